What follows belongs to an exercise in optimizing a design on an open flow for small area; a production flow would make more cautious choices.
Where RTL was checked, it was by simulation tests only, not by an equivalence proof against the original.
Order is by start time. A run may have started before the one above it ended, and the first run may already hold edits.
Not every run is shown, and edits may drop behaviour that the tests do not exercise.
No functional check of the RTL was part of runs 2 to 5 and 10.
Power and IR drop assume default switching activity. The flow treats the clock pin as an ideal source, which a real chip does not have.

<file path="design/flow/config.mk">
export PLATFORM = sky130hd
export DESIGN_NAME = UARTinterface
export DESIGN_NICKNAME = UARTinterface
export VERILOG_FILES = /design/flow/design.v
export SDC_FILE = /design/flow/constraint.sdc
export NUM_CORES = 8
export LEC_CHECK = 0
export CAP_MARGIN = 20
export CORE_MARGIN = 2
export CORE_UTILIZATION = 40
export SLEW_MARGIN = 20
</file>
<file path="design/flow/constraint.sdc">
create_clock -name core_clock -period 10.0 [get_ports {CLK}]
set_input_delay 2.0000 -clock core_clock [delete_from_list [all_inputs] [get_ports {CLK}]]
set_output_delay 2.0000 -clock core_clock [all_outputs]
set_load 0.01 [all_outputs]
</file>
<file path="design/flow/design.v">
module baudPLL(
		input CLK, RST, SET,
		input [31:0] BAUDRATE,
		output reg BAUD_TICK, BAUD_TICK_X32
	);
	reg [31:0] baudrate_reg, baud_count_reg, oversample32_count_reg;
	always@(posedge CLK or negedge RST) begin
		if (~RST) begin
			baudrate_reg <= 32'b0;
			baud_count_reg <= ~{32'b0};
			oversample32_count_reg <= 32'b0;
			BAUD_TICK <= 1'b0;
			BAUD_TICK_X32 <= 1'b0;
		end else begin
			if (SET) begin
				baudrate_reg <= BAUDRATE;
				baud_count_reg <= 32'b0;
				oversample32_count_reg <= 32'b0;
				BAUD_TICK <= 1'b0;
				BAUD_TICK_X32 <= 1'b0;
			end else begin
				if (baud_count_reg == baudrate_reg - 32'b1) begin
					baud_count_reg <= 32'b0;
					BAUD_TICK <= 1'b1;
				end else begin
					baud_count_reg <= baud_count_reg + 32'd1;
					BAUD_TICK <= 1'b0;
				end
				if (oversample32_count_reg == (baudrate_reg >> 5) - 32'b1) begin
					oversample32_count_reg <= 32'b0;
					BAUD_TICK_X32 <= 1'b1;
				end else begin
					oversample32_count_reg <= oversample32_count_reg + 32'd1;
					BAUD_TICK_X32 <= 1'b0;
				end
			end
		end
	end
endmodule 
module fifo_buffer(
		input CLK, RST, READ_BUFFER, WRITETO_BUFFER, PARITY_IN,
		input  [7:0] DATA_IN,
		output [7:0] DATA_OUT,
		output DIRTYBUFFER, FILLED, PARITY_OUT
	);
	reg [8:0] current_read;
	wire data_avail_to_read;
	reg [8:0] buffer [255:0];
	reg [255:0] buffer_valid;
	reg [7:0] write_head, read_head;
	always@(posedge CLK) begin
		if (WRITETO_BUFFER)
			buffer[write_head] <= {PARITY_IN, DATA_IN};
		if (READ_BUFFER)
			current_read <= buffer[read_head];
	end
	always@(posedge CLK or negedge RST) begin
		if (~RST) begin
			write_head <= 8'b0;
			read_head <= 8'b0;
			buffer_valid <= 256'b0;
		end else begin
			if (WRITETO_BUFFER) begin
				write_head <= write_head + 8'd1;
			end
			if (READ_BUFFER) begin
				read_head <= read_head + 8'd1;
			end
			if (WRITETO_BUFFER & READ_BUFFER) begin
				buffer_valid <= buffer_valid & ~(256'b1 << read_head) | (256'b1 << write_head);     
			end else if (WRITETO_BUFFER) begin
				buffer_valid <= buffer_valid | (256'b1 << write_head);  
			end else if (READ_BUFFER) begin
				buffer_valid <= buffer_valid & ~(256'b1 << read_head);  
			end
		end
	end
	assign DIRTYBUFFER = buffer_valid[read_head];
	assign DATA_OUT = current_read[7:0];
	assign PARITY_OUT = current_read[8];	
	assign FILLED = &{buffer_valid};
endmodule
module tx(
		input CLK, BAUD, RST, DATA_AVAILABLE,
		input [7:0] DATA,
		input  [1:0] MODE,
		output reg TX,BUSY
	);
	localparam [3:0] tx_idle   = 4'd0,
	                 tx_start  = 4'd1,
	                 tx_send   = 4'd2,
	                 tx_parity = 4'd3,
	                 tx_stop   = 4'd4,
	                 tx_sync   = 4'd5;
	reg [3:0] tx_state;
	parameter M8N1 = 00,
	          M8E1 = 01,
			    M8O1 = 11;
	reg [7:0] buffer;
	reg [2:0] count;
	wire parity;
	assign parity = ~(^buffer);
	always@(posedge CLK or negedge RST) begin
		if (~RST) begin
			TX <= 1'b1;
			BUSY <= 1'b0;
			buffer <= 8'b0;
			tx_state <= tx_idle;
			count <= 3'b0;
		end else begin
			case (tx_state)
				tx_idle:
					begin
						TX <= 1'b1;
						if (DATA_AVAILABLE) begin
							tx_state <= tx_sync;
							BUSY <= 1'b1;
						end else begin
							BUSY <= 1'b0;
						end
					end
				tx_sync:
					begin
						TX <= 1'b1;
						buffer <= DATA;
						if (BAUD) tx_state <= tx_start;
					end
				tx_start:
					begin
						TX <= 1'b0;
						if (BAUD) tx_state <= tx_send;
					end
				tx_send:
					begin
						TX <= buffer[count];
						if (count == 3'd7) begin
							if (BAUD) begin
								count <= 3'b0;
								if (MODE == M8N1) 
									tx_state <= tx_stop;
								else
									tx_state <= tx_parity;
							end
						end else begin
							if (BAUD) count <= count + 3'd1;
						end
					end
				tx_parity:
					begin
						if (MODE == M8E1)
							TX <= parity;
						else
							TX <= ~parity;
						if (BAUD) tx_state <= tx_stop;
					end
				tx_stop:
					begin
						TX <= 1'b1;
						if (BAUD) begin
							tx_state <= tx_idle;
							BUSY <= 1'b0;
						end
					end
				default:
					begin
						TX <= 1'b1;
						BUSY <= 1'b0;
						tx_state <= tx_idle;
					end
			endcase
		end
	end
endmodule
module rx(
		input CLK, TICK, RST, RX,
		input [1:0] MODE,
		output reg DATA_DONE,
		output reg [7:0] DATA,
		output reg PARITY
	);
	localparam [2:0] rx_idle   = 3'd0,
	                 rx_data   = 3'd1,
	                 rx_parity = 3'd2,
	                 rx_start  = 3'd3,
	                 rx_stop   = 3'd4;
	parameter M8N1 = 00,
	          M8E1 = 01,
			    M8O1 = 11;
	reg [2:0] rx_state;
	reg [4:0] sample_count;
	reg [2:0] data_buffer_pos;
	always@(posedge CLK or negedge RST) begin
		if (~RST) begin
			rx_state <= rx_idle;
			sample_count <= 5'b0;
			data_buffer_pos <= 3'b0;
			DATA_DONE <= 1'b0;
			DATA <= 8'b0;
			PARITY <= 1'b0;
		end else begin
			DATA_DONE <= 1'b0;
			if (TICK) begin
				sample_count <= sample_count + 5'd1;
				case (rx_state)
					rx_idle:
						begin
							if (~RX) begin
								sample_count <= 5'b0;
								data_buffer_pos <= 3'b0;
								rx_state <= rx_start;
							end
						end
					rx_start:
						begin
							if (sample_count == 5'd16) begin
								if (RX)
									rx_state <= rx_idle;
								else
									rx_state <= rx_data;
							end
						end
					rx_data:
						begin
							if (sample_count == 5'd16) begin
								DATA[data_buffer_pos] <= RX;
								data_buffer_pos <= data_buffer_pos + 3'd1;
								if (data_buffer_pos == 3'd7) begin
									if (MODE == M8N1) begin
										PARITY <= 1'b0;
										rx_state <= rx_stop;
									end else begin
										rx_state <= rx_parity;
									end
								end
							end
						end
					rx_parity:
						begin
							if (sample_count == 5'd16) begin
								PARITY <= RX;
								rx_state <= rx_stop;
							end
						end
					rx_stop:
						begin
							if (sample_count == 5'd16) begin
								DATA_DONE <= 1'b1;
								rx_state <= rx_idle;
							end
						end
					default:
						begin
							rx_state <= rx_idle;
							sample_count <= 5'b0;
							data_buffer_pos <= 3'b0;
						end
				endcase
			end
		end
	end
endmodule
module UARTinterface(
		input CLK, RST, WRITE_TO_TX_BUFFER, READ_BUFFER, SET_BR, SET_MODE,
		input [31:0] DATA_IN__CONFIG,
		output [7:0] DATA_OUT,
		output INTERRUPT, BUSY, PARITY,
		input RX,
		output TX
	);
	wire baudclk, baudclkx32;
	baudPLL pll(
		.CLK(CLK), 
		.RST(RST), 
		.SET(SET_BR),
		.BAUDRATE(DATA_IN__CONFIG),
		.BAUD_TICK(baudclk),
		.BAUD_TICK_X32(baudclkx32)
	); 
	wire read_byte_from_tx_buffer, data_avail_to_read;
	wire [7:0] current_byte;
	fifo_buffer tx_buffer(
		.CLK(CLK), 
		.RST(RST), 
		.READ_BUFFER(read_byte_from_tx_buffer), 
		.WRITETO_BUFFER(WRITE_TO_TX_BUFFER),
		.DATA_IN(DATA_IN__CONFIG[7:0]),
		.DATA_OUT(current_byte),
		.DIRTYBUFFER(data_avail_to_read),
		.FILLED(BUSY),
		.PARITY_IN(1'b0),
		.PARITY_OUT()
	);
	reg [1:0] mode;
	always@(posedge CLK or negedge RST) begin
		if (~RST)
			mode <= 2'b0;
		else
			if (SET_MODE) mode <= DATA_IN__CONFIG[1:0];
	end
	wire tx_busy;
	tx tx(
		.CLK(CLK), 
		.BAUD(baudclk),
		.RST(RST), 
		.DATA_AVAILABLE(data_avail_to_read),
		.DATA(current_byte),
		.MODE(mode),
		.BUSY(tx_busy), 
		.TX(TX)
	);
	assign read_byte_from_tx_buffer = data_avail_to_read & ~tx_busy;
	wire [7:0] out_byte;
	wire write_to_rx_buffer, interrupt, parity;
	rx rx(
		.CLK(CLK), 
		.TICK(baudclkx32),
		.RST(RST), 
		.RX(RX),
		.MODE(mode),
		.DATA_DONE(write_to_rx_buffer),
		.DATA(out_byte),
		.PARITY(parity)
	);
	fifo_buffer rx_buffer(
		.CLK(CLK), 
		.RST(RST), 
		.READ_BUFFER(READ_BUFFER), 
		.WRITETO_BUFFER(write_to_rx_buffer),
		.DATA_IN(out_byte),
		.DATA_OUT(DATA_OUT),
		.DIRTYBUFFER(interrupt),
		.FILLED(),
		.PARITY_IN(parity),
		.PARITY_OUT(PARITY)
	);
	assign INTERRUPT = {7'b0, interrupt};
endmodule 
</file>
<file path="design/flow/run.sh">
#!/bin/bash
# synth_recipe.tcl (not shown) runs the flow's synth.tcl, then flattens the netlist and writes it again
# the make line also repeats each setting of config.mk as NAME=value (left out here)
make -C /OpenROAD-flow-scripts/flow DESIGN_CONFIG=/design/flow/config.mk WORK_HOME=/design/flow/orfs CLKGATE_MAP_FILE= SYNTH_SCRIPT=/design/flow/synth_recipe.tcl finish
</file>
==> impl_results.md, run 1 <==
* Post-Syn Instances at just over 10000
* Die span in y at just over 700 um
* Ys async rst share at a little over an eighth
* Setup TNS at 0 ns
* Biggest register: rx_buffer.buffer
* Clk Latency, worst-skew pair at between 1 and 1.5 ns
* Worst-margin pin slew at roughly 1.2 ns
* Yosys warning count at 5
* Worst-path clk slew at roughly 0.060 ns
* Switch share at around 24%
* CTS resizes at 0
* Core area at around 0.50 mm2
* Routed WL at between 500 and 600 mm
* Clock power share at between 40% and 50%
* Number of flip-flops in the largest register at 2304
* Cell Area, Placed at about 0.21 mm2
* Fin. Hold Viols at 0
* RSZ-0062 raised after global routing: no
* Via/cell ratio at about 6
* Reg2reg end: rx_buffer.current_read[1]
* DIE AREA at approximately 0.51 mm2
* Post-synth top flop: edfxtp_1
* Initial antenna violation count at 30
* Biggest regs: rx_buffer.buffer x2304, tx_buffer.buffer x2048
* Nets at ~10000
* Critical path origin: rx_buffer.read_head[0]
* Deepest clock path buffer count at 4
* Unique masters post-synth at 74
* Clock sinks at approximately 5000
* CTS tree: done
* Die W at a little over 700 um
* Worst slew margin at 17.7%
* Comb power frac at under 10%
* Final Power at ~47000 uW
* ANT nets after route at 0
* Routed wire length per instance at slightly above 30 um
* NetSw at between 10000 and 15000 uW
* Worst flop-to-flop path startpoint: rx_buffer.read_head[1]
* Post-synth EDFFs at 4369
* CP Capture Type: output pin
* Seq pwr share at between 40 and 50%
* CTS Hold Bufs at 0
* Site Rows at 260
* Mean post-synth cell area at roughly 20 um2
* Slew Viols, Final at 0
* Syn nets at roughly 10000
* Worst path arrival time at about 5.7 ns
* Port Buffer Count at 50
* Achievable frequency at between 100 and 150 MHz
* Power per cell area at about 210 mW/mm2
* Pin count of the biggest net entering global routing at roughly 170
* Starting DRC count in detailed routing at approximately 12000
* Setup Crit Path Kind: flop to output pin
* Setup Skew at 0.0587 ns
* Startpoint Class: flop
* VDD IR max at roughly 0.25 mV
* Register area share after synthesis at ~73%
* Max-cap violations at 0
* H-tree depth at 6
* Worst Setup EP: INTERRUPT
* Worst endpoint required time at approximately 8 ns
* Hold depth at 1
* Clock period minus worst slack at about 7.7 ns
* First-pass DRT Iterations at 6
* Period utilisation layout at between 70% and 80%
* Post-CTS Setup Bufs at 0
* Global-route wire length before repair at roughly 760 mm
* Yosys reg bits at roughly 5100
* CTS Root Cell: clkbuf_16
* CTS buffer count at between 500 and 600
* GRT Overall Usage at between 20 and 25%
* Fillers at approximately 42000
* GRT overflow at 0
* Lkg Pwr at 0.0746 uW
* I/O pins at 51
* Area grow syn2layout at 12.5%
* Vias in the first global route at 106000
* Vias at about 100k
* Fin area at 0.227 mm2
* Setup violators final at 0
* Status: timing/DRC/antenna clean
* Worst hold path type: flop to flop
* R2R Setup Slk at about 4.0 ns
* R2R depth at 7
* Crit-path max FO at 95
* Starting density of the core at 40.2%
* Final Wtd Congestion at 0.939
* Power Internal at ~36000 uW
* HPWL after detailed placement at between 300 and 400 mm
* Post-Syn Area at between 0.2 and 0.25 mm2
* Layout cells sized above 1 at roughly 25%
* DRC Markers at 0
stage by stage:
stage / worst slack (ns) / util, % / hold WS, ns / std cells
floorplan: 4.38 / - / 0.455 / 10200
global placement: 3.37 / 41.8 / 0.471 / 16400
detailed placement: 3.33 / 41.8 / 0.468 / 16400
CTS: 2.22 / 45.2 / 0.484 / 17400
global route: 2.07 / 45.2 / 0.486 / 17400
finish: 2.32 / 45.3 / 0.484 / 17400
area by class of cell:
cell class	instances	area (um2)	area share (%)
clock inverter	262	2540	1.12
tap	6681	8360	3.68
timing repair buffer	240	2310	1.02
antenna	18	45.0	0.0198
clock buffer	700	14400	6.32
multi-input combinational	4410	51200	22.5
inverter	42	173	0.0760
sequential	5050	148000	65.3
cells in the mapped netlist, drive strengths merged, types with 6 or more instances:
master     n  area share [%]
mux2      49            0.27
o21ai   1016             2.5
nand2b    15           0.046
and2      15           0.046
or3       11           0.037
ha        37            0.23
a21oi     27           0.067
nor2b     32           0.099
nor3      36           0.089
nand3    125            0.31
nor2     653             1.2
mux2i     70            0.35
a22oi     21           0.078
nor3b     10           0.037
buf      218            0.51
or2        6           0.019
nand4    120            0.37
dfrtp    648             8.0
inv       40           0.074
and4       7           0.030
nand3b     6           0.022
clkbuf   432            0.80
edfxtp  4369              65
xnor2     96            0.42
nor4b      7           0.030
or4        8           0.032
a31oi     11           0.034
o31ai     44            0.16
and3      20           0.062
nor4      42            0.14
mux4    1564              17
nand2    211            0.39
xor2      83            0.36
a22o       7           0.030
dfstp     33            0.43
cell families after synthesis:
kind of cell / after synthesis / synth area share, %
adders and majority gates: 37 / 0.229
buffers and inverters: 692 / 1.39
muxes: 1683 / 18.1
xor gates and xnor gates: 179 / 0.776
DFF: 5050 / 73.4
AOI/OAI and AO/OA: 1178 / 3.12
and+or+nand+nor: 1333 / 3.03
per-layer routing:
layer  GRT usage, %  up-vias  wire length [um]
met1           27.6    55300            210000
met2           33.3     4848            257000
met5         0.0943        -               201
met3           3.96     1064             41800
met4           6.85       22             19200
li1               -    42100                 -
power groups by stage:
stage / logic (uW) / clock network (uW) / registers [uW]
after global placement: 4710 / 0 / 23800
after global routing: 5000 / 20400 / 23400
after detailed placement: 4770 / 0 / 23800
after CTS: 4770 / 19600 / 23400
final: 4710 / 19300 / 23400
after floorplan: 3440 / 0 / 23500
cells in the final DEF (no fill, tap or decap), types with 27 or more instances in the layout:
master,n
a21oi_1,27
xnor2_1,96
nand4_1,120
nor4_1,40
nand2_1,205
clkinv_2,64
nor3_1,34
nand3_1,100
mux2i_1,70
nor2b_1,29
clkinv_1,103
bufinv_16,34
mux4_2,1564
dfrtp_1,628
edfxtp_1,4369
ha_1,37
clkdlybuf4s50_1,39
mux2_2,49
o31ai_1,44
nor2_1,628
xor2_1,83
dfstp_2,33
buf_4,159
clkbuf_16,546
o21ai_0,1016
clkbuf_1,142
inv_1,38
critical path, cell delays in order, from the launching register on:
cell and delay [ns]:
dfrtp_4 1.04, buf_12 0.62, mux4_2 0.60, mux4_2 0.49, mux4_2 0.54, mux4_2 0.60, clkdlybuf4s50_1 0.52
worst min-delay path by stage:
stage                              startpoint  slack, ns           end
detailed placement  tx_buffer.current_read[4]       0.47  tx.buffer[4]
finish              tx_buffer.current_read[4]       0.48  tx.buffer[4]
global placement    tx_buffer.current_read[4]       0.47  tx.buffer[4]
CTS                 tx_buffer.current_read[4]       0.48  tx.buffer[4]
floorplan           tx_buffer.current_read[0]       0.46  tx.buffer[0]
global route        tx_buffer.current_read[4]       0.49  tx.buffer[4]
==> run 2: changes to the inputs <==
==> design/flow/design.v (replaced) <==
module baudPLL(
		input CLK, RST, SET,
		input [31:0] BAUDRATE,
		output reg BAUD_TICK, BAUD_TICK_X32
	);
	reg [31:0] baudrate_reg, baud_count_reg, oversample32_count_reg;
	wire [31:0] baud_next = baud_count_reg + 32'd1;
	wire [31:0] over_next = oversample32_count_reg + 32'd1;
	wire baud_hit = (baud_next == baudrate_reg);
	wire over_hit = (over_next == {5'b0, baudrate_reg[31:5]});
	always@(posedge CLK or negedge RST) begin
		if (~RST) begin
			baudrate_reg <= 32'b0;
			baud_count_reg <= ~{32'b0};
			oversample32_count_reg <= 32'b0;
			BAUD_TICK <= 1'b0;
			BAUD_TICK_X32 <= 1'b0;
		end else begin
			if (SET) baudrate_reg <= BAUDRATE;
			baud_count_reg <= (SET | baud_hit) ? 32'b0 : baud_next;
			oversample32_count_reg <= (SET | over_hit) ? 32'b0 : over_next;
			BAUD_TICK <= ~SET & baud_hit;
			BAUD_TICK_X32 <= ~SET & over_hit;
		end
	end
endmodule
module fifo_buffer #(parameter W = 9) (
		input CLK, RST, RD, WR,
		input  [W-1:0] DIN,
		output [W-1:0] RDATA,
		output NOT_EMPTY, FULL
	);
	reg [8:0] wp, rp;
	always@(posedge CLK or negedge RST) begin
		if (~RST) begin
			wp <= 9'd0;
			rp <= 9'd0;
		end else begin
			if (WR) wp <= wp + 9'd1;
			if (RD) rp <= rp + 9'd1;
		end
	end
	wire same = (wp[7:0] == rp[7:0]);
	assign NOT_EMPTY = ~(same & (wp[8] == rp[8]));
	assign FULL = same & (wp[8] != rp[8]);
	wire [W-1:0] term [0:255];
	wire clr_ok = ~FULL | WR;
	genvar i;
	generate
		for (i = 0; i < 256; i = i + 1) begin : word
			wire ws = (wp[7:0] == i);
			wire we = WR & ws;
			wire wc = clr_ok & ws;
			wire rs = (rp[7:0] == i);
			reg [W-1:0] m;
			always@(posedge CLK)
				m <= (m & {W{~wc}}) | (DIN & {W{we}});
			assign term[i] = m & {W{rs}};
		end
	endgenerate
	reg [W-1:0] rd_or;
	integer k;
	always@(*) begin
		rd_or = {W{1'b0}};
		for (k = 0; k < 256; k = k + 1)
			rd_or = rd_or | term[k];
	end
	assign RDATA = rd_or;
endmodule
module tx(
		input CLK, BAUD, RST, POP,
		input [7:0] DATA,
		input [1:0] MODE,
		output reg TX,
		output BUSY
	);
	localparam [2:0] tx_idle   = 3'd0,
	                 tx_start  = 3'd1,
	                 tx_send   = 3'd2,
	                 tx_parity = 3'd3,
	                 tx_stop   = 3'd4,
	                 tx_sync   = 3'd5;
	reg [2:0] tx_state;
	reg [7:0] buffer;
	reg [2:0] count;
	assign BUSY = (tx_state != tx_idle);
	always@(posedge CLK)
		if (POP) buffer <= DATA;
	always@(posedge CLK or negedge RST) begin
		if (~RST) begin
			TX <= 1'b1;
			tx_state <= tx_idle;
			count <= 3'b0;
		end else begin
			case (tx_state)
				tx_idle:
					begin
						TX <= 1'b1;
						if (POP) tx_state <= tx_sync;
					end
				tx_sync:
					begin
						TX <= 1'b1;
						if (BAUD) tx_state <= tx_start;
					end
				tx_start:
					begin
						TX <= 1'b0;
						if (BAUD) tx_state <= tx_send;
					end
				tx_send:
					begin
						TX <= buffer[count];
						if (BAUD) begin
							count <= count + 3'd1;
							if (count == 3'd7)
								tx_state <= (MODE == 2'b00) ? tx_stop : tx_parity;
						end
					end
				tx_parity:
					begin
						TX <= (^buffer) ^ (MODE == 2'b01);
						if (BAUD) tx_state <= tx_stop;
					end
				tx_stop:
					begin
						TX <= 1'b1;
						if (BAUD) tx_state <= tx_idle;
					end
				default:
					begin
						TX <= 1'b1;
						tx_state <= tx_idle;
					end
			endcase
		end
	end
endmodule
module rx(
		input CLK, TICK, RST, RX,
		input [1:0] MODE,
		output reg DATA_DONE,
		output reg [7:0] DATA,
		output reg PARITY
	);
	localparam [2:0] rx_idle   = 3'd0,
	                 rx_data   = 3'd1,
	                 rx_parity = 3'd2,
	                 rx_start  = 3'd3,
	                 rx_stop   = 3'd4;
	reg [2:0] rx_state;
	reg [4:0] sample_count;
	reg [2:0] data_buffer_pos;
	wire mid = (sample_count == 5'd16);
	always@(posedge CLK)
		if (TICK & mid & (rx_state == rx_data))
			DATA <= {RX, DATA[7:1]};
	always@(posedge CLK or negedge RST) begin
		if (~RST) begin
			rx_state <= rx_idle;
			sample_count <= 5'b0;
			data_buffer_pos <= 3'b0;
			DATA_DONE <= 1'b0;
			PARITY <= 1'b0;
		end else begin
			DATA_DONE <= 1'b0;
			if (TICK) begin
				sample_count <= sample_count + 5'd1;
				case (rx_state)
					rx_idle:
						if (~RX) begin
							sample_count <= 5'b0;
							data_buffer_pos <= 3'b0;
							rx_state <= rx_start;
						end
					rx_start:
						if (mid) rx_state <= RX ? rx_idle : rx_data;
					rx_data:
						if (mid) begin
							data_buffer_pos <= data_buffer_pos + 3'd1;
							if (data_buffer_pos == 3'd7) begin
								if (MODE == 2'b00) begin
									PARITY <= 1'b0;
									rx_state <= rx_stop;
								end else
									rx_state <= rx_parity;
							end
						end
					rx_parity:
						if (mid) begin
							PARITY <= RX;
							rx_state <= rx_stop;
						end
					rx_stop:
						if (mid) begin
							DATA_DONE <= 1'b1;
							rx_state <= rx_idle;
						end
					default:
						rx_state <= rx_idle;
				endcase
			end
		end
	end
endmodule
module UARTinterface(
		input CLK, RST, WRITE_TO_TX_BUFFER, READ_BUFFER, SET_BR, SET_MODE,
		input [31:0] DATA_IN__CONFIG,
		output [7:0] DATA_OUT,
		output INTERRUPT, BUSY, PARITY,
		input RX,
		output TX
	);
	wire baudclk, baudclkx32;
	baudPLL pll(
		.CLK(CLK),
		.RST(RST),
		.SET(SET_BR),
		.BAUDRATE(DATA_IN__CONFIG),
		.BAUD_TICK(baudclk),
		.BAUD_TICK_X32(baudclkx32)
	);
	reg [1:0] mode;
	always@(posedge CLK or negedge RST) begin
		if (~RST)
			mode <= 2'b0;
		else if (SET_MODE)
			mode <= DATA_IN__CONFIG[1:0];
	end
	wire tx_avail, tx_busy;
	wire [7:0] tx_byte;
	wire tx_pop = tx_avail & ~tx_busy;
	fifo_buffer #(.W(8)) tx_buffer(
		.CLK(CLK),
		.RST(RST),
		.RD(tx_pop),
		.WR(WRITE_TO_TX_BUFFER),
		.DIN(DATA_IN__CONFIG[7:0]),
		.RDATA(tx_byte),
		.NOT_EMPTY(tx_avail),
		.FULL(BUSY)
	);
	tx tx(
		.CLK(CLK),
		.BAUD(baudclk),
		.RST(RST),
		.POP(tx_pop),
		.DATA(tx_byte),
		.MODE(mode),
		.TX(TX),
		.BUSY(tx_busy)
	);
	wire [7:0] rx_byte;
	wire rx_done, rx_parity;
	wire [8:0] rx_word;
	reg  [8:0] current_read;
	rx rx(
		.CLK(CLK),
		.TICK(baudclkx32),
		.RST(RST),
		.RX(RX),
		.MODE(mode),
		.DATA_DONE(rx_done),
		.DATA(rx_byte),
		.PARITY(rx_parity)
	);
	fifo_buffer #(.W(9)) rx_buffer(
		.CLK(CLK),
		.RST(RST),
		.RD(READ_BUFFER),
		.WR(rx_done),
		.DIN({rx_parity, rx_byte}),
		.RDATA(rx_word),
		.NOT_EMPTY(INTERRUPT),
		.FULL()
	);
	always@(posedge CLK)
		if (READ_BUFFER) current_read <= rx_word;
	assign DATA_OUT = current_read[7:0];
	assign PARITY = current_read[8];
endmodule
--- a/design/flow/config.mk
+++ b/design/flow/config.mk
@@ -7,5 +7,9 @@
 export LEC_CHECK = 0
 export CAP_MARGIN = 20
 export CORE_MARGIN = 2
-export CORE_UTILIZATION = 40
+export CORE_UTILIZATION = 60
+export CTS_BUF_LIST = sky130_fd_sc_hd__clkbuf_8
+export CTS_CLUSTER_DIAMETER = 60
+export CTS_CLUSTER_SIZE = 30
+export PLACE_DENSITY = 0.7
 export SLEW_MARGIN = 20
==> run 2 against run 1 <==
  * Synthesized cell count is 55% higher
  * Area after synthesis is 16% lower
  * The flow now stops in global routing (5_1_grt)
==> impl_results.md, run 2 <==
* I/O pins at 51 (unchanged)
* Yosys reg bits at 4533 (-10%)
* Synth cell count leaders: dfxtp_1, a22o_1, o2bb2ai_1
* Yosys warning count at 6 (+1)
* Run Error: [ERROR GRT-0116] Global routing finished with congestion. Check the congestion regions in the DRC Viewer.
* Post-synth top area share at 51.1% (-14 points)
* Cell Area, Placed at 0.177 mm2 (-16%)
* Register area share after synthesis at 53.9% (-20 points)
* Vias in the first global route at approximately 190k
* Final Wtd Congestion at 1.78 (+89%)
* CTS buffer count at 279 (-48%)
* Die W at 537 um (-25%)
* Post-synth top flop: dfxtp_1
* Clock sinks at 4533 (-10%)
* Post-CTS Setup Bufs at 0 (unchanged)
* GRT overflow at about 23000
* Area contributors post-synth: dfxtp_1, a22o_1, o2bb2ai_1, a22oi_1, clkbuf_1
* Mean post-synth cell area at 10.8 um2 (-46%)
* Top-count cell post-synth: dfxtp_1
* Exit stage: global routing (5_1_grt)
* Starting density of the core at 60.4% (+20 points)
* Most area-hungry cell type in the Yosys netlist: dfxtp_1
* Post-Syn Area at 0.170 mm2 (-16%)
* CTS Root Cell: clkbuf_8
* Ys async rst share at 3.44% (-10 points)
* Global-route wire length before repair at between 1500 and 2000 mm
* Syn nets at 15800 (+55%)
* CTS Hold Bufs at 0 (unchanged)
* Unique masters post-synth at 79 (+6.8%)
* Site Rows at 195 (-25%)
* Deepest clock path buffer count at 4 (unchanged)
* Die span in y at 537 um (-25%)
* Post-synth EDFFs at 25 (-99%)
* GRT Overall Usage at a little under 100%
* CTS resizes at 0 (unchanged)
* Pin count of the biggest net entering global routing at 140
* Status: did not finish
* HPWL after detailed placement at 897 mm (+190%)
* Post-Syn Instances at 15800 (+55%)
* Port Buffer Count at 50 (unchanged)
* H-tree depth at 5 (-1)
==> run 2: cell count changes after synthesis, sizes merged, moves of 207 or more <==
| cell | previous run | this run |
|---|---|---|
| o21ai | 1016 | 71 |
| dfxtp | 0 | 4352 |
| a22o | 7 | 2467 |
| o22ai | 1 | 281 |
| o2bb2ai | 0 | 2048 |
| dfrtp | 648 | 123 |
| mux4 | 1564 | 2 |
| a22oi | 21 | 1430 |
| clkbuf | 432 | 1098 |
| nand2 | 211 | 956 |
| edfxtp | 4369 | 25 |
| a32oi | 4 | 211 |
==> run 2: metal layers <==
metal | GRT usage, % | GRT overflow
met1 | 91.5 | 2076
met2 | 117 | 14700
met3 | 81.0 | 1509
met4 | 96.0 | 4143
met5 | 61.2 | 187
==> run 2: per-stage QoR <==
stage	hold WS, ns	utilization, %	setup slack (ns)	cells	power, uW
after detailed placement	0.446	62.8	4.50	19000	26100
after global placement	0.441	62.6	4.24	19000	26000
after floorplan	0.424	-	6.35	15800	22200
after CTS	0.465	65.1	4.44	19500	35800
==> run 2: power by group through the flow <==
stage / registers [uW] / logic (uW) / clock network [uW]
4_1_cts: 19600 / 6070 / 10100
3_5_place_dp: 20000 / 6060 / 0
3_3_place_gp: 20000 / 5960 / 0
2_1_floorplan: 19500 / 2740 / 0
==> run 2: logic make-up after synthesis <==
kind of cell / Yosys count / share of synthesized area [%]
AOI/OAI and AO/OA: 6996 / 34.2
DFF: 4533 / 53.9
and+or+nand+nor: 2704 / 7.52
buffers and inverters: 1312 / 2.99
xor gates and xnor gates: 171 / 0.937
muxes: 44 / 0.298
adders and majority gates: 24 / 0.176
==> run 2: how the worst min path moves through the flow <==
stage,startpoint,to
after floorplan,tx_buffer.word[33].m[7],tx_buffer.word[33].m[7]
after global placement,rx.DATA[1],rx.DATA[0]
after detailed placement,tx_buffer.word[165].m[0],tx_buffer.word[165].m[0]
after CTS,rx.DATA[3],rx.DATA[2]
==> run 3: changes to the inputs <==
--- a/design/flow/design.v
+++ b/design/flow/design.v
@@ -67,6 +67,52 @@
 	end
 	assign RDATA = rd_or;
 endmodule
+module rx_fifo #(parameter W = 9) (
+		input CLK, RST, RD, WR,
+		input  [W-1:0] DIN,
+		output [W-1:0] RDATA,
+		output NOT_EMPTY
+	);
+	reg [W-1:0] ring [0:255];
+	reg [W-1:0] pend;
+	reg pending;
+	reg [7:0] wpp, rpp;    
+	reg [8:0] cnt;         
+	wire ins = pending & (&wpp);
+	always@(posedge CLK) begin
+		ring[0] <= ins ? pend : ring[255];
+		if (WR) pend <= DIN;
+	end
+	genvar i;
+	generate
+		for (i = 1; i < 256; i = i + 1) begin : rot
+			always@(posedge CLK) ring[i] <= ring[i-1];
+		end
+	endgenerate
+	always@(posedge CLK or negedge RST) begin
+		if (~RST) begin
+			pending <= 1'b0;
+			wpp <= 8'd0;
+			rpp <= 8'd0;
+			cnt <= 9'd0;
+		end else begin
+			pending <= WR | (pending & ~ins);
+			if (~ins) wpp <= wpp + 8'd1;
+			if (~RD) rpp <= rpp + 8'd1;
+			cnt <= cnt + {8'd0, WR} - {8'd0, RD};
+		end
+	end
+	assign NOT_EMPTY = |cnt;
+	wire bypass = pending & (cnt == 9'd1);
+	reg [W-1:0] rd_or;
+	integer k;
+	always@(*) begin
+		rd_or = bypass ? pend : {W{1'b0}};
+		for (k = 0; k < 256; k = k + 1)
+			rd_or = rd_or | (ring[k] & {W{~bypass & (rpp == k)}});
+	end
+	assign RDATA = rd_or;
+endmodule
 module tx(
 		input CLK, BAUD, RST, POP,
 		input [7:0] DATA,
@@ -264,15 +310,14 @@
 		.DATA(rx_byte),
 		.PARITY(rx_parity)
 	);
-	fifo_buffer #(.W(9)) rx_buffer(
+	rx_fifo #(.W(9)) rx_buffer(
 		.CLK(CLK),
 		.RST(RST),
 		.RD(READ_BUFFER),
 		.WR(rx_done),
 		.DIN({rx_parity, rx_byte}),
 		.RDATA(rx_word),
-		.NOT_EMPTY(INTERRUPT),
-		.FULL()
+		.NOT_EMPTY(INTERRUPT)
 	);
 	always@(posedge CLK)
 		if (READ_BUFFER) current_read <= rx_word;
--- a/design/flow/config.mk
+++ b/design/flow/config.mk
@@ -7,9 +7,8 @@
 export LEC_CHECK = 0
 export CAP_MARGIN = 20
 export CORE_MARGIN = 2
-export CORE_UTILIZATION = 60
+export CORE_UTILIZATION = 40
 export CTS_BUF_LIST = sky130_fd_sc_hd__clkbuf_8
 export CTS_CLUSTER_DIAMETER = 60
 export CTS_CLUSTER_SIZE = 30
-export PLACE_DENSITY = 0.7
 export SLEW_MARGIN = 20
==> run 3 against run 2 <==
  * The run again fails in global routing (5_1_grt)
  * Area after synthesis is 12% lower
  * Synthesized cell count fell by 18%
==> impl_results.md, run 3 <==
* Status: did not finish
* Exit stage: global routing (5_1_grt)
* Run Error: [ERROR GRT-0116] Global routing finished with congestion. Check the congestion regions in the DRC Viewer.
* Mean post-synth cell area at 11.5 um2 (+6.5%)
* Die W at 615 um (+15%)
* Yosys warning count at 7 (+1)
* Simple logic cell fraction of the synthesized area at 7.67% (+0.15 points)
* Die span in y at 615 um (+15%)
* CTS resizes at 0 (unchanged)
* Port Buffer Count at 50 (unchanged)
* Global-route wire length before repair at approximately 1900 mm
* Largest family of logic cells by synthesized area: compound AO/OA/AOI/OAI gates
* XOR/XNOR Fraction of Synth Area at 1.02% (+0.082 points)
* Pin count of the biggest net entering global routing at ~120
* H-tree depth at 5 (unchanged)
* Deepest clock path buffer count at 4 (unchanged)
* CTS Root Cell: clkbuf_8
* Unique masters post-synth at 98 (+24%)
* Clock sinks at 4550 (+0.38%)
* Register area share after synthesis at 61.7% (+7.9 points)
* Top-count cell post-synth: dfxtp_1
* Post-Syn Instances at 13000 (-18%)
* Mux contribution to synthesized area at 0.480% (+0.18 points)
* HPWL after detailed placement at 938 mm (+4.5%)
* Post-synth top flop: dfxtp_1
* Ys async rst share at 3.60% (+0.16 points)
* I/O pins at 51 (unchanged)
* Starting density of the core at 40.2% (-20 points)
* Area contributors post-synth: dfxtp_1, o2bb2ai_1, a22oi_1, dfrtp_1, clkbuf_1
* Post-Syn Area at 0.150 mm2 (-12%)
* Most area-hungry cell type in the Yosys netlist: dfxtp_1
* CTS Hold Bufs at 0 (unchanged)
* CTS buffer count at 368 (+32%)
* Synth cell count leaders: dfxtp_1, o2bb2ai_1, a22oi_1
* Area share of fa/ha/maj cells after synthesis at 0.290% (+0.11 points)
* Yosys reg bits at 4550 (+0.38%)
* Post-Place Cells at 17800 (-6.1%)
* Compound-cell area share of the yosys netlist at 26.0% (-8.2 points)
* Post-CTS Setup Bufs at 0 (unchanged)
* Final Wtd Congestion at 1.32 (-25%)
* GRT overflow at around 350
* Vias in the first global route at 157000
* Post-synth EDFFs at 34 (+36%)
* GRT Overall Usage at 76.2%
* Site Rows at 224 (+15%)
* Syn nets at 13100 (-17%)
* Post-synth top area share at 58.3% (+7.2 points)
[run 3: cell count changes after synthesis, sizes merged, moves of 42 or more]
| cell | previous run | this run |
|---|---|---|
| a22oi | 1430 | 1100 |
| a32oi | 211 | 289 |
| a22o | 2467 | 166 |
| nor2 | 807 | 504 |
| nand2 | 956 | 671 |
| clkbuf | 1098 | 816 |
| o21ai | 71 | 147 |
| nand3 | 125 | 393 |
| a31oi | 15 | 57 |
| a21oi | 97 | 164 |
[run 3: power by group through the flow]
stage	combinational [uW]	sequential, uW	clock [uW]
after CTS	9080	19900	12600
after detailed placement	9060	20300	0
after floorplan	3330	19600	0
after global placement	9080	20400	0
[run 3: logic make-up after synthesis]
logic type / Yosys count
AOI/OAI and AO/OA: 4813
DFF: 4550
and+or+nand+nor: 2314
adders and majority gates: 34
buffers and inverters: 1067
muxes: 63
xor gates and xnor gates: 161
[run 3: metrics by stage]
step	setup slack [ns]	cell area, um2	hold slack [ns]	power [uW]
after floorplan	6.03	150000	0.322	22900
after global placement	3.96	161000	0.327	29500
after CTS	3.66	170000	0.299	41600
after detailed placement	4.23	161000	0.328	29400
[run 3: worst min-delay path by stage]
| stage | endpoint | slack, ns | depth (start not counted) |
|---|---|---|---|
| after floorplan | rx_buffer.ring[137][2] | 0.32 | 0 |
| after global placement | rx_buffer.ring[186][8] | 0.33 | 0 |
| after detailed placement | rx_buffer.ring[194][3] | 0.33 | 0 |
| after CTS | rx_buffer.ring[128][4] | 0.30 | 0 |
[run 3: per-layer routing]
metal	GRT usage [%]	overflow
met1	78.0	3
met2	88.0	170
met3	63.7	7
met4	74.3	170
met5	39.8	3
==> run 4: changes to the inputs <==
--- a/design/flow/config.mk
+++ b/design/flow/config.mk
@@ -8,7 +8,4 @@
 export CAP_MARGIN = 20
 export CORE_MARGIN = 2
 export CORE_UTILIZATION = 40
-export CTS_BUF_LIST = sky130_fd_sc_hd__clkbuf_8
-export CTS_CLUSTER_DIAMETER = 60
-export CTS_CLUSTER_SIZE = 30
 export SLEW_MARGIN = 20
==> run 4 against run 3 <==
  * The flow again stops in global routing (5_1_grt)
  * Area after synthesis stayed put
  * Synthesized cell count did not move
==> impl_results.md, run 4 <==
* Die W at 615 um (unchanged)
* Yosys warning count at 7 (unchanged)
* Deepest clock path buffer count at 4 (unchanged)
* Pin count of the biggest net entering global routing at roughly 120
* CTS resizes at 0 (unchanged)
* Placement Setup Slack at 4.23 ns (unchanged)
* Starting density of the core at 40.2% (unchanged)
* Post-synth top flop: dfxtp_1
* Syn nets at 13100 (unchanged)
* CTS Hold Bufs at 0 (unchanged)
* Mean post-synth cell area at 11.5 um2 (unchanged)
* Register area share after synthesis at 61.7% (unchanged)
* Unique masters post-synth at 98 (unchanged)
* Exit stage: global routing (5_1_grt)
* Site Rows at 224 (unchanged)
* Post-Syn Area at 0.150 mm2 (unchanged)
* GRT overflow at ~400
* Post-synth EDFFs at 34 (unchanged)
* Top-count cell post-synth: dfxtp_1
* Port Buffer Count at 50 (unchanged)
* Synth cell count leaders: dfxtp_1, o2bb2ai_1, a22oi_1
* CTS buffer count at 467 (+27%)
* Most area-hungry cell type in the Yosys netlist: dfxtp_1
* Status: did not finish
* Global-route wire length before repair at 1940 mm
* Die span in y at 615 um (unchanged)
* CTS Root Cell: clkbuf_16
* Post-synth top area share at 58.3% (unchanged)
* Run Error: [ERROR GRT-0116] Global routing finished with congestion. Check the congestion regions in the DRC Viewer.
* Area contributors post-synth: dfxtp_1, o2bb2ai_1, a22oi_1, dfrtp_1, clkbuf_1
* Post-CTS Setup Bufs at 0 (unchanged)
* Clock sinks at 4550 (unchanged)
* I/O pins at 51 (unchanged)
* HPWL after detailed placement at 938 mm (unchanged)
* H-tree depth at 5 (unchanged)
* Final Wtd Congestion at 1.32 (unchanged)
* GRT Overall Usage at between 70% and 80%
* Yosys reg bits at 4550 (unchanged)
* Ys async rst share at 3.60% (unchanged)
* Post-Syn Instances at 13000 (unchanged)
* Vias in the first global route at between 150k and 200k
## run 4: cell counts after synthesis
No cell type changed its count.
## run 4: metrics by stage
stage	instances	util (%)	cell area (um2)
2_1_floorplan	13000	-	150000
4_1_cts	18700	47.8	178000
3_3_place_gp	17800	43.2	161000
3_5_place_dp	17800	43.3	161000
## run 4: layer usage
| layer | overflow | track usage (%) |
|---|---|---|
| met5 | 1 | 35.9 |
| met4 | 179 | 74.7 |
| met3 | 12 | 63.5 |
| met2 | 202 | 88.6 |
| met1 | 10 | 78.6 |
## run 4: worst max path at each step
stage | start | end | cells after the start
4_1_cts | tx_buffer.rp[5] | BUSY | 5
3_5_place_dp | WRITE_TO_TX_BUFFER | tx_buffer.word[242].m[3] | 6
2_1_floorplan | READ_BUFFER | rx_buffer.cnt[8] | 13
3_3_place_gp | WRITE_TO_TX_BUFFER | tx_buffer.word[150].m[0] | 8
## run 4: kinds of logic after synthesis
| logic type | synth area share [%] |
|---|---|
| flip-flops | 61.7 |
| multiplexers | 0.480 |
| XOR/XNOR | 1.02 |
| AND/OR/NAND/NOR | 7.67 |
| buffers and inverters | 2.79 |
| AO/OA/AOI/OAI | 26.0 |
| adder cells (fa/ha/maj) | 0.290 |
## run 4: power groups by stage
stage	clock [uW]	sequential, uW	combinational [uW]
2_1_floorplan	0	19600	3330
3_3_place_gp	0	20400	9080
3_5_place_dp	0	20300	9060
4_1_cts	18900	19900	9080
==> run 5: changes to the inputs <==
--- a/design/flow/design.v
+++ b/design/flow/design.v
@@ -113,6 +113,62 @@
 	end
 	assign RDATA = rd_or;
 endmodule
+module tx_fifo (
+		input CLK, RST, RD, WR,
+		input  [7:0] DIN,
+		output [7:0] RDATA,
+		output NOT_EMPTY, FULL
+	);
+	reg [7:0] ring [0:255];
+	reg [7:0] q [0:7];
+	reg [7:0] head;
+	reg [2:0] qw, qr;
+	reg [3:0] qc;          
+	reg [7:0] wpp, rpp;    
+	reg [8:0] cnt;         
+	wire [7:0] qhead = q[qr];
+	wire xfer = (|qc) & (&wpp[2:0]);
+	wire ring_empty = (cnt == {5'd0, qc});
+	wire deq = xfer | (RD & ring_empty);
+	wire at_ext = ~|rpp[2:0];
+	wire [7:0] ext = ring[{rpp[7:3], 3'b000}];
+	assign RDATA = ring_empty ? qhead : (at_ext ? ext : head);
+	assign NOT_EMPTY = |cnt;
+	assign FULL = cnt[8];
+	always@(posedge CLK) begin
+		ring[0] <= (xfer & (wpp[7:3] == 5'd31)) ? qhead : ring[255];
+		if (WR) q[qw] <= DIN;
+		if (at_ext) head <= ext;
+	end
+	genvar i;
+	generate
+		for (i = 1; i < 256; i = i + 1) begin : rot
+			if (i % 8 == 0) begin : ins
+				always@(posedge CLK)
+					ring[i] <= (xfer & (wpp[7:3] == i / 8 - 1)) ? qhead : ring[i-1];
+			end else begin : sh
+				always@(posedge CLK) ring[i] <= ring[i-1];
+			end
+		end
+	endgenerate
+	always@(posedge CLK or negedge RST) begin
+		if (~RST) begin
+			qw <= 3'd0;
+			qr <= 3'd0;
+			qc <= 4'd0;
+			wpp <= 8'd0;
+			rpp <= 8'd0;
+			cnt <= 9'd0;
+		end else begin
+			if (WR) qw <= qw + 3'd1;
+			if (deq) qr <= qr + 3'd1;
+			qc <= qc + {3'd0, WR} - {3'd0, deq};
+			if (~deq) wpp <= wpp + 8'd1;
+			if (~RD) rpp <= rpp + 8'd1;
+			cnt <= cnt + {8'd0, WR} - {8'd0, RD};
+		end
+	end
+endmodule
 module tx(
 		input CLK, BAUD, RST, POP,
 		input [7:0] DATA,
@@ -276,7 +332,7 @@
 	wire tx_avail, tx_busy;
 	wire [7:0] tx_byte;
 	wire tx_pop = tx_avail & ~tx_busy;
-	fifo_buffer #(.W(8)) tx_buffer(
+	tx_fifo tx_buffer(
 		.CLK(CLK),
 		.RST(RST),
 		.RD(tx_pop),
--- a/design/flow/config.mk
+++ b/design/flow/config.mk
@@ -8,4 +8,5 @@
 export CAP_MARGIN = 20
 export CORE_MARGIN = 2
 export CORE_UTILIZATION = 40
+export PLACE_DENSITY = 0.5
 export SLEW_MARGIN = 20
==> run 5 against run 4 <==
  * The run now finishes clean
  * Synthesized cell count is 28% lower
  * Area after synthesis down 17%
==> impl_results.md, run 5 <==
* Status: timing/DRC/antenna clean
* Die W at 560 um (-9.0%)
* Max stage delay on crit path at roughly 0.74 ns
* Critical Path, Cell by Cell: inv_1, ha_1, and3b_2, buf_4, nand4_1, clkdlybuf4s50_1
* Setup Skew at around 0.13 ns
* Slew Viols, Final at 0
* Register area share after synthesis at 76.6% (+15 points)
* Starting DRC count in detailed routing at 13900
* H-tree depth at 5 (unchanged)
* Worst endpoint required time at about 8.0 ns
* Post-Syn Instances at 9325 (-28%)
* CTS resizes at 0 (unchanged)
* Most common cell after layout, fill and taps aside: dfxtp_1
* DIE AREA at ~0.31 mm2
* Port Buffer Count at 50 (unchanged)
* Post-CTS Setup Bufs at 0 (unchanged)
* RSZ-0062 raised after global routing: no
* Vias in the first global route at 81200
* Fin. Hold Viols at 0
* Clk Latency, worst-skew pair at roughly 1.1 ns
* VDD IR max at 0.230 mV
* Global-route wire length before repair at roughly 760 mm
* Post-synth top area share at 70.6% (+12 points)
* Worst slew margin at approximately an eighth
* Crit-path max FO at 34
* Yosys warning count at 8 (+1)
* ANT nets after route at 0
* Number of flip-flops in the largest register at 2304
* Worst hold path type: flop to flop
* Yosys reg bits at 4639 (+2.0%)
* CTS tree: done
* Setup Crit Path Kind: flop to output pin
* HPWL after detailed placement at 406 mm (-57%)
* Period utilisation layout at between 50% and 60%
* Most area-hungry cell type in the Yosys netlist: dfxtp_1
* Biggest register: rx_buffer.ring
* Via/cell ratio at roughly 6.1
* Initial antenna violation count at 121
* Area contributors post-synth: dfxtp_1, a22oi_1, dfrtp_1, edfxtp_1, nand3_1
* Startpoint Class: flop
* Clock sinks at 4639 (+2.0%)
* CTS Root Cell: clkbuf_16
* Biggest regs: rx_buffer.ring x2304, tx_buffer.ring x2048, tx_buffer.q x64
* Die span in y at 560 um (-9.0%)
* Post-synth EDFFs at 98 (+190%)
* Worst-path clk slew at 0.06 ns
* Post-synth top flop: dfxtp_1
* Site Rows at 204 (-8.9%)
* Pin count of the biggest net entering global routing at between 90 and 100
* Synth cell count leaders: dfxtp_1, a22oi_1, nor2_1
* Top-count cell post-synth: dfxtp_1
* Layout cells sized above 1 at between 10% and 20%
* Routed wire length per instance at between 40 and 50 um
* Setup violators final at 0
* Final WS setup at approximately 4.0 ns
* Post-Syn Area at 0.124 mm2 (-17%)
* Placement Setup Slack at 4.84 ns (+0.609 ns)
* DRC Markers at 0
* First-pass DRT Iterations at 10
* Starting density of the core at 40.1% (-0.052 points)
* Unique masters post-synth at 93 (-5.1%)
* Deepest clock path buffer count at 4 (unchanged)
* CP max stage cell: buf_4
* Area grow syn2layout at 18.4%
* Max-cap violations at 0
* Fillers at roughly 27000
* I/O pins at 51 (unchanged)
* Power per cell area at roughly 300 mW/mm2
* Achievable frequency at between 150 and 200 MHz
* Core area at 0.308 mm2
* GRT Overall Usage at ~36%
* Lkg Pwr at around 0.055 uW
* Worst-margin pin slew at between 1 and 1.5 ns
* Ys async rst share at 3.90% (+0.30 points)
* Nets at a little under 10000
* Setup TNS at 0 ns
* Most frequent cells in the layout: dfxtp_1, a22oi_1, clkbuf_16
* Routed WL at 586 mm
* CP Capture Type: output pin
* CTS buffer count at 443 (-5.1%)
* Syn nets at 9415 (-28%)
* Final Wtd Congestion at 1.04 (-21%)
* Worst path arrival time at roughly 4.0 ns
* CTS Hold Bufs at 0 (unchanged)
* GRT overflow at 0
* Clock period minus worst slack at 5.97 ns
* Mean post-synth cell area at 13.3 um2 (+15%)
* Vias at ~87000
-- run 5: cell types whose count changed after synthesis, moves of 64 or more --
cell | previous run | this run
o22ai_1 | 318 | 173
a222oi_1 | 157 | 27
clkbuf_1 | 814 | 314
o21ai_0 | 121 | 208
a22oi_1 | 1100 | 653
a22o_1 | 166 | 73
o2bb2ai_1 | 2052 | 6
nand2_1 | 671 | 376
a32oi_1 | 289 | 144
edfxtp_1 | 34 | 98
a21oi_1 | 163 | 282
-- run 5: critical path: cells and delay by family, from the launching register on --
kind,cells,cell delay (ns)
flops,1,0.39
fa+ha+maj,1,0.22
simple gates,2,0.89
buf+inv,3,1.52
-- run 5: metrics by stage --
stage	cell area, um2	power (uW)	util [%]	hold WS (ns)	instances
floorplan	124000	22200	-	0.310	9325
global placement	131000	26100	42.4	0.309	13300
detailed placement	131000	26100	42.4	0.312	13300
CTS	146000	43400	47.4	0.261	14100
global route	146000	44400	47.4	0.276	14100
finish	146000	43700	47.5	0.259	14200
-- run 5: final cells by class --
cell class | count | area (um2) | area share [%]
Inverter | 72 | 270 | 0.185
Clock buffer | 631 | 13100 | 8.91
Timing Repair Buffer | 358 | 2910 | 1.99
Clock inverter | 188 | 2450 | 1.67
Multi-Input combinational cell | 4125 | 27600 | 18.9
Sequential cell | 4639 | 94800 | 64.7
Antenna cell | 75 | 188 | 0.128
Tap cell | 4120 | 5150 | 3.52
-- run 5: power breakdown --
group	internal, uW	total (uW)	switching [uW]	leakage (uW)
sequential	19400	20000	612	0.0382
combinational	1040	6140	5100	0.00886
clock	10100	17500	7460	0.00762
-- run 5: cell families (layout without fill, tap and decap cells) --
kind of cell,after synthesis,after routing,share of synthesized area [%]
DFF,4639,4639,76.6
AOI/OAI and AO/OA,1957,1957,11.2
and+or+nand+nor,1825,1825,7.28
buffers and inverters,561,1249,1.83
xor gates and xnor gates,172,172,1.29
muxes,119,119,1.22
adders and majority gates,52,52,0.542
other,0,75,0
-- run 5: per-layer routing --
metal	GRT usage (%)	vias to the layer above	part of all wire, %
met5	0.473	-	0.12
met4	21.6	82	6.9
met3	15.7	2003	13
met2	47.7	7022	39
met1	48.1	43400	41
li1	-	34100	-
-- run 5: final timing paths --
kind	from	to	slack [ns]	depth (start not counted)
min in group asynchronous	RST	pll.baudrate_reg[27]	1.16	1
min reg2reg	tx_buffer.ring[70][6]	tx_buffer.ring[71][6]	0.26	0
max	rx_buffer.cnt[5]	INTERRUPT	4.03	6
max reg2reg	rx_buffer.rpp[0]	current_read[5]	4.40	13
max in group asynchronous	RST	rx_buffer.rpp[3]	6.81	3
min	tx_buffer.ring[70][6]	tx_buffer.ring[71][6]	0.26	0
==> run 6: changes to the inputs <==
--- a/design/flow/design.v
+++ b/design/flow/design.v
@@ -74,14 +74,27 @@
 		output NOT_EMPTY
 	);
 	reg [W-1:0] ring [0:255];
+	reg [W-1:0] ob [0:7];
 	reg [W-1:0] pend;
 	reg pending;
-	reg [7:0] wpp, rpp;    
-	reg [8:0] cnt;         
-	wire ins = pending & (&wpp);
+	reg [7:0] wpp, xpp;    
+	reg [2:0] obw, obr;
+	reg [3:0] obc;         
+	wire ring_empty = (wpp == xpp);
+	wire room = ~obc[3] | RD;
+	wire ext_do = ~ring_empty & ~|xpp[2:0] & room;
+	wire pend_ob = pending & ring_empty & room;
+	wire direct = WR & ring_empty & ~pending & room;
+	wire ob_we = ext_do | pend_ob | direct;
+	wire ins = pending & ~pend_ob & (&wpp);
+	wire [W-1:0] ext = ring[{xpp[7:3], 3'b000}];
+	wire [W-1:0] ob_din = ~ring_empty ? ext : (pending ? pend : DIN);
+	assign RDATA = ob[obr];
+	assign NOT_EMPTY = |obc;
 	always@(posedge CLK) begin
 		ring[0] <= ins ? pend : ring[255];
 		if (WR) pend <= DIN;
+		if (ob_we) ob[obw] <= ob_din;
 	end
 	genvar i;
 	generate
@@ -93,25 +106,19 @@
 		if (~RST) begin
 			pending <= 1'b0;
 			wpp <= 8'd0;
-			rpp <= 8'd0;
-			cnt <= 9'd0;
+			xpp <= 8'd0;
+			obw <= 3'd0;
+			obr <= 3'd0;
+			obc <= 4'd0;
 		end else begin
-			pending <= WR | (pending & ~ins);
+			pending <= (WR & ~direct) | (pending & ~ins & ~pend_ob);
 			if (~ins) wpp <= wpp + 8'd1;
-			if (~RD) rpp <= rpp + 8'd1;
-			cnt <= cnt + {8'd0, WR} - {8'd0, RD};
+			if (~ext_do) xpp <= xpp + 8'd1;
+			if (ob_we) obw <= obw + 3'd1;
+			if (RD) obr <= obr + 3'd1;
+			obc <= obc + {3'd0, ob_we} - {3'd0, RD};
 		end
 	end
-	assign NOT_EMPTY = |cnt;
-	wire bypass = pending & (cnt == 9'd1);
-	reg [W-1:0] rd_or;
-	integer k;
-	always@(*) begin
-		rd_or = bypass ? pend : {W{1'b0}};
-		for (k = 0; k < 256; k = k + 1)
-			rd_or = rd_or | (ring[k] & {W{~bypass & (rpp == k)}});
-	end
-	assign RDATA = rd_or;
 endmodule
 module tx_fifo (
 		input CLK, RST, RD, WR,
@@ -135,8 +142,9 @@
 	assign RDATA = ring_empty ? qhead : (at_ext ? ext : head);
 	assign NOT_EMPTY = |cnt;
 	assign FULL = cnt[8];
+	wire aligned = &wpp[2:0] & ((|qc) | ~cnt[8]);
 	always@(posedge CLK) begin
-		ring[0] <= (xfer & (wpp[7:3] == 5'd31)) ? qhead : ring[255];
+		ring[0] <= (ring[255] & {8{~(aligned & (wpp[7:3] == 5'd31))}}) | (qhead & {8{xfer & (wpp[7:3] == 5'd31)}});
 		if (WR) q[qw] <= DIN;
 		if (at_ext) head <= ext;
 	end
@@ -145,7 +153,7 @@
 		for (i = 1; i < 256; i = i + 1) begin : rot
 			if (i % 8 == 0) begin : ins
 				always@(posedge CLK)
-					ring[i] <= (xfer & (wpp[7:3] == i / 8 - 1)) ? qhead : ring[i-1];
+					ring[i] <= (ring[i-1] & {8{~(aligned & (wpp[7:3] == i / 8 - 1))}}) | (qhead & {8{xfer & (wpp[7:3] == i / 8 - 1)}});
 			end else begin : sh
 				always@(posedge CLK) ring[i] <= ring[i-1];
 			end
--- a/design/flow/config.mk
+++ b/design/flow/config.mk
@@ -8,5 +8,8 @@
 export CAP_MARGIN = 20
 export CORE_MARGIN = 2
 export CORE_UTILIZATION = 40
+export CTS_BUF_LIST = sky130_fd_sc_hd__clkbuf_16
+export CTS_CLUSTER_DIAMETER = 40
+export CTS_CLUSTER_SIZE = 30
 export PLACE_DENSITY = 0.5
 export SLEW_MARGIN = 20
==> run 6 against run 5 <==
  * Still clean on timing, DRC and antenna
  * Worst hold slack better by 0.0075 ns
  * Synthesized cell count down 27%
  * Area after synthesis down 10%
  * Final cell count down 20%
  * Total power is 8.4% lower
  * Flip-flop and latch count up 73
==> impl_results.md, run 6 <==
* Worst-margin pin slew at 1.21 ns (-0.107 ns)
* Die span in y at 530 um (-5.3%)
* Clock period minus worst slack at 4.33 ns (-1.64 ns)
* Routed WL at 229 mm (-61%)
* CTS tree: done
* Fillers at 23500 (-14%)
* DRC Markers at 0 (unchanged)
* Final Wtd Congestion at 0.894 (-14%)
* Setup Crit Path Kind: flop to output pin
* Most frequent cells in the layout: dfxtp_1, clkbuf_16, nand2_1
* Port Buffer Count at 50 (unchanged)
* Post-Syn Area at 0.111 mm2 (-10%)
* Syn nets at 6874 (-27%)
* Most area-hungry cell type in the Yosys netlist: dfxtp_1
* Period utilisation layout at 43.3% (-16 points)
* Setup violators final at 0 (unchanged)
* Register area share after synthesis at 87.5% (+11 points)
* Vias in the first global route at 49600 (-39%)
* Final Power at 40100 uW (-8.4%)
* Die W at 530 um (-5.3%)
* Achievable frequency at 231 MHz (+38%)
* Synth cell count leaders: dfxtp_1, nand2_1, nor2_1
* Worst hold path type: flop to flop
* Site Rows at 193 (-5.4%)
* Initial antenna violation count at 29 (-76%)
* Mean post-synth cell area at 16.3 um2 (+23%)
* Startpoint Class: flop
* Starting DRC count in detailed routing at 3819 (-72%)
* Post-synth top flop: dfxtp_1
* Core area at 0.276 mm2 (-10%)
* Crit-path max FO at 3 (-91%)
* CP Capture Type: output pin
* Number of flip-flops in the largest register at 2304 (unchanged)
* Status: timing/DRC/antenna clean
* Vias at 50700 (-41%)
* Compound-cell area share of the yosys netlist at 4.41% (-6.8 points)
* HPWL after detailed placement at 153 mm (-62%)
* Worst-path clk slew at 0.07 ns (about the same)
* CTS resizes at 0 (unchanged)
* ANT nets after route at 0 (unchanged)
* GRT overflow at 0 (unchanged)
* Post-synth top area share at 78.8% (+8.2 points)
* Deepest clock path buffer count at 4 (unchanged)
* Most common cell after layout, fill and taps aside: dfxtp_1
* CTS buffer count at 436 (-1.6%)
* H-tree depth at 5 (unchanged)
* Worst slew margin at 18.7% (+6.9 points)
* Post-Place Cells at 10500 (-21%)
* Pin count of the biggest net entering global routing at 69 (-27%)
* CTS Hold Bufs at 0 (unchanged)
* GRT Overall Usage at 16.1% (-20 points)
* Final cell utilization of the core at 47.7% (+0.24 points)
* Power per cell area at 304 mW/mm2 (+1.8%)
* Setup TNS at 0 ns (unchanged)
* Post-synth EDFFs at 170 (+73%)
* Worst path arrival time at 2.33 ns (-1.64 ns)
* Top-count cell post-synth: dfxtp_1
* I/O pins at 51 (unchanged)
* Area contributors post-synth: dfxtp_1, edfxtp_1, dfrtp_1, a22o_1, nand2_1
* Area share of fa/ha/maj cells after synthesis at 0.517% (-0.025 points)
* Setup Skew at 0.0813 ns (-0.0537 ns)
* Nets at 7326 (-25%)
* First-pass DRT Iterations at 6 (-4)
* Post-Layout Cell Count at 11300 (-20%)
* Yosys warning count at 8 (unchanged)
* Ys async rst share at 3.86% (-0.039 points)
* Routed wire length per instance at 20.2 um (-51%)
* RSZ-0062 raised after global routing: no
* DIE AREA at 0.281 mm2 (-10%)
* Yosys reg bits at 4712 (+1.6%)
* Clk Latency, worst-skew pair at 0.96 ns (-0.09 ns)
* Lkg Pwr at 0.0516 uW (-5.7%)
* Biggest register: rx_buffer.ring
* Area grow syn2layout at 18.9%
* VDD IR max at 0.213 mV (-7.5%)
* Max-cap violations at 0 (unchanged)
* Slew Viols, Final at 0 (unchanged)
* Largest family of logic cells by synthesized area: compound AO/OA/AOI/OAI gates
* Via/cell ratio at 4.47 (-27%)
* Biggest regs: rx_buffer.ring x2304, tx_buffer.ring x2048, rx_buffer.ob x72
* Fin. Hold Viols at 0 (unchanged)
* Worst endpoint required time at 8.00 ns (about the same)
* CTS Root Cell: clkbuf_16
* Mux contribution to synthesized area at 1.65% (+0.44 points)
* Layout cells sized above 1 at 13.8% (-0.13 points)
* Global-route wire length before repair at 332 mm (-56%)
* XOR/XNOR Fraction of Synth Area at 1.51% (+0.23 points)
* Clock sinks at 4712 (+1.6%)
* Post-Syn Instances at 6791 (-27%)
* Simple logic cell fraction of the synthesized area at 3.74% (-3.5 points)
* Starting density of the core at 40.1% (about the same)
* Post-CTS Setup Bufs at 0 (unchanged)
* Unique masters post-synth at 79 (-15%)
run 6: worst paths after layout:
| kind | from | endpoint | slack, ns | cells past startpoint |
|---|---|---|---|---|
| max in group asynchronous | RST | pll.oversample32_count_reg[0] | 7.50 | 2 |
| min reg2reg | tx_buffer.ring[53][7] | tx_buffer.ring[54][7] | 0.27 | 0 |
| min in group asynchronous | RST | tx_buffer.rpp[0] | 1.10 | 1 |
| min | tx_buffer.ring[53][7] | tx_buffer.ring[54][7] | 0.27 | 0 |
| max reg2reg | rx_buffer.xpp[3] | rx_buffer.ob[7][3] | 6.05 | 8 |
| max | rx_buffer.obc[3] | INTERRUPT | 5.67 | 4 |
run 6: kinds of logic (layout without fill, tap and decap cells):
kind of cell	count (synthesis)	in the layout
AO/OA/AOI/OAI	674	674
AND/OR/NAND/NOR	878	878
multiplexers	128	128
XOR/XNOR	183	183
buffers and inverters	172	1010
other	0	11
adder cells (fa/ha/maj)	44	44
flip-flops	4712	4712
run 6: cell type report:
cell class | instances | area [um2] | area share, %
inverters | 55 | 206 | 0.157
clock buffers | 443 | 11100 | 8.41
flip-flops and latches | 4712 | 97000 | 73.6
diodes | 11 | 27.5 | 0.0209
multi-input cells | 1907 | 13300 | 10.1
clock inverters | 381 | 4470 | 3.39
repair buffers | 131 | 1100 | 0.838
well taps | 3705 | 4640 | 3.52
run 6: routing by layer:
layer / up-vias / wire length, um / global-route usage, %
li1: 23800 / - / -
met2: 1412 / 98700 / 24.2
met4: 0 / 7420 / 5.59
met1: 24900 / 109000 / 23.1
met3: 496 / 13500 / 3.15
met5: - / 0 / 0
run 6: power breakdown:
part / switching (uW) / total [uW] / internal, uW
Combinational: 1690 / 2510 / 820
Clock: 7640 / 17200 / 9530
Sequential: 562 / 20400 / 19800
run 6: per-stage QoR:
step | area [um2] | worst slack, ns | hold slack, ns
floorplan | 111000 | 6.38 | 0.310
finish | 132000 | 5.67 | 0.266
CTS | 132000 | 5.51 | 0.267
global placement | 116000 | 5.23 | 0.310
detailed placement | 116000 | 5.16 | 0.312
global route | 132000 | 5.57 | 0.267
run 6: critical path, cell delays in order, from the launching register on:
cell	delay (ns)
dfrtp_1	0.36
inv_1	0.12
ha_1	0.16
nand3_1	0.17
clkdlybuf4s50_1	0.62
==> run 7: changes to the inputs <==
--- a/design/flow/config.mk
+++ b/design/flow/config.mk
@@ -9,7 +9,7 @@
 export CORE_MARGIN = 2
 export CORE_UTILIZATION = 40
 export CTS_BUF_LIST = sky130_fd_sc_hd__clkbuf_16
-export CTS_CLUSTER_DIAMETER = 40
-export CTS_CLUSTER_SIZE = 30
+export CTS_CLUSTER_DIAMETER = 50
+export CTS_CLUSTER_SIZE = 25
 export PLACE_DENSITY = 0.5
 export SLEW_MARGIN = 20
==> run 7 against run 6 <==
  * Still clean on timing, DRC and antenna
  * Via count down 0.87%
  * Design area down 1.7%
  * Utilization down 0.82 points
  * Clock skew down 0.015 ns
==> impl_results.md, run 7 <==
* Status: timing/DRC/antenna clean
* Most frequent cells in the layout: dfxtp_1, clkbuf_16, nand2_1
* Post-synth top flop: dfxtp_1
* CTS buffer count at 360 (-17%)
* Top-count cell post-synth: dfxtp_1
* Post-Layout Cell Count at 11200 (-1.3%)
* Startpoint Class: flop
* Clock period minus worst slack at 4.32 ns (-0.00422 ns)
* Met3 WL at 13.3 mm (-1.6%)
* Biggest regs: rx_buffer.ring x2304, tx_buffer.ring x2048, rx_buffer.ob x72
* Yosys reg bits at 4712 (unchanged)
* HPWL after detailed placement at 153 mm (unchanged)
* Slew Viols, Final at 0 (unchanged)
* Pin count of the biggest net entering global routing at 69 (unchanged)
* Post-Syn Instances at 6791 (unchanged)
* Post-synth EDFFs at 170 (unchanged)
* Period utilisation layout at 43.2% (about the same)
* Min Hold Slack at 0.276 ns (+0.00948 ns)
* Layout cells sized above 1 at 12.3% (-1.4 points)
* Final Wtd Congestion at 0.894 (unchanged)
* Worst hold path type: flop to flop
* Achievable frequency at 231 MHz (about the same)
* Post-Syn Area at 0.111 mm2 (unchanged)
* Vias in the first global route at 48900 (-1.4%)
* H-tree depth at 5 (unchanged)
* CP max stage cell: clkdlybuf4s50_1
* Worst endpoint required time at 8.00 ns (about the same)
* Initial antenna violation count at 30 (+3.4%)
* Global-route wire length before repair at 331 mm (-0.54%)
* HP Start: tx_buffer.ring[212][7]
* I/O pins at 51 (unchanged)
* VDD IR max at 0.217 mV (+2.2%)
* Worst-margin pin slew at 1.20 ns (-0.0141 ns)
* Routed WL at 228 mm (-0.60%)
* Top layer reached by signal wires: met4
* Lkg Pwr at 0.0504 uW (-2.3%)
* Setup Skew at 0.0658 ns (-0.0155 ns)
* Post-Place Cells at 10500 (unchanged)
* RSZ-0062 raised after global routing: no
* Mean post-synth cell area at 16.3 um2 (unchanged)
* Power per cell area at 296 mW/mm2 (-2.8%)
* Post-synth top area share at 78.8% (unchanged)
* Setup Crit Path Kind: flop to output pin
* Starting DRC count in detailed routing at 4124 (+8.0%)
* Number of flip-flops in the largest register at 2304 (unchanged)
* Critical Path, Cell by Cell: inv_1, ha_1, nand3_1, clkdlybuf4s50_1
* Crit-path max FO at 3 (unchanged)
* DRC Markers at 0 (unchanged)
* Core area at 0.276 mm2 (unchanged)
* Syn nets at 6874 (unchanged)
* Synth cell count leaders: dfxtp_1, nand2_1, nor2_1
* Clk Latency, worst-skew pair at 0.94 ns (-0.02 ns)
* Routed wire length per instance at 20.3 um (+0.75%)
* Area contributors post-synth: dfxtp_1, edfxtp_1, dfrtp_1, a22o_1, nand2_1
* Register area share after synthesis at 87.5% (unchanged)
* Fin. Hold Viols at 0 (unchanged)
* Setup violators final at 0 (unchanged)
* Die span in y at 530 um (unchanged)
* CTS resizes at 0 (unchanged)
* GRT overflow at 0 (unchanged)
* Vias at 50200 (-0.87%)
* Ys async rst share at 3.86% (unchanged)
* Worst path arrival time at 2.32 ns (about the same)
* Unique masters post-synth at 79 (unchanged)
* Post-CTS Setup Bufs at 0 (unchanged)
* DIE AREA at 0.281 mm2 (unchanged)
* Biggest register: rx_buffer.ring
* Most area-hungry cell type in the Yosys netlist: dfxtp_1
* CTS tree: done
* Routed met2 length at 97.5 mm (-1.2%)
* Nets at 7250 (-1.0%)
* CTS Hold Bufs at 0 (unchanged)
* Yosys warning count at 8 (unchanged)
* Reg2reg end: rx_buffer.ob[3][3]
* Hold depth at 0 (unchanged)
* R2R depth at 8 (unchanged)
* Via/cell ratio at 4.49 (+0.47%)
* Clock sinks at 4712 (unchanged)
* Port Buffer Count at 50 (unchanged)
* ANT nets after route at 0 (unchanged)
* Site Rows at 193 (unchanged)
* Worst-path clk slew at 0.09 ns (+0.02 ns)
* Area grow syn2layout at 16.9%
* Starting density of the core at 40.1% (unchanged)
* Worst slew margin at 19.6% (+0.94 points)
* Deepest clock path buffer count at 4 (unchanged)
* Worst flop-to-flop path startpoint: rx_buffer.xpp[3]
* Worst Hold End: tx_buffer.ring[213][7]
* CP Capture Type: output pin
* Max stage delay on crit path at 0.62 ns (about the same)
* CTS Root Cell: clkbuf_16
* Die W at 530 um (unchanged)
* GRT Overall Usage at 16.1% (-0.047 points)
* First-pass DRT Iterations at 6 (unchanged)
* R2R Setup Slk at 6.04 ns (about the same)
* Max-cap violations at 0 (unchanged)
* WL met1 at 109 mm (-0.61%)
* Most common cell after layout, fill and taps aside: dfxtp_1
* Setup TNS at 0 ns (unchanged)
==> run 7: cell families after synthesis <==
kind of cell,Yosys count,share of synthesized area (%)
flip-flops,4712,87.5
AND/OR/NAND/NOR,878,3.74
AO/OA/AOI/OAI,674,4.41
XOR/XNOR,183,1.51
buffers and inverters,172,0.637
multiplexers,128,1.65
adder cells (fa/ha/maj),44,0.517
==> run 7: worst max path at each step <==
stage / start / slack [ns] / cells past startpoint / endpoint
floorplan: READ_BUFFER / 6.38 / 4 / rx_buffer.ob[6][0]
global placement: READ_BUFFER / 5.23 / 7 / rx_buffer.ob[6][2]
detailed placement: READ_BUFFER / 5.16 / 7 / rx_buffer.ob[6][0]
CTS: rx_buffer.obc[3] / 5.52 / 4 / INTERRUPT
global route: rx_buffer.obc[3] / 5.57 / 4 / INTERRUPT
finish: rx_buffer.obc[3] / 5.68 / 4 / INTERRUPT
==> run 7: where the power goes <==
part	internal [uW]	switching (uW)	total, uW
Clock	7840	7570	15400
Sequential	19800	565	20400
Combinational	819	1690	2510
Total	28500	9820	38300
==> run 7: metal layers <==
layer	vias to the layer above	global-route usage [%]
met2	1418	24.1
met3	468	3.05
met5	-	0
met1	24700	23.1
met4	0	5.83
li1	23600	-
==> run 7: worst max-delay path, delay by kind of cell, from the launching register on <==
family                   cells  cell delay [ns]
adder cells (fa/ha/maj)      1             0.16
buffers and inverters        2             0.74
flip-flops                   1             0.36
AND/OR/NAND/NOR              1             0.17
==> run 7: layout make-up <==
type                    count  area (um2)
diodes                      9        22.5
multi-input cells        1907       13300
clock buffers             366        9160
repair buffers            131        1100
inverters                  55         206
flip-flops and latches   4712       97000
well taps                3705        4640
clock inverters           308        4150
fillers                 23700      146000
==> run 7: stage by stage <==
step | util, % | power [uW] | setup slack (ns) | cell area, um2
2_1_floorplan | - | 21800 | 6.38 | 111000
3_3_place_gp | 42.1 | 23300 | 5.23 | 116000
3_5_place_dp | 42.1 | 23300 | 5.16 | 116000
4_1_cts | 46.9 | 38700 | 5.52 | 129000
5_1_grt | 46.9 | 39700 | 5.57 | 130000
6_report | 46.9 | 38300 | 5.68 | 130000
==> run 8: changes to the inputs <==
--- a/design/flow/config.mk
+++ b/design/flow/config.mk
@@ -9,7 +9,7 @@
 export CORE_MARGIN = 2
 export CORE_UTILIZATION = 40
 export CTS_BUF_LIST = sky130_fd_sc_hd__clkbuf_16
-export CTS_CLUSTER_DIAMETER = 50
-export CTS_CLUSTER_SIZE = 25
+export CTS_CLUSTER_DIAMETER = 100
+export CTS_CLUSTER_SIZE = 27
 export PLACE_DENSITY = 0.5
 export SLEW_MARGIN = 20
==> run 8 against run 7 <==
  * Largest cell class unchanged
  * Via count down 3.4%
  * Design area down 6.0%
  * Largest power group unchanged
  * Sequential power about the same
  * Still clean on timing, DRC and antenna
==> impl_results.md, run 8 <==
* Status: timing/DRC/antenna clean
* Post-Syn Area at 0.111 mm2 (unchanged)
* Lkg Pwr at 0.0467 uW (-7.2%)
* Startpoint Class: flop
* Most common cell after layout, fill and taps aside: dfxtp_1
* Nets at 7090 (-2.2%)
* GRT overflow at 0 (unchanged)
* Register area share after synthesis at 87.5% (unchanged)
* Most area-hungry cell type in the Yosys netlist: dfxtp_1
* Deepest clock path buffer count at 4 (unchanged)
* Routed wire length per instance at 20.8 um (+2.2%)
* R2R Setup Slk at 6.06 ns (+0.02 ns)
* Post-Place Cells at 10500 (unchanged)
* Clock sinks at 4712 (unchanged)
* R2R depth at 8 (unchanged)
* Layout cells sized above 1 at 7.12% (-5.2 points)
* RSZ-0062 raised after global routing: no
* Most frequent cells in the layout: dfxtp_1, nand2_1, clkbuf_16
* Setup Skew at 0.0748 ns (+0.00901 ns)
* Setup Crit Path Kind: flop to output pin
* HPWL after detailed placement at 153 mm (unchanged)
* Starting density of the core at 40.1% (unchanged)
* Vias at 48500 (-3.4%)
* Post-Syn Instances at 6791 (unchanged)
* Site Rows at 193 (unchanged)
* CTS Root Cell: clkbuf_16
* Mean post-synth cell area at 16.3 um2 (unchanged)
* Worst-path clk slew at 0.11 ns (+0.02 ns)
* Max-cap violations at 0 (unchanged)
* Clk Latency, worst-skew pair at 0.89 ns (-0.05 ns)
* Clock period minus worst slack at 4.37 ns (+0.0427 ns)
* ANT nets after route at 0 (unchanged)
* DRC Markers at 0 (unchanged)
* Synth cell count leaders: dfxtp_1, nand2_1, nor2_1
* Final WS setup at 5.63 ns (-0.0427 ns)
* Syn nets at 6874 (unchanged)
* H-tree depth at 4 (-1)
* Setup violators final at 0 (unchanged)
* Post-Layout Cell Count at 10800 (-3.8%)
* Top-count cell post-synth: dfxtp_1
* Die span in y at 530 um (unchanged)
* Ys async rst share at 3.86% (unchanged)
* I/O pins at 51 (unchanged)
* Final Wtd Congestion at 0.894 (unchanged)
* Worst endpoint required time at 8.00 ns (about the same)
* Yosys warning count at 8 (unchanged)
* CTS resizes at 0 (unchanged)
* Core area at 0.276 mm2 (unchanged)
* Pin count of the biggest net entering global routing at 69 (unchanged)
* Worst Hold End: rx_buffer.ring[82][5]
* Worst hold path type: flop to flop
* Crit-path max FO at 3 (unchanged)
* Vias in the first global route at 47000 (-3.9%)
* Power per cell area at 263 mW/mm2 (-11%)
* Starting DRC count in detailed routing at 4152 (+0.68%)
* Biggest register: rx_buffer.ring
* Post-synth top flop: dfxtp_1
* Via/cell ratio at 4.51 (+0.47%)
* Achievable frequency at 229 MHz (-0.98%)
* HP Start: rx_buffer.ring[81][5]
* Port Buffer Count at 50 (unchanged)
* Fin. Hold Viols at 0 (unchanged)
* DIE AREA at 0.281 mm2 (unchanged)
* Post-synth top area share at 78.8% (unchanged)
* Setup TNS at 0 ns (unchanged)
* Worst flop-to-flop path startpoint: rx_buffer.xpp[3]
* Reg2reg end: rx_buffer.ob[2][3]
* Area contributors post-synth: dfxtp_1, edfxtp_1, dfrtp_1, a22o_1, nand2_1
* Hold depth at 0 (unchanged)
* Worst-margin pin slew at 1.21 ns (+0.0101 ns)
* VDD IR max at 0.188 mV (-13%)
* Biggest regs: rx_buffer.ring x2304, tx_buffer.ring x2048, rx_buffer.ob x72
* Yosys reg bits at 4712 (unchanged)
* Unique masters post-synth at 79 (unchanged)
* CTS tree: done
* Routed WL at 224 mm (-1.8%)
* Post-CTS Setup Bufs at 0 (unchanged)
* Final cell utilization of the core at 44.1% (-2.8 points)
* Area grow syn2layout at 9.88%
* Number of flip-flops in the largest register at 2304 (unchanged)
* GRT Overall Usage at 15.7% (-0.35 points)
* Post-synth EDFFs at 170 (unchanged)
* First-pass DRT Iterations at 6 (unchanged)
* Initial antenna violation count at 30 (unchanged)
* Global-route wire length before repair at 322 mm (-2.4%)
* Worst slew margin at 19.0% (-0.68 points)
* Placement Setup Slack at 5.16 ns (unchanged)
* CTS buffer count at 201 (-44%)
* Slew Viols, Final at 0 (unchanged)
* CP Capture Type: output pin
* Die W at 530 um (unchanged)
* Period utilisation layout at 43.7% (+0.43 points)
* Worst path arrival time at 2.37 ns (+0.05 ns)
* CTS Hold Bufs at 0 (unchanged)
run 8: cell count changes in the layout (fill, tap and decap cells not counted), sizes merged:
cell,previous run,this run
diode,9,11
inv,208,87
clkbuf,367,207
bufinv,22,0
clkinvlp,24,0
buf,82,81
clkinv,109,5
run 8: area by class of cell:
cell class                      instances  area [um2]
Fill cell                           24300      154000
Multi-Input combinational cell       1907       13300
Tap cell                             3705        4640
Antenna cell                           11        27.5
Inverter                               55         206
Timing Repair Buffer                  130        1100
Sequential cell                      4712       97000
Clock buffer                          206        5150
Clock inverter                         37         362
run 8: worst max-delay path, stage by stage (launching register included):
cell	delay [ns]
dfrtp_1	0.38
inv_1	0.13
ha_1	0.16
nand3_1	0.17
clkdlybuf4s50_1	0.62
run 8: worst max-delay path by stage:
stage	startpoint	to	cells after the start
after detailed placement	READ_BUFFER	rx_buffer.ob[6][0]	7
after floorplan	READ_BUFFER	rx_buffer.ob[6][0]	4
final	rx_buffer.obc[3]	INTERRUPT	4
after global routing	rx_buffer.obc[3]	INTERRUPT	4
after global placement	READ_BUFFER	rx_buffer.ob[6][2]	7
after CTS	rx_buffer.obc[3]	INTERRUPT	4
run 8: logic make-up after synthesis:
kind of cell	Yosys count	synth area share [%]
adders and majority gates	44	0.517
DFF	4712	87.5
and+or+nand+nor	878	3.74
muxes	128	1.65
buffers and inverters	172	0.637
xor gates and xnor gates	183	1.51
AOI/OAI and AO/OA	674	4.41
run 8: layer usage:
metal | vias up | GRT usage, % | share of wire (%)
li1 | 22900 | - | -
met1 | 24100 | 23.0 | 48
met2 | 1198 | 23.9 | 43
met3 | 363 | 2.63 | 5.5
met4 | 2 | 4.48 | 2.9
met5 | - | 0 | 0.0058
run 8: through the flow:
| step | instance area [um2] | total power (uW) | hold WS, ns |
|---|---|---|---|
| floorplan | 111000 | 21800 | 0.310 |
| global placement | 116000 | 23300 | 0.310 |
| detailed placement | 116000 | 23300 | 0.312 |
| CTS | 122000 | 32500 | 0.268 |
| global route | 122000 | 33300 | 0.288 |
| finish | 122000 | 32100 | 0.271 |
run 8: where the power goes:
group	internal (uW)	total (uW)	switching [uW]	leakage (uW)
registers	19800	20400	564	0.0389
clock network	3770	9200	5440	0.00277
logic	819	2510	1690	0.00512
==> run 9: changes to the inputs <==
--- a/design/flow/config.mk
+++ b/design/flow/config.mk
@@ -10,6 +10,6 @@
 export CORE_UTILIZATION = 40
 export CTS_BUF_LIST = sky130_fd_sc_hd__clkbuf_16
 export CTS_CLUSTER_DIAMETER = 100
-export CTS_CLUSTER_SIZE = 27
+export CTS_CLUSTER_SIZE = 30
 export PLACE_DENSITY = 0.5
 export SLEW_MARGIN = 20
==> run 9 against run 8 <==
  * Still clean on timing, DRC and antenna
  * Utilization decreased by 0.13 points
  * Total power decreased by 0.88%
  * Sequential power about the same
  * Highest routed layer is now met4
==> impl_results.md, run 9 <==
* Vias in the first global route at 46900 (-0.094%)
* Deepest clock path buffer count at 4 (unchanged)
* Max-cap violations at 0 (unchanged)
* HP Start: rx_buffer.ring[61][6]
* Worst-margin pin slew at 1.21 ns (+0.00280 ns)
* Startpoint Class: flop
* Cell Area, Placed at 0.116 mm2 (unchanged)
* Slew Viols, Final at 0 (unchanged)
* Worst-path clk slew at 0.10 ns (about the same)
* Fillers at 24400 (+0.25%)
* Syn nets at 6874 (unchanged)
* HPWL after detailed placement at 153 mm (unchanged)
* Post-Syn Area at 0.111 mm2 (unchanged)
* Worst slew margin at 18.8% (-0.19 points)
* CTS tree: done
* Status: timing/DRC/antenna clean
* Initial antenna violation count at 30 (unchanged)
* GRT overflow at 0 (unchanged)
* Clock sinks at 4712 (unchanged)
* Critical Path, Cell by Cell: inv_1, ha_1, nand3_1, clkdlybuf4s50_1
* R2R depth at 8 (unchanged)
* Register area share after synthesis at 87.5% (unchanged)
* Vias at 48400 (-0.31%)
* Top-count cell post-synth: dfxtp_1
* Area grow syn2layout at 9.55%
* Lkg Pwr at 0.0465 uW (-0.41%)
* Post-CTS Setup Bufs at 0 (unchanged)
* Layout cells sized above 1 at 6.93% (-0.20 points)
* Clk Latency, worst-skew pair at 0.91 ns (+0.02 ns)
* Routed WL at 224 mm (about the same)
* Most frequent cells in the layout: dfxtp_1, nand2_1, nor2_1
* CP max stage cell: clkdlybuf4s50_1
* Post-synth top area share at 78.8% (unchanged)
* Port Buffer Count at 50 (unchanged)
* Achievable frequency at 229 MHz (about the same)
* Final Wtd Congestion at 0.894 (unchanged)
* Crit path buf inv count at 2 (unchanged)
* R2R Setup Slk at 6.05 ns (about the same)
* Ys async rst share at 3.86% (unchanged)
* ANT nets after route at 0 (unchanged)
* Worst hold path type: flop to flop
* Worst path arrival time at 2.37 ns (about the same)
* Setup Skew at 0.0811 ns (+0.00627 ns)
* Starting density of the core at 40.1% (unchanged)
* Number of flip-flops in the largest register at 2304 (unchanged)
* Mean post-synth cell area at 16.3 um2 (unchanged)
* Post-Syn Instances at 6791 (unchanged)
* Power per cell area at 262 mW/mm2 (-0.59%)
* Core area at 0.276 mm2 (unchanged)
* Post-synth EDFFs at 170 (unchanged)
* Biggest register: rx_buffer.ring
* Crit-path max FO at 3 (unchanged)
* CTS Root Cell: clkbuf_16
* Worst Hold End: rx_buffer.ring[62][6]
* Via/cell ratio at 4.50 (-0.15%)
* Setup Crit Path Kind: flop to output pin
* Die span in y at 530 um (unchanged)
* DIE AREA at 0.281 mm2 (unchanged)
* Post-synth top flop: dfxtp_1
* Setup TNS at 0 ns (unchanged)
* Period utilisation layout at 43.7% (about the same)
* Hold depth at 0 (unchanged)
* GRT Overall Usage at 15.7% (about the same)
* I/O pins at 51 (unchanged)
* CP Capture Type: output pin
* CTS buffer count at 184 (-8.5%)
* Die W at 530 um (unchanged)
* Max stage delay on crit path at 0.62 ns (about the same)
* First-pass DRT Iterations at 6 (unchanged)
* VDD IR max at 0.190 mV (+1.1%)
* Reg2reg end: rx_buffer.ob[4][0]
* RSZ-0062 raised after global routing: no
* DRC Markers at 0 (unchanged)
* Yosys reg bits at 4712 (unchanged)
* Worst flop-to-flop path startpoint: rx_buffer.xpp[4]
* H-tree depth at 4 (unchanged)
* CTS Hold Bufs at 0 (unchanged)
* Most area-hungry cell type in the Yosys netlist: dfxtp_1
* Routed wire length per instance at 20.8 um (about the same)
* Starting DRC count in detailed routing at 3957 (-4.7%)
* Synth cell count leaders: dfxtp_1, nand2_1, nor2_1
* Unique masters post-synth at 79 (unchanged)
* Biggest regs: rx_buffer.ring x2304, tx_buffer.ring x2048, rx_buffer.ob x72
* Clock period minus worst slack at 4.37 ns (+0.000920 ns)
* Most common cell after layout, fill and taps aside: dfxtp_1
* Nets at 7074 (-0.23%)
* Worst endpoint required time at 8.00 ns (about the same)
* Setup violators final at 0 (unchanged)
* CTS resizes at 0 (unchanged)
* CP delay by family, top: buffers and inverters
* Site Rows at 193 (unchanged)
* Fin. Hold Viols at 0 (unchanged)
* Pin count of the biggest net entering global routing at 69 (unchanged)
* Area contributors post-synth: dfxtp_1, edfxtp_1, dfrtp_1, a22o_1, nand2_1
* Yosys warning count at 8 (unchanged)
* Fin area at 0.121 mm2 (-0.29%)
* Global-route wire length before repair at 322 mm (about the same)
## run 9: cell counts after synthesis
No cell type changed its count.
## run 9: layout make-up
class / count / area [um2] / area share [%]
sequential: 4712 / 97000 / 79.9
multi-input combinational: 1907 / 13300 / 10.9
clock buffer: 186 / 4650 / 3.83
tap: 3705 / 4640 / 3.82
timing repair buffer: 131 / 1100 / 0.910
clock inverter: 40 / 510 / 0.421
inverter: 55 / 206 / 0.170
antenna: 9 / 22.5 / 0.0186
## run 9: worst max path at each step
stage	endpoint	start	cells after the start	slack (ns)
after global placement	rx_buffer.ob[6][2]	READ_BUFFER	7	5.23
after CTS	INTERRUPT	rx_buffer.obc[3]	4	5.50
after floorplan	rx_buffer.ob[6][0]	READ_BUFFER	4	6.38
after detailed placement	rx_buffer.ob[6][0]	READ_BUFFER	7	5.16
after global routing	INTERRUPT	rx_buffer.obc[3]	4	5.53
final	INTERRUPT	rx_buffer.obc[3]	4	5.63
## run 9: logic make-up after synthesis
family	Yosys count	synth area share, %
flip-flops	4712	87.5
AND/OR/NAND/NOR	878	3.74
AO/OA/AOI/OAI	674	4.41
XOR/XNOR	183	1.51
buffers and inverters	172	0.637
multiplexers	128	1.65
adder cells (fa/ha/maj)	44	0.517
## run 9: layer usage
| metal | global-route usage [%] | vias to the layer above | share of wire (%) |
|---|---|---|---|
| met5 | 0 | - | 0 |
| met4 | 4.77 | 0 | 3.1 |
| met3 | 2.60 | 383 | 5.4 |
| met2 | 23.8 | 1177 | 43 |
| met1 | 22.9 | 24000 | 49 |
| li1 | - | 22900 | - |
## run 9: power breakdown
part	leakage, uW	total, uW	switching [uW]	internal (uW)
combinational	0.00512	2510	1690	820
sequential	0.0389	20400	562	19800
clock	0.00258	8920	5440	3480
## run 9: per-stage QoR
step                total power, uW  hold slack [ns]  util [%]  setup WS, ns  cells
CTS                           32200            0.268      44.0          5.50  10700
finish                        31800            0.275      44.0          5.63  10700
global route                  33000            0.271      44.0          5.53  10700
detailed placement            23300            0.312      42.1          5.16  10500
floorplan                     21800            0.310         -          6.38   6791
global placement              23300            0.310      42.1          5.23  10500
==> run 10: changes to the inputs <==
--- a/design/flow/design.v
+++ b/design/flow/design.v
@@ -73,38 +73,40 @@
 		output [W-1:0] RDATA,
 		output NOT_EMPTY
 	);
-	reg [W-1:0] ring [0:255];
+	reg [W-1:0] ring [0:247];
 	reg [W-1:0] ob [0:7];
 	reg [W-1:0] pend;
 	reg pending;
+	reg full;              
 	reg [7:0] wpp, xpp;    
 	reg [2:0] obw, obr;
 	reg [3:0] obc;         
-	wire ring_empty = (wpp == xpp);
+	wire ring_empty = (wpp == xpp) & ~full;
 	wire room = ~obc[3] | RD;
 	wire ext_do = ~ring_empty & ~|xpp[2:0] & room;
 	wire pend_ob = pending & ring_empty & room;
 	wire direct = WR & ring_empty & ~pending & room;
 	wire ob_we = ext_do | pend_ob | direct;
-	wire ins = pending & ~pend_ob & (&wpp);
+	wire ins = pending & ~pend_ob & ~full & (wpp == 8'd247);
 	wire [W-1:0] ext = ring[{xpp[7:3], 3'b000}];
 	wire [W-1:0] ob_din = ~ring_empty ? ext : (pending ? pend : DIN);
 	assign RDATA = ob[obr];
 	assign NOT_EMPTY = |obc;
 	always@(posedge CLK) begin
-		ring[0] <= ins ? pend : ring[255];
+		ring[0] <= ins ? pend : ring[247];
 		if (WR) pend <= DIN;
 		if (ob_we) ob[obw] <= ob_din;
 	end
 	genvar i;
 	generate
-		for (i = 1; i < 256; i = i + 1) begin : rot
+		for (i = 1; i < 248; i = i + 1) begin : rot
 			always@(posedge CLK) ring[i] <= ring[i-1];
 		end
 	endgenerate
 	always@(posedge CLK or negedge RST) begin
 		if (~RST) begin
 			pending <= 1'b0;
+			full <= 1'b0;
 			wpp <= 8'd0;
 			xpp <= 8'd0;
 			obw <= 3'd0;
@@ -112,8 +114,9 @@
 			obc <= 4'd0;
 		end else begin
 			pending <= (WR & ~direct) | (pending & ~ins & ~pend_ob);
-			if (~ins) wpp <= wpp + 8'd1;
-			if (~ext_do) xpp <= xpp + 8'd1;
+			full <= (full & ~ext_do) | (ins & ~ext_do & (xpp == 8'd246));
+			if (~ins) wpp <= (wpp == 8'd247) ? 8'd0 : wpp + 8'd1;
+			if (~ext_do) xpp <= (xpp == 8'd247) ? 8'd0 : xpp + 8'd1;
 			if (ob_we) obw <= obw + 3'd1;
 			if (RD) obr <= obr + 3'd1;
 			obc <= obc + {3'd0, ob_we} - {3'd0, RD};
--- a/design/flow/config.mk
+++ b/design/flow/config.mk
@@ -7,9 +7,9 @@
 export LEC_CHECK = 0
 export CAP_MARGIN = 20
 export CORE_MARGIN = 2
-export CORE_UTILIZATION = 40
+export CORE_UTILIZATION = 50
 export CTS_BUF_LIST = sky130_fd_sc_hd__clkbuf_16
 export CTS_CLUSTER_DIAMETER = 100
 export CTS_CLUSTER_SIZE = 30
-export PLACE_DENSITY = 0.5
+export PLACE_DENSITY = 0.65
 export SLEW_MARGIN = 20
==> run 10 against run 9 <==
  * Synthesized cell count fell by 1.1%
  * Register-to-register slack got worse by 0.28 ns
  * Sequential share of layout area is 0.65 points higher
  * Via count fell by 1.2%
  * Combinational power down 11%
  * Worst hold slack improved by 0.0077 ns
  * First-iteration DRC count is 5.0% higher
  * Clock power is 3.7% lower
  * Area after synthesis fell by 1.2%
  * Design area decreased by 2.3%
==> impl_results.md, run 10 <==
* Final WS setup at 5.31 ns (-0.321 ns)
* R2R Setup Slk at 5.77 ns (-0.28 ns)
* Worst slew margin at 10.4% (-8.4 points)
* Max-cap violations at 0 (unchanged)
* Post-synth top area share at 78.4% (-0.35 points)
* CTS resizes at 0 (unchanged)
* Post-CTS Setup Bufs at 0 (unchanged)
* Worst Hold End: tx_buffer.ring[102][5]
* CP Capture Type: flop
* Number of flip-flops in the largest register at 2232 (-3.1%)
* Reg2reg end: pll.baud_count_reg[17]
* Worst hold path type: flop to flop
* Fillers at 17200 (-29%)
* Vias in the first global route at 46300 (-1.3%)
* Nets at 6963 (-1.6%)
* Top-count cell post-synth: dfxtp_1
* Worst flop-to-flop path startpoint: pll.baud_count_reg[11]
* Slew Viols, Final at 0 (unchanged)
* Most common cell after layout, fill and taps aside: dfxtp_1
* Synth cell count leaders: dfxtp_1, nand2_1, nor2_1
* Clock period minus worst slack at 4.69 ns (+0.321 ns)
* Vias at 47800 (-1.2%)
* DIE AREA at 0.223 mm2 (-21%)
* Port Buffer Count at 50 (unchanged)
* Startpoint Class: primary input
* Crit-path max FO at 15 (+12)
* GRT overflow at 0 (unchanged)
* Register area share after synthesis at 87.3% (-0.22 points)
* HP Start: tx_buffer.ring[101][5]
* Starting DRC count in detailed routing at 4156 (+5.0%)
* CTS Root Cell: clkbuf_16
* Achievable frequency at 213 MHz (-6.8%)
* Post-synth top flop: dfxtp_1
* Post-Syn Area at 0.109 mm2 (-1.2%)
* Yosys reg bits at 4641 (-1.5%)
* Die span in y at 472 um (-11%)
* Setup Skew at 0.0724 ns (-0.00869 ns)
* Worst-margin pin slew at 1.33 ns (+0.120 ns)
* Ys async rst share at 3.94% (+0.081 points)
* Routed WL at 207 mm (-7.4%)
* Site Rows at 171 (-11%)
* CTS buffer count at 176 (-4.3%)
* Yosys warning count at 8 (unchanged)
* Lkg Pwr at 0.0458 uW (-1.5%)
* Worst path arrival time at 5.17 ns (+2.80 ns)
* Post-synth EDFFs at 170 (unchanged)
* Unique masters post-synth at 84 (+6.3%)
* Final Wtd Congestion at 0.947 (+6.0%)
* CTS tree: done
* I/O pins at 51 (unchanged)
* Cell Area, Placed at 0.114 mm2 (-2.2%)
* Hold depth at 0 (unchanged)
* CTS Hold Bufs at 0 (unchanged)
* Clk Latency, worst-skew pair at 0.88 ns (-0.03 ns)
* Pin count of the biggest net entering global routing at 111 (+61%)
* Via/cell ratio at 4.89 (+8.6%)
* Fin area at 0.119 mm2 (-2.3%)
* Setup Crit Path Kind: primary input to flop
* Routed wire length per instance at 21.2 um (+1.8%)
* Period utilisation layout at 46.9% (+3.2 points)
* First-pass DRT Iterations at 8 (+2)
* Biggest regs: rx_buffer.ring x2232, tx_buffer.ring x2048, rx_buffer.ob x72
* Post-Place Cells at 9554 (-9.1%)
* VDD IR max at 0.208 mV (+9.2%)
* Biggest register: rx_buffer.ring
* Status: timing/DRC/antenna clean
* Power per cell area at 260 mW/mm2 (-0.75%)
* Placement Setup Slack at 4.17 ns (-0.989 ns)
* Initial antenna violation count at 19 (-37%)
* Post-Layout Cell Count at 9782 (-9.0%)
* Fin. Hold Viols at 0 (unchanged)
* Min Hold Slack at 0.283 ns (+0.00773 ns)
* GRT Overall Usage at 18.3% (+2.6 points)
* RSZ-0062 raised after global routing: no
* HPWL after detailed placement at 138 mm (-9.3%)
* Setup violators final at 0 (unchanged)
* Post-Syn Instances at 6716 (-1.1%)
* Most area-hungry cell type in the Yosys netlist: dfxtp_1
* Global-route wire length before repair at 301 mm (-6.7%)
* Deepest clock path buffer count at 3 (-1)
* Worst endpoint required time at 10.48 ns (+2.48 ns)
* Syn nets at 6800 (-1.1%)
* Area contributors post-synth: dfxtp_1, edfxtp_1, dfrtp_1, a22o_1, nand2_1
* Area grow syn2layout at 8.39%
* Starting density of the core at 50.4% (+10 points)
* Worst-path clk slew at 0.11 ns (about the same)
* Clock sinks at 4641 (-1.5%)
* Mean post-synth cell area at 16.3 um2 (-0.10%)
* Setup TNS at 0 ns (unchanged)
* Most frequent cells in the layout: dfxtp_1, nand2_1, nor2_1
* R2R depth at 9 (+1)
* H-tree depth at 4 (unchanged)
* DRC Markers at 0 (unchanged)
* Core area at 0.217 mm2 (-21%)
* ANT nets after route at 0 (unchanged)
* Layout cells sized above 1 at 6.59% (-0.34 points)
* Die W at 472 um (-11%)
## run 10: cell count changes in the layout (fill, tap and decap cells not counted), moves of 9 or more
cell       before   now
xnor2_1       117    97
a22oi_1       166   120
clkbuf_16     186   177
dfxtp_1      4360  4288
a22o_1        175   192
a221oi_1       46    64
nand2_1       338   310
buf_4          80    49
mux2i_1         4    15
o21ai_0       156   173
a222oi_1        0     9
a21oi_1        43    56
## run 10: cell type report
class	instances	area, um2	area share, %
inverter	60	225	0.190
clock inverter	43	563	0.475
tap	2854	3570	3.01
multi-input combinational	1896	13300	11.2
sequential	4641	95600	80.5
clock buffer	177	4430	3.73
antenna	7	17.5	0.0148
timing repair buffer	104	935	0.788
## run 10: stage by stage
step	power [uW]	util (%)
CTS	31100	54.6
global placement	22600	52.2
global route	31900	54.6
floorplan	21300	-
finish	30800	54.6
detailed placement	22700	52.3
## run 10: metal layers
layer | vias to the layer above | wire length [um] | GRT usage [%]
li1 | 22600 | - | -
met1 | 23700 | 99800 | 26.9
met2 | 1110 | 89400 | 27.6
met3 | 383 | 10600 | 3.04
met4 | 4 | 7280 | 6.23
met5 | - | 27 | 0
## run 10: critical path, cell delays in order
cell and delay, ns:
clkdlybuf4s50_1 0.99, nor2_1 0.10, nor4b_1 0.77, o21bai_1 0.38, nand2b_1 0.22, nor2_1 0.70
## run 10: worst max-delay path by stage
stage	start	end	slack, ns	cells past startpoint
after floorplan	READ_BUFFER	rx_buffer.ob[4][0]	5.84	5
after detailed placement	READ_BUFFER	rx_buffer.ob[4][3]	4.17	6
after global routing	READ_BUFFER	rx_buffer.ob[1][4]	5.04	6
after global placement	READ_BUFFER	rx_buffer.ob[0][1]	4.23	6
after CTS	READ_BUFFER	rx_buffer.ob[4][3]	5.03	6
final	READ_BUFFER	rx_buffer.ob[1][0]	5.31	6
## run 10: cell families (layout without fill, tap and decap cells)
family	count (synthesis)	count (layout)	share of synthesized area, %
XOR/XNOR	164	164	1.38
other	0	7	0
adder cells (fa/ha/maj)	45	45	0.535
buffers and inverters	179	384	0.660
AND/OR/NAND/NOR	848	848	3.70
AO/OA/AOI/OAI	705	705	4.69
multiplexers	134	134	1.72
flip-flops	4641	4641	87.3
## run 10: power breakdown
part           leakage (uW)  internal (uW)  switching, uW
sequential           0.0383          19500            555
clock               0.00249           3320           5270
combinational       0.00500            729           1510
==> run 11: changes to the inputs <==
--- a/design/flow/design.v
+++ b/design/flow/design.v
@@ -3,22 +3,21 @@
 		input [31:0] BAUDRATE,
 		output reg BAUD_TICK, BAUD_TICK_X32
 	);
-	reg [31:0] baudrate_reg, baud_count_reg, oversample32_count_reg;
-	wire [31:0] baud_next = baud_count_reg + 32'd1;
-	wire [31:0] over_next = oversample32_count_reg + 32'd1;
-	wire baud_hit = (baud_next == baudrate_reg);
-	wire over_hit = (over_next == {5'b0, baudrate_reg[31:5]});
+	reg [31:0] baudrate_reg, baud_left, oversample_left;
+	wire [31:0] baudrate_next = SET ? BAUDRATE : baudrate_reg;
+	wire baud_hit = (baud_left == 32'd1);
+	wire over_hit = (oversample_left == 32'd1);
 	always@(posedge CLK or negedge RST) begin
 		if (~RST) begin
-			baudrate_reg <= 32'b0;
-			baud_count_reg <= ~{32'b0};
-			oversample32_count_reg <= 32'b0;
+			baudrate_reg <= 32'd0;
+			baud_left <= 32'd1;
+			oversample_left <= 32'd0;
 			BAUD_TICK <= 1'b0;
 			BAUD_TICK_X32 <= 1'b0;
 		end else begin
-			if (SET) baudrate_reg <= BAUDRATE;
-			baud_count_reg <= (SET | baud_hit) ? 32'b0 : baud_next;
-			oversample32_count_reg <= (SET | over_hit) ? 32'b0 : over_next;
+			baudrate_reg <= baudrate_next;
+			baud_left <= (SET | baud_hit) ? baudrate_next : baud_left - 32'd1;
+			oversample_left <= (SET | over_hit) ? {5'd0, baudrate_next[31:5]} : oversample_left - 32'd1;
 			BAUD_TICK <= ~SET & baud_hit;
 			BAUD_TICK_X32 <= ~SET & over_hit;
 		end
--- a/design/flow/config.mk
+++ b/design/flow/config.mk
@@ -7,9 +7,9 @@
 export LEC_CHECK = 0
 export CAP_MARGIN = 20
 export CORE_MARGIN = 2
-export CORE_UTILIZATION = 50
+export CORE_UTILIZATION = 40
 export CTS_BUF_LIST = sky130_fd_sc_hd__clkbuf_16
 export CTS_CLUSTER_DIAMETER = 100
 export CTS_CLUSTER_SIZE = 30
-export PLACE_DENSITY = 0.65
+export PLACE_DENSITY = 0.5
 export SLEW_MARGIN = 20
==> run 11 against run 10 <==
  * Via count is 2.0% higher
  * Die area is 25% higher
  * Design area is 1.2% higher
  * Critical endpoint is now rx_buffer.ob[6][2]
==> impl_results.md, run 11 <==
* GRT overflow at 0 (unchanged)
* Global-route wire length before repair at 329 mm (+9.4%)
* Worst flop-to-flop path startpoint: rx_buffer.xpp[5]
* Yosys warning count at 8 (unchanged)
* CTS buffer count at 184 (+4.5%)
* Via/cell ratio at 4.60 (-6.0%)
* Startpoint Class: primary input
* Clock sinks at 4641 (unchanged)
* Post-synth top area share at 78.2% (-0.21 points)
* Worst Setup EP: rx_buffer.ob[6][2]
* R2R depth at 7 (-2)
* Ys async rst share at 3.94% (unchanged)
* Critical path origin: READ_BUFFER
* Setup Skew at 0.101 ns (+0.0286 ns)
* Placement Setup Slack at 4.12 ns (-0.0528 ns)
* Final Wtd Congestion at 0.906 (-4.4%)
* Die W at 528 um (+12%)
* Starting DRC count in detailed routing at 4399 (+5.8%)
* Area grow syn2layout at 9.43%
* Post-Place Cells at 10400 (+8.5%)
* Register area share after synthesis at 87.0% (-0.26 points)
* Top-count cell post-synth: dfxtp_1
* Site Rows at 192 (+12%)
* Deepest clock path buffer count at 4 (+1)
* Reg2reg end: rx_buffer.ob[5][5]
* Status: timing/DRC/antenna clean
* Final Power at 31900 uW (+3.3%)
* RSZ-0062 raised after global routing: no
* Initial antenna violation count at 39 (+20)
* Synth cell count leaders: dfxtp_1, nand2_1, dfrtp_1
* Setup Crit Path Kind: primary input to flop
* Slew Viols, Final at 0 (unchanged)
* Max-cap violations at 0 (unchanged)
* GRT Overall Usage at 16.2% (-2.1 points)
* Worst-path clk slew at 0.11 ns (about the same)
* H-tree depth at 4 (unchanged)
* Max stage delay on crit path at 0.87 ns (-0.12 ns)
* I/O pins at 51 (unchanged)
* Syn nets at 6896 (+1.4%)
* Post-Syn Instances at 6810 (+1.4%)
* Setup TNS at 0 ns (unchanged)
* Critical Path, Cell by Cell: clkdlybuf4s50_1, nand2b_1, o21ai_0, mux2i_1, nand2_1, nor3b_2
* Period utilisation layout at 46.1% (-0.81 points)
* Worst path arrival time at 5.12 ns (-0.05 ns)
* Routed wire length per instance at 21.7 um (+2.3%)
* Vias at 48800 (+2.0%)
* CP Capture Type: flop
* Yosys reg bits at 4641 (unchanged)
* Number of flip-flops in the largest register at 2232 (unchanged)
* Nets at 7047 (+1.2%)
* Post-Syn Area at 0.110 mm2 (+0.26%)
* Most frequent cells in the layout: dfxtp_1, nand2_1, clkbuf_16
* Post-CTS Setup Bufs at 0 (unchanged)
* DIE AREA at 0.279 mm2 (+25%)
* Vias in the first global route at 46800 (+0.98%)
* CP max stage cell: clkdlybuf4s50_1
* HPWL after detailed placement at 158 mm (+14%)
* Worst slew margin at 19.4% (+9.0 points)
* CTS tree: done
* Mean post-synth cell area at 16.1 um2 (-1.1%)
* Biggest regs: rx_buffer.ring x2232, tx_buffer.ring x2048, rx_buffer.ob x72
* Clk Latency, worst-skew pair at 0.92 ns (+0.04 ns)
* Setup violators final at 0 (unchanged)
* Routed WL at 230 mm (+11%)
* Die span in y at 528 um (+12%)
* VDD IR max at 0.179 mV (-14%)
* Pin count of the biggest net entering global routing at 64 (-42%)
* CTS Root Cell: clkbuf_16
* Most area-hungry cell type in the Yosys netlist: dfxtp_1
* Clock period minus worst slack at 4.61 ns (-0.0815 ns)
* Most common cell after layout, fill and taps aside: dfxtp_1
* Worst hold path type: flop to flop
* DRC Markers at 0 (unchanged)
* CTS resizes at 0 (unchanged)
* First-pass DRT Iterations at 5 (-3)
* CTS Hold Bufs at 0 (unchanged)
* Post-synth top flop: dfxtp_1
* ANT nets after route at 0 (unchanged)
* Biggest register: rx_buffer.ring
* R2R Setup Slk at 5.49 ns (-0.28 ns)
* Post-synth EDFFs at 170 (unchanged)
* Core area at 0.273 mm2 (+26%)
* Post-Layout Cell Count at 10600 (+8.5%)
* Port Buffer Count at 50 (unchanged)
* Achievable frequency at 217 MHz (+1.8%)
* Starting density of the core at 40.1% (-10 points)
* Worst-margin pin slew at 1.21 ns (-0.125 ns)
* Power per cell area at 265 mW/mm2 (+2.1%)
* Lkg Pwr at 0.0462 uW (+0.88%)
* Layout cells sized above 1 at 6.28% (-0.31 points)
* Unique masters post-synth at 82 (-2.4%)
* Fin. Hold Viols at 0 (unchanged)
* Crit-path max FO at 14 (-1)
* Final WS setup at 5.39 ns (+0.0815 ns)
* Worst endpoint required time at 10.52 ns (+0.04 ns)
* Area contributors post-synth: dfxtp_1, edfxtp_1, dfrtp_1, a22o_1, nand2_1
run 11: kinds of logic (layout without fill, tap and decap cells):
family / Yosys count / in the layout / synth area share, %
flip-flops: 4641 / 4641 / 87.0
AND/OR/NAND/NOR: 957 / 957 / 4.40
AO/OA/AOI/OAI: 626 / 626 / 4.04
buffers and inverters: 234 / 427 / 0.816
multiplexers: 189 / 189 / 2.21
XOR/XNOR: 116 / 116 / 0.938
adder cells (fa/ha/maj): 47 / 47 / 0.556
other: 0 / 22 / 0
run 11: where the power goes:
group / total, uW / switching [uW] / internal (uW)
sequential: 20200 / 664 / 19500
clock: 8870 / 5350 / 3530
combinational: 2800 / 1920 / 882
run 11: worst max-delay path, delay by kind of cell:
kind | cells | cell delay [ns]
simple gates | 3 | 1.40
buf+inv | 1 | 0.87
mux | 1 | 0.69
compound gates | 1 | 0.15
run 11: per-stage QoR:
step	instance area, um2	hold WS (ns)	util, %
global placement	115000	0.310	42.0
detailed placement	115000	0.312	42.0
finish	120000	0.248	43.9
global route	120000	0.268	43.9
floorplan	110000	0.310	-
CTS	120000	0.263	43.9
run 11: per-layer routing:
metal	wire length [um]	share of wire, %	vias up	global-route usage [%]
li1	-	-	22900	-
met1	115000	50	24300	24.5
met2	95600	42	1193	23.7
met3	13200	5.7	347	2.83
met4	6300	2.7	2	4.55
met5	14	0.0061	-	0
run 11: area by class of cell:
type | count | area, um2
fill | 24200 | 153000
sequential | 4641 | 95500
multi-input combinational | 1935 | 13500
clock buffer | 188 | 4700
tap | 3589 | 4490
timing repair buffer | 123 | 1060
clock inverter | 40 | 455
inverter | 76 | 285
antenna | 22 | 55.1
run 11: how the worst min path moves through the flow:
stage | start | end | cells after the start
global placement | rx_buffer.ring[105][8] | rx_buffer.ring[106][8] | 0
global route | rx_buffer.ring[81][3] | rx_buffer.ring[82][3] | 0
floorplan | rx_buffer.ring[99][0] | rx_buffer.ring[100][0] | 0
finish | rx_buffer.ring[190][3] | rx_buffer.ring[191][3] | 0
CTS | rx_buffer.ring[190][3] | rx_buffer.ring[191][3] | 0
detailed placement | rx_buffer.ring[143][3] | rx_buffer.ring[144][3] | 0
==> run 12: changes to the inputs <==
--- a/design/flow/config.mk
+++ b/design/flow/config.mk
@@ -5,11 +5,11 @@
 export SDC_FILE = /design/flow/constraint.sdc
 export NUM_CORES = 8
 export LEC_CHECK = 0
-export CAP_MARGIN = 20
+export CAP_MARGIN = 0
 export CORE_MARGIN = 2
 export CORE_UTILIZATION = 40
 export CTS_BUF_LIST = sky130_fd_sc_hd__clkbuf_16
 export CTS_CLUSTER_DIAMETER = 100
 export CTS_CLUSTER_SIZE = 30
 export PLACE_DENSITY = 0.5
-export SLEW_MARGIN = 20
+export SLEW_MARGIN = 0
==> run 12 against run 11 <==
  * Still clean on timing, DRC and antenna
  * Area after synthesis is the same
  * Clock skew grew 0.012 ns
  * Sequential share of layout area up 0.11 points
  * Sequential power about the same
  * Critical path type unchanged
==> impl_results.md, run 12 <==
* Worst-margin pin slew at 1.30 ns (+0.0882 ns)
* Global-route wire length before repair at 330 mm (+0.23%)
* Most frequent cells in the layout: dfxtp_1, nand2_1, clkbuf_16
* Power per cell area at 265 mW/mm2 (-0.13%)
* Hold depth at 0 (unchanged)
* Biggest regs: rx_buffer.ring x2232, tx_buffer.ring x2048, rx_buffer.ob x72
* Unique masters post-synth at 82 (unchanged)
* Routed WL at 230 mm (about the same)
* Register area share after synthesis at 87.0% (unchanged)
* Fin. Hold Viols at 0 (unchanged)
* Starting DRC count in detailed routing at 4097 (-6.9%)
* Mean post-synth cell area at 16.1 um2 (unchanged)
* GRT Overall Usage at 16.2% (+0.029 points)
* Most common cell after layout, fill and taps aside: dfxtp_1
* Routed met2 length at 95.6 mm (about the same)
* Period utilisation layout at 49.5% (+3.4 points)
* Final Wtd Congestion at 0.906 (unchanged)
* Clk Latency, worst-skew pair at 0.91 ns (about the same)
* R2R depth at 6 (-1)
* Area grow syn2layout at 9.27%
* Setup Crit Path Kind: primary input to flop
* First-pass DRT Iterations at 6 (+1)
* Post-CTS Setup Bufs at 0 (unchanged)
* Status: timing/DRC/antenna clean
* CP Capture Type: flop
* Area share of fa/ha/maj cells after synthesis at 0.556% (unchanged)
* Met3 WL at 13.9 mm (+5.3%)
* Worst slew margin at 12.9% (-6.5 points)
* Final WS setup at 5.05 ns (-0.341 ns)
* Core area at 0.273 mm2 (unchanged)
* Biggest register: rx_buffer.ring
* Post-synth top area share at 78.2% (unchanged)
* DRC Markers at 0 (unchanged)
* Largest family of logic cells by synthesized area: simple AND/OR/NAND/NOR gates
* Post-synth top flop: dfxtp_1
* Synth cell count leaders: dfxtp_1, nand2_1, dfrtp_1
* Achievable frequency at 202 MHz (-6.9%)
* Deepest clock path buffer count at 4 (unchanged)
* CTS tree: done
* Simple logic cell fraction of the synthesized area at 4.40% (unchanged)
* Via/cell ratio at 4.60 (about the same)
* Routed wire length per instance at 21.7 um (+0.18%)
* Post-synth EDFFs at 170 (unchanged)
* CTS resizes at 0 (unchanged)
* Setup TNS at 0 ns (unchanged)
* Yosys reg bits at 4641 (unchanged)
* ANT nets after route at 0 (unchanged)
* CTS buffer count at 183 (-0.54%)
* Layout cells sized above 1 at 6.10% (-0.18 points)
* I/O pins at 51 (unchanged)
* GRT overflow at 0 (unchanged)
* Top-count cell post-synth: dfxtp_1
* Min Hold Slack at 0.246 ns (-0.00161 ns)
* Port Buffer Count at 50 (unchanged)
* Nets at 7045 (-0.028%)
* Placement Setup Slack at 4.07 ns (-0.0513 ns)
* Startpoint Class: primary input
* Worst path arrival time at 5.44 ns (+0.32 ns)
* Post-Syn Area at 0.110 mm2 (unchanged)
* Compound-cell area share of the yosys netlist at 4.04% (unchanged)
* Lkg Pwr at 0.0462 uW (-0.11%)
* Post-Syn Instances at 6810 (unchanged)
* WL met1 at 114 mm (-0.69%)
* Clock sinks at 4641 (unchanged)
* Most area-hungry cell type in the Yosys netlist: dfxtp_1
* Setup Skew at 0.113 ns (+0.0122 ns)
* Clock period minus worst slack at 4.95 ns (+0.341 ns)
* H-tree depth at 4 (unchanged)
* Ys async rst share at 3.94% (unchanged)
* Vias in the first global route at 46800 (+0.20%)
* DIE AREA at 0.279 mm2 (unchanged)
* Worst-path clk slew at 0.11 ns (about the same)
* Worst hold path type: flop to flop
* CTS Hold Bufs at 0 (unchanged)
* Top layer reached by signal wires: met5
* Worst endpoint required time at 10.49 ns (-0.03 ns)
* Site Rows at 192 (unchanged)
* Max-cap violations at 0 (unchanged)
* CTS Root Cell: clkbuf_16
* Crit-path max FO at 14 (unchanged)
* Number of flip-flops in the largest register at 2232 (unchanged)
* Mux contribution to synthesized area at 2.21% (unchanged)
* Vias at 48700 (-0.10%)
* XOR/XNOR Fraction of Synth Area at 0.938% (unchanged)
* Die span in y at 528 um (unchanged)
* Pin count of the biggest net entering global routing at 64 (unchanged)
* Setup violators final at 0 (unchanged)
* VDD IR max at 0.183 mV (+2.3%)
* Syn nets at 6896 (unchanged)
* RSZ-0062 raised after global routing: no
* Yosys warning count at 8 (unchanged)
* Initial antenna violation count at 35 (-10%)
* Slew Viols, Final at 0 (unchanged)
* Starting density of the core at 40.1% (unchanged)
* Area contributors post-synth: dfxtp_1, edfxtp_1, dfrtp_1, a22o_1, nand2_1
* Die W at 528 um (unchanged)
* HPWL after detailed placement at 158 mm (about the same)
run 12: cell counts after synthesis:
Identical to the previous run, type by type.
run 12: area by class of cell:
class,instances,area [um2]
clock buffer,188,4700
sequential,4641,95500
inverter,76,285
tap,3589,4490
multi-input combinational,1935,13500
clock inverter,38,367
fill,24200,153000
antenna,16,40.0
timing repair buffer,122,1040
run 12: layer usage:
metal	up-vias	global-route usage (%)
li1	22900	-
met1	24200	24.5
met2	1254	23.7
met3	352	2.82
met4	2	4.73
met5	-	0
run 12: cell families after synthesis:
family,after synthesis
buffers and inverters,234
AOI/OAI and AO/OA,626
and+or+nand+nor,957
DFF,4641
xor gates and xnor gates,116
adders and majority gates,47
muxes,189
run 12: worst paths after layout:
path                                   startpoint                      to  slack, ns
min in group asynchronous                     RST             tx.count[1]       1.11
hold / removal             rx_buffer.ring[190][3]  rx_buffer.ring[191][3]       0.25
setup reg to reg                 rx_buffer.xpp[5]      rx_buffer.ob[2][0]       5.50
setup / recovery                      READ_BUFFER      rx_buffer.ob[2][0]       5.05
max in group asynchronous                     RST        rx_buffer.xpp[3]       6.65
hold reg to reg            rx_buffer.ring[190][3]  rx_buffer.ring[191][3]       0.25
run 12: stage by stage:
stage               instances  instance area [um2]  utilization (%)  total power (uW)
floorplan                6810               110000                -             21700
global placement        10400               115000             42.0             23400
detailed placement      10400               115000             42.0             23400
CTS                     10600               120000             43.9             32100
global route            10600               120000             43.9             33000
finish                  10600               120000             43.9             31800
run 12: critical path: stages:
cell and delay (ns):
clkdlybuf4s50_1 0.87, nand2b_1 0.38, o21ai_0 0.16, mux2i_1 0.68
nand2b_1 0.27, nor3b_1 1.07
run 12: report_power, final:
part | switching, uW | total (uW) | internal [uW]
registers | 661 | 20200 | 19500
clock network | 5320 | 8790 | 3470
logic | 1920 | 2810 | 881
total | 7900 | 31800 | 23900
==> run 13: changes to the inputs <==
--- a/design/flow/config.mk
+++ b/design/flow/config.mk
@@ -7,9 +7,9 @@
 export LEC_CHECK = 0
 export CAP_MARGIN = 0
 export CORE_MARGIN = 2
-export CORE_UTILIZATION = 40
+export CORE_UTILIZATION = 50
 export CTS_BUF_LIST = sky130_fd_sc_hd__clkbuf_16
 export CTS_CLUSTER_DIAMETER = 100
 export CTS_CLUSTER_SIZE = 30
-export PLACE_DENSITY = 0.5
+export PLACE_DENSITY = 0.65
 export SLEW_MARGIN = 0
==> run 13 against run 12 <==
  * Clock skew shrank 0.055 ns
  * Synthesized cell count is the same
  * Highest routed layer unchanged
  * Critical endpoint is now rx_buffer.ob[6][5]
  * Critical path depth grew 1
  * Combinational power is essentially flat
==> impl_results.md, run 13 <==
* Unique masters post-synth at 82 (unchanged)
* Setup violators final at 0 (unchanged)
* Post-synth top area share at 78.2% (unchanged)
* Pin count of the biggest net entering global routing at 77 (+20%)
* Slew Viols, Final at 0 (unchanged)
* Die span in y at 473 um (-10%)
* Lkg Pwr at 0.0461 uW (about the same)
* Worst path arrival time at 5.12 ns (-0.32 ns)
* Setup TNS at 0 ns (unchanged)
* CP max stage cell: nor3b_1
* Post-Place Cells at 9627 (-7.1%)
* Crit-path max FO at 14 (unchanged)
* R2R Setup Slk at 5.39 ns (-0.11 ns)
* Reg2reg end: rx_buffer.ob[6][5]
* NetSw at 7770 uW (-1.7%)
* Post-Syn Area at 0.110 mm2 (unchanged)
* Yosys reg bits at 4641 (unchanged)
* Setup Crit Path Kind: primary input to flop
* Worst endpoint required time at 10.47 ns (-0.02 ns)
* Compound-cell area share of the yosys netlist at 4.04% (unchanged)
* Worst-path clk slew at 0.11 ns (about the same)
* Routed wire length per instance at 22.2 um (+2.4%)
* Vias in the first global route at 46600 (-0.54%)
* Layout cells sized above 1 at 5.95% (-0.15 points)
* Seq pwr share at 64.0% (+0.5 points)
* Post-Layout Cell Count at 9868 (-6.9%)
* Area share of fa/ha/maj cells after synthesis at 0.556% (unchanged)
* CP Capture Type: flop
* Clock period minus worst slack at 4.65 ns (-0.298 ns)
* Post-Syn Instances at 6810 (unchanged)
* Most common cell after layout, fill and taps aside: dfxtp_1
* ANT nets after route at 0 (unchanged)
* Fin. Hold Viols at 0 (unchanged)
* Largest family of logic cells by synthesized area: simple AND/OR/NAND/NOR gates
* Final WS setup at 5.35 ns (+0.298 ns)
* CTS Hold Bufs at 0 (unchanged)
* Comb power frac at 8.9% (about the same)
* Crit path buf inv count at 2 (+1)
* Final Power at 31500 uW (-0.96%)
* CTS buffer count at 176 (-3.8%)
* Max-cap violations at 0 (unchanged)
* Die W at 473 um (-10%)
* Power Internal at 23700 uW (-0.71%)
* Starting DRC count in detailed routing at 4163 (+1.6%)
* Simple logic cell fraction of the synthesized area at 4.40% (unchanged)
* Top-count cell post-synth: dfxtp_1
* Biggest regs: rx_buffer.ring x2232, tx_buffer.ring x2048, rx_buffer.ob x72
* CP delay by family, top: simple AND/OR/NAND/NOR gates
* Nets at 7037 (-0.11%)
* Worst flop-to-flop path startpoint: rx_buffer.xpp[7]
* CTS tree: done
* Crit path depth at 7 (+1)
* Critical Path, Cell by Cell: clkdlybuf4s50_1, buf_4, nand2b_1, o21ai_0, mux2i_1, nand2_1, nor3b_1
* Worst slew margin at 8.16% (-4.7 points)
* R2R depth at 7 (+1)
* Port Buffer Count at 50 (unchanged)
* Hold depth at 0 (unchanged)
* H-tree depth at 4 (unchanged)
* Switch share at 24.7% (-0.19 points)
* CTS resizes at 0 (unchanged)
* Status: timing/DRC/antenna clean
* Power per cell area at 265 mW/mm2 (-0.16%)
* Core area at 0.218 mm2 (-20%)
* DRC Markers at 0 (unchanged)
* Number of flip-flops in the largest register at 2232 (unchanged)
* Vias at 48900 (+0.31%)
* Startpoint Class: primary input
* Clk Latency, worst-skew pair at 0.86 ns (-0.05 ns)
* Via/cell ratio at 4.95 (+7.8%)
* Deepest clock path buffer count at 3 (-1)
* Post-synth top flop: dfxtp_1
* Register area share after synthesis at 87.0% (unchanged)
* RSZ-0062 raised after global routing: no
* Setup Skew at 0.0581 ns (-0.0551 ns)
* Routed WL at 219 mm (-4.7%)
* Critical path origin: READ_BUFFER
* Achievable frequency at 215 MHz (+6.4%)
* Biggest register: rx_buffer.ring
* Global-route wire length before repair at 314 mm (-4.7%)
* VDD IR max at 0.207 mV (+13%)
* First-pass DRT Iterations at 6 (unchanged)
* Placement Setup Slack at 4.38 ns (+0.308 ns)
* I/O pins at 51 (unchanged)
* DIE AREA at 0.223 mm2 (-20%)
* Most area-hungry cell type in the Yosys netlist: dfxtp_1
* Max stage delay on crit path at 1.08 ns (about the same)
* Area contributors post-synth: dfxtp_1, edfxtp_1, dfrtp_1, a22o_1, nand2_1
* CTS Root Cell: clkbuf_16
* Clock sinks at 4641 (unchanged)
* Clock power share at 27.1% (-0.6 points)
* Synth cell count leaders: dfxtp_1, nand2_1, dfrtp_1
* Fillers at 17000 (-30%)
* HPWL after detailed placement at 151 mm (-4.8%)
* Period utilisation layout at 46.5% (-3.0 points)
* Post-synth EDFFs at 170 (unchanged)
* Most frequent cells in the layout: dfxtp_1, nand2_1, clkbuf_16
* Mean post-synth cell area at 16.1 um2 (unchanged)
* Site Rows at 171 (-11%)
* Initial antenna violation count at 28 (-20%)
* Syn nets at 6896 (unchanged)
* Mux contribution to synthesized area at 2.21% (unchanged)
* XOR/XNOR Fraction of Synth Area at 0.938% (unchanged)
* Yosys warning count at 8 (unchanged)
* Post-CTS Setup Bufs at 0 (unchanged)
* Starting density of the core at 50.4% (+10 points)
* Area grow syn2layout at 8.39%
* Worst hold path type: flop to flop
* Worst-margin pin slew at 1.37 ns (+0.0699 ns)
* Worst Setup EP: rx_buffer.ob[6][5]
* Final Wtd Congestion at 0.984 (+8.6%)
* GRT overflow at 0 (unchanged)
* GRT Overall Usage at 19.3% (+3.1 points)
* Ys async rst share at 3.94% (unchanged)
run 13: through the flow:
step	util, %	hold WS, ns	instance area [um2]
after floorplan	-	0.310	110000
after global placement	52.4	0.310	114000
after detailed placement	52.4	0.312	114000
after CTS	54.6	0.294	119000
after global routing	54.7	0.287	119000
final	54.7	0.290	119000
run 13: power by group through the flow:
stage | Sequential, uW | Combinational, uW | Clock, uW
4_1_cts | 20100 | 2780 | 8730
3_5_place_dp | 20600 | 2770 | 0
6_report | 20100 | 2800 | 8520
3_3_place_gp | 20500 | 2730 | 0
2_1_floorplan | 20200 | 1550 | 0
5_1_grt | 20200 | 2920 | 9350
run 13: how the worst min path moves through the flow:
stage | slack [ns] | end | startpoint
after CTS | 0.29 | tx_buffer.ring[159][5] | tx_buffer.ring[158][5]
after detailed placement | 0.31 | rx_buffer.ring[170][7] | rx_buffer.ring[169][7]
after global routing | 0.29 | tx_buffer.ring[159][5] | tx_buffer.ring[158][5]
final | 0.29 | tx_buffer.ring[159][5] | tx_buffer.ring[158][5]
after floorplan | 0.31 | rx_buffer.ring[100][0] | rx_buffer.ring[99][0]
after global placement | 0.31 | tx_buffer.ring[155][7] | tx_buffer.ring[154][7]
run 13: logic make-up (layout without fill, tap and decap cells):
group,Yosys count,in the layout
other cells,0,17
mux,189,189
fa+ha+maj,47,47
buf+inv,234,421
xor+xnor,116,116
simple gates,957,957
flops,4641,4641
compound gates,626,626
run 13: metal layers:
metal | GRT usage, % | up-vias | part of all wire (%)
li1 | - | 22900 | -
met1 | 28.9 | 24000 | 48
met2 | 28.4 | 1551 | 42
met3 | 3.43 | 428 | 6.2
met4 | 6.38 | 2 | 3.5
met5 | 0 | - | 0.0059
run 13: final cells by class:
cell class | instances | area (um2) | area share, %
Sequential cell | 4641 | 95500 | 80.3
Multi-Input combinational cell | 1935 | 13500 | 11.3
Clock buffer | 177 | 4430 | 3.72
Tap cell | 2854 | 3570 | 3.00
Timing Repair Buffer | 121 | 1030 | 0.868
Clock inverter | 47 | 563 | 0.473
Inverter | 76 | 285 | 0.240
Antenna cell | 17 | 42.5 | 0.0358
==> run 14: changes to the inputs <==
==> design/flow/flow/run.sh (new file) <==
#!/bin/bash
# Layout flow: the standard flow (standard.sh) unchanged, with two settings
# passed through the environment to the ORFS scripts:
#  - ports are buffered with the smallest buffer, sky130_fd_sc_hd__buf_1;
#  - clock tree synthesis does not add dummy loads.
# The whole output of the flow goes to flow_run.log in this folder; each ORFS
# step also keeps its own log under orfs/logs.
set -o pipefail
export BUFFER_PORTS_ARGS="-buffer_cell sky130_fd_sc_hd__buf_1"
export CTS_ARGS="-sink_clustering_enable -repair_clock_nets -dont_use_dummy_load -buf_list sky130_fd_sc_hd__clkbuf_16 -sink_clustering_size 30 -sink_clustering_max_diameter 100"
bash standard.sh > flow_run.log 2>&1
==> design/flow/standard.sh (new file) <==
#!/bin/bash
# synth_recipe.tcl (not shown) runs the flow's synth.tcl, then flattens the netlist and writes it again
# the make line also repeats each setting of config.mk as NAME=value (left out here)
make -C /OpenROAD-flow-scripts/flow DESIGN_CONFIG=/design/flow/config.mk WORK_HOME=/design/flow/orfs CLKGATE_MAP_FILE= SYNTH_SCRIPT=/design/flow/synth_recipe.tcl "${@:-finish}"
--- a/design/flow/config.mk
+++ b/design/flow/config.mk
@@ -5,11 +5,11 @@
 export SDC_FILE = /design/flow/constraint.sdc
 export NUM_CORES = 8
 export LEC_CHECK = 0
-export CAP_MARGIN = 0
+export CAP_MARGIN = 10
 export CORE_MARGIN = 2
 export CORE_UTILIZATION = 50
 export CTS_BUF_LIST = sky130_fd_sc_hd__clkbuf_16
 export CTS_CLUSTER_DIAMETER = 100
 export CTS_CLUSTER_SIZE = 30
 export PLACE_DENSITY = 0.65
-export SLEW_MARGIN = 0
+export SLEW_MARGIN = 10
removed: design/flow/run.sh
==> run 14 against run 13 <==
  * Clock power is 4.1% lower
  * Register-to-register slack better by 0.20 ns
  * Routed wire length hardly changed
  * Clock skew is 0.040 ns higher
  * Critical path depth stayed put
  * First-iteration DRC count is 0.34% lower
  * Final cell count is 0.70% lower
  * Maximum frequency is 5.5% higher
  * Worst setup slack better by 0.24 ns
  * Non-clock buffer count is 13 lower
  * Total power is 1.4% lower
  * Worst hold slack worse by 0.043 ns
  * Critical endpoint is now rx_buffer.ob[1][3]
  * Largest cell class unchanged
==> impl_results.md, run 14 <==
* ANT nets after route at 0 (unchanged)
* Core area at 0.218 mm2 (unchanged)
* Mean post-synth cell area at 16.1 um2 (unchanged)
* Nets at 7024 (-0.18%)
* Period utilisation layout at 44.1% (-2.4 points)
* Placement Setup Slack at 4.71 ns (+0.331 ns)
* GRT Overall Usage at 19.3% (about the same)
* Clock sinks at 4641 (unchanged)
* HP Start: tx_buffer.ring[157][5]
* Synth cell count leaders: dfxtp_1, nand2_1, dfrtp_1
* Post-Syn Instances at 6810 (unchanged)
* Fin. Hold Viols at 0 (unchanged)
* Global-route wire length before repair at 313 mm (-0.23%)
* Startpoint Class: flop
* GR Layer Usage met2 at 28.3% (-0.098 points)
* GRT overflow at 0 (unchanged)
* Area grow syn2layout at 7.48%
* Final cell utilization of the core at 54.2% (-0.46 points)
* Most common cell after layout, fill and taps aside: dfxtp_1
* Most area-hungry cell type in the Yosys netlist: dfxtp_1
* Top-count cell post-synth: dfxtp_1
* RSZ-0062 raised after global routing: no
* Area contributors post-synth: dfxtp_1, edfxtp_1, dfrtp_1, a22o_1, nand2_1
* GRT met1 Usage at 29.3% (+0.37 points)
* Post-Syn Area at 0.110 mm2 (unchanged)
* Max-cap violations at 0 (unchanged)
* CTS Hold Bufs at 0 (unchanged)
* DRC Markers at 0 (unchanged)
* Die W at 473 um (unchanged)
* CTS tree: done
* Syn nets at 6896 (unchanged)
* Post-synth top area share at 78.2% (unchanged)
* Port Buffer Count at 50 (unchanged)
* Lkg Pwr at 0.0456 uW (-1.1%)
* Setup violators final at 0 (unchanged)
* HPWL after detailed placement at 151 mm (+0.49%)
* I/O pins at 51 (unchanged)
* Die span in y at 473 um (unchanged)
* Status: timing/DRC/antenna clean
* CTS Root Cell: clkbuf_16
* Fillers at 17300 (+1.4%)
* Most frequent cells in the layout: dfxtp_1, nand2_1, clkbuf_16
* Worst slew margin at 15.0% (+6.9 points)
* Worst-path clk slew at 0.11 ns (about the same)
* Biggest regs: rx_buffer.ring x2232, tx_buffer.ring x2048, rx_buffer.ob x72
* Worst-margin pin slew at 1.26 ns (-0.102 ns)
* Worst hold path type: flop to flop
* Post-synth EDFFs at 170 (unchanged)
* Routed wire length per instance at 22.3 um (+0.66%)
* Starting density of the core at 50.4% (unchanged)
* H-tree depth at 4 (unchanged)
* Setup Skew at 0.0977 ns (+0.0396 ns)
* Final Wtd Congestion at 0.959 (-2.5%)
* Unique masters post-synth at 82 (unchanged)
* GR Util met3 at 3.11% (-0.31 points)
* Critical path origin: rx_buffer.xpp[6]
* Busiest grt layer: met1
* Vias at 48400 (-1.1%)
* Crit-path max FO at 42 (+28)
* Setup Crit Path Kind: flop to flop
* Pin count of the biggest net entering global routing at 153 (+99%)
* Number of flip-flops in the largest register at 2232 (unchanged)
* Site Rows at 171 (unchanged)
* Final WS setup at 5.59 ns (+0.241 ns)
* Worst path arrival time at 4.86 ns (-0.26 ns)
* Post-CTS Setup Bufs at 0 (unchanged)
* Via/cell ratio at 4.94 (-0.38%)
* Worst endpoint required time at 10.45 ns (-0.02 ns)
* Achievable frequency at 227 MHz (+5.5%)
* Initial antenna violation count at 24 (-14%)
* Vias in the first global route at 46500 (-0.20%)
* Biggest register: rx_buffer.ring
* Slew Viols, Final at 0 (unchanged)
* Yosys reg bits at 4641 (unchanged)
* DIE AREA at 0.223 mm2 (unchanged)
* Layout cells sized above 1 at 5.49% (-0.45 points)
* CTS buffer count at 176 (unchanged)
* Power per cell area at 263 mW/mm2 (-0.56%)
* Clk Latency, worst-skew pair at 0.82 ns (-0.04 ns)
* Deepest clock path buffer count at 3 (unchanged)
* Register area share after synthesis at 87.0% (unchanged)
* VDD IR max at 0.211 mV (+2.2%)
* CTS resizes at 0 (unchanged)
* CP Capture Type: flop
* Clock period minus worst slack at 4.41 ns (-0.241 ns)
* Starting DRC count in detailed routing at 4149 (-0.34%)
* Yosys warning count at 8 (unchanged)
* First-pass DRT Iterations at 8 (+2)
* Routed WL at 219 mm (about the same)
* Post-synth top flop: dfxtp_1
* Ys async rst share at 3.94% (unchanged)
* Worst flop-to-flop path startpoint: rx_buffer.xpp[6]
* Setup TNS at 0 ns (unchanged)
[run 14: cell counts after synthesis]
No cell type changed its count.
[run 14: kinds of logic after synthesis]
logic type                 Yosys count  share of synthesized area [%]
muxes                              189                           2.21
xor gates and xnor gates           116                          0.938
buffers and inverters              234                          0.816
DFF                               4641                           87.0
and+or+nand+nor                    957                           4.40
AOI/OAI and AO/OA                  626                           4.04
adders and majority gates           47                          0.556
[run 14: worst paths after layout]
path	endpoint	cells past startpoint	slack, ns
max in group asynchronous	rx_buffer.xpp[6]	2	7.42
min	tx_buffer.ring[158][5]	0	0.25
max	rx_buffer.ob[1][3]	7	5.59
max reg2reg	rx_buffer.ob[1][3]	7	5.59
min in group asynchronous	tx.tx_state[1]	1	1.18
min reg2reg	tx_buffer.ring[158][5]	0	0.25
[run 14: metrics by stage]
| stage | hold slack, ns | total power, uW | cell area (um2) | cells |
|---|---|---|---|---|
| after floorplan | 0.310 | 21700 | 110000 | 6810 |
| after global placement | 0.309 | 23200 | 114000 | 9614 |
| after detailed placement | 0.312 | 23200 | 114000 | 9614 |
| after CTS | 0.262 | 31200 | 118000 | 9790 |
| after global routing | 0.263 | 32100 | 118000 | 9791 |
| final | 0.246 | 31000 | 118000 | 9799 |
[run 14: layout make-up]
| type | count | area (um2) | area share (%) |
|---|---|---|---|
| diodes | 9 | 22.5 | 0.0191 |
| multi-input cells | 1935 | 13500 | 11.4 |
| well taps | 2854 | 3570 | 3.03 |
| inverters | 76 | 285 | 0.242 |
| flip-flops and latches | 4641 | 95500 | 81.0 |
| repair buffers | 108 | 641 | 0.543 |
| clock buffers | 176 | 4400 | 3.73 |
[run 14: worst max-delay path, cell delays in order (launching register included)]
cell and delay (ns):
dfrtp_2 0.36, buf_4 0.43, xor2_1 0.13, nor4_1 0.40, and3_1 0.62, mux2i_1 0.79, nand2b_1 0.27, nor3b_1 1.03
[run 14: per-layer routing]
layer / wire (um) / up-vias
li1: - / 22800
met5: 0 / -
met2: 92000 / 1341
met4: 7160 / 0
met3: 12200 / 345
met1: 108000 / 23900
[run 14: report_power, final]
part	switching (uW)	internal [uW]
clock	5000	3170
sequential	619	19500
combinational	1880	838
total	7500	23500
==> run 15: changes to the inputs <==
--- a/design/flow/design.v
+++ b/design/flow/design.v
@@ -128,7 +128,7 @@
 		output [7:0] RDATA,
 		output NOT_EMPTY, FULL
 	);
-	reg [7:0] ring [0:255];
+	reg [7:0] ring [0:248];
 	reg [7:0] q [0:7];
 	reg [7:0] head;
 	reg [2:0] qw, qr;
@@ -136,26 +136,28 @@
 	reg [7:0] wpp, rpp;    
 	reg [8:0] cnt;         
 	wire [7:0] qhead = q[qr];
-	wire xfer = (|qc) & (&wpp[2:0]);
 	wire ring_empty = (cnt == {5'd0, qc});
+	wire ring_full = (wpp == rpp) & ~ring_empty;
+	wire at_ins = (&wpp[2:0]) | (&wpp[7:3]);
+	wire aligned = at_ins & ~ring_full;
+	wire xfer = (|qc) & aligned;
 	wire deq = xfer | (RD & ring_empty);
 	wire at_ext = ~|rpp[2:0];
 	wire [7:0] ext = ring[{rpp[7:3], 3'b000}];
 	assign RDATA = ring_empty ? qhead : (at_ext ? ext : head);
 	assign NOT_EMPTY = |cnt;
 	assign FULL = cnt[8];
-	wire aligned = &wpp[2:0] & ((|qc) | ~cnt[8]);
 	always@(posedge CLK) begin
-		ring[0] <= (ring[255] & {8{~(aligned & (wpp[7:3] == 5'd31))}}) | (qhead & {8{xfer & (wpp[7:3] == 5'd31)}});
+		ring[0] <= (ring[248] & {8{~(aligned & (&wpp[7:3]))}}) | (qhead & {8{xfer & (&wpp[7:3])}});
 		if (WR) q[qw] <= DIN;
 		if (at_ext) head <= ext;
 	end
 	genvar i;
 	generate
-		for (i = 1; i < 256; i = i + 1) begin : rot
+		for (i = 1; i < 249; i = i + 1) begin : rot
 			if (i % 8 == 0) begin : ins
 				always@(posedge CLK)
-					ring[i] <= (ring[i-1] & {8{~(aligned & (wpp[7:3] == i / 8 - 1))}}) | (qhead & {8{xfer & (wpp[7:3] == i / 8 - 1)}});
+					ring[i] <= (ring[i-1] & {8{~(aligned & (&wpp[2:0]) & (wpp[7:3] == i / 8 - 1))}}) | (qhead & {8{xfer & (&wpp[2:0]) & (wpp[7:3] == i / 8 - 1)}});
 			end else begin : sh
 				always@(posedge CLK) ring[i] <= ring[i-1];
 			end
@@ -173,8 +175,8 @@
 			if (WR) qw <= qw + 3'd1;
 			if (deq) qr <= qr + 3'd1;
 			qc <= qc + {3'd0, WR} - {3'd0, deq};
-			if (~deq) wpp <= wpp + 8'd1;
-			if (~RD) rpp <= rpp + 8'd1;
+			if (~deq) wpp <= (&wpp[7:3]) ? 8'd0 : wpp + 8'd1;
+			if (~RD) rpp <= (&rpp[7:3]) ? 8'd0 : rpp + 8'd1;
 			cnt <= cnt + {8'd0, WR} - {8'd0, RD};
 		end
 	end
==> run 15 against run 14 <==
  * Highest routed layer is now met5
  * Synthesized cell count down 3.3%
  * Largest cell class unchanged
  * Largest power group unchanged
  * Routed wire length is 0.26% lower
  * Still clean on timing, DRC and antenna
  * Clock skew shrank 0.013 ns
==> impl_results.md, run 15 <==
* Crit path buf inv count at 2 (+1)
* Biggest regs: rx_buffer.ring x2232, tx_buffer.ring x1992, rx_buffer.ob x72
* Routed wire length per instance at 22.8 um (+1.9%)
* ANT nets after route at 0 (unchanged)
* Worst path arrival time at 4.64 ns (-0.22 ns)
* Vias at 47000 (-2.7%)
* Post-Syn Area at 0.109 mm2 (-0.85%)
* Worst endpoint required time at 10.43 ns (-0.02 ns)
* Clock sinks at 4585 (-1.2%)
* Setup violators final at 0 (unchanged)
* GRT Overall Usage at 19.5% (+0.15 points)
* Port Buffer Count at 50 (unchanged)
* H-tree depth at 4 (unchanged)
* CTS buffer count at 175 (-0.57%)
* CTS resizes at 0 (unchanged)
* CP max stage cell: a22oi_1
* Yosys reg bits at 4585 (-1.2%)
* VDD IR max at 0.185 mV (-13%)
* Worst hold path type: flop to flop
* Cell Area, Placed at 0.113 mm2 (-0.76%)
* Pin count of the biggest net entering global routing at 89 (-42%)
* First-pass DRT Iterations at 6 (-2)
* HPWL after detailed placement at 154 mm (+1.9%)
* CTS Root Cell: clkbuf_16
* Max-cap violations at 0 (unchanged)
* Yosys warning count at 8 (unchanged)
* Period utilisation layout at 42.0% (-2.1 points)
* Setup Skew at 0.0851 ns (-0.0126 ns)
* Unique masters post-synth at 81 (-1.2%)
* Nets at 6809 (-3.1%)
* Ys async rst share at 3.99% (+0.048 points)
* Vias in the first global route at 45100 (-3.1%)
* Post-Syn Instances at 6588 (-3.3%)
* Post-synth top flop: dfxtp_1
* DIE AREA at 0.221 mm2 (-0.84%)
* Core area at 0.217 mm2 (-0.39%)
* Status: timing/DRC/antenna clean
* Crit-path max FO at 21 (-50%)
* Routed WL at 218 mm (-0.26%)
* Slew Viols, Final at 0 (unchanged)
* Critical Path, Cell by Cell: buf_4, or3b_2, nor2_1, buf_4, a22oi_1, nand2_1, nor4_1, a22oi_1
* Starting density of the core at 50.2% (-0.23 points)
* Worst-margin pin slew at 1.30 ns (+0.0350 ns)
* Worst slew margin at 11.1% (-3.9 points)
* Clk Latency, worst-skew pair at 0.88 ns (+0.06 ns)
* Most common cell after layout, fill and taps aside: dfxtp_1
* Deepest clock path buffer count at 3 (unchanged)
* Register area share after synthesis at 86.8% (-0.29 points)
* CTS Hold Bufs at 0 (unchanged)
* Die span in y at 471 um (-0.42%)
* Syn nets at 6674 (-3.2%)
* Biggest register: rx_buffer.ring
* Power per cell area at 257 mW/mm2 (-2.2%)
* Clock period minus worst slack at 4.20 ns (-0.206 ns)
* Top-count cell post-synth: dfxtp_1
* Die W at 471 um (-0.42%)
* RSZ-0062 raised after global routing: no
* Most area-hungry cell type in the Yosys netlist: dfxtp_1
* Mean post-synth cell area at 16.5 um2 (+2.5%)
* Area grow syn2layout at 7.61%
* Placement Setup Slack at 5.36 ns (+0.654 ns)
* Startpoint Class: flop
* Synth cell count leaders: dfxtp_1, mux2_2, dfrtp_1
* Post-CTS Setup Bufs at 0 (unchanged)
* Area contributors post-synth: dfxtp_1, edfxtp_1, dfrtp_1, mux2_2, mux4_2
* GRT overflow at 0 (unchanged)
* Setup TNS at 0 ns (unchanged)
* CP Capture Type: flop
* Setup Crit Path Kind: flop to flop
* Post-synth top area share at 77.9% (-0.36 points)
* Max stage delay on crit path at 1.05 ns (+0.02 ns)
* Most frequent cells in the layout: dfxtp_1, mux2_2, dfrtp_1
* Final WS setup at 5.80 ns (+0.206 ns)
* Fin area at 0.117 mm2 (-0.72%)
* Global-route wire length before repair at 311 mm (-0.67%)
* Min Hold Slack at 0.238 ns (-0.00813 ns)
* Post-synth EDFFs at 170 (unchanged)
* Worst-path clk slew at 0.11 ns (about the same)
* Layout cells sized above 1 at 10.1% (+4.6 points)
* DRC Markers at 0 (unchanged)
* CTS tree: done
* I/O pins at 51 (unchanged)
* Lkg Pwr at 0.0456 uW (about the same)
* Starting DRC count in detailed routing at 4381 (+5.6%)
* Achievable frequency at 238 MHz (+4.9%)
* Site Rows at 171 (unchanged)
* CP delay by family, top: simple AND/OR/NAND/NOR gates
* Final Wtd Congestion at 0.952 (-0.73%)
* Number of flip-flops in the largest register at 2232 (unchanged)
* Initial antenna violation count at 54 (+130%)
* Fin. Hold Viols at 0 (unchanged)
* Via/cell ratio at 4.90 (-0.65%)
-- run 15: layer usage --
metal / vias up / routed length, um / track usage (%)
met2: 1372 / 87800 / 27.2
met3: 327 / 15700 / 3.71
met1: 23300 / 110000 / 30.9
met5: - / 33 / 0
li1: 22100 / - / -
met4: 6 / 5200 / 4.72
-- run 15: kinds of logic (layout without fill, tap and decap cells) --
family	Yosys count	count (layout)	synth area share [%]
adder cells (fa/ha/maj)	47	47	0.561
buffers and inverters	221	354	0.783
XOR/XNOR	115	115	0.926
AO/OA/AOI/OAI	404	404	2.61
AND/OR/NAND/NOR	825	825	3.97
other	0	17	0
multiplexers	391	391	4.39
flip-flops	4585	4585	86.8
-- run 15: worst register-to-register path: cells and delay by family (launching register included) --
family	cells	cell delay [ns]
simple gates	4	1.22
flops	1	0.76
compound gates	2	1.15
buf+inv	2	0.67
-- run 15: cell type report --
class,instances,area (um2)
Multi-Input combinational cell,1782,13800
Inverter,61,229
Antenna cell,17,42.5
Tap cell,2854,3570
Sequential cell,4585,94400
Timing Repair Buffer,118,716
Clock buffer,175,4380
Fill cell,17200,99600
-- run 15: metrics by stage --
| stage | power [uW] | util, % | instances |
|---|---|---|---|
| 3_5_place_dp | 22500 | 52.0 | 9398 |
| 2_1_floorplan | 21200 | - | 6588 |
| 5_1_grt | 31200 | 54.0 | 9577 |
| 4_1_cts | 30400 | 54.0 | 9573 |
| 3_3_place_gp | 22400 | 52.0 | 9398 |
| 6_report | 30100 | 54.0 | 9592 |
-- run 15: final timing paths --
kind | startpoint | end | slack (ns) | depth (start not counted)
max | rx_buffer.xpp[6] | rx_buffer.ob[7][2] | 5.80 | 8
min | rx_buffer.ring[26][2] | rx_buffer.ring[27][2] | 0.24 | 0
max reg2reg | rx_buffer.xpp[6] | rx_buffer.ob[7][2] | 5.80 | 8
min reg2reg | rx_buffer.ring[26][2] | rx_buffer.ring[27][2] | 0.24 | 0
max in group asynchronous | RST | rx_buffer.obr[0] | 7.23 | 2
min in group asynchronous | RST | tx_buffer.cnt[8] | 1.33 | 1
-- run 15: report_power, final --
group	leakage (uW)	internal, uW	switching, uW	total [uW]
Combinational	0.00568	761	1590	2350
Clock	0.00216	3150	4940	8090
Sequential	0.0378	19100	551	19700
Total	0.0456	23100	7080	30100
==> run 16: changes to the inputs <==
--- a/design/flow/config.mk
+++ b/design/flow/config.mk
@@ -11,5 +11,6 @@
 export CTS_BUF_LIST = sky130_fd_sc_hd__clkbuf_16
 export CTS_CLUSTER_DIAMETER = 100
 export CTS_CLUSTER_SIZE = 30
+export GPL_TIMING_DRIVEN = 0
 export PLACE_DENSITY = 0.65
 export SLEW_MARGIN = 10
==> run 16 against run 15 <==
  * Worst setup slack lost 0.67 ns
  * Combinational power up 12%
  * Non-clock buffer count up 144
  * Critical path depth stayed put
  * Sequential share of layout area fell by 0.48 points
  * Still clean on timing, DRC and antenna
  * Worst hold slack improved by 0.029 ns
  * Critical endpoint is now rx_buffer.ob[0][1]
  * First-iteration DRC count shrank 6.6%
  * Die area stayed put
  * Sequential power about the same
  * Synthesized cell count unchanged
==> impl_results.md, run 16 <==
* Top layer reached by signal wires: met4
* Lkg Pwr at 0.0459 uW (+0.49%)
* Core area at 0.217 mm2 (unchanged)
* Yosys warning count at 8 (unchanged)
* Routed met2 length at 85.8 mm (-2.2%)
* Synth cell count leaders: dfxtp_1, mux2_2, dfrtp_1
* Achievable frequency at 205 MHz (-14%)
* Max-cap violations at 0 (unchanged)
* Top-count cell post-synth: dfxtp_1
* CTS Root Cell: clkbuf_16
* Worst path arrival time at 5.35 ns (+0.71 ns)
* Deepest clock path buffer count at 3 (unchanged)
* Critical Path, Cell by Cell: clkbuf_1, clkbuf_1, buf_1, clkbuf_1, a31oi_1, nand4_1, a2111oi_0, a21oi_2
* Clock sinks at 4585 (unchanged)
* Register area share after synthesis at 86.8% (unchanged)
* Area contributors post-synth: dfxtp_1, edfxtp_1, dfrtp_1, mux2_2, mux4_2
* Starting density of the core at 50.2% (unchanged)
* Biggest regs: rx_buffer.ring x2232, tx_buffer.ring x1992, rx_buffer.ob x72
* Clock period minus worst slack at 4.88 ns (+0.675 ns)
* Syn nets at 6674 (unchanged)
* ANT nets after route at 0 (unchanged)
* Worst Setup EP: rx_buffer.ob[0][1]
* Most frequent cells in the layout: dfxtp_1, mux2_2, dfrtp_1
* Max stage delay on crit path at 0.89 ns (-0.16 ns)
* Routed WL at 214 mm (-1.9%)
* Final WS setup at 5.12 ns (-0.675 ns)
* DIE AREA at 0.221 mm2 (unchanged)
* Worst endpoint required time at 10.47 ns (+0.04 ns)
* Multi-input gate area at 0.0137 mm2 (about the same)
* Site Rows at 171 (unchanged)
* I/O pins at 51 (unchanged)
* Most common cell after layout, fill and taps aside: dfxtp_1
* WL met1 at 107 mm (-2.6%)
* Die span in y at 471 um (unchanged)
* Worst-margin pin slew at 1.41 ns (+0.105 ns)
* Starting DRC count in detailed routing at 4092 (-6.6%)
* VDD IR max at 0.136 mV (-26%)
* CP dominant cell by count: clkbuf_1
* Post-synth top flop: dfxtp_1
* Met3 WL at 14.2 mm (-9.4%)
* Post-Place Cells at 9540 (+1.5%)
* Crit path depth at 8 (unchanged)
* Vias at 47800 (+1.7%)
* R2R depth at 8 (unchanged)
* Unique masters post-synth at 81 (unchanged)
* CTS resizes at 0 (unchanged)
* Fillers at 17100 (-0.54%)
* Startpoint Class: flop
* Nets at 6950 (+2.1%)
* GRT overflow at 0 (unchanged)
* Setup TNS at 0 ns (unchanged)
* R2R Setup Slk at 5.12 ns (-0.67 ns)
* CTS tree: done
* Worst flop-to-flop path startpoint: rx_buffer.xpp[5]
* CP Capture Type: flop
* RSZ-0062 raised after global routing: no
* Setup violators final at 0 (unchanged)
* Initial antenna violation count at 17 (-69%)
* Final Wtd Congestion at 0.911 (-4.3%)
* Worst hold path type: flop to flop
* CP delay by family, top: buffers and inverters
* Storage cell area at 0.0944 mm2 (about the same)
* Reg2reg end: rx_buffer.ob[0][1]
* Routed wire length per instance at 22.0 um (-3.2%)
* Critical path origin: rx_buffer.xpp[5]
* Worst-path clk slew at 0.11 ns (about the same)
* HPWL after detailed placement at 146 mm (-5.6%)
* Mean post-synth cell area at 16.5 um2 (unchanged)
* Crit-path max FO at 10 (-52%)
* Power per cell area at 257 mW/mm2 (-0.33%)
* Worst slew margin at 6.13% (-5.0 points)
* CP max stage cell: buf_1
* CTS Hold Bufs at 0 (unchanged)
* Post-Syn Area at 0.109 mm2 (unchanged)
* Post-synth top area share at 77.9% (unchanged)
* Ys async rst share at 3.99% (unchanged)
* Biggest register: rx_buffer.ring
* Status: timing/DRC/antenna clean
* DRC Markers at 0 (unchanged)
* Number of flip-flops in the largest register at 2232 (unchanged)
* Setup Crit Path Kind: flop to flop
* Placement Setup Slack at 4.73 ns (-0.632 ns)
* Most area-hungry cell type in the Yosys netlist: dfxtp_1
* Vias in the first global route at 46100 (+2.2%)
* Period utilisation layout at 48.8% (+6.7 points)
* Area grow syn2layout at 8.26%
* CTS buffer count at 172 (-1.7%)
* Global-route wire length before repair at 308 mm (-0.88%)
* Clk Latency, worst-skew pair at 0.87 ns (about the same)
* Post-CTS Setup Bufs at 0 (unchanged)
* Fin. Hold Viols at 0 (unchanged)
* H-tree depth at 4 (unchanged)
* Crit path buf inv count at 4 (+2)
* Post-Syn Instances at 6588 (unchanged)
* First-pass DRT Iterations at 6 (unchanged)
* Post-synth EDFFs at 170 (unchanged)
* Pin count of the biggest net entering global routing at 36 (-60%)
* GRT Overall Usage at 19.1% (-0.42 points)
* Die W at 471 um (unchanged)
* Yosys reg bits at 4585 (unchanged)
* Setup Skew at 0.0827 ns (-0.00238 ns)
* Post-Layout Cell Count at 9724 (+1.4%)
* Layout cells sized above 1 at 9.95% (-0.10 points)
* Slew Viols, Final at 0 (unchanged)
* Port Buffer Count at 49 (-2.0%)
* Via/cell ratio at 4.92 (+0.28%)
* HP Start: tx_buffer.ring[115][1]
## run 16: changes by cell type in the layout (fill, tap and decap cells not counted), sizes merged
cell | previous run | this run
diode | 17 | 8
dlymetal6s2s | 0 | 1
clkbuf | 178 | 298
buf | 115 | 135
## run 16: layer usage
metal,GRT usage (%),up-vias
met5,0,-
met1,29.6,23700
met2,26.4,1404
met3,3.73,407
met4,6.48,0
li1,-,22300
## run 16: layout make-up
cell class                 count  share of cell area (%)
antenna                        8                  0.0170
sequential                  4585                    80.1
tap                         2854                    3.03
timing repair buffer         102                   0.769
inverter                      61                   0.194
buffer                       160                   0.529
multi-input combinational   1782                    11.7
clock buffer                 172                    3.65
## run 16: worst min-delay path by stage
stage	endpoint	slack, ns	depth (start not counted)
finish	tx_buffer.ring[116][1]	0.27	0
global route	tx_buffer.ring[98][1]	0.27	0
CTS	tx_buffer.ring[98][1]	0.25	0
detailed placement	rx_buffer.ring[108][1]	0.31	0
global placement	rx_buffer.ring[83][6]	0.31	0
floorplan	rx_buffer.ring[100][0]	0.31	0
## run 16: where the power goes
part | total [uW] | switching (uW) | leakage (uW) | internal, uW
clock | 8080 | 4980 | 0.00212 | 3100
sequential | 19500 | 366 | 0.0378 | 19200
combinational | 2630 | 1820 | 0.00595 | 805
## run 16: cell families (layout without fill, tap and decap cells)
| group | after synthesis | count (layout) | share of synthesized area [%] |
|---|---|---|---|
| xor+xnor | 115 | 115 | 0.926 |
| other cells | 0 | 8 | 0 |
| buf+inv | 221 | 495 | 0.783 |
| simple gates | 825 | 825 | 3.97 |
| flops | 4585 | 4585 | 86.8 |
| mux | 391 | 391 | 4.39 |
| compound gates | 404 | 404 | 2.61 |
| fa+ha+maj | 47 | 47 | 0.561 |
## run 16: per-stage QoR
stage	hold slack [ns]	total power [uW]	instance area (um2)	utilization, %
2_1_floorplan	0.310	21200	109000	-
3_3_place_gp	0.310	22400	113000	51.9
3_5_place_dp	0.312	22500	113000	52.3
4_1_cts	0.253	30400	118000	54.3
5_1_grt	0.270	31300	118000	54.3
6_report	0.267	30200	118000	54.4
==> run 17: changes to the inputs <==
--- a/design/flow/config.mk
+++ b/design/flow/config.mk
@@ -7,10 +7,9 @@
 export LEC_CHECK = 0
 export CAP_MARGIN = 10
 export CORE_MARGIN = 2
-export CORE_UTILIZATION = 50
+export CORE_UTILIZATION = 45
 export CTS_BUF_LIST = sky130_fd_sc_hd__clkbuf_16
 export CTS_CLUSTER_DIAMETER = 100
 export CTS_CLUSTER_SIZE = 30
-export GPL_TIMING_DRIVEN = 0
-export PLACE_DENSITY = 0.65
+export PLACE_DENSITY = 0.6
 export SLEW_MARGIN = 10
==> run 17 against run 16 <==
  * Sequential share of layout area rose by 0.30 points
  * Highest routed layer is now met5
  * Clock skew rose by 0.012 ns
  * Clock-buffer cell count rose by 3
  * Critical path depth fell by 1
  * Synthesized cell count did not move
  * First-iteration DRC count rose by 9.5%
  * Worst hold slack improved by 0.013 ns
  * Flip-flop and latch count did not move
  * Total power fell by 0.43%
  * Still clean on timing, DRC and antenna
  * Sequential power barely moved
  * Clock power rose by 0.5%
  * Area after synthesis did not move
==> impl_results.md, run 17 <==
* Most common cell after layout, fill and taps aside: dfxtp_1
* Via/cell ratio at 4.75 (-3.4%)
* Global-route wire length before repair at 306 mm (-0.69%)
* Comb power frac at 7.6% (-1.1 points)
* Unique masters post-synth at 81 (unchanged)
* GRT overflow at 0 (unchanged)
* Crit-path max FO at 23 (+13)
* Worst-path clk slew at 0.12 ns (about the same)
* Achievable frequency at 227 MHz (+11%)
* R2R depth at 7 (-1)
* Post-synth EDFFs at 170 (unchanged)
* Clock sinks at 4585 (unchanged)
* XOR/XNOR Fraction of Synth Area at 0.926% (unchanged)
* Storage cell area at 0.0944 mm2 (about the same)
* Min Hold Slack at 0.280 ns (+0.0129 ns)
* Slew Viols, Final at 0 (unchanged)
* Seq pwr share at 65.4% (+0.8 points)
* Final cell utilization of the core at 48.8% (-5.6 points)
* Fillers at 20200 (+18%)
* Die span in y at 496 um (+5.4%)
* Status: timing/DRC/antenna clean
* Vias at 47000 (-1.6%)
* Period utilisation layout at 44.0% (-4.8 points)
* H-tree depth at 4 (unchanged)
* Clock period minus worst slack at 4.40 ns (-0.476 ns)
* Area share of fa/ha/maj cells after synthesis at 0.561% (unchanged)
* Site Rows at 180 (+5.3%)
* CTS Hold Bufs at 0 (unchanged)
* Power Internal at 23000 uW (about the same)
* Hold depth at 0 (unchanged)
* Mux contribution to synthesized area at 4.39% (unchanged)
* Top-count cell post-synth: dfxtp_1
* CTS buffer count at 175 (+1.7%)
* Crit path depth at 7 (-1)
* RSZ-0062 raised after global routing: no
* VDD IR max at 0.286 mV (+110%)
* Final Wtd Congestion at 0.958 (+5.1%)
* I/O pins at 51 (unchanged)
* Starting DRC count in detailed routing at 4482 (+9.5%)
* Startpoint Class: flop
* Post-Syn Area at 0.109 mm2 (unchanged)
* GRT met1 Usage at 26.4% (-3.2 points)
* Biggest regs: rx_buffer.ring x2232, tx_buffer.ring x1992, rx_buffer.ob x72
* Vias in the first global route at 44700 (-2.9%)
* Routed wire length per instance at 21.6 um (-2.1%)
* Most frequent cells in the layout: dfxtp_1, mux2_2, dfrtp_1
* GR Layer Usage met2 at 24.5% (-1.9 points)
* Routed WL at 214 mm (-0.35%)
* Core area at 0.241 mm2 (+11%)
* Pin count of the biggest net entering global routing at 82 (+130%)
* Max stage delay on crit path at 0.96 ns (+0.07 ns)
* Synth cell count leaders: dfxtp_1, mux2_2, dfrtp_1
* CTS Root Cell: clkbuf_16
* GR Util met3 at 3.53% (-0.21 points)
* Cell Area, Placed at 0.113 mm2 (-0.44%)
* Power per cell area at 256 mW/mm2 (about the same)
* Initial antenna violation count at 45 (+28)
* Area contributors post-synth: dfxtp_1, edfxtp_1, dfrtp_1, mux2_2, mux4_2
* Final WS setup at 5.60 ns (+0.476 ns)
* Number of flip-flops in the largest register at 2232 (unchanged)
* Worst slew margin at 18.1% (+12 points)
* CP dominant cell by count: nor2_1
* Ys async rst share at 3.99% (unchanged)
* Post-synth top flop: dfxtp_1
* Setup violators final at 0 (unchanged)
* Setup TNS at 0 ns (unchanged)
* Busiest grt layer: met1
* CTS tree: done
* HPWL after detailed placement at 148 mm (+2.0%)
* Mean post-synth cell area at 16.5 um2 (unchanged)
* Layout cells sized above 1 at 9.84% (-0.11 points)
* Worst hold path type: flop to flop
* Worst-margin pin slew at 1.22 ns (-0.182 ns)
* Most area-hungry cell type in the Yosys netlist: dfxtp_1
* Switch share at 23.4% (-0.27 points)
* Die W at 496 um (+5.4%)
* First-pass DRT Iterations at 7 (+1)
* Crit path buf inv count at 1 (-3)
* Multi-input gate area at 0.0137 mm2 (about the same)
* Syn nets at 6674 (unchanged)
* Placement Setup Slack at 5.03 ns (+0.302 ns)
* Lkg Pwr at 0.0455 uW (-0.69%)
* Fin area at 0.117 mm2 (-0.37%)
* CP Capture Type: flop
* Largest family of logic cells by synthesized area: multiplexers
* Deepest clock path buffer count at 3 (unchanged)
* Simple logic cell fraction of the synthesized area at 3.97% (unchanged)
* Register area share after synthesis at 86.8% (unchanged)
* CP max stage cell: a31oi_1
* Setup Skew at 0.0942 ns (+0.0115 ns)
* Post-CTS Setup Bufs at 0 (unchanged)
* GRT Overall Usage at 17.2% (-1.9 points)
* ANT nets after route at 0 (unchanged)
* Nets at 6792 (-2.3%)
* Clock power share at 27.0% (+0.3 points)
* CP delay by family, top: simple AND/OR/NAND/NOR gates
* Setup Crit Path Kind: flop to flop
* Clk Latency, worst-skew pair at 0.87 ns (about the same)
* Yosys reg bits at 4585 (unchanged)
* DIE AREA at 0.246 mm2 (+11%)
* CTS resizes at 0 (unchanged)
* Starting density of the core at 45.2% (-5.0 points)
* Post-synth top area share at 77.9% (unchanged)
* Worst endpoint required time at 10.42 ns (-0.05 ns)
* Port Buffer Count at 50 (+2.0%)
* Post-Syn Instances at 6588 (unchanged)
* Yosys warning count at 8 (unchanged)
* Max-cap violations at 0 (unchanged)
* NetSw at 7050 uW (-1.6%)
* Area grow syn2layout at 7.85%
* DRC Markers at 0 (unchanged)
* Fin. Hold Viols at 0 (unchanged)
* Critical Path, Cell by Cell: buf_4, or3b_2, nor2_1, a22oi_1, nand4_1, nor2_1, a31oi_1
* Worst path arrival time at 4.82 ns (-0.53 ns)
* Compound-cell area share of the yosys netlist at 2.61% (unchanged)
* R2R Setup Slk at 5.60 ns (+0.48 ns)
* Biggest register: rx_buffer.ring
run 17: cells by family after synthesis:
kind of cell / after synthesis
muxes: 391
AOI/OAI and AO/OA: 404
adders and majority gates: 47
xor gates and xnor gates: 115
buffers and inverters: 221
DFF: 4585
and+or+nand+nor: 825
run 17: layer usage:
metal	routed length [um]	vias up
met3	14700	399
met1	106000	23200
met4	5690	4
li1	-	22000
met5	29	-
met2	86900	1400
run 17: final timing paths:
path,from,to
hold reg to reg,tx_buffer.ring[171][4],tx_buffer.ring[172][4]
hold / removal,tx_buffer.ring[171][4],tx_buffer.ring[172][4]
setup reg to reg,rx_buffer.xpp[6],rx_buffer.ob[1][8]
min in group asynchronous,RST,tx_buffer.cnt[7]
max in group asynchronous,RST,rx_buffer.obr[0]
setup / recovery,rx_buffer.xpp[6],rx_buffer.ob[1][8]
run 17: per-stage QoR:
stage | std cells | total power [uW]
4_1_cts | 9888 | 30300
5_1_grt | 9890 | 31200
3_5_place_dp | 9713 | 22400
2_1_floorplan | 6588 | 21200
6_report | 9903 | 30100
3_3_place_gp | 9713 | 22300
run 17: power groups by stage:
stage / combinational, uW / clock (uW) / sequential, uW
after floorplan: 1450 / 0 / 19800
after global placement: 2220 / 0 / 20100
after detailed placement: 2270 / 0 / 20100
after CTS: 2270 / 8360 / 19700
after global routing: 2440 / 8990 / 19800
final: 2280 / 8120 / 19700
run 17: final cells by class:
type / count / area share [%]
flip-flops and latches: 4585 / 80.4
inverters: 61 / 0.195
repair buffers: 101 / 0.491
multi-input cells: 1782 / 11.7
well taps: 3185 / 3.40
diodes: 14 / 0.0299
clock buffers: 175 / 3.73
==> run 18: changes to the inputs <==
--- a/design/flow/design.v
+++ b/design/flow/design.v
@@ -143,12 +143,12 @@
 	wire xfer = (|qc) & aligned;
 	wire deq = xfer | (RD & ring_empty);
 	wire at_ext = ~|rpp[2:0];
-	wire [7:0] ext = ring[{rpp[7:3], 3'b000}];
+	wire [7:0] ext = ring[{rpp[7:3], 3'b000}] ^ {8{rpp[3]}};
 	assign RDATA = ring_empty ? qhead : (at_ext ? ext : head);
 	assign NOT_EMPTY = |cnt;
 	assign FULL = cnt[8];
 	always@(posedge CLK) begin
-		ring[0] <= (ring[248] & {8{~(aligned & (&wpp[7:3]))}}) | (qhead & {8{xfer & (&wpp[7:3])}});
+		ring[0] <= ~((xfer & (&wpp[7:3])) ? ~qhead : ring[248]);
 		if (WR) q[qw] <= DIN;
 		if (at_ext) head <= ext;
 	end
@@ -157,7 +157,7 @@
 		for (i = 1; i < 249; i = i + 1) begin : rot
 			if (i % 8 == 0) begin : ins
 				always@(posedge CLK)
-					ring[i] <= (ring[i-1] & {8{~(aligned & (&wpp[2:0]) & (wpp[7:3] == i / 8 - 1))}}) | (qhead & {8{xfer & (&wpp[2:0]) & (wpp[7:3] == i / 8 - 1)}});
+					ring[i] <= ~((xfer & (&wpp[2:0]) & (wpp[7:3] == i / 8 - 1)) ? ((i / 8) % 2 ? qhead : ~qhead) : ring[i-1]);
 			end else begin : sh
 				always@(posedge CLK) ring[i] <= ring[i-1];
 			end
--- a/design/flow/config.mk
+++ b/design/flow/config.mk
@@ -7,9 +7,9 @@
 export LEC_CHECK = 0
 export CAP_MARGIN = 10
 export CORE_MARGIN = 2
-export CORE_UTILIZATION = 45
+export CORE_UTILIZATION = 50
 export CTS_BUF_LIST = sky130_fd_sc_hd__clkbuf_16
 export CTS_CLUSTER_DIAMETER = 100
 export CTS_CLUSTER_SIZE = 30
-export PLACE_DENSITY = 0.6
+export PLACE_DENSITY = 0.65
 export SLEW_MARGIN = 10
==> run 18 against run 17 <==
  * Utilization up 5.4 points
  * Flip-flop and latch count unchanged
  * Largest cell class unchanged
  * Sequential power about the same
==> impl_results.md, run 18 <==
* Achievable frequency at 216 MHz (-5.1%)
* Period utilisation layout at 46.4% (+2.3 points)
* Storage cell area at 0.0944 mm2 (about the same)
* Final Power at 29900 uW (-0.58%)
* Layout cells sized above 1 at 6.37% (-3.5 points)
* Startpoint Class: primary input
* Post-CTS Setup Bufs at 0 (unchanged)
* Synth cell count leaders: dfxtp_1, mux2i_1, dfrtp_1
* Area contributors post-synth: dfxtp_1, edfxtp_1, dfrtp_1, mux2i_1, mux4_2
* HP Start: rx_buffer.ring[178][4]
* Die W at 469 um (-5.3%)
* CP max stage cell: nor3b_1
* Vias in the first global route at 44700 (+0.0022%)
* Core area at 0.215 mm2 (-11%)
* Register area share after synthesis at 87.2% (+0.48 points)
* Site Rows at 170 (-5.6%)
* Fin. Hold Viols at 0 (unchanged)
* Power Internal at 23000 uW (-0.30%)
* Number of flip-flops in the largest register at 2232 (unchanged)
* Comb power frac at 7.6% (about the same)
* Hold depth at 0 (unchanged)
* Post-synth EDFFs at 170 (unchanged)
* Post-synth top area share at 78.3% (+0.43 points)
* VDD IR max at 0.240 mV (-16%)
* R2R Setup Slk at 5.43 ns (-0.17 ns)
* Post-Syn Instances at 6486 (-1.5%)
* Seq pwr share at 65.5% (about the same)
* Multi-input gate area at 0.0131 mm2 (-4.7%)
* Clock sinks at 4585 (unchanged)
* Final WS setup at 5.36 ns (-0.235 ns)
* Global-route wire length before repair at 291 mm (-4.9%)
* Port Buffer Count at 50 (unchanged)
* Die span in y at 469 um (-5.3%)
* Worst endpoint required time at 10.46 ns (+0.04 ns)
* Nets at 6727 (-0.96%)
* Mean post-synth cell area at 16.7 um2 (+1.0%)
* Final Wtd Congestion at 0.950 (-0.87%)
* Placement Setup Slack at 4.50 ns (-0.533 ns)
* I/O pins at 51 (unchanged)
* CTS resizes at 0 (unchanged)
* R2R depth at 6 (-1)
* DIE AREA at 0.220 mm2 (-10%)
* Worst flop-to-flop path startpoint: rx_buffer.xpp[6]
* Yosys reg bits at 4585 (unchanged)
* Yosys warning count at 8 (unchanged)
* Post-synth top flop: dfxtp_1
* Fillers at 17000 (-16%)
* CTS buffer count at 174 (-0.57%)
* Biggest register: rx_buffer.ring
* Setup TNS at 0 ns (unchanged)
* Worst slew margin at 10.6% (-7.5 points)
* Top-count cell post-synth: dfxtp_1
* ANT nets after route at 0 (unchanged)
* Worst-margin pin slew at 1.31 ns (+0.0849 ns)
* Starting density of the core at 50.4% (+5.1 points)
* Most area-hungry cell type in the Yosys netlist: dfxtp_1
* Biggest regs: rx_buffer.ring x2232, tx_buffer.ring x1992, rx_buffer.ob x72
* NetSw at 6950 uW (-1.5%)
* Most common cell after layout, fill and taps aside: dfxtp_1
* Status: timing/DRC/antenna clean
* GRT overflow at 0 (unchanged)
* Clock power share at 27.0% (about the same)
* Unique masters post-synth at 82 (+1.2%)
* Syn nets at 6572 (-1.5%)
* Setup violators final at 0 (unchanged)
* Deepest clock path buffer count at 3 (unchanged)
* Worst hold path type: flop to flop
* Lkg Pwr at 0.0456 uW (about the same)
* CP delay by family, top: simple AND/OR/NAND/NOR gates
* Most frequent cells in the layout: dfxtp_1, mux2i_1, dfrtp_1
* GRT Overall Usage at 17.8% (+0.65 points)
* Slew Viols, Final at 0 (unchanged)
* CTS Root Cell: clkbuf_16
* Pin count of the biggest net entering global routing at 161 (+96%)
* Vias at 45700 (-2.8%)
* Setup Crit Path Kind: primary input to flop
* DRC Markers at 0 (unchanged)
* Routed WL at 200 mm (-6.4%)
* H-tree depth at 4 (unchanged)
* Routed wire length per instance at 21.1 um (-2.2%)
* RSZ-0062 raised after global routing: no
* Worst path arrival time at 5.09 ns (+0.27 ns)
* Crit path buf inv count at 1 (unchanged)
* Critical Path, Cell by Cell: buf_1, nor2_1, a211oi_1, nand2b_1, nor3b_1
* Post-Syn Area at 0.108 mm2 (-0.55%)
* Clock period minus worst slack at 4.64 ns (+0.235 ns)
* Max stage delay on crit path at 1.03 ns (+0.07 ns)
* Worst Hold End: rx_buffer.ring[179][4]
* Area grow syn2layout at 7.60%
* Via/cell ratio at 4.82 (+1.6%)
* Ys async rst share at 3.99% (unchanged)
* HPWL after detailed placement at 132 mm (-11%)
* Power per cell area at 257 mW/mm2 (+0.21%)
* Worst-path clk slew at 0.10 ns (-0.02 ns)
* Max-cap violations at 0 (unchanged)
* Crit-path max FO at 14 (-39%)
* Clk Latency, worst-skew pair at 0.85 ns (-0.02 ns)
* CTS Hold Bufs at 0 (unchanged)
* Setup Skew at 0.108 ns (+0.0136 ns)
* Switch share at 23.2% (-0.22 points)
* First-pass DRT Iterations at 6 (-1)
* CP Capture Type: flop
* Reg2reg end: rx_buffer.ob[4][2]
* CTS tree: done
* Starting DRC count in detailed routing at 3731 (-17%)
* Initial antenna violation count at 11 (-76%)
-- run 18: cell type report --
cell class | count | area share (%)
diodes | 4 | 0.00860
clock buffers | 174 | 3.74
inverters | 80 | 0.258
multi-input cells | 1683 | 11.3
flip-flops and latches | 4585 | 81.1
well taps | 2838 | 3.05
repair buffers | 117 | 0.606
-- run 18: metal layers --
metal  up-vias  track usage (%)  wire, um
met1     22600             25.0     93100
li1      21700                -         -
met2      1068             28.1     89700
met3       372             2.95      9630
met5         -                0         0
met4         0             6.43      7490
-- run 18: stage by stage --
stage / hold WS (ns) / cells / util [%] / cell area (um2)
final: 0.250 / 9481 / 54.2 / 116000
after global routing: 0.248 / 9477 / 54.2 / 116000
after CTS: 0.243 / 9476 / 54.2 / 116000
after detailed placement: 0.312 / 9302 / 52.2 / 112000
after global placement: 0.310 / 9302 / 52.2 / 112000
after floorplan: 0.310 / 6486 / - / 108000
-- run 18: worst reg2reg max path, cell delays in order, from the launching register on --
cell and delay (ns):
dfrtp_1 0.55, xnor2_1 0.28, nand3_1 0.10, or4_1 0.83, a211oi_1 1.05, nand2b_1 0.36
nor3b_1 1.03
-- run 18: worst max-delay path by stage --
stage                      from                 end  slack (ns)  cells after the start
floorplan           READ_BUFFER  rx_buffer.ob[3][0]        6.08                      4
global placement    READ_BUFFER  rx_buffer.ob[5][2]        4.68                      5
detailed placement  READ_BUFFER  rx_buffer.ob[2][2]        4.50                      5
CTS                 READ_BUFFER  rx_buffer.ob[5][2]        5.42                      5
global route        READ_BUFFER  rx_buffer.ob[4][8]        5.15                      5
finish              READ_BUFFER  rx_buffer.ob[4][2]        5.36                      5
-- run 18: power by group through the flow --
stage	Sequential, uW	Combinational, uW	Clock [uW]
2_1_floorplan	19700	1300	0
3_3_place_gp	20000	2230	0
3_5_place_dp	20000	2280	0
4_1_cts	19600	2290	8280
5_1_grt	19700	2390	8900
6_report	19600	2270	8070
-- run 18: cells by family (layout without fill, tap and decap cells) --
family,count (synthesis),in the layout,share of synthesized area [%]
flops,4585,4585,87.2
mux,424,424,4.42
xor+xnor,114,114,0.923
compound gates,423,423,2.80
fa+ha+maj,47,47,0.564
simple gates,675,675,3.26
buf+inv,218,371,0.804
other cells,0,4,0
==> run 19: changes to the inputs <==
--- a/design/flow/flow/run.sh
+++ b/design/flow/flow/run.sh
@@ -7,5 +7,5 @@
 # step also keeps its own log under orfs/logs.
 set -o pipefail
 export BUFFER_PORTS_ARGS="-buffer_cell sky130_fd_sc_hd__buf_1"
-export CTS_ARGS="-sink_clustering_enable -repair_clock_nets -dont_use_dummy_load -buf_list sky130_fd_sc_hd__clkbuf_16 -sink_clustering_size 30 -sink_clustering_max_diameter 100"
+export CTS_ARGS="-sink_clustering_enable -repair_clock_nets -dont_use_dummy_load -buf_list sky130_fd_sc_hd__clkbuf_16 -sink_clustering_size 36 -sink_clustering_max_diameter 70"
 bash standard.sh > flow_run.log 2>&1
--- a/design/flow/config.mk
+++ b/design/flow/config.mk
@@ -9,7 +9,7 @@
 export CORE_MARGIN = 2
 export CORE_UTILIZATION = 50
 export CTS_BUF_LIST = sky130_fd_sc_hd__clkbuf_16
-export CTS_CLUSTER_DIAMETER = 100
-export CTS_CLUSTER_SIZE = 30
+export CTS_CLUSTER_DIAMETER = 70
+export CTS_CLUSTER_SIZE = 36
 export PLACE_DENSITY = 0.65
 export SLEW_MARGIN = 10
==> run 19 against run 18 <==
  * Maximum frequency decreased by 2.5%
  * Combinational power about the same
  * Worst hold slack got worse by 0.030 ns
  * Utilization decreased by 0.11 points
  * Worst setup slack got worse by 0.12 ns
  * Clock power decreased by 2.6%
  * Register-to-register slack got worse by 0.13 ns
  * Highest routed layer is now met5
  * Die area unchanged
  * Critical endpoint is now rx_buffer.ob[4][6]
  * Critical path depth unchanged
  * Sequential share of layout area increased by 0.17 points
  * Global-route usage about the same
==> impl_results.md, run 19 <==
* Deepest clock path buffer count at 3 (unchanged)
* Synth cell count leaders: dfxtp_1, mux2i_1, dfrtp_1
* Worst Hold End: rx_buffer.ring[76][4]
* Post-synth top flop: dfxtp_1
* Worst-margin pin slew at 1.21 ns (-0.0929 ns)
* Yosys reg bits at 4585 (unchanged)
* Hold depth at 0 (unchanged)
* VDD IR max at 0.215 mV (-10%)
* Routed WL at 200 mm (-0.10%)
* R2R depth at 6 (unchanged)
* Final WS setup at 5.24 ns (-0.121 ns)
* Lkg Pwr at 0.0455 uW (-0.27%)
* Core area at 0.215 mm2 (unchanged)
* GRT Overall Usage at 17.8% (-0.030 points)
* Power per cell area at 256 mW/mm2 (-0.46%)
* CTS Hold Bufs at 0 (unchanged)
* Period utilisation layout at 47.6% (+1.2 points)
* Startpoint Class: primary input
* Max-cap violations at 0 (unchanged)
* Storage cell area at 0.0944 mm2 (unchanged)
* Number of flip-flops in the largest register at 2232 (unchanged)
* Starting DRC count in detailed routing at 3734 (+0.080%)
* Worst-path clk slew at 0.11 ns (about the same)
* Post-CTS Setup Bufs at 0 (unchanged)
* CTS tree: done
* Clock sinks at 4585 (unchanged)
* Post-synth EDFFs at 170 (unchanged)
* Area grow syn2layout at 7.38%
* CP Capture Type: flop
* Final Power at 29700 uW (-0.66%)
* Port Buffer Count at 50 (unchanged)
* Crit-path max FO at 14 (unchanged)
* Nets at 6717 (-0.15%)
* Starting density of the core at 50.4% (unchanged)
* Site Rows at 170 (unchanged)
* Most common cell after layout, fill and taps aside: dfxtp_1
* Setup Skew at 0.118 ns (+0.0100 ns)
* Area contributors post-synth: dfxtp_1, edfxtp_1, dfrtp_1, mux2i_1, mux4_2
* Pin count of the biggest net entering global routing at 161 (unchanged)
* Placement Setup Slack at 4.50 ns (unchanged)
* Multi-input gate area at 0.0131 mm2 (unchanged)
* Worst path arrival time at 5.16 ns (+0.07 ns)
* Vias in the first global route at 44500 (-0.60%)
* Unique masters post-synth at 82 (unchanged)
* Status: timing/DRC/antenna clean
* R2R Setup Slk at 5.30 ns (-0.13 ns)
* Post-Syn Instances at 6486 (unchanged)
* Syn nets at 6572 (unchanged)
* HP Start: rx_buffer.ring[75][4]
* DRC Markers at 0 (unchanged)
* RSZ-0062 raised after global routing: no
* Setup Crit Path Kind: primary input to flop
* Setup TNS at 0 ns (unchanged)
* DIE AREA at 0.220 mm2 (unchanged)
* Mean post-synth cell area at 16.7 um2 (unchanged)
* Global-route wire length before repair at 290 mm (-0.27%)
* Fin area at 0.116 mm2 (-0.20%)
* Register area share after synthesis at 87.2% (unchanged)
* Clock period minus worst slack at 4.76 ns (+0.121 ns)
* Post-Syn Area at 0.108 mm2 (unchanged)
* Setup violators final at 0 (unchanged)
* Worst hold path type: flop to flop
* Slew Viols, Final at 0 (unchanged)
* Clk Latency, worst-skew pair at 0.87 ns (+0.02 ns)
* Fin. Hold Viols at 0 (unchanged)
* Biggest register: rx_buffer.ring
* Fillers at 17000 (+0.12%)
* H-tree depth at 4 (unchanged)
* Layout cells sized above 1 at 6.23% (-0.14 points)
* Worst slew margin at 18.8% (+8.3 points)
* Final Wtd Congestion at 0.950 (unchanged)
* Top-count cell post-synth: dfxtp_1
* First-pass DRT Iterations at 6 (unchanged)
* Die W at 469 um (unchanged)
* Min Hold Slack at 0.220 ns (-0.0299 ns)
* CTS resizes at 0 (unchanged)
* Post-synth top area share at 78.3% (unchanged)
* Most frequent cells in the layout: dfxtp_1, mux2i_1, dfrtp_1
* CTS Root Cell: clkbuf_16
* ANT nets after route at 0 (unchanged)
* Vias at 45700 (-0.12%)
* Reg2reg end: rx_buffer.ob[4][6]
* Die span in y at 469 um (unchanged)
* Most area-hungry cell type in the Yosys netlist: dfxtp_1
* Cell Area, Placed at 0.112 mm2 (unchanged)
* Worst flop-to-flop path startpoint: rx_buffer.xpp[6]
* Initial antenna violation count at 12 (+1)
* GRT overflow at 0 (unchanged)
* Worst endpoint required time at 10.41 ns (-0.05 ns)
* Ys async rst share at 3.99% (unchanged)
* Achievable frequency at 210 MHz (-2.5%)
* HPWL after detailed placement at 132 mm (unchanged)
* I/O pins at 51 (unchanged)
* Yosys warning count at 8 (unchanged)
* Via/cell ratio at 4.82 (about the same)
* Biggest regs: rx_buffer.ring x2232, tx_buffer.ring x1992, rx_buffer.ob x72
* Routed wire length per instance at 21.1 um (about the same)
* CTS buffer count at 164 (-5.7%)
run 19: cell count changes in the layout (fill, tap and decap cells not counted), sizes merged:
cell    change
clkbuf     -10
diode       +5
run 19: worst max-delay path by stage:
| stage | from | to | slack (ns) | cells past startpoint |
|---|---|---|---|---|
| finish | READ_BUFFER | rx_buffer.ob[4][6] | 5.24 | 5 |
| global route | rx_buffer.xpp[6] | rx_buffer.ob[4][6] | 5.05 | 6 |
| detailed placement | READ_BUFFER | rx_buffer.ob[2][2] | 4.50 | 5 |
| floorplan | READ_BUFFER | rx_buffer.ob[3][0] | 6.08 | 4 |
| global placement | READ_BUFFER | rx_buffer.ob[5][2] | 4.68 | 5 |
| CTS | READ_BUFFER | rx_buffer.ob[5][2] | 5.37 | 5 |
run 19: cell families (layout without fill, tap and decap cells):
family | count (synthesis) | in the layout | synth area share, %
multiplexers | 424 | 424 | 4.42
buffers and inverters | 218 | 361 | 0.804
flip-flops | 4585 | 4585 | 87.2
AND/OR/NAND/NOR | 675 | 675 | 3.26
adder cells (fa/ha/maj) | 47 | 47 | 0.564
AO/OA/AOI/OAI | 423 | 423 | 2.80
other | 0 | 9 | 0
XOR/XNOR | 114 | 114 | 0.923
run 19: critical path, cell delays in order:
cell	delay, ns
buf_1	0.53
nor2_1	0.25
a211oi_1	0.96
nand2b_1	0.35
nor3b_1	1.06
run 19: report_power, final:
group	switching [uW]	total, uW	internal, uW
Combinational	1540	2270	728
Sequential	477	19600	19100
Clock	4890	7860	2970
run 19: metrics by stage:
step | utilization [%] | cells
floorplan | - | 6486
global placement | 52.2 | 9302
detailed placement | 52.2 | 9302
CTS | 54.1 | 9466
global route | 54.1 | 9468
finish | 54.1 | 9476
run 19: cell type report:
class                   count  area share, %
inverters                  80          0.258
diodes                      9         0.0194
well taps                2838           3.06
flip-flops and latches   4585           81.2
repair buffers            117          0.607
clock buffers             164           3.53
multi-input cells        1683           11.3
run 19: layer usage:
layer / share of wire, % / up-vias / track usage [%]
li1: - / 21600 / -
met4: 3.6 / 2 / 6.25
met5: 0.0070 / - / 0
met2: 45 / 1081 / 28.1
met3: 4.9 / 344 / 2.98
met1: 47 / 22600 / 25.0
==> run 20: changes to the inputs <==
--- a/design/flow/flow/run.sh
+++ b/design/flow/flow/run.sh
@@ -7,5 +7,5 @@
 # step also keeps its own log under orfs/logs.
 set -o pipefail
 export BUFFER_PORTS_ARGS="-buffer_cell sky130_fd_sc_hd__buf_1"
-export CTS_ARGS="-sink_clustering_enable -repair_clock_nets -dont_use_dummy_load -buf_list sky130_fd_sc_hd__clkbuf_16 -sink_clustering_size 36 -sink_clustering_max_diameter 70"
+export CTS_ARGS="-sink_clustering_enable -repair_clock_nets -dont_use_dummy_load -buf_list sky130_fd_sc_hd__clkbuf_16 -sink_clustering_size 33 -sink_clustering_max_diameter 90"
 bash standard.sh > flow_run.log 2>&1
--- a/design/flow/config.mk
+++ b/design/flow/config.mk
@@ -9,7 +9,7 @@
 export CORE_MARGIN = 2
 export CORE_UTILIZATION = 50
 export CTS_BUF_LIST = sky130_fd_sc_hd__clkbuf_16
-export CTS_CLUSTER_DIAMETER = 70
-export CTS_CLUSTER_SIZE = 36
+export CTS_CLUSTER_DIAMETER = 90
+export CTS_CLUSTER_SIZE = 33
 export PLACE_DENSITY = 0.65
 export SLEW_MARGIN = 10
==> run 20 against run 19 <==
  * Die area did not move
  * Design area hardly changed
  * Clock skew down 0.010 ns
  * Non-clock buffer count did not move
  * Register-to-register slack gained 0.08 ns
  * Area after synthesis is the same
  * Global-route usage barely moved
==> impl_results.md, run 20 <==
* DRC Markers at 0 (unchanged)
* Worst-path clk slew at 0.11 ns (about the same)
* Seq pwr share at 66.0% (about the same)
* Post-synth top flop: dfxtp_1
* Status: timing/DRC/antenna clean
* Power per cell area at 256 mW/mm2 (about the same)
* Fillers at 17000 (+0.11%)
* Biggest register: rx_buffer.ring
* CTS tree: done
* Clock sinks at 4585 (unchanged)
* Die span in y at 469 um (unchanged)
* Via/cell ratio at 4.80 (-0.36%)
* Post-CTS Setup Bufs at 0 (unchanged)
* Post-Syn Area at 0.108 mm2 (unchanged)
* Mux contribution to synthesized area at 4.42% (unchanged)
* Period utilisation layout at 46.9% (-0.65 points)
* Crit-path max FO at 14 (unchanged)
* Worst hold path type: flop to flop
* CTS buffer count at 162 (-1.2%)
* First-pass DRT Iterations at 8 (+2)
* CP Capture Type: flop
* NetSw at 6910 uW (about the same)
* GRT overflow at 0 (unchanged)
* CTS Root Cell: clkbuf_16
* I/O pins at 51 (unchanged)
* H-tree depth at 4 (unchanged)
* Clock period minus worst slack at 4.69 ns (-0.0649 ns)
* Post-synth top area share at 78.3% (unchanged)
* Vias in the first global route at 44500 (+0.083%)
* Most common cell after layout, fill and taps aside: dfxtp_1
* Site Rows at 170 (unchanged)
* VDD IR max at 0.206 mV (-4.3%)
* HPWL after detailed placement at 132 mm (unchanged)
* Power Internal at 22800 uW (-0.16%)
* Deepest clock path buffer count at 3 (unchanged)
* Area contributors post-synth: dfxtp_1, edfxtp_1, dfrtp_1, mux2i_1, mux4_2
* Initial antenna violation count at 13 (+1)
* Worst-margin pin slew at 1.18 ns (-0.0329 ns)
* Most area-hungry cell type in the Yosys netlist: dfxtp_1
* Yosys warning count at 8 (unchanged)
* ANT nets after route at 0 (unchanged)
* Fin. Hold Viols at 0 (unchanged)
* Post-Syn Instances at 6486 (unchanged)
* Achievable frequency at 213 MHz (+1.4%)
* Setup TNS at 0 ns (unchanged)
* Switch share at 23.3% (about the same)
* Mean post-synth cell area at 16.7 um2 (unchanged)
* Placement Setup Slack at 4.50 ns (unchanged)
* Max-cap violations at 0 (unchanged)
* Routed WL at 199 mm (about the same)
* Area share of fa/ha/maj cells after synthesis at 0.564% (unchanged)
* DIE AREA at 0.220 mm2 (unchanged)
* Number of flip-flops in the largest register at 2232 (unchanged)
* Post-synth EDFFs at 170 (unchanged)
* Lkg Pwr at 0.0454 uW (about the same)
* Die W at 469 um (unchanged)
* Ys async rst share at 3.99% (unchanged)
* Synth cell count leaders: dfxtp_1, mux2i_1, dfrtp_1
* Comb power frac at 7.6% (about the same)
* Setup Skew at 0.108 ns (-0.0101 ns)
* Vias at 45500 (-0.43%)
* Worst path arrival time at 5.10 ns (-0.06 ns)
* Top-count cell post-synth: dfxtp_1
* Syn nets at 6572 (unchanged)
* CTS Hold Bufs at 0 (unchanged)
* Biggest regs: rx_buffer.ring x2232, tx_buffer.ring x1992, rx_buffer.ob x72
* Pin count of the biggest net entering global routing at 161 (unchanged)
* Clk Latency, worst-skew pair at 0.88 ns (about the same)
* Compound-cell area share of the yosys netlist at 2.80% (unchanged)
* Register area share after synthesis at 87.2% (unchanged)
* GRT Overall Usage at 17.8% (+0.025 points)
* Port Buffer Count at 50 (unchanged)
* Area grow syn2layout at 7.32% (about the same)
* Setup Crit Path Kind: primary input to flop
* Final WS setup at 5.31 ns (+0.0649 ns)
* Starting DRC count in detailed routing at 3621 (-3.0%)
* Simple logic cell fraction of the synthesized area at 3.26% (unchanged)
* RSZ-0062 raised after global routing: no
* Most frequent cells in the layout: dfxtp_1, mux2i_1, dfrtp_1
* R2R Setup Slk at 5.38 ns (+0.08 ns)
* Starting density of the core at 50.4% (unchanged)
* Startpoint Class: primary input
* XOR/XNOR Fraction of Synth Area at 0.923% (unchanged)
* Slew Viols, Final at 0 (unchanged)
* Unique masters post-synth at 82 (unchanged)
* Worst endpoint required time at 10.41 ns (about the same)
* Global-route wire length before repair at 291 mm (about the same)
* Yosys reg bits at 4585 (unchanged)
* Largest family of logic cells by synthesized area: multiplexers
* Final Wtd Congestion at 0.950 (unchanged)
* CTS resizes at 0 (unchanged)
* Routed wire length per instance at 21.1 um (about the same)
* Clock power share at 26.4% (about the same)
* Worst slew margin at 19.2% (+0.33 points)
* Nets at 6715 (-0.030%)
* Core area at 0.215 mm2 (unchanged)
* Setup violators final at 0 (unchanged)
* Layout cells sized above 1 at 6.20% (-0.028 points)
-- run 20: changes by cell type in the layout (fill, tap and decap cells not counted), sizes merged --
cell / previous run / this run
clkbuf: 166 / 164
diode: 9 / 4
-- run 20: cells by family (layout without fill, tap and decap cells) --
kind of cell | count (synthesis) | count (layout)
compound gates | 423 | 423
xor+xnor | 114 | 114
fa+ha+maj | 47 | 47
buf+inv | 218 | 359
flops | 4585 | 4585
mux | 424 | 424
other cells | 0 | 4
simple gates | 675 | 675
-- run 20: final timing paths --
kind / startpoint / to / cells past startpoint
worst min-delay path: rx_buffer.ring[178][4] / rx_buffer.ring[179][4] / 0
max in group asynchronous: RST / rx_buffer.obr[0] / 2
worst max register to register: rx_buffer.xpp[6] / rx_buffer.ob[4][2] / 6
min in group asynchronous: RST / tx_buffer.wpp[7] / 1
worst min register to register: rx_buffer.ring[178][4] / rx_buffer.ring[179][4] / 0
worst max-delay path: READ_BUFFER / rx_buffer.ob[4][2] / 5
-- run 20: per-layer routing --
metal  vias up  share of wire (%)  track usage [%]
li1      21600                  -                -
met1     22500                 47             25.0
met2       973                 45             28.1
met3       343                4.4             2.92
met4         0                3.6             6.22
met5         -                  0                0
-- run 20: power groups by stage --
stage | registers [uW] | logic [uW] | clock network [uW]
5_1_grt | 19700 | 2390 | 8650
4_1_cts | 19600 | 2290 | 8040
2_1_floorplan | 19700 | 1300 | 0
3_3_place_gp | 20000 | 2230 | 0
6_report | 19600 | 2270 | 7830
3_5_place_dp | 20000 | 2280 | 0
-- run 20: metrics by stage --
step	util (%)	area, um2	hold slack [ns]	std cells	total power, uW
after floorplan	-	108000	0.310	6486	21000
after global placement	52.2	112000	0.310	9302	22200
after detailed placement	52.2	112000	0.312	9302	22300
after CTS	54.0	116000	0.256	9464	29900
after global routing	54.1	116000	0.253	9466	30700
final	54.1	116000	0.262	9469	29700
-- run 20: layout make-up --
type,count,area (um2),share of cell area [%]
clock buffers,162,4050,3.49
flip-flops and latches,4585,94400,81.3
inverters,80,300,0.259
repair buffers,117,706,0.608
diodes,4,10.0,0.00862
well taps,2838,3550,3.06
multi-input cells,1683,13100,11.3
-- run 20: worst max-delay path, cell delays in order --
cell	delay, ns
buf_1	0.52
nor2_1	0.25
a211oi_1	0.93
nand2b_1	0.36
nor3b_1	1.03
==> run 21: changes to the inputs <==
--- a/design/flow/flow/run.sh
+++ b/design/flow/flow/run.sh
@@ -7,5 +7,5 @@
 # step also keeps its own log under orfs/logs.
 set -o pipefail
 export BUFFER_PORTS_ARGS="-buffer_cell sky130_fd_sc_hd__buf_1"
-export CTS_ARGS="-sink_clustering_enable -repair_clock_nets -dont_use_dummy_load -buf_list sky130_fd_sc_hd__clkbuf_16 -sink_clustering_size 33 -sink_clustering_max_diameter 90"
+export CTS_ARGS="-sink_clustering_enable -repair_clock_nets -dont_use_dummy_load -buf_list sky130_fd_sc_hd__buf_12 -sink_clustering_size 30 -sink_clustering_max_diameter 100"
 bash standard.sh > flow_run.log 2>&1
--- a/design/flow/config.mk
+++ b/design/flow/config.mk
@@ -9,7 +9,7 @@
 export CORE_MARGIN = 2
 export CORE_UTILIZATION = 50
 export CTS_BUF_LIST = sky130_fd_sc_hd__clkbuf_16
-export CTS_CLUSTER_DIAMETER = 90
-export CTS_CLUSTER_SIZE = 33
+export CTS_CLUSTER_DIAMETER = 100
+export CTS_CLUSTER_SIZE = 30
 export PLACE_DENSITY = 0.65
 export SLEW_MARGIN = 10
==> run 21 against run 20 <==
  * Still clean
  * Combinational power about the same
  * Clock power is 1% lower
  * Total power fell by 0.30%
  * Critical path depth unchanged
  * Largest cell class unchanged
==> impl_results.md, run 21 <==
* Worst endpoint required time at 10.42 ns (about the same)
* Routed wire length per instance at 21.1 um (about the same)
* Post-synth top flop: dfxtp_1
* Pin count of the biggest net entering global routing at 161 (unchanged)
* Die W at 469 um (unchanged)
* Post-synth EDFFs at 170 (unchanged)
* Layout cells sized above 1 at 6.37% (+0.17 points)
* Min Hold Slack at 0.239 ns (-0.0231 ns)
* GR Layer Usage met2 at 28.2% (+0.077 points)
* Mean post-synth cell area at 16.7 um2 (unchanged)
* ANT nets after route at 0 (unchanged)
* Setup Crit Path Kind: primary input to flop
* Routed WL at 200 mm (+0.17%)
* Comb power frac at 7.7% (about the same)
* Starting DRC count in detailed routing at 3664 (+1.2%)
* HPWL after detailed placement at 132 mm (unchanged)
* I/O pins at 51 (unchanged)
* Top-count cell post-synth: dfxtp_1
* Yosys warning count at 8 (unchanged)
* First-pass DRT Iterations at 6 (-2)
* Critical path origin: READ_BUFFER
* Number of flip-flops in the largest register at 2232 (unchanged)
* Worst path arrival time at 5.05 ns (-0.05 ns)
* Worst Hold End: rx_buffer.ring[179][4]
* Register area share after synthesis at 87.2% (unchanged)
* R2R Setup Slk at 5.46 ns (+0.08 ns)
* Final Wtd Congestion at 0.950 (unchanged)
* HP Start: rx_buffer.ring[178][4]
* Post-Syn Area at 0.108 mm2 (unchanged)
* Final cell utilization of the core at 53.8% (-0.27 points)
* Busiest grt layer: met2
* Lkg Pwr at 0.0451 uW (-0.80%)
* Seq pwr share at 66.2% (+0.2 points)
* Clock period minus worst slack at 4.63 ns (-0.0628 ns)
* CTS resizes at 0 (unchanged)
* Worst flop-to-flop path startpoint: rx_buffer.xpp[6]
* Deepest clock path buffer count at 3 (unchanged)
* Ys async rst share at 3.99% (unchanged)
* Max-cap violations at 0 (unchanged)
* CTS buffer count at 174 (+7.4%)
* Most area-hungry cell type in the Yosys netlist: dfxtp_1
* H-tree depth at 4 (unchanged)
* Vias at 45700 (+0.39%)
* Cell Area, Placed at 0.112 mm2 (unchanged)
* Fin area at 0.116 mm2 (-0.49%)
* Yosys reg bits at 4585 (unchanged)
* Power per cell area at 256 mW/mm2 (+0.19%)
* GRT overflow at 0 (unchanged)
* NetSw at 7050 uW (+2.0%)
* Most frequent cells in the layout: dfxtp_1, mux2i_1, dfrtp_1
* Port Buffer Count at 50 (unchanged)
* Clk Latency, worst-skew pair at 0.82 ns (-0.06 ns)
* Slew Viols, Final at 0 (unchanged)
* RSZ-0062 raised after global routing: no
* R2R depth at 6 (unchanged)
* Period utilisation layout at 46.3% (-0.63 points)
* Syn nets at 6572 (unchanged)
* Crit-path max FO at 14 (unchanged)
* Biggest register: rx_buffer.ring
* Status: timing/DRC/antenna clean
* Nets at 6727 (+0.18%)
* GR Util met3 at 2.94% (+0.014 points)
* GRT Overall Usage at 17.8% (about the same)
* Initial antenna violation count at 12 (-1)
* Synth cell count leaders: dfxtp_1, mux2i_1, dfrtp_1
* Most common cell after layout, fill and taps aside: dfxtp_1
* Unique masters post-synth at 82 (unchanged)
* Power Internal at 22500 uW (-1.0%)
* Post-Syn Instances at 6486 (unchanged)
* Area grow syn2layout at 6.79%
* CTS tree: done
* GRT met1 Usage at 25.1% (+0.053 points)
* DRC Markers at 0 (unchanged)
* Worst slew margin at 13.6% (-5.6 points)
* Fin. Hold Viols at 0 (unchanged)
* CP Capture Type: flop
* Startpoint Class: primary input
* Switch share at 23.8% (+0.53 points)
* Worst-path clk slew at 0.11 ns (about the same)
* Starting density of the core at 50.4% (unchanged)
* Setup violators final at 0 (unchanged)
* Hold depth at 0 (unchanged)
* Clock sinks at 4585 (unchanged)
* Clock power share at 26.2% (-0.2 points)
* Worst hold path type: flop to flop
* DIE AREA at 0.220 mm2 (unchanged)
* Biggest regs: rx_buffer.ring x2232, tx_buffer.ring x1992, rx_buffer.ob x72
* Site Rows at 170 (unchanged)
* Vias in the first global route at 44700 (+0.40%)
* CTS Hold Bufs at 0 (unchanged)
* VDD IR max at 0.234 mV (+14%)
* Worst-margin pin slew at 1.26 ns (+0.0815 ns)
* Die span in y at 469 um (unchanged)
* CTS Root Cell: buf_12
* Setup Skew at 0.119 ns (+0.0111 ns)
* Post-synth top area share at 78.3% (unchanged)
* Achievable frequency at 216 MHz (+1.4%)
* Reg2reg end: rx_buffer.ob[4][2]
* Post-CTS Setup Bufs at 0 (unchanged)
* Core area at 0.215 mm2 (unchanged)
* Setup TNS at 0 ns (unchanged)
* Area contributors post-synth: dfxtp_1, edfxtp_1, dfrtp_1, mux2i_1, mux4_2
* Via/cell ratio at 4.82 (+0.26%)
* Global-route wire length before repair at 291 mm (+0.23%)
## run 21: how the worst max path moves through the flow
| stage | to |
|---|---|
| 5_1_grt | rx_buffer.ob[4][8] |
| 6_report | rx_buffer.ob[4][2] |
| 4_1_cts | rx_buffer.ob[2][2] |
| 3_3_place_gp | rx_buffer.ob[5][2] |
| 3_5_place_dp | rx_buffer.ob[2][2] |
| 2_1_floorplan | rx_buffer.ob[3][0] |
## run 21: cells by family (layout without fill, tap and decap cells)
| group | Yosys count | in the layout | synth area share, % |
|---|---|---|---|
| simple gates | 675 | 675 | 3.26 |
| flops | 4585 | 4585 | 87.2 |
| mux | 424 | 424 | 4.42 |
| xor+xnor | 114 | 114 | 0.923 |
| buf+inv | 218 | 371 | 0.804 |
| compound gates | 423 | 423 | 2.80 |
| fa+ha+maj | 47 | 47 | 0.564 |
| other cells | 0 | 4 | 0 |
## run 21: layout make-up
type | instances | area (um2)
Timing Repair Buffer | 117 | 706
Multi-Input combinational cell | 1683 | 13100
Tap cell | 2838 | 3550
Sequential cell | 4585 | 94400
Fill cell | 17100 | 99300
Antenna cell | 4 | 10.0
Clock buffer | 174 | 3480
Inverter | 80 | 300
## run 21: layer usage
| layer | share of wire (%) | up-vias |
|---|---|---|
| li1 | - | 21600 |
| met1 | 47 | 22600 |
| met2 | 45 | 1008 |
| met3 | 4.6 | 377 |
| met4 | 3.5 | 0 |
| met5 | 0 | - |
## run 21: power by group through the flow
stage | Sequential [uW] | Combinational (uW) | Clock, uW
after floorplan | 19700 | 1300 | 0
after global placement | 20000 | 2230 | 0
after detailed placement | 20000 | 2280 | 0
after CTS | 19600 | 2290 | 7950
after global routing | 19700 | 2390 | 8560
final | 19600 | 2270 | 7750
## run 21: worst max-delay path, stage by stage
cell,delay [ns]
buf_1,0.52
nor2_1,0.25
a211oi_1,0.91
nand2b_1,0.33
nor3b_1,1.04
## run 21: metrics by stage
stage / setup slack, ns / instances / power (uW)
finish: 5.37 / 9481 / 29600
global route: 5.13 / 9477 / 30600
CTS: 5.31 / 9476 / 29800
detailed placement: 4.50 / 9302 / 22300
global placement: 4.68 / 9302 / 22200
floorplan: 6.08 / 6486 / 21000
==> run 22: changes to the inputs <==
--- a/design/flow/flow/run.sh
+++ b/design/flow/flow/run.sh
@@ -7,5 +7,5 @@
 # step also keeps its own log under orfs/logs.
 set -o pipefail
 export BUFFER_PORTS_ARGS="-buffer_cell sky130_fd_sc_hd__buf_1"
-export CTS_ARGS="-sink_clustering_enable -repair_clock_nets -dont_use_dummy_load -buf_list sky130_fd_sc_hd__buf_12 -sink_clustering_size 30 -sink_clustering_max_diameter 100"
+export CTS_ARGS="-sink_clustering_enable -repair_clock_nets -dont_use_dummy_load -buf_list sky130_fd_sc_hd__buf_12 -sink_clustering_size 28 -sink_clustering_max_diameter 100"
 bash standard.sh > flow_run.log 2>&1
--- a/design/flow/config.mk
+++ b/design/flow/config.mk
@@ -10,6 +10,6 @@
 export CORE_UTILIZATION = 50
 export CTS_BUF_LIST = sky130_fd_sc_hd__clkbuf_16
 export CTS_CLUSTER_DIAMETER = 100
-export CTS_CLUSTER_SIZE = 30
+export CTS_CLUSTER_SIZE = 28
 export PLACE_DENSITY = 0.65
 export SLEW_MARGIN = 10
==> run 22 against run 21 <==
  * Utilization rose by 0.094 points
  * Critical path depth stayed put
  * Flip-flop and latch count stayed put
  * Sequential power about the same
  * Clock skew fell by 0.015 ns
  * Clock power increased by 2%
  * Final cell count up 0.12%
  * Critical path type unchanged
  * Critical endpoint is now rx_buffer.ob[4][7]
==> impl_results.md, run 22 <==
* Final WS setup at 5.31 ns (-0.0614 ns)
* I/O pins at 51 (unchanged)
* Syn nets at 6572 (unchanged)
* Storage cell area at 0.0944 mm2 (unchanged)
* Routed WL at 200 mm (about the same)
* CTS tree: done
* CTS resizes at 0 (unchanged)
* CTS Hold Bufs at 0 (unchanged)
* Lkg Pwr at 0.0452 uW (+0.21%)
* Post-Syn Instances at 6486 (unchanged)
* Deepest clock path buffer count at 3 (unchanged)
* Worst endpoint required time at 10.43 ns (about the same)
* Startpoint Class: primary input
* Starting DRC count in detailed routing at 3646 (-0.49%)
* Post-Syn Area at 0.108 mm2 (unchanged)
* Synth cell count leaders: dfxtp_1, mux2i_1, dfrtp_1
* CP max stage cell: nor3b_1
* GRT met1 Usage at 25.1% (about the same)
* GRT overflow at 0 (unchanged)
* Area grow syn2layout at 6.98%
* Area contributors post-synth: dfxtp_1, edfxtp_1, dfrtp_1, mux2i_1, mux4_2
* Biggest register: rx_buffer.ring
* HPWL after detailed placement at 132 mm (unchanged)
* Hold depth at 0 (unchanged)
* Biggest regs: rx_buffer.ring x2232, tx_buffer.ring x1992, rx_buffer.ob x72
* Busiest grt layer: met2
* Die span in y at 469 um (unchanged)
* Worst-path clk slew at 0.11 ns (about the same)
* Via/cell ratio at 4.82 (about the same)
* Reg2reg end: rx_buffer.ob[4][7]
* Worst hold path type: flop to flop
* Status: timing/DRC/antenna clean
* Unique masters post-synth at 82 (unchanged)
* Most common cell after layout, fill and taps aside: dfxtp_1
* Post-synth top flop: dfxtp_1
* Achievable frequency at 213 MHz (-1.3%)
* Slew Viols, Final at 0 (unchanged)
* Die W at 469 um (unchanged)
* Vias in the first global route at 44900 (+0.45%)
* Global-route wire length before repair at 292 mm (+0.22%)
* Fin. Hold Viols at 0 (unchanged)
* CTS Root Cell: buf_12
* Port Buffer Count at 50 (unchanged)
* Starting density of the core at 50.4% (unchanged)
* Post-CTS Setup Bufs at 0 (unchanged)
* Pin count of the biggest net entering global routing at 161 (unchanged)
* RSZ-0062 raised after global routing: no
* Critical Path, Cell by Cell: buf_1, nor2_1, a211oi_1, nand2b_1, nor3b_1
* Yosys warning count at 8 (unchanged)
* Clk Latency, worst-skew pair at 0.82 ns (about the same)
* Period utilisation layout at 46.9% (+0.61 points)
* R2R Setup Slk at 5.42 ns (-0.04 ns)
* Worst flop-to-flop path startpoint: rx_buffer.xpp[6]
* CTS buffer count at 184 (+5.7%)
* VDD IR max at 0.214 mV (-8.2%)
* Layout cells sized above 1 at 6.51% (+0.14 points)
* First-pass DRT Iterations at 10 (+4)
* CP Capture Type: flop
* Post-Place Cells at 9302 (unchanged)
* Mean post-synth cell area at 16.7 um2 (unchanged)
* Worst Hold End: tx_buffer.ring[142][0]
* Worst-margin pin slew at 1.33 ns (+0.0618 ns)
* Core area at 0.215 mm2 (unchanged)
* Setup Skew at 0.104 ns (-0.0147 ns)
* Clock sinks at 4585 (unchanged)
* Vias at 45800 (+0.21%)
* Most frequent cells in the layout: dfxtp_1, mux2i_1, buf_12
* Setup TNS at 0 ns (unchanged)
* Crit-path max FO at 14 (unchanged)
* Setup violators final at 0 (unchanged)
* Nets at 6737 (+0.15%)
* Ys async rst share at 3.99% (unchanged)
* Power per cell area at 257 mW/mm2 (+0.46%)
* Clock period minus worst slack at 4.69 ns (+0.0614 ns)
* Top-count cell post-synth: dfxtp_1
* Post-synth EDFFs at 170 (unchanged)
* Placement Setup Slack at 4.50 ns (unchanged)
* Initial antenna violation count at 11 (-1)
* Multi-input gate area at 0.0131 mm2 (unchanged)
* Register area share after synthesis at 87.2% (unchanged)
* HP Start: tx_buffer.ring[141][0]
* R2R depth at 6 (unchanged)
* GR Layer Usage met2 at 28.2% (about the same)
* Crit path buf inv count at 1 (unchanged)
* ANT nets after route at 0 (unchanged)
* GRT Overall Usage at 17.9% (+0.053 points)
* Fillers at 17100 (-0.12%)
* DRC Markers at 0 (unchanged)
* Number of flip-flops in the largest register at 2232 (unchanged)
* CP delay by family, top: simple AND/OR/NAND/NOR gates
* Yosys reg bits at 4585 (unchanged)
* Max-cap violations at 0 (unchanged)
* Post-synth top area share at 78.3% (unchanged)
* H-tree depth at 4 (unchanged)
* Most area-hungry cell type in the Yosys netlist: dfxtp_1
* DIE AREA at 0.220 mm2 (unchanged)
* GR Util met3 at 3.02% (+0.081 points)
* Setup Crit Path Kind: primary input to flop
* Worst slew margin at 9.38% (-4.2 points)
* Post-Layout Cell Count at 9492 (+0.12%)
* Site Rows at 170 (unchanged)
* Routed wire length per instance at 21.1 um (about the same)
* Worst path arrival time at 5.12 ns (+0.07 ns)
* Max stage delay on crit path at 1.03 ns (about the same)
* Final Wtd Congestion at 0.950 (unchanged)
-- run 22: changes by cell type in the layout (fill, tap and decap cells not counted) --
cell     change
buf_12      +10
diode_2      +1
-- run 22: worst register-to-register path: cells and delay by family (launching register included) --
family	cells	cell delay [ns]
AOI/OAI and AO/OA	1	1.06
xor gates and xnor gates	1	0.28
DFF	1	0.55
and+or+nand+nor	4	2.32
-- run 22: through the flow --
step	utilization [%]	total power [uW]	hold slack (ns)	area, um2
finish	53.9	29800	0.234	116000
global route	53.9	30800	0.245	116000
CTS	53.9	30000	0.233	116000
detailed placement	52.2	22300	0.312	112000
global placement	52.2	22200	0.310	112000
floorplan	-	21000	0.310	108000
-- run 22: worst max path at each step --
stage                            from  slack (ns)                  to  cells after the start
after floorplan           READ_BUFFER        6.08  rx_buffer.ob[3][0]                      4
after global routing      READ_BUFFER        5.10  rx_buffer.ob[4][6]                      5
after detailed placement  READ_BUFFER        4.50  rx_buffer.ob[2][2]                      5
final                     READ_BUFFER        5.31  rx_buffer.ob[4][7]                      5
after CTS                 READ_BUFFER        5.38  rx_buffer.ob[2][7]                      5
after global placement    READ_BUFFER        4.68  rx_buffer.ob[5][2]                      5
-- run 22: cell type report --
type | instances | area share [%]
multi-input combinational | 1683 | 11.3
clock buffer | 184 | 3.18
timing repair buffer | 117 | 0.610
antenna | 5 | 0.0108
sequential | 4585 | 81.5
tap | 2838 | 3.07
inverter | 80 | 0.259
-- run 22: cells by family after synthesis --
family | Yosys count | share of synthesized area [%]
flip-flops | 4585 | 87.2
adder cells (fa/ha/maj) | 47 | 0.564
XOR/XNOR | 114 | 0.923
AND/OR/NAND/NOR | 675 | 3.26
multiplexers | 424 | 4.42
buffers and inverters | 218 | 0.804
AO/OA/AOI/OAI | 423 | 2.80
-- run 22: metal layers --
| layer | vias to the layer above | share of wire [%] |
|---|---|---|
| li1 | 21700 | - |
| met1 | 22700 | 47 |
| met2 | 1028 | 45 |
| met3 | 346 | 4.8 |
| met4 | 0 | 3.6 |
| met5 | - | 0 |
-- run 22: power by group --
group | total [uW] | internal [uW] | switching [uW] | leakage [uW]
combinational | 2270 | 727 | 1540 | 0.00533
clock | 7930 | 2870 | 5070 | 0.00173
sequential | 19600 | 19100 | 475 | 0.0381
total | 29800 | 22700 | 7080 | 0.0452
==> run 23: changes to the inputs <==
--- a/design/flow/flow/run.sh
+++ b/design/flow/flow/run.sh
@@ -7,5 +7,5 @@
 # step also keeps its own log under orfs/logs.
 set -o pipefail
 export BUFFER_PORTS_ARGS="-buffer_cell sky130_fd_sc_hd__buf_1"
-export CTS_ARGS="-sink_clustering_enable -repair_clock_nets -dont_use_dummy_load -buf_list sky130_fd_sc_hd__buf_12 -sink_clustering_size 28 -sink_clustering_max_diameter 100"
+export CTS_ARGS="-sink_clustering_enable -repair_clock_nets -dont_use_dummy_load -buf_list sky130_fd_sc_hd__buf_12 -sink_clustering_size 32 -sink_clustering_max_diameter 70"
 bash standard.sh > flow_run.log 2>&1
--- a/design/flow/config.mk
+++ b/design/flow/config.mk
@@ -9,7 +9,7 @@
 export CORE_MARGIN = 2
 export CORE_UTILIZATION = 50
 export CTS_BUF_LIST = sky130_fd_sc_hd__clkbuf_16
-export CTS_CLUSTER_DIAMETER = 100
-export CTS_CLUSTER_SIZE = 28
+export CTS_CLUSTER_DIAMETER = 70
+export CTS_CLUSTER_SIZE = 32
 export PLACE_DENSITY = 0.65
 export SLEW_MARGIN = 10
==> run 23 against run 22 <==
  * Total power is 0.68% lower
  * Sequential power hardly changed
  * Combinational power hardly changed
  * Highest routed layer unchanged
  * Global-route usage is 0.053 points lower
  * Register-to-register slack worse by 0.04 ns
  * Critical endpoint is now rx_buffer.ob[4][4]
  * Sequential share of layout area is 0.14 points higher
  * First-iteration DRC count is 0.71% higher
  * Die area stayed put
  * Synthesized cell count stayed put
  * Critical path depth stayed put
  * Maximum frequency is 0.34% lower
==> impl_results.md, run 23 <==
* Status: timing/DRC/antenna clean
* Final Wtd Congestion at 0.950 (unchanged)
* Register area share after synthesis at 87.2% (unchanged)
* Starting density of the core at 50.4% (unchanged)
* CTS Hold Bufs at 0 (unchanged)
* Worst slew margin at 13.6% (+4.3 points)
* Multi-input gate area at 0.0131 mm2 (unchanged)
* Die span in y at 469 um (unchanged)
* Lkg Pwr at 0.0451 uW (-0.21%)
* Clock period minus worst slack at 4.71 ns (+0.0160 ns)
* DIE AREA at 0.220 mm2 (unchanged)
* CP max stage cell: nor3b_1
* CTS buffer count at 174 (-5.4%)
* GRT overflow at 0 (unchanged)
* H-tree depth at 4 (unchanged)
* DRC Markers at 0 (unchanged)
* Worst-path clk slew at 0.10 ns (about the same)
* Routed wire length per instance at 21.1 um (about the same)
* Power per cell area at 256 mW/mm2 (-0.50%)
* Post-Syn Instances at 6486 (unchanged)
* Max-cap violations at 0 (unchanged)
* Most frequent cells in the layout: dfxtp_1, mux2i_1, dfrtp_1
* HP Start: rx_buffer.ring[75][4]
* Post-CTS Setup Bufs at 0 (unchanged)
* Most common cell after layout, fill and taps aside: dfxtp_1
* Biggest register: rx_buffer.ring
* Area grow syn2layout at 6.79%
* Starting DRC count in detailed routing at 3672 (+0.71%)
* Pin count of the biggest net entering global routing at 161 (unchanged)
* Startpoint Class: primary input
* Worst Hold End: rx_buffer.ring[76][4]
* Unique masters post-synth at 82 (unchanged)
* Post-Layout Cell Count at 9480 (-0.13%)
* Die W at 469 um (unchanged)
* Max stage delay on crit path at 1.04 ns (about the same)
* Worst hold path type: flop to flop
* Biggest regs: rx_buffer.ring x2232, tx_buffer.ring x1992, rx_buffer.ob x72
* Top-count cell post-synth: dfxtp_1
* Reg2reg end: rx_buffer.ob[4][4]
* Worst path arrival time at 5.08 ns (-0.04 ns)
* CTS Root Cell: buf_12
* First-pass DRT Iterations at 5 (-5)
* Final Power at 29600 uW (-0.68%)
* Critical Path, Cell by Cell: buf_1, nor2_1, a211oi_1, nand2b_1, nor3b_1
* Comb power frac at 7.7% (about the same)
* Nets at 6727 (-0.15%)
* Most area-hungry cell type in the Yosys netlist: dfxtp_1
* Area contributors post-synth: dfxtp_1, edfxtp_1, dfrtp_1, mux2i_1, mux4_2
* VDD IR max at 0.262 mV (+22%)
* Clk Latency, worst-skew pair at 0.86 ns (+0.04 ns)
* Routed WL at 200 mm (about the same)
* Worst flop-to-flop path startpoint: rx_buffer.xpp[6]
* R2R depth at 6 (unchanged)
* Setup violators final at 0 (unchanged)
* CTS resizes at 0 (unchanged)
* Storage cell area at 0.0944 mm2 (unchanged)
* Seq pwr share at 66.2% (+0.4 points)
* CP delay by family, top: simple AND/OR/NAND/NOR gates
* Port Buffer Count at 50 (unchanged)
* Vias at 45600 (-0.44%)
* Ys async rst share at 3.99% (unchanged)
* Initial antenna violation count at 10 (-1)
* Syn nets at 6572 (unchanged)
* Setup Crit Path Kind: primary input to flop
* Core area at 0.215 mm2 (unchanged)
* Slew Viols, Final at 0 (unchanged)
* NetSw at 7030 uW (-0.73%)
* Crit-path max FO at 14 (unchanged)
* RSZ-0062 raised after global routing: no
* Worst endpoint required time at 10.37 ns (-0.06 ns)
* Fillers at 17100 (+0.25%)
* I/O pins at 51 (unchanged)
* HPWL after detailed placement at 132 mm (unchanged)
* CTS tree: done
* Setup Skew at 0.125 ns (+0.0210 ns)
* Switch share at 23.8% (about the same)
* Hold depth at 0 (unchanged)
* Worst-margin pin slew at 1.26 ns (-0.0622 ns)
* Post-Syn Area at 0.108 mm2 (unchanged)
* Global-route wire length before repair at 291 mm (-0.40%)
* Period utilisation layout at 47.1% (+0.16 points)
* Mean post-synth cell area at 16.7 um2 (unchanged)
* Clock power share at 26.1% (-0.5 points)
* Final cell utilization of the core at 53.8% (-0.096 points)
* Power Internal at 22600 uW (-0.66%)
* Achievable frequency at 212 MHz (-0.34%)
* Vias in the first global route at 44600 (-0.63%)
* Post-synth top flop: dfxtp_1
* R2R Setup Slk at 5.38 ns (-0.04 ns)
* Fin. Hold Viols at 0 (unchanged)
* Via/cell ratio at 4.81 (-0.31%)
* GRT Overall Usage at 17.8% (-0.053 points)
* CP Capture Type: flop
* Layout cells sized above 1 at 6.37% (-0.14 points)
* Deepest clock path buffer count at 3 (unchanged)
* Crit path buf inv count at 1 (unchanged)
* Site Rows at 170 (unchanged)
* Number of flip-flops in the largest register at 2232 (unchanged)
* Post-synth top area share at 78.3% (unchanged)
* Post-synth EDFFs at 170 (unchanged)
* Post-Place Cells at 9302 (unchanged)
* Yosys warning count at 8 (unchanged)
* Synth cell count leaders: dfxtp_1, mux2i_1, dfrtp_1
* ANT nets after route at 0 (unchanged)
* Yosys reg bits at 4585 (unchanged)
* Setup TNS at 0 ns (unchanged)
* Clock sinks at 4585 (unchanged)
-- run 23: cell counts after synthesis --
Identical to the previous run, type by type.
-- run 23: routing by layer --
layer	GRT usage, %	up-vias	wire length (um)
met5	0	-	0
met4	5.99	0	6900
met3	2.97	344	8920
met2	28.2	1023	90300
met1	25.1	22500	93600
li1	-	21600	-
-- run 23: how the worst max path moves through the flow --
stage / from / end / slack [ns] / cells past startpoint
CTS: READ_BUFFER / rx_buffer.ob[5][2] / 5.36 / 5
floorplan: READ_BUFFER / rx_buffer.ob[3][0] / 6.08 / 4
global route: READ_BUFFER / rx_buffer.ob[4][4] / 5.06 / 5
detailed placement: READ_BUFFER / rx_buffer.ob[2][2] / 4.50 / 5
global placement: READ_BUFFER / rx_buffer.ob[5][2] / 4.68 / 5
finish: READ_BUFFER / rx_buffer.ob[4][4] / 5.29 / 5
-- run 23: cell type report --
cell class                 instances  share of cell area, %
clock buffer                     174                   3.01
antenna                            3                0.00650
tap                             2838                   3.07
multi-input combinational       1683                   11.3
sequential                      4585                   81.7
inverter                          80                  0.260
timing repair buffer             117                  0.611
-- run 23: power groups by stage --
stage,logic (uW),clock network (uW),registers [uW]
after floorplan,1300,0,19700
after global placement,2230,0,20000
after detailed placement,2280,0,20000
after CTS,2290,7940,19600
after global routing,2390,8550,19700
final,2260,7730,19600
-- run 23: cell families (layout without fill, tap and decap cells) --
| kind of cell | Yosys count | in the layout | synth area share, % |
|---|---|---|---|
| flops | 4585 | 4585 | 87.2 |
| simple gates | 675 | 675 | 3.26 |
| mux | 424 | 424 | 4.42 |
| compound gates | 423 | 423 | 2.80 |
| buf+inv | 218 | 371 | 0.804 |
| xor+xnor | 114 | 114 | 0.923 |
| fa+ha+maj | 47 | 47 | 0.564 |
| other cells | 0 | 3 | 0 |
-- run 23: worst reg2reg max path, stage by stage, from the launching register on --
cell and delay (ns):
dfrtp_1 0.56, xnor2_1 0.28, nand3_1 0.10, or4_1 0.83, a211oi_1 1.03, nand2b_1 0.35
nor3b_1 1.04
-- run 23: through the flow --
stage | hold WS, ns | setup WS, ns | area, um2
floorplan | 0.310 | 6.08 | 108000
global placement | 0.310 | 4.68 | 112000
detailed placement | 0.312 | 4.50 | 112000
CTS | 0.220 | 5.36 | 116000
global route | 0.232 | 5.06 | 116000
finish | 0.225 | 5.29 | 116000
==> run 24: changes to the inputs <==
==> design/flow/flow/run.sh (replaced) <==
#!/bin/bash
# Layout flow: the standard flow (standard.sh) unchanged, with settings
# passed through the environment to the ORFS scripts:
#  - ports are buffered with the smallest buffer, sky130_fd_sc_hd__buf_1;
#  - clock tree synthesis builds the tree from sky130_fd_sc_hd__buf_12 (as
#    strong as clkbuf_16 at the leaf loads here, with 20% less area), clusters
#    up to 30 sinks within 70 um per leaf buffer and adds no dummy loads.
# The whole output of the flow goes to flow_run.log in this folder; each ORFS
# step also keeps its own log under orfs/logs.
set -o pipefail
export BUFFER_PORTS_ARGS="-buffer_cell sky130_fd_sc_hd__buf_1"
export CTS_ARGS="-sink_clustering_enable -repair_clock_nets -dont_use_dummy_load -buf_list sky130_fd_sc_hd__buf_12 -sink_clustering_size 30 -sink_clustering_max_diameter 70"
bash standard.sh > flow_run.log 2>&1
--- a/design/flow/config.mk
+++ b/design/flow/config.mk
@@ -10,6 +10,6 @@
 export CORE_UTILIZATION = 50
 export CTS_BUF_LIST = sky130_fd_sc_hd__clkbuf_16
 export CTS_CLUSTER_DIAMETER = 70
-export CTS_CLUSTER_SIZE = 32
+export CTS_CLUSTER_SIZE = 30
 export PLACE_DENSITY = 0.65
 export SLEW_MARGIN = 10
==> run 24 against run 23 <==
  * Global-route usage is essentially flat
  * Largest cell class unchanged
  * Clock-buffer cell count is 9 higher
  * Worst setup slack worse by 0.015 ns
  * Routed wire length decreased by 0.12%
  * Utilization is 0.085 points higher
  * Critical path depth unchanged
  * Non-clock buffer count unchanged
  * Clock power up 2%
  * Maximum frequency fell by 0.32%
  * Clock skew is 0.013 ns lower
  * Combinational power about the same
  * Synthesized cell count unchanged
==> impl_results.md, run 24 <==
* Status: timing/DRC/antenna clean
* Yosys warning count at 8 (unchanged)
* CTS Hold Bufs at 0 (unchanged)
* Area contributors post-synth: dfxtp_1, edfxtp_1, dfrtp_1, mux2i_1, mux4_2
* HPWL after detailed placement at 132 mm (unchanged)
* Layout cells sized above 1 at 6.50% (+0.13 points)
* Fin area at 0.116 mm2 (+0.16%)
* Fillers at 17100 (-0.38%)
* Syn nets at 6572 (unchanged)
* Global-route wire length before repair at 291 mm (about the same)
* Yosys reg bits at 4585 (unchanged)
* Lkg Pwr at 0.0452 uW (+0.19%)
* I/O pins at 51 (unchanged)
* Via/cell ratio at 4.81 (+0.11%)
* Post-CTS Setup Bufs at 0 (unchanged)
* Power Internal at 22700 uW (+0.59%)
* Routed WL at 200 mm (-0.12%)
* First-pass DRT Iterations at 5 (unchanged)
* Max-cap violations at 0 (unchanged)
* CP Capture Type: flop
* Pin count of the biggest net entering global routing at 161 (unchanged)
* VDD IR max at 0.207 mV (-21%)
* Fin. Hold Viols at 0 (unchanged)
* Unique masters post-synth at 82 (unchanged)
* Slew Viols, Final at 0 (unchanged)
* Setup TNS at 0 ns (unchanged)
* Power per cell area at 257 mW/mm2 (+0.41%)
* Setup violators final at 0 (unchanged)
* Area grow syn2layout at 6.96%
* Post-Syn Area at 0.108 mm2 (unchanged)
* Worst slew margin at 15.2% (+1.5 points)
* Seq pwr share at 65.8% (-0.4 points)
* Worst-margin pin slew at 1.24 ns (-0.0226 ns)
* Worst hold path type: flop to flop
* Number of flip-flops in the largest register at 2232 (unchanged)
* Clock power share at 26.5% (+0.4 points)
* GRT Overall Usage at 17.8% (about the same)
* Clock period minus worst slack at 4.72 ns (+0.0151 ns)
* Worst path arrival time at 5.09 ns (about the same)
* Routed wire length per instance at 21.0 um (-0.22%)
* Starting DRC count in detailed routing at 3662 (-0.27%)
* Clock sinks at 4585 (unchanged)
* Initial antenna violation count at 12 (+2)
* CTS resizes at 0 (unchanged)
* Mean post-synth cell area at 16.7 um2 (unchanged)
* H-tree depth at 4 (unchanged)
* DRC Markers at 0 (unchanged)
* Synth cell count leaders: dfxtp_1, mux2i_1, dfrtp_1
* Starting density of the core at 50.4% (unchanged)
* Ys async rst share at 3.99% (unchanged)
* CTS Root Cell: buf_12
* Cell Area, Placed at 0.112 mm2 (unchanged)
* Setup Crit Path Kind: primary input to flop
* Biggest regs: rx_buffer.ring x2232, tx_buffer.ring x1992, rx_buffer.ob x72
* Final Wtd Congestion at 0.950 (unchanged)
* Post-synth top flop: dfxtp_1
* Achievable frequency at 212 MHz (-0.32%)
* Multi-input gate area at 0.0131 mm2 (unchanged)
* Deepest clock path buffer count at 3 (unchanged)
* Most area-hungry cell type in the Yosys netlist: dfxtp_1
* NetSw at 7060 uW (+0.49%)
* ANT nets after route at 0 (unchanged)
* Most frequent cells in the layout: dfxtp_1, mux2i_1, buf_12
* Switch share at 23.7% (about the same)
* Post-synth top area share at 78.3% (unchanged)
* Register area share after synthesis at 87.2% (unchanged)
* Core area at 0.215 mm2 (unchanged)
* Comb power frac at 7.6% (about the same)
* Top-count cell post-synth: dfxtp_1
* Nets at 6736 (+0.13%)
* CTS buffer count at 183 (+5.2%)
* Post-Syn Instances at 6486 (unchanged)
* Biggest register: rx_buffer.ring
* GRT overflow at 0 (unchanged)
* Final cell utilization of the core at 53.9% (+0.085 points)
* Worst endpoint required time at 10.37 ns (about the same)
* Die W at 469 um (unchanged)
* Vias at 45700 (+0.22%)
* CTS tree: done
* Vias in the first global route at 44600 (-0.025%)
* Die span in y at 469 um (unchanged)
* RSZ-0062 raised after global routing: no
* DIE AREA at 0.220 mm2 (unchanged)
* Clk Latency, worst-skew pair at 0.82 ns (-0.04 ns)
* Period utilisation layout at 47.2% (+0.15 points)
* Setup Skew at 0.113 ns (-0.0126 ns)
* Startpoint Class: primary input
* Crit-path max FO at 14 (unchanged)
* Site Rows at 170 (unchanged)
* Storage cell area at 0.0944 mm2 (unchanged)
* Port Buffer Count at 50 (unchanged)
* Most common cell after layout, fill and taps aside: dfxtp_1
* Post-synth EDFFs at 170 (unchanged)
* Worst-path clk slew at 0.08 ns (-0.02 ns)
[run 24: cell count changes in the layout (fill, tap and decap cells not counted), sizes merged]
| cell | delta |
|---|---|
| buf | +9 |
| diode | +1 |
[run 24: cell type report]
cell class | instances | area share, %
inverter | 80 | 0.259
antenna | 4 | 0.00865
multi-input combinational | 1683 | 11.3
clock buffer | 183 | 3.16
timing repair buffer | 117 | 0.610
sequential | 4585 | 81.6
tap | 2838 | 3.07
[run 24: path summary, 6_finish.rpt]
kind                       slack, ns  cells past startpoint                      to                    from
setup / recovery                5.28                      5      rx_buffer.ob[4][4]             READ_BUFFER
hold / removal                  0.25                      0  tx_buffer.ring[245][1]  tx_buffer.ring[244][1]
setup reg to reg                5.38                      6      rx_buffer.ob[4][4]        rx_buffer.xpp[6]
hold reg to reg                 0.25                      0  tx_buffer.ring[245][1]  tx_buffer.ring[244][1]
max in group asynchronous       7.44                      2        rx_buffer.obr[0]                     RST
min in group asynchronous       1.17                      1        tx_buffer.rpp[3]                     RST
[run 24: worst max-delay path, cell delays in order]
cell	delay [ns]
buf_1	0.53
nor2_1	0.25
a211oi_1	0.92
nand2b_1	0.35
nor3b_1	1.03
[run 24: logic make-up (layout without fill, tap and decap cells)]
logic type,count (synthesis),in the layout,share of synthesized area [%]
flip-flops,4585,4585,87.2
AND/OR/NAND/NOR,675,675,3.26
multiplexers,424,424,4.42
AO/OA/AOI/OAI,423,423,2.80
buffers and inverters,218,380,0.804
XOR/XNOR,114,114,0.923
adder cells (fa/ha/maj),47,47,0.564
other,0,4,0
[run 24: layer usage]
metal / up-vias / global-route usage [%] / wire length (um)
li1: 21700 / - / -
met1: 22600 / 25.1 / 93300
met2: 1030 / 28.1 / 89900
met3: 352 / 2.91 / 9130
met4: 0 / 6.18 / 7180
met5: - / 0 / 0
[run 24: power by group through the flow]
stage	logic, uW	registers (uW)	clock network, uW
6_report	2270	19600	7890
5_1_grt	2390	19700	8730
4_1_cts	2290	19600	8110
3_5_place_dp	2280	20000	0
3_3_place_gp	2230	20000	0
2_1_floorplan	1300	19700	0
[run 24: stage by stage]
step                setup WS (ns)  hold slack (ns)  power, uW  instances
detailed placement           4.50            0.312      22300       9302
floorplan                    6.08            0.310      21000       6486
global placement             4.68            0.310      22200       9302
global route                 5.06            0.251      30800       9486
CTS                          5.35            0.238      30000       9485
finish                       5.28            0.252      29700       9490
==> run 25: changes to the inputs <==
==> design/flow/flow/run.sh (replaced) <==
#!/bin/bash
# Layout flow: the standard flow (standard.sh) unchanged, with settings
# passed through the environment to the ORFS scripts:
#  - ports are buffered with the smallest buffer, sky130_fd_sc_hd__buf_1;
#  - clock tree synthesis builds the tree from sky130_fd_sc_hd__buf_12 (as
#    strong as clkbuf_16 at the leaf loads here, with 20% less area), clusters
#    up to 31 sinks within 70 um per leaf buffer and adds no dummy loads.
# The whole output of the flow goes to flow_run.log in this folder; each ORFS
# step also keeps its own log under orfs/logs.
set -o pipefail
export BUFFER_PORTS_ARGS="-buffer_cell sky130_fd_sc_hd__buf_1"
export CTS_ARGS="-sink_clustering_enable -repair_clock_nets -dont_use_dummy_load -buf_list sky130_fd_sc_hd__buf_12 -sink_clustering_size 31 -sink_clustering_max_diameter 70"
bash standard.sh > flow_run.log 2>&1
--- a/design/flow/config.mk
+++ b/design/flow/config.mk
@@ -10,6 +10,6 @@
 export CORE_UTILIZATION = 50
 export CTS_BUF_LIST = sky130_fd_sc_hd__clkbuf_16
 export CTS_CLUSTER_DIAMETER = 70
-export CTS_CLUSTER_SIZE = 30
+export CTS_CLUSTER_SIZE = 31
 export PLACE_DENSITY = 0.65
 export SLEW_MARGIN = 10
==> run 25 against run 24 <==
  * Critical endpoint unchanged
  * Area after synthesis is the same
  * Highest routed layer unchanged
  * Largest cell class unchanged
  * Sequential share of layout area grew 0.083 points
  * Total power shrank 0.34%
  * Maximum frequency is essentially flat
==> impl_results.md, run 25 <==
* DRC Markers at 0 (unchanged)
* Routed WL at 200 mm (about the same)
* Worst Setup EP: rx_buffer.ob[4][4]
* Area contributors post-synth: dfxtp_1, edfxtp_1, dfrtp_1, mux2i_1, mux4_2
* Post-Syn Area at 0.108 mm2 (unchanged)
* Setup Crit Path Kind: primary input to flop
* Post-CTS Setup Bufs at 0 (unchanged)
* CTS Root Cell: buf_12
* Initial antenna violation count at 12 (unchanged)
* Post-synth top flop: dfxtp_1
* Max-cap violations at 0 (unchanged)
* Biggest regs: rx_buffer.ring x2232, tx_buffer.ring x1992, rx_buffer.ob x72
* Lkg Pwr at 0.0451 uW (-0.12%)
* Clock period minus worst slack at 4.72 ns (-0.00247 ns)
* Mean post-synth cell area at 16.7 um2 (unchanged)
* Register area share after synthesis at 87.2% (unchanged)
* RSZ-0062 raised after global routing: no
* Deepest clock path buffer count at 3 (unchanged)
* Syn nets at 6572 (unchanged)
* CTS tree: done
* Clock sinks at 4585 (unchanged)
* Most common cell after layout, fill and taps aside: dfxtp_1
* Startpoint Class: primary input
* HPWL after detailed placement at 132 mm (unchanged)
* Site Rows at 170 (unchanged)
* CTS resizes at 0 (unchanged)
* Worst hold path type: flop to flop
* Area grow syn2layout at 6.85%
* Synth cell count leaders: dfxtp_1, mux2i_1, dfrtp_1
* Vias at 45700 (+0.0088%)
* Worst flop-to-flop path startpoint: rx_buffer.xpp[6]
* Pin count of the biggest net entering global routing at 161 (unchanged)
* Die W at 469 um (unchanged)
* Post-synth EDFFs at 170 (unchanged)
* DIE AREA at 0.220 mm2 (unchanged)
* H-tree depth at 4 (unchanged)
* Final Power at 29600 uW (-0.34%)
* Global-route wire length before repair at 291 mm (about the same)
* Reg2reg end: rx_buffer.ob[4][4]
* Via/cell ratio at 4.81 (about the same)
* Ys async rst share at 3.99% (unchanged)
* ANT nets after route at 0 (unchanged)
* Storage cell area at 0.0944 mm2 (unchanged)
* Max stage delay on crit path at 1.04 ns (about the same)
* Number of flip-flops in the largest register at 2232 (unchanged)
* Post-Syn Instances at 6486 (unchanged)
* I/O pins at 51 (unchanged)
* CP Capture Type: flop
* R2R depth at 6 (unchanged)
* Layout cells sized above 1 at 6.41% (-0.084 points)
* Starting density of the core at 50.4% (unchanged)
* Post-synth top area share at 78.3% (unchanged)
* Setup Skew at 0.118 ns (+0.00547 ns)
* Most area-hungry cell type in the Yosys netlist: dfxtp_1
* GRT Overall Usage at 17.8% (about the same)
* CTS Hold Bufs at 0 (unchanged)
* Status: timing/DRC/antenna clean
* VDD IR max at 0.213 mV (+3.3%)
* Starting DRC count in detailed routing at 3675 (+0.35%)
* Setup violators final at 0 (unchanged)
* Final Wtd Congestion at 0.950 (unchanged)
* Nets at 6730 (-0.089%)
* Top-count cell post-synth: dfxtp_1
* Die span in y at 469 um (unchanged)
* Final cell utilization of the core at 53.8% (-0.055 points)
* Crit-path max FO at 14 (unchanged)
* CP max stage cell: nor3b_1
* Routed wire length per instance at 21.0 um (+0.11%)
* Multi-input gate area at 0.0131 mm2 (unchanged)
* Slew Viols, Final at 0 (unchanged)
* Most frequent cells in the layout: dfxtp_1, mux2i_1, buf_12
* GRT overflow at 0 (unchanged)
* CTS buffer count at 177 (-3.3%)
* Worst-margin pin slew at 1.25 ns (+0.0146 ns)
* Worst slew margin at 14.2% (-1.0 points)
* Unique masters post-synth at 82 (unchanged)
* Clk Latency, worst-skew pair at 0.82 ns (about the same)
* Achievable frequency at 212 MHz (about the same)
* First-pass DRT Iterations at 6 (+1)
* Period utilisation layout at 47.2% (about the same)
* Placement Setup Slack at 4.50 ns (unchanged)
* Port Buffer Count at 50 (unchanged)
* Power per cell area at 256 mW/mm2 (-0.24%)
* Worst path arrival time at 5.09 ns (about the same)
* Worst-path clk slew at 0.10 ns (+0.02 ns)
* Vias in the first global route at 44600 (-0.072%)
* R2R Setup Slk at 5.40 ns (+0.02 ns)
* Critical Path, Cell by Cell: buf_1, nor2_1, a211oi_1, nand2b_1, nor3b_1
* Setup TNS at 0 ns (unchanged)
* Yosys reg bits at 4585 (unchanged)
* Worst endpoint required time at 10.37 ns (about the same)
* Fillers at 17100 (+0.070%)
* Critical path origin: READ_BUFFER
* Biggest register: rx_buffer.ring
* Yosys warning count at 8 (unchanged)
* Final WS setup at 5.28 ns (+0.00247 ns)
* Core area at 0.215 mm2 (unchanged)
* Fin. Hold Viols at 0 (unchanged)
==> run 25: layout make-up <==
class | count | share of cell area [%]
sequential | 4585 | 81.6
multi-input combinational | 1683 | 11.3
tap | 2838 | 3.07
clock buffer | 177 | 3.06
timing repair buffer | 117 | 0.610
inverter | 80 | 0.260
antenna | 5 | 0.0108
==> run 25: power by group <==
part           switching, uW  total (uW)  internal [uW]
Clock                   5040        7800           2760
Sequential               476       19600          19100
Combinational           1540        2270            727
==> run 25: worst min path at each step <==
stage / slack (ns) / cells past startpoint / endpoint / from
after floorplan: 0.31 / 0 / rx_buffer.ring[100][0] / rx_buffer.ring[99][0]
after global placement: 0.31 / 0 / tx_buffer.ring[42][7] / tx_buffer.ring[41][7]
after detailed placement: 0.31 / 0 / rx_buffer.ring[103][0] / rx_buffer.ring[102][0]
after CTS: 0.23 / 0 / rx_buffer.ring[76][4] / rx_buffer.ring[75][4]
after global routing: 0.25 / 0 / rx_buffer.ring[76][4] / rx_buffer.ring[75][4]
final: 0.24 / 0 / rx_buffer.ring[76][4] / rx_buffer.ring[75][4]
==> run 25: critical path: cells and delay by family <==
kind / cells / cell delay [ns]
AND/OR/NAND/NOR: 3 / 1.64
buffers and inverters: 1 / 0.53
AO/OA/AOI/OAI: 1 / 0.91
==> run 25: metrics by stage <==
| step | area, um2 | instances | hold WS (ns) |
|---|---|---|---|
| 3_3_place_gp | 112000 | 9302 | 0.310 |
| 6_report | 116000 | 9485 | 0.239 |
| 3_5_place_dp | 112000 | 9302 | 0.312 |
| 5_1_grt | 116000 | 9480 | 0.246 |
| 2_1_floorplan | 108000 | 6486 | 0.310 |
| 4_1_cts | 116000 | 9479 | 0.228 |
==> run 25: logic make-up after synthesis <==
family / share of synthesized area [%]
flip-flops: 87.2
buffers and inverters: 0.804
multiplexers: 4.42
AND/OR/NAND/NOR: 3.26
AO/OA/AOI/OAI: 2.80
XOR/XNOR: 0.923
adder cells (fa/ha/maj): 0.564
==> run 25: per-layer routing <==
layer / vias up / global-route usage, % / wire length, um
met3: 341 / 2.92 / 9510
met2: 1060 / 28.0 / 89800
met4: 0 / 6.33 / 7040
met5: - / 0 / 0
li1: 21700 / - / -
met1: 22600 / 25.1 / 93300
==> run 26: changes to the inputs <==
--- a/design/flow/config.mk
+++ b/design/flow/config.mk
@@ -5,11 +5,11 @@
 export SDC_FILE = /design/flow/constraint.sdc
 export NUM_CORES = 8
 export LEC_CHECK = 0
-export CAP_MARGIN = 10
+export CAP_MARGIN = 5
 export CORE_MARGIN = 2
 export CORE_UTILIZATION = 50
 export CTS_BUF_LIST = sky130_fd_sc_hd__clkbuf_16
 export CTS_CLUSTER_DIAMETER = 70
 export CTS_CLUSTER_SIZE = 31
 export PLACE_DENSITY = 0.65
-export SLEW_MARGIN = 10
+export SLEW_MARGIN = 5
==> run 26 against run 25 <==
  * Highest routed layer is now met5
  * Combinational power about the same
  * Largest cell class unchanged
  * Still clean
  * Critical path type unchanged
  * Maximum frequency is 0.67% lower
  * Clock power about the same
  * Routed wire length barely moved
==> impl_results.md, run 26 <==
* Status: timing/DRC/antenna clean
* Crit path depth at 5 (unchanged)
* Area contributors post-synth: dfxtp_1, edfxtp_1, dfrtp_1, mux2i_1, mux4_2
* R2R depth at 6 (unchanged)
* Comb power frac at 7.6% (about the same)
* VDD IR max at 0.343 mV (+60%)
* NetSw at 7030 uW (-0.32%)
* Synth cell count leaders: dfxtp_1, mux2i_1, dfrtp_1
* Startpoint Class: primary input
* Vias at 45600 (-0.074%)
* Biggest regs: rx_buffer.ring x2232, tx_buffer.ring x1992, rx_buffer.ob x72
* Clock sinks at 4585 (unchanged)
* Yosys warning count at 8 (unchanged)
* Period utilisation layout at 47.5% (+0.32 points)
* Fin area at 0.116 mm2 (about the same)
* Fin. Hold Viols at 0 (unchanged)
* Crit-path max FO at 14 (unchanged)
* Vias in the first global route at 44500 (-0.038%)
* CP max stage cell: nor3b_1
* Worst slew margin at 14.0% (-0.22 points)
* Worst-path clk slew at 0.10 ns (about the same)
* Most common cell after layout, fill and taps aside: dfxtp_1
* Core area at 0.215 mm2 (unchanged)
* Setup TNS at 0 ns (unchanged)
* Die span in y at 469 um (unchanged)
* Post-synth EDFFs at 170 (unchanged)
* H-tree depth at 4 (unchanged)
* Most frequent cells in the layout: dfxtp_1, mux2i_1, buf_12
* Most area-hungry cell type in the Yosys netlist: dfxtp_1
* Mean post-synth cell area at 16.7 um2 (unchanged)
* Lkg Pwr at 0.0451 uW (about the same)
* GRT overflow at 0 (unchanged)
* Max-cap violations at 0 (unchanged)
* RSZ-0062 raised after global routing: no
* Initial antenna violation count at 13 (+1)
* CP Capture Type: flop
* Critical Path, Cell by Cell: buf_1, nor2_1, a211oi_1, nand2b_1, nor3b_1
* Setup violators final at 0 (unchanged)
* Register area share after synthesis at 87.2% (unchanged)
* Port Buffer Count at 50 (unchanged)
* Clk Latency, worst-skew pair at 0.83 ns (about the same)
* I/O pins at 51 (unchanged)
* CTS Hold Bufs at 0 (unchanged)
* Slew Viols, Final at 0 (unchanged)
* Final cell utilization of the core at 53.8% (about the same)
* CTS buffer count at 178 (+0.56%)
* Worst hold path type: flop to flop
* Unique masters post-synth at 82 (unchanged)
* Max stage delay on crit path at 1.10 ns (+0.06 ns)
* Fillers at 17100 (+0.30%)
* Post-CTS Setup Bufs at 0 (unchanged)
* Switch share at 23.7% (-0.070 points)
* Starting density of the core at 50.4% (unchanged)
* Worst endpoint required time at 10.40 ns (+0.03 ns)
* ANT nets after route at 0 (unchanged)
* Layout cells sized above 1 at 6.37% (-0.045 points)
* Setup Crit Path Kind: primary input to flop
* Hold depth at 0 (unchanged)
* First-pass DRT Iterations at 6 (unchanged)
* Area grow syn2layout at 6.85% (about the same)
* Worst path arrival time at 5.15 ns (+0.06 ns)
* Syn nets at 6572 (unchanged)
* Final Wtd Congestion at 0.950 (unchanged)
* Post-Layout Cell Count at 9483 (-0.021%)
* Power Internal at 22600 uW (about the same)
* Achievable frequency at 210 MHz (-0.67%)
* Via/cell ratio at 4.81 (about the same)
* Post-synth top area share at 78.3% (unchanged)
* Post-Syn Instances at 6486 (unchanged)
* Worst-margin pin slew at 1.26 ns (+0.00329 ns)
* CTS Root Cell: buf_12
* Ys async rst share at 3.99% (unchanged)
* Setup Skew at 0.135 ns (+0.0164 ns)
* CTS resizes at 0 (unchanged)
* Nets at 6730 (unchanged)
* Clock period minus worst slack at 4.75 ns (+0.0316 ns)
* Seq pwr share at 66.1% (about the same)
* Final Power at 29600 uW (about the same)
* Number of flip-flops in the largest register at 2232 (unchanged)
* Starting DRC count in detailed routing at 3469 (-5.6%)
* Post-synth top flop: dfxtp_1
* Routed wire length per instance at 21.0 um (about the same)
* Crit path buf inv count at 1 (unchanged)
* DRC Markers at 0 (unchanged)
* Deepest clock path buffer count at 3 (unchanged)
* Biggest register: rx_buffer.ring
* Top-count cell post-synth: dfxtp_1
* Site Rows at 170 (unchanged)
* Post-Place Cells at 9302 (unchanged)
* GRT Overall Usage at 17.8% (about the same)
* Routed WL at 200 mm (about the same)
* Power per cell area at 256 mW/mm2 (about the same)
* CP delay by family, top: simple AND/OR/NAND/NOR gates
* CTS tree: done
* HPWL after detailed placement at 132 mm (about the same)
* Global-route wire length before repair at 291 mm (about the same)
* Yosys reg bits at 4585 (unchanged)
* Post-Syn Area at 0.108 mm2 (unchanged)
* Cell Area, Placed at 0.112 mm2 (about the same)
* Die W at 469 um (unchanged)
* Clock power share at 26.3% (about the same)
* Pin count of the biggest net entering global routing at 161 (unchanged)
* DIE AREA at 0.220 mm2 (unchanged)
==> run 26: cell counts after synthesis <==
No cell type changed its count.
==> run 26: final timing paths <==
path                                          end  slack (ns)                   start
max in group asynchronous        rx_buffer.obr[1]        7.41                     RST
max reg2reg                    rx_buffer.ob[2][8]        5.38        rx_buffer.xpp[6]
min in group asynchronous        tx_buffer.rpp[6]        1.18                     RST
min                        rx_buffer.ring[182][4]        0.20  rx_buffer.ring[181][4]
max                            rx_buffer.ob[2][8]        5.25             READ_BUFFER
min reg2reg                rx_buffer.ring[182][4]        0.20  rx_buffer.ring[181][4]
==> run 26: worst register-to-register path, cell delays in order (launching register included) <==
cell and delay (ns):
dfrtp_1 0.55, xnor2_1 0.27, nand3_1 0.10, or4_1 0.83, a211oi_1 1.05, nand2b_1 0.33, nor3b_1 1.10
==> run 26: cell families (layout without fill, tap and decap cells) <==
logic type	Yosys count	in the layout	share of synthesized area, %
buffers and inverters	218	374	0.804
multiplexers	424	424	4.42
adder cells (fa/ha/maj)	47	47	0.564
flip-flops	4585	4585	87.2
AO/OA/AOI/OAI	423	423	2.80
AND/OR/NAND/NOR	675	675	3.26
XOR/XNOR	114	114	0.923
other	0	3	0
==> run 26: per-layer routing <==
metal / share of wire, % / vias up / wire length (um) / global-route usage (%)
met4: 3.6 / 2 / 7270 / 6.43
met2: 45 / 1081 / 89700 / 28.0
met3: 4.9 / 350 / 9800 / 3.19
met1: 46 / 22500 / 92800 / 24.9
met5: 0.0080 / - / 16 / 0
li1: - / 21700 / - / -
==> run 26: final cells by class <==
class                   count  area (um2)  share of cell area, %
diodes                      3        7.51                0.00649
clock buffers             178        3560                   3.08
inverters                  80         300                  0.260
multi-input cells        1683       13100                   11.3
flip-flops and latches   4585       94400                   81.6
well taps                2838        3550                   3.07
repair buffers            116         701                  0.606
==> run 26: power groups by stage <==
stage	registers (uW)	clock network, uW	logic [uW]
after floorplan	19700	0	1300
after global placement	20000	0	2230
after detailed placement	20000	0	2280
after CTS	19600	8010	2290
after global routing	19700	8620	2390
final	19600	7800	2260
==> run 26: through the flow <==
stage	hold slack [ns]	setup WS, ns
global placement	0.310	4.68
detailed placement	0.312	4.51
global route	0.198	5.07
floorplan	0.310	6.08
finish	0.200	5.25
CTS	0.190	5.36
==> run 27: changes to the inputs <==
==> design/flow/config.mk (replaced) <==
export PLATFORM = sky130hd
export DESIGN_NAME = UARTinterface
export DESIGN_NICKNAME = UARTinterface
export VERILOG_FILES = /design/flow/design.v
export SDC_FILE = /design/flow/constraint.sdc
export NUM_CORES = 8
export LEC_CHECK = 0
export CAP_MARGIN = 10
export CORE_MARGIN = 2
export CORE_UTILIZATION = 45
export CTS_BUF_LIST = sky130_fd_sc_hd__clkbuf_16
export CTS_CLUSTER_DIAMETER = 70
export CTS_CLUSTER_SIZE = 31
export PLACE_DENSITY = 0.6
export SLEW_MARGIN = 10
==> run 27 against run 26 <==
  * Critical path type unchanged
  * Largest cell class unchanged
  * Design area up 0.42%
  * Worst hold slack gained 0.034 ns
  * Routed wire length up 0.95%
==> impl_results.md, run 27 <==
* Status: timing/DRC/antenna clean
* Post-CTS Setup Bufs at 0 (unchanged)
* Clock sinks at 4585 (unchanged)
* Comb power frac at 7.7% (about the same)
* ANT nets after route at 0 (unchanged)
* Period utilisation layout at 43.9% (-3.6 points)
* Deepest clock path buffer count at 3 (unchanged)
* HPWL after detailed placement at 132 mm (+0.30%)
* Mean post-synth cell area at 16.7 um2 (unchanged)
* Clock period minus worst slack at 4.39 ns (-0.365 ns)
* CP delay by family, top: simple AND/OR/NAND/NOR gates
* Core area at 0.240 mm2 (+12%)
* Critical Path, Cell by Cell: buf_1, nor2_1, a211oi_1, nand2b_1, nor3b_2
* Setup violators final at 0 (unchanged)
* H-tree depth at 4 (unchanged)
* Site Rows at 180 (+5.9%)
* Fin area at 0.116 mm2 (+0.42%)
* Pin count of the biggest net entering global routing at 149 (-7.5%)
* DIE AREA at 0.244 mm2 (+11%)
* Clock power share at 26.4% (about the same)
* Biggest regs: rx_buffer.ring x2232, tx_buffer.ring x1992, rx_buffer.ob x72
* Most area-hungry cell type in the Yosys netlist: dfxtp_1
* Fillers at 20200 (+18%)
* Vias at 45400 (-0.50%)
* Worst slew margin at 12.0% (-1.9 points)
* Clk Latency, worst-skew pair at 0.81 ns (-0.02 ns)
* GRT overflow at 0 (unchanged)
* Yosys warning count at 8 (unchanged)
* Crit path buf inv count at 1 (unchanged)
* Final Wtd Congestion at 0.945 (-0.48%)
* Via/cell ratio at 4.61 (-4.1%)
* Biggest register: rx_buffer.ring
* Switch share at 23.8% (+0.087 points)
* Routed wire length per instance at 20.5 um (-2.7%)
* Seq pwr share at 65.9% (-0.2 points)
* Top-count cell post-synth: dfxtp_1
* Setup Crit Path Kind: primary input to flop
* VDD IR max at 0.208 mV (-39%)
* Worst-path clk slew at 0.11 ns (about the same)
* Most frequent cells in the layout: dfxtp_1, mux2i_1, buf_12
* Area contributors post-synth: dfxtp_1, edfxtp_1, dfrtp_1, mux2i_1, mux4_2
* Storage cell area at 0.0944 mm2 (about the same)
* CP max stage cell: a211oi_1
* Die span in y at 494 um (+5.4%)
* Die W at 494 um (+5.4%)
* Layout cells sized above 1 at 6.42% (+0.055 points)
* Initial antenna violation count at 12 (-1)
* Worst path arrival time at 4.78 ns (-0.37 ns)
* Post-Syn Instances at 6486 (unchanged)
* I/O pins at 51 (unchanged)
* RSZ-0062 raised after global routing: no
* Multi-input gate area at 0.0131 mm2 (about the same)
* CTS resizes at 0 (unchanged)
* CTS Hold Bufs at 0 (unchanged)
* First-pass DRT Iterations at 6 (unchanged)
* Crit-path max FO at 14 (unchanged)
* Setup Skew at 0.113 ns (-0.0216 ns)
* Area grow syn2layout at 7.30%
* Vias in the first global route at 43900 (-1.4%)
* CTS Root Cell: buf_12
* Routed WL at 201 mm (+0.95%)
* Starting DRC count in detailed routing at 3379 (-2.6%)
* Fin. Hold Viols at 0 (unchanged)
* Starting density of the core at 45.1% (-5.3 points)
* Ys async rst share at 3.99% (unchanged)
* Min Hold Slack at 0.234 ns (+0.0344 ns)
* Worst-margin pin slew at 1.31 ns (+0.0565 ns)
* Power Internal at 22600 uW (about the same)
* Number of flip-flops in the largest register at 2232 (unchanged)
* Most common cell after layout, fill and taps aside: dfxtp_1
* CTS tree: done
* Synth cell count leaders: dfxtp_1, mux2i_1, dfrtp_1
* Nets at 6735 (+0.074%)
* Syn nets at 6572 (unchanged)
* Max-cap violations at 0 (unchanged)
* Post-Syn Area at 0.108 mm2 (unchanged)
* Register area share after synthesis at 87.2% (unchanged)
* Cell Area, Placed at 0.113 mm2 (+0.41%)
* Global-route wire length before repair at 292 mm (+0.15%)
* Lkg Pwr at 0.0451 uW (about the same)
* Achievable frequency at 228 MHz (+8.3%)
* Slew Viols, Final at 0 (unchanged)
* Port Buffer Count at 50 (unchanged)
* Post-synth EDFFs at 170 (unchanged)
* NetSw at 7070 uW (+0.51%)
* Yosys reg bits at 4585 (unchanged)
* CTS buffer count at 178 (unchanged)
* Post-synth top flop: dfxtp_1
* Max stage delay on crit path at 0.94 ns (-0.16 ns)
* DRC Markers at 0 (unchanged)
* Unique masters post-synth at 82 (unchanged)
* Post-synth top area share at 78.3% (unchanged)
* Worst hold path type: flop to flop
* Setup TNS at 0 ns (unchanged)
* GRT Overall Usage at 16.2% (-1.6 points)
* Startpoint Class: primary input
* CP Capture Type: flop
* Worst endpoint required time at 10.39 ns (about the same)
* Power per cell area at 256 mW/mm2 (-0.29%)
-- run 27: cell types whose count changed in the layout (fill, tap and decap cells not counted) --
cell / change
nor3b_2: +3
nor2_2: -4
nor3b_1: -3
diode_2: +7
nor3_1: +1
nor2_1: +4
a2111oi_1: -1
buf_4: +5
dfrtp_2: +1
nor3_2: -1
dfrtp_1: -1
a2111oi_0: +1
-- run 27: area by class of cell --
type | instances | share of cell area, %
clock buffer | 178 | 3.07
timing repair buffer | 121 | 0.636
tap | 3185 | 3.43
antenna | 10 | 0.0215
inverter | 80 | 0.259
multi-input combinational | 1683 | 11.3
sequential | 4585 | 81.3
-- run 27: power by group through the flow --
| stage | registers (uW) | logic (uW) | clock network, uW |
|---|---|---|---|
| final | 19600 | 2270 | 7850 |
| after floorplan | 19700 | 1300 | 0 |
| after global placement | 20000 | 2300 | 0 |
| after detailed placement | 20000 | 2310 | 0 |
| after global routing | 19600 | 2420 | 8680 |
| after CTS | 19600 | 2320 | 8080 |
-- run 27: kinds of logic after synthesis --
kind of cell	share of synthesized area, %
xor gates and xnor gates	0.923
AOI/OAI and AO/OA	2.80
DFF	87.2
buffers and inverters	0.804
adders and majority gates	0.564
muxes	4.42
and+or+nand+nor	3.26
-- run 27: routing by layer --
layer	GRT usage, %	wire length, um	vias to the layer above
li1	-	-	21700
met1	23.2	96200	22400
met2	24.8	88400	949
met3	2.51	8400	367
met4	6.37	8360	2
met5	0	13	-
-- run 27: worst register-to-register path: stages, from the launching register on --
cell and delay [ns]:
dfrtp_1 0.53, xnor2_1 0.25, nand3_1 0.09, or4_1 0.85, a211oi_1 1.08, nand2b_1 0.38
nor3b_2 0.72
-- run 27: per-stage QoR --
stage / power (uW) / setup slack [ns] / cells / utilization [%]
finish: 29700 / 5.61 / 9842 / 48.4
CTS: 30000 / 5.21 / 9832 / 48.4
floorplan: 21000 / 6.08 / 6486 / -
global placement: 22300 / 4.61 / 9654 / 46.9
global route: 30800 / 5.36 / 9833 / 48.4
detailed placement: 22300 / 4.38 / 9654 / 46.9
-- run 27: worst paths after layout --
kind / from / to / slack (ns) / cells past startpoint
setup / recovery: READ_BUFFER / rx_buffer.ob[2][2] / 5.61 / 5
hold / removal: tx_buffer.ring[57][5] / tx_buffer.ring[58][5] / 0.23 / 0
setup reg to reg: rx_buffer.xpp[6] / rx_buffer.ob[2][2] / 5.70 / 6
hold reg to reg: tx_buffer.ring[57][5] / tx_buffer.ring[58][5] / 0.23 / 0
max in group asynchronous: RST / rx_buffer.obr[0] / 7.41 / 2
min in group asynchronous: RST / tx_buffer.qr[2] / 1.24 / 1
==> run 28: changes to the inputs <==
==> design/flow/flow/run.sh (replaced) <==
#!/bin/bash
# Layout flow: the standard flow (standard.sh) unchanged, with settings
# passed through the environment to the ORFS scripts:
#  - ports are buffered with the smallest buffer, sky130_fd_sc_hd__buf_1;
#  - clock tree synthesis builds the tree from sky130_fd_sc_hd__buf_12 and buf_8 (buf_12 is as
#    strong as clkbuf_16 at the leaf loads here, with 20% less area), clusters
#    up to 31 sinks within 70 um per leaf buffer and adds no dummy loads.
# The whole output of the flow goes to flow_run.log in this folder; each ORFS
# step also keeps its own log under orfs/logs.
set -o pipefail
export BUFFER_PORTS_ARGS="-buffer_cell sky130_fd_sc_hd__buf_1"
export CTS_ARGS="-sink_clustering_enable -repair_clock_nets -dont_use_dummy_load -buf_list \"sky130_fd_sc_hd__buf_12 sky130_fd_sc_hd__buf_8\" -sink_clustering_size 31 -sink_clustering_max_diameter 70"
bash standard.sh > flow_run.log 2>&1
--- a/design/flow/config.mk
+++ b/design/flow/config.mk
@@ -7,9 +7,9 @@
 export LEC_CHECK = 0
 export CAP_MARGIN = 10
 export CORE_MARGIN = 2
-export CORE_UTILIZATION = 45
+export CORE_UTILIZATION = 50
 export CTS_BUF_LIST = sky130_fd_sc_hd__clkbuf_16
 export CTS_CLUSTER_DIAMETER = 70
 export CTS_CLUSTER_SIZE = 31
-export PLACE_DENSITY = 0.6
+export PLACE_DENSITY = 0.65
 export SLEW_MARGIN = 10
==> run 28 against run 27 <==
  * Clock skew up 0.029 ns
  * Clock power decreased by 2%
  * Global-route usage rose by 1.6 points
  * Sequential power about the same
  * Sequential share of layout area up 0.41 points
  * Largest cell class unchanged
  * Critical endpoint is now rx_buffer.ob[4][4]
  * Routed wire length decreased by 0.83%
==> impl_results.md, run 28 <==
* Clock period minus worst slack at 4.65 ns (+0.267 ns)
* First-pass DRT Iterations at 6 (unchanged)
* Worst-path clk slew at 0.10 ns (about the same)
* Period utilisation layout at 46.5% (+2.7 points)
* Number of flip-flops in the largest register at 2232 (unchanged)
* VDD IR max at 0.199 mV (-4.4%)
* Worst hold path type: flop to flop
* Synth cell count leaders: dfxtp_1, mux2i_1, dfrtp_1
* CTS tree: done
* CP Capture Type: flop
* Setup TNS at 0 ns (unchanged)
* DRC Markers at 0 (unchanged)
* Port Buffer Count at 50 (unchanged)
* Deepest clock path buffer count at 3 (unchanged)
* Unique masters post-synth at 82 (unchanged)
* GR Layer Usage met2 at 28.1% (+3.2 points)
* Post-CTS Setup Bufs at 0 (unchanged)
* Site Rows at 170 (-5.6%)
* Routed WL at 200 mm (-0.83%)
* Mean post-synth cell area at 16.7 um2 (unchanged)
* Crit-path max FO at 22 (+8)
* Critical Path, Cell by Cell: xnor2_1, nand3_1, or4_1, a211oi_1, nand2b_1, nor3b_1
* DIE AREA at 0.220 mm2 (-9.9%)
* Post-Layout Cell Count at 9484 (-3.6%)
* Busiest grt layer: met2
* Post-Syn Instances at 6486 (unchanged)
* Register area share after synthesis at 87.2% (unchanged)
* Lkg Pwr at 0.0451 uW (-0.14%)
* Power per cell area at 256 mW/mm2 (about the same)
* Routed wire length per instance at 21.1 um (+2.9%)
* CTS Root Cell: buf_8
* Crit path buf inv count at 0 (-1)
* Max-cap violations at 0 (unchanged)
* Post-Place Cells at 9302 (-3.6%)
* HPWL after detailed placement at 132 mm (-0.27%)
* Clock power share at 26.0% (-0.4 points)
* Seq pwr share at 66.3% (+0.4 points)
* Switch share at 23.8% (+0.041 points)
* Die W at 469 um (-5.1%)
* ANT nets after route at 0 (unchanged)
* Starting DRC count in detailed routing at 3722 (+10%)
* CTS resizes at 0 (unchanged)
* Core area at 0.215 mm2 (-10%)
* Worst slew margin at 15.2% (+3.1 points)
* Area grow syn2layout at 6.77%
* Layout cells sized above 1 at 6.41% (-0.010 points)
* Syn nets at 6572 (unchanged)
* Setup Crit Path Kind: flop to flop
* Post-synth top area share at 78.3% (unchanged)
* Final Wtd Congestion at 0.950 (+0.49%)
* Nets at 6730 (-0.074%)
* Starting density of the core at 50.4% (+5.3 points)
* Most common cell after layout, fill and taps aside: dfxtp_1
* Area contributors post-synth: dfxtp_1, edfxtp_1, dfrtp_1, mux2i_1, mux4_2
* GR Util met3 at 2.91% (+0.40 points)
* RSZ-0062 raised after global routing: no
* Fin. Hold Viols at 0 (unchanged)
* Setup Skew at 0.142 ns (+0.0291 ns)
* Slew Viols, Final at 0 (unchanged)
* Final WS setup at 5.35 ns (-0.267 ns)
* Yosys reg bits at 4585 (unchanged)
* Worst path arrival time at 5.14 ns (+0.36 ns)
* Initial antenna violation count at 12 (unchanged)
* Vias in the first global route at 44500 (+1.3%)
* Comb power frac at 7.7% (about the same)
* Biggest regs: rx_buffer.ring x2232, tx_buffer.ring x1992, rx_buffer.ob x72
* Achievable frequency at 215 MHz (-5.7%)
* Via/cell ratio at 4.80 (+4.1%)
* Power Internal at 22500 uW (-0.52%)
* Yosys warning count at 8 (unchanged)
* GRT overflow at 0 (unchanged)
* Vias at 45600 (+0.35%)
* Worst endpoint required time at 10.49 ns (+0.10 ns)
* Post-synth EDFFs at 170 (unchanged)
* Placement Setup Slack at 4.50 ns (+0.122 ns)
* Top-count cell post-synth: dfxtp_1
* Die span in y at 469 um (-5.1%)
* CTS buffer count at 177 (-0.56%)
* CP max stage cell: a211oi_1
* Final cell utilization of the core at 53.8% (+5.4 points)
* Worst-margin pin slew at 1.24 ns (-0.0739 ns)
* Post-synth top flop: dfxtp_1
* Most frequent cells in the layout: dfxtp_1, mux2i_1, dfrtp_1
* I/O pins at 51 (unchanged)
* Global-route wire length before repair at 291 mm (-0.28%)
* Max stage delay on crit path at 1.06 ns (+0.12 ns)
* Clk Latency, worst-skew pair at 0.95 ns (+0.14 ns)
* Biggest register: rx_buffer.ring
* Status: timing/DRC/antenna clean
* Clock sinks at 4585 (unchanged)
* Setup violators final at 0 (unchanged)
* CTS Hold Bufs at 0 (unchanged)
* Post-Syn Area at 0.108 mm2 (unchanged)
* NetSw at 7040 uW (-0.30%)
* GRT met1 Usage at 25.1% (+1.9 points)
* Ys async rst share at 3.99% (unchanged)
* Startpoint Class: flop
* Most area-hungry cell type in the Yosys netlist: dfxtp_1
* CP delay by family, top: simple AND/OR/NAND/NOR gates
* H-tree depth at 4 (unchanged)
* GRT Overall Usage at 17.8% (+1.6 points)
* Pin count of the biggest net entering global routing at 161 (+8.1%)
run 28: layer usage:
metal | share of wire [%] | vias to the layer above
met5 | 0 | -
li1 | - | 21700
met4 | 3.7 | 0
met3 | 4.6 | 348
met1 | 47 | 22600
met2 | 45 | 982
run 28: area by class of cell:
class	instances	area, um2
multi-input cells	1683	13100
inverters	80	300
fillers	17100	99300
diodes	4	10.0
repair buffers	117	706
clock buffers	177	3460
well taps	2838	3550
flip-flops and latches	4585	94400
run 28: kinds of logic (layout without fill, tap and decap cells):
family / after synthesis / count (layout) / share of synthesized area [%]
AOI/OAI and AO/OA: 423 / 423 / 2.80
xor gates and xnor gates: 114 / 114 / 0.923
adders and majority gates: 47 / 47 / 0.564
buffers and inverters: 218 / 374 / 0.804
DFF: 4585 / 4585 / 87.2
muxes: 424 / 424 / 4.42
other: 0 / 4 / 0
and+or+nand+nor: 675 / 675 / 3.26
run 28: path summary, 6_finish.rpt:
path	cells after the start	startpoint	to	slack (ns)
max in group asynchronous	2	RST	rx_buffer.obr[0]	7.55
min in group asynchronous	1	RST	tx_buffer.wpp[0]	1.06
worst min register to register	0	rx_buffer.ring[75][4]	rx_buffer.ring[76][4]	0.22
worst max-delay path	6	rx_buffer.xpp[6]	rx_buffer.ob[4][4]	5.35
worst min-delay path	0	rx_buffer.ring[75][4]	rx_buffer.ring[76][4]	0.22
worst max register to register	6	rx_buffer.xpp[6]	rx_buffer.ob[4][4]	5.35
run 28: power groups by stage:
| stage | Combinational [uW] | Sequential (uW) | Clock [uW] |
|---|---|---|---|
| 2_1_floorplan | 1300 | 19700 | 0 |
| 3_3_place_gp | 2230 | 20000 | 0 |
| 3_5_place_dp | 2280 | 20000 | 0 |
| 4_1_cts | 2290 | 19600 | 7890 |
| 5_1_grt | 2390 | 19700 | 8510 |
| 6_report | 2270 | 19600 | 7690 |
run 28: worst reg2reg max path: cells and delay by family (launching register included):
kind	cells	cell delay (ns)
AOI/OAI and AO/OA	1	1.07
xor gates and xnor gates	1	0.28
DFF	1	0.55
and+or+nand+nor	4	2.32
run 28: per-stage QoR:
step	cell area (um2)	total power [uW]	hold slack, ns
floorplan	108000	21000	0.310
global placement	112000	22200	0.310
detailed placement	112000	22300	0.312
CTS	116000	29800	0.210
global route	116000	30600	0.228
finish	116000	29500	0.223

-- afterwards: timing with drivers on the ports --
In the flow no input, the clock included, has a driving cell. The finished layouts below were timed again as built, in two steps. Step 1: set_driving_cell puts a clkbuf_16 on CLK and a buf_2 on each other input, an assumption about the parent block. Step 2 times the ports against the registers' clock, not the clock port: input delays grow and output delays shrink by t, the midpoint of the rising clock arrivals with the driver on. Slacks: no drivers / after step 1 / after step 2; pairs: no drivers / after step 1.
run	t, ns	setup WS [ns]	worst setup path at the end	worst slew at a driven data input, ns	pins driven straight from the clock port
run 1	1.155	2.321 / 2.207 / 3.362	register to output	0.20	1
run 5	1.079	4.029 / 3.927 / 4.399	register to register	0.10	1
run 6	0.994	5.672 / 5.587 / 5.167	input to register	0.11	1
run 7	0.995	5.676 / 5.587 / 5.208	input to register	0.11	1
run 8	0.952	5.634 / 5.544 / 5.200	input to register	0.10	1
run 9	0.959	5.633 / 5.543 / 5.241	input to register	0.10	1
run 10	0.925	5.312 / 5.376 / 4.451	input to register	0.08	1
run 11	0.945	5.393 / 5.462 / 4.517	input to register	0.06	1
run 12	0.943	5.053 / 5.122 / 4.179	input to register	0.07	1
run 13	0.912	5.350 / 5.388 / 4.502	input to register	0.07	1
run 14	0.889	5.591 / 5.591 / 4.873	input to register	0.08	1
run 15	0.911	5.796 / 5.796 / 5.463	input to register	0.06	1
run 16	0.909	5.122 / 5.122 / 4.816	input to register	0.12	1
run 17	0.905	5.598 / 5.598 / 5.065	input to register	0.12	1
run 18	0.881	5.363 / 5.431 / 4.551	input to register	0.09	1
run 19	0.881	5.242 / 5.302 / 4.424	input to register	0.08	1
run 20	0.889	5.307 / 5.371 / 4.482	input to register	0.08	1
run 21	0.842	5.370 / 5.435 / 4.593	input to register	0.08	1
run 22	0.849	5.308 / 5.372 / 4.523	input to register	0.10	1
run 23	0.855	5.292 / 5.359 / 4.504	input to register	0.10	1
run 24	0.836	5.277 / 5.341 / 4.505	input to register	0.08	1
run 25	0.838	5.280 / 5.345 / 4.507	input to register	0.10	1
run 26	0.849	5.248 / 5.314 / 4.465	input to register	0.08	1
run 27	0.858	5.613 / 5.671 / 4.813	input to register	0.13	1
run 28	0.952	5.346 / 5.346 / 4.477	input to register	0.10	1
After both steps every run listed still meets setup and hold. For run 11, which loses most, drivers alone change the setup slack by +0.069 ns; drivers and shift together by -0.876 ns.
